What follows belongs to an exercise in optimizing a design on an open flow for small area, a short achievable clock period and few clock cycles; a production flow would make more cautious choices.
At most, simulation tests tie the RTL to the original design; equivalence was not proved.
Order is by start time. A run may have started before the one above it ended, and the first run may already hold edits.
Not every run is shown, and edits may drop behaviour that the tests do not exercise.
For runs 2 and 4, only the layout was checked, not whether the RTL still works.

$ cat design/flow/design.v
module alu #(
    parameter INT_W  = 6,
    parameter FRAC_W = 10,
    parameter INST_W = 4,
    parameter DATA_W = INT_W + FRAC_W
)(
    input                     i_clk,
    input                     i_rst_n,
    input signed [DATA_W-1:0] i_data_a,
    input signed [DATA_W-1:0] i_data_b,
    input        [INST_W-1:0] i_inst,
    output                    o_valid,
    output                    o_busy,
    output       [DATA_W-1:0] o_data
);
integer i;
reg [3:0] cnt;
reg [1:0] state, n_state;
reg o_valid_w, o_valid_r;
wire [INST_W-1:0] i_inst_w;
reg [INST_W-1:0] i_inst_r;
wire signed [DATA_W-1:0] i_data_a_w, i_data_b_w;
reg signed [DATA_W-1:0] i_data_a_r, i_data_b_r;
reg signed [DATA_W-1:0] o_data_w;
reg signed [DATA_W-1:0] o_data_r;
reg o_busy_r;
wire signed [DATA_W:0] add, sub;
wire signed [2*DATA_W-1:0] mul;
wire signed [21:0] mul_trunc_temp;
wire signed [DATA_W-1:0] mul_rnd;
wire signed [DATA_W:0] mac;
wire [4:0] mask;
wire signed [DATA_W-1:0] gelu_stg1_rnd;
wire signed [2*DATA_W-1:0] rhs1_1;
wire signed [40:0] rhs1_2;
wire signed [41:0] rhs1;
wire signed [25:0] lhs1;
wire signed [67:0] gelu_stg1;
wire signed [28:0] gelu_stg1_trunc_temp;
assign rhs1_1 = i_data_a_r * i_data_a_r;
assign rhs1_2 = rhs1_1 * 23;
assign rhs1 = rhs1_2 + 536870912;
assign lhs1 = i_data_a_r * 817;
assign gelu_stg1 = lhs1 * rhs1;
assign gelu_stg1_trunc_temp = gelu_stg1[67:39]+gelu_stg1[38];
assign gelu_stg1_rnd = (gelu_stg1[67]) ? ((gelu_stg1_trunc_temp < 16'sh8000)?16'h8000:{gelu_stg1_trunc_temp[28], gelu_stg1_trunc_temp[14:0]}) : ((gelu_stg1_trunc_temp > 16'sh7FFF)?16'h7FFF:{gelu_stg1_trunc_temp[28], gelu_stg1_trunc_temp[14:0]});
wire signed [DATA_W:0] gelu_stg2;
wire [DATA_W-1:0] abs_gelu_stg1_rnd;
wire signed [DATA_W-1:0] gelu_stg2_rnd;
wire signed [25:0] gelu_stg2_1;
wire signed [26:0] gelu_stg2_2;
wire signed [DATA_W:0] gelu_stg2_trunc_temp;
assign abs_gelu_stg1_rnd = (gelu_stg1_rnd[DATA_W-1]) ? ~(gelu_stg1_rnd)+1 : gelu_stg1_rnd;
assign gelu_stg2_1 = gelu_stg1_rnd * 512;
assign gelu_stg2_2 = (gelu_stg2_1[25]) ? gelu_stg2_1 - 262144 : gelu_stg2_1 + 262144;
assign gelu_stg2_trunc_temp = gelu_stg2_2[26:10]+gelu_stg2_2[9];
assign gelu_stg2 = (abs_gelu_stg1_rnd < 1536) ? ((abs_gelu_stg1_rnd < 512)?{gelu_stg1_rnd[DATA_W-1], gelu_stg1_rnd}:gelu_stg2_trunc_temp) : ((gelu_stg1_rnd[DATA_W-1]) ? -1024 : 1024);
assign gelu_stg2_rnd = (gelu_stg1_rnd[DATA_W-1]) ? ((gelu_stg2_trunc_temp < 16'sh8000)?16'h8000:{gelu_stg2[DATA_W], gelu_stg2[14:0]}) : ((gelu_stg2_trunc_temp > 16'sh7FFF)?16'h7FFF:{gelu_stg2[DATA_W], gelu_stg2[14:0]});
wire signed [DATA_W-1:0] gelu_stg3_rnd;
wire signed [DATA_W:0] rhs3;
wire signed [25:0] lhs3;
wire signed [42:0] gelu_stg3;
wire signed [22:0] gelu_stg3_trunc_temp;
assign rhs3 = 1024 + gelu_stg2_rnd;
assign lhs3 = 512 * i_data_a_r;
assign gelu_stg3 = lhs3*rhs3;
assign gelu_stg3_trunc_temp = gelu_stg3[42:20]+gelu_stg3[19];
assign gelu_stg3_rnd = (gelu_stg3[42]) ? ((gelu_stg3_trunc_temp < 16'sh8000)?16'h8000:{gelu_stg3_trunc_temp[22], gelu_stg3_trunc_temp[14:0]}) : ((gelu_stg3_trunc_temp > 16'sh7FFF)?16'h7FFF:{gelu_stg3_trunc_temp[22], gelu_stg3_trunc_temp[14:0]});
wire SIGN_A, SIGN_B;
wire [4:0] EXPO_A, EXPO_B;
wire [10:0] MANT_A, MANT_B;  
wire [5:0] abs_expo_diff;
wire [18:0] extend_mant_A, extend_mant_B;
wire [18:0] sh_mant_A, sh_mant_B;
wire [19:0] mant_S_temp;
reg sign_S_r;
wire sign_S_w;
reg [5:0] expo_S_w, expo_S_r;
reg [19:0] mant_S_w, mant_S_r;
wire carry, borrow;
wire guard, round, sticky, bias;
wire SIGN_S;
wire [4:0] EXPO_S;
wire [10:0] MANT_S;
assign SIGN_A = i_data_a_r[DATA_W-1];
assign EXPO_A = i_data_a_r[14:10];
assign MANT_A = {1'b1, i_data_a_r[9:0]};
assign SIGN_B = (i_inst_r == 9) ? !i_data_b_r[DATA_W-1] : i_data_b_r[DATA_W-1];
assign EXPO_B = i_data_b_r[14:10];
assign MANT_B = {1'b1, i_data_b_r[9:0]};
assign abs_expo_diff = (EXPO_A > EXPO_B) ? EXPO_A-EXPO_B : EXPO_B-EXPO_A;
assign extend_mant_A = {MANT_A, 8'b0};
assign extend_mant_B = {MANT_B, 8'b0};
assign sh_mant_A = (EXPO_A > EXPO_B) ? extend_mant_A : extend_mant_A>>abs_expo_diff;     
assign sh_mant_B = (EXPO_A > EXPO_B) ? extend_mant_B>>abs_expo_diff : extend_mant_B;
assign mant_S_temp = (SIGN_A^SIGN_B) ? ((SIGN_A)?sh_mant_B-sh_mant_A:sh_mant_A-sh_mant_B) : sh_mant_A+sh_mant_B;
assign sign_S_w = borrow || (SIGN_A & SIGN_B);
assign carry = mant_S_r[19] & !(SIGN_A^SIGN_B);
assign borrow = mant_S_temp[19] & (SIGN_A^SIGN_B);
assign guard = mant_S_w[8];
assign round = mant_S_w[7];
assign sticky = |mant_S_w[6:0];
assign bias = (round && sticky) || (guard && round && !sticky);
assign SIGN_S = sign_S_w; 
assign EXPO_S = (MANT_S[10]) ? expo_S_w+1 : expo_S_w;
assign MANT_S = mant_S_w[17:8]+bias;
assign add = i_data_a_r + i_data_b_r;
assign sub = i_data_a_r - i_data_b_r;
assign mul = i_data_a_r * i_data_b_r;
assign mul_trunc_temp = mul[31:10]+mul[9];
assign mul_rnd = (mul[2*DATA_W-1]) ? ((mul_trunc_temp < 16'sh8000)?16'h8000:{mul_trunc_temp[21], mul_trunc_temp[14:0]}) : ((mul_trunc_temp > 16'sh7FFF)?16'h7FFF:{mul_trunc_temp[21], mul_trunc_temp[14:0]});
assign mac = o_data_r + mul_rnd;
assign mask = i_data_a_r[0]+i_data_a_r[1]+i_data_a_r[2]+i_data_a_r[3]+
            i_data_a_r[4]+i_data_a_r[5]+i_data_a_r[6]+i_data_a_r[7]+
            i_data_a_r[8]+i_data_a_r[9]+i_data_a_r[10]+i_data_a_r[11]+
            i_data_a_r[12]+i_data_a_r[13]+i_data_a_r[14]+i_data_a_r[15];
assign i_inst_w = (state == 2) ? i_inst : i_inst_r;
assign i_data_a_w = (state == 2) ? i_data_a : i_data_a_r;
assign i_data_b_w = (state == 2) ? i_data_b : i_data_b_r;
assign o_busy = o_busy_r;
assign o_data = o_data_r;
assign o_valid = o_valid_r;
always @(*) begin
    expo_S_w = 0;
    if(cnt == 0)begin  
        expo_S_w = (EXPO_A > EXPO_B) ? {1'b0, EXPO_A} : {1'b0, EXPO_B};
    end
    else begin
        expo_S_w = (carry) ? expo_S_r+1 : ((mant_S_r[18])?expo_S_r:expo_S_r-1);
    end
end
always @(*) begin
    mant_S_w = 0;
    if(cnt == 0)begin
        mant_S_w = (borrow) ? ~(mant_S_temp)+1 : mant_S_temp;
    end
    else begin
        mant_S_w = (carry) ? mant_S_r>>1 : ((mant_S_r[18])?mant_S_r:mant_S_r<<1);
    end
end
always @(*) begin
    case (state)
        0: n_state = 1;
        1: n_state = 2;
        2: n_state = 3;
        3: n_state = (o_valid_w) ? 1 : 3;
    endcase
end
always @(*) begin
    if(state == 1)begin
        o_busy_r = 0;
    end
    else begin
        o_busy_r = 1;
    end
end
always @(*) begin
    if(state == 3)
        case (i_inst_r)
            0: o_valid_w = 1;
            1: o_valid_w = 1;
            2: o_valid_w = 1;
            3: o_valid_w = 1;
            4: o_valid_w = 1;
            5: o_valid_w = (i_data_a_r[15-cnt] == 1);
            6: o_valid_w = (cnt == mask-1);
            7: o_valid_w = (cnt == i_data_b_r-1);
            8,9: o_valid_w = (cnt != 0 && mant_S_r[18]);
            default: o_valid_w = 0;
        endcase
    else begin
        o_valid_w = 0; 
    end
end
always @(*) begin
    if(state == 3)begin
        case (i_inst_r)
            0: begin
                o_data_w = (add[DATA_W]) ? ((add < 16'sh8000)?16'h8000:{add[DATA_W], add[14:0]}) : ((add > 16'sh7FFF)?16'h7FFF:{add[DATA_W], add[14:0]});
            end
            1: begin
                o_data_w = (sub[DATA_W]) ? ((sub < 16'sh8000)?16'h8000:{sub[DATA_W], sub[14:0]}) : ((sub > 16'sh7FFF)?16'h7FFF:{sub[DATA_W], sub[14:0]});
            end
            2: begin
                o_data_w = mul_rnd;
            end
            3: begin
                o_data_w = (mac[DATA_W]) ? ((mac < 16'sh8000)?16'h8000:{mac[DATA_W], mac[14:0]}) : ((mac > 16'sh7FFF)?16'h7FFF:{mac[DATA_W], mac[14:0]});
            end
            4: begin
                o_data_w = gelu_stg3_rnd;
            end
            5: begin
                o_data_w = {12'b0, cnt};
            end
            6: begin
                o_data_w[0] = (cnt == 0) ? ~i_data_b_r[15] : ~o_data_r[15];
                for(i=0; i<DATA_W-1; i=i+1)begin
                    o_data_w[i+1] = (cnt == 0) ?  i_data_b_r[i] : o_data_r[i];
                end
            end
            7: begin
                o_data_w[0] = (cnt == 0) ? (((i_data_a_r[15]^i_data_a_r[13])^i_data_a_r[12])^i_data_a_r[10]) : (((o_data_r[15]^o_data_r[13])^o_data_r[12])^o_data_r[10]);
                for(i=0; i<DATA_W-1; i=i+1)begin
                    o_data_w[i+1] = (cnt == 0) ?  i_data_a_r[i] : o_data_r[i];
                end
            end 
            8,9: begin
                o_data_w = {SIGN_S, EXPO_S, MANT_S[9:0]};
            end
            default: o_data_w = 0;
        endcase
    end
    else begin
        o_data_w = o_data_r;
    end
end
always @(posedge i_clk or negedge i_rst_n) begin
    if(!i_rst_n)begin
        cnt <= 0;
    end
    else begin
        if(state == 3)begin
            case (i_inst)
                5: cnt <= (i_data_a_r[15-cnt] == 1) ? 0 : cnt+1;
                6: cnt <= (cnt == mask-1) ? 0 : cnt+1;
                7: cnt <= (cnt == i_data_b_r-1) ? 0 : cnt+1;
                8,9: cnt <= (cnt != 0 && mant_S_r[18]) ? 0 : cnt+1;
            endcase
        end
    end
end
always @(posedge i_clk or negedge i_rst_n) begin
    if(!i_rst_n)begin
        state <= 0;
        sign_S_r <= 0;
        expo_S_r <= 0;
        mant_S_r <= 0;
        i_inst_r <= 0;
        i_data_a_r <= 0;
        i_data_b_r <= 0;
        o_valid_r <= 0;
        o_data_r <= 0;
    end
    else begin
        state <= n_state;
        sign_S_r <= sign_S_w;
        expo_S_r <= expo_S_w;
        mant_S_r <= mant_S_w;
        i_inst_r <= i_inst_w;
        i_data_a_r <= i_data_a_w;
        i_data_b_r <= i_data_b_w;
        o_valid_r <= o_valid_w;
        o_data_r <= o_data_w;
    end
end
endmodule
$ cat design/flow/run.sh
#!/bin/bash
# synth_recipe.tcl (not shown) runs the flow's synth.tcl, then flattens the netlist and writes it again
# the make line also repeats each setting of config.mk as NAME=value (left out here)
make -C /OpenROAD-flow-scripts/flow DESIGN_CONFIG=/design/flow/config.mk WORK_HOME=/design/flow/orfs CLKGATE_MAP_FILE= SYNTH_SCRIPT=/design/flow/synth_recipe.tcl finish
$ cat design/flow/config.mk
export PLATFORM = sky130hd
export DESIGN_NAME = alu
export DESIGN_NICKNAME = alu
export VERILOG_FILES = /design/flow/design.v
export SDC_FILE = /design/flow/constraint.sdc
export NUM_CORES = 4
export LEC_CHECK = 0
export CAP_MARGIN = 20
export CORE_MARGIN = 2
export CORE_UTILIZATION = 40
export SLEW_MARGIN = 20
$ cat design/flow/constraint.sdc
create_clock -name core_clock -period 32.0 [get_ports {i_clk}]
set_input_delay 6.4000 -clock core_clock [delete_from_list [all_inputs] [get_ports {i_clk}]]
set_output_delay 6.4000 -clock core_clock [all_outputs]
set_load 0.01 [all_outputs]
==> qor.txt, run 1 <==
Worst Hold Depth -> 2
CP required -> 32260 ps
Worst path depth -> 127
Gr ovfl total -> 0
Post-synthesis cell count -> 10200
Final instance area -> 93010 sq um
Final Core Density -> 43.42%
Initial DRC count -> 5721
Layout area overhead -> 8.073%
Cell variety after synth -> 114
R2R depth -> 127
Final worst slack -> 1547 ps
Post-synthesis sequential area ratio -> 2.442%
Critical Path Start Type -> register
CTS tree -> yes
Synth Flop Type -> dfrtp_1
Pins Over Slew Limit -> 0
Worst Hold Class -> register to register
GRT Util Overall -> 26.72%
TritonCTS Buffers -> 9
Final HPWL DP -> 234.4 mm
Maximum clock rate -> 32.84 MHz
CP Class -> register to register
# DRC -> 0
Period utilisation layout -> 95.16%
H-tree levels -> 3
Synthesized area -> 86060 sq um
CP Capture Type -> register
R2r endpoint -> o_data_r[5]
Crit-path leading delay family -> adder cells
Port bufs -> 55
Critical R2R Launch -> i_data_a_r[3]
Asr flop ratio synth -> 100.0%
Post-DP Area -> 91710 sq um
Cell Rows -> 170
Max stage delay cell, worst path -> fa_1
Post-synth EDFFs -> 0
Flop and latch count out of synthesis -> 84
First-pass GRT wire length -> 451.3 mm
Layout cell share with drive strength beyond 1 -> 7.110%
Outcome -> no timing/DRC/antenna violations
Top cell by count, worst path -> fa_1
Drt wl/cell -> 22.05 um
Hold path endpoint -> state[1]
Final setup viols -> 0
Hold Vio Cnt, Final -> 0
Post-synth top area cell -> fa_1
Post-route clock skew -> 15.87 ps
Count leader, synth -> inv_1
Total number of yosys warnings -> 1
Die width -> 467.8 um
Final ANT Viol Nets -> 0
Yosys top cell area share -> 43.82%
Max_slew headroom -> 21.38%
Clk pin slew, worst setup/hold paths -> 80 ps
Worst slew pin tran -> 1167 ps
Clk root buf -> clkbuf_16
Avg Inst Size Synth -> 8.442 sq um
Pre-CTS setup slack -> 163.3 ps
Top cells by count, synth -> inv_1, fa_1, nand2_1
Die H -> 467.8 um
Die area -> 218900 sq um
Starting Density -> 40.18%
Min cycle time layout -> 30450 ps
CORE AREA -> 214200 sq um
Clock insertion delay at the later pin of the skew report -> 410 ps
Drt via density -> 5.499
CP max FO -> 35
Syn_nets -> 12860
Setup TNS -> 0 ps
Max_cap viols -> 0
Max incr delay on CP -> 610 ps
Drt first pass iters -> 6
Fillcell total -> 21250
CP Data Arrival Time -> 30720 ps
WP buf/inv -> 25
Final net count -> 12870
Min-delay src -> state[1]
Vias -> 71840
RD Place Congestion -> 1.005
FF-to-FF setup slack -> 1550 ps
Vias in the first global route -> 76240
Worst-case clock buffer depth -> 2
Largest net degree at the start of global routing -> 69
CTS sink cnt -> 84
# hold bufs at CTS -> 0
I/O pin total -> 56
Initial antenna violation count -> 19
Final wirelength -> 288.0 mm
Synth area leaders -> fa_1, ha_1, inv_1
==> worst max path at each step <==
stage,start,end,slack (ps)
after floorplan,i_data_a_r[15],o_data_r[10],40
after global placement,i_data_a_r[3],o_data_r[2],470
after detailed placement,i_data_a_r[3],o_data_r[8],160
after CTS,i_data_a_r[3],o_data_r[8],5
after global routing,i_data_a_r[6],o_data_r[5],-50
final,i_data_a_r[3],o_data_r[5],1550
==> cell type report <==
class	count	area, sq um	share of cell area, %
Clock buffer	9	225.2	0.2421
Multi-Input combinational cell	7400	74890	80.52
Inverter	2261	8509	9.149
Timing Repair Buffer	450	3588	3.858
Sequential cell	84	2128	2.288
Clock inverter	7	76.32	0.08206
Tap cell	2838	3551	3.818
Antenna cell	15	37.54	0.04036
==> metal layers <==
metal,part of all wire (%),global-route usage [%],wire length (um)
met1,42,36.24,120800
met2,47,44.11,135300
met3,7.8,4.075,22360
met4,3.3,7.820,9521
met5,0.0045,0,13
==> worst reg2reg max path, delay by kind of cell, from the launching register on <==
| kind | cells | cell delay, ps |
|---|---|---|
| adders and majority gates | 30 | 13830 |
| DFF | 1 | 440 |
| xor gates and xnor gates | 3 | 630 |
| and+or+nand+nor | 35 | 7010 |
| muxes | 3 | 500 |
| buffers and inverters | 25 | 2620 |
| AOI/OAI and AO/OA | 31 | 5300 |
==> placed cells by master, fill, tap and decap left out, types with 43 or more instances in the layout <==
cell type	n
or3_1	48
and2_1	232
a21o_1	90
nand4_1	43
nor3_1	210
inv_1	2235
xnor2_1	235
and3_1	49
nor2_1	678
dfrtp_1	69
nand3_1	100
o21bai_1	72
fa_1	1881
mux2i_1	59
a211oi_1	49
xor2_1	103
buf_4	382
o21ai_0	290
o211ai_1	46
a31oi_1	67
nand2_1	1241
a21oi_1	327
nand2b_1	124
clkdlybuf4s50_1	54
ha_1	733
==> per-stage QoR <==
stage               hold WS (ps)  instances
floorplan                  494.0      10200
global placement           525.9      13010
detailed placement         549.6      13010
CTS                        570.3      13030
global route               612.3      13060
finish                     564.1      13060
==> cells by family after synthesis <==
kind of cell	after synthesis	synth area share, %
buf+inv	2711	11.86
xor+xnor	393	4.008
mux	89	1.210
fa+ha+maj	2629	54.64
simple gates	2938	15.64
flops	84	2.442
compound gates	1351	10.20
==> timing repair <==
action	4_1_cts	5_1_grt
resized for setup	0	183
setup buffers	0	23
endpoints found under the setup margin	0	16
==> sequential cells by signal, indices dropped and copies added, names as in the netlist <==
signal	cells
i_data_a_r	16
cnt	4
i_inst_r	4
o_data_r	16
state	2
i_data_b_r	16
mant_S_r	20
o_valid_r	1
expo_S_r	5
Testbench counts, summed over its fixed seeds: cycles 8,058.
Power of run 1 is not shown: default switching activity piles up to over one toggle a cycle in this logic, so the estimate is an artifact.
==> run 2: changes to the inputs <==
==> design/flow/design.v (replaced) <==
module alu #(
    parameter INT_W  = 6,
    parameter FRAC_W = 10,
    parameter INST_W = 4,
    parameter DATA_W = INT_W + FRAC_W
)(
    input                     i_clk,
    input                     i_rst_n,
    input signed [DATA_W-1:0] i_data_a,
    input signed [DATA_W-1:0] i_data_b,
    input        [INST_W-1:0] i_inst,
    output                    o_valid,
    output                    o_busy,
    output       [DATA_W-1:0] o_data
);
reg busy_r;
reg v1, v2, v3, v4;
always @(posedge i_clk or negedge i_rst_n) begin
    if (!i_rst_n) begin
        busy_r <= 1'b1;
        v1 <= 1'b0; v2 <= 1'b0; v3 <= 1'b0; v4 <= 1'b0;
    end else begin
        busy_r <= 1'b0;
        v1 <= ~busy_r;
        v2 <= v1;
        v3 <= v2;
        v4 <= v3;
    end
end
assign o_busy  = busy_r;
assign o_valid = v4;
reg [15:0] a1, b1;
reg [3:0]  op1;
always @(posedge i_clk) begin
    a1  <= i_data_a;
    b1  <= i_data_b;
    op1 <= i_inst;
end
wire [10:0] amag = a1[15] ? (~a1[10:0] + 11'd1) : a1[10:0];
wire        g_in = ($signed(a1) >= -16'sd1710) && ($signed(a1) <= 16'sd1709);
wire [21:0] asq  = amag * amag;
wire [27:0] kprod = asq[21:6] * 12'd2349 + 28'd8192;
wire [15:0] gM   = 16'd52288 + kprod[27:14];
wire        fsa  = a1[15];
wire        fsb  = b1[15] ^ op1[0];
wire        fswp = b1[14:0] > a1[14:0];
wire [14:0] fbig = fswp ? b1[14:0] : a1[14:0];
wire [14:0] fsml = fswp ? a1[14:0] : b1[14:0];
wire [4:0]  fdif = fbig[14:10] - fsml[14:10];
wire [18:0] fsh  = {1'b1, fsml[9:0], 8'b0} >> fdif;
wire [19:0] fsum = (fsa ^ fsb) ? ({1'b0, 1'b1, fbig[9:0], 8'b0} - {1'b0, fsh})
                               : ({1'b0, 1'b1, fbig[9:0], 8'b0} + {1'b0, fsh});
wire        fsgn = fswp ? fsb : fsa;
reg [15:0] a2;
reg [16:0] y2;
reg [3:0]  op2;
reg        gin2;
reg [4:0]  fe2;
reg        fs2;
always @(posedge i_clk) begin
    op2  <= op1;
    gin2 <= g_in;
    fe2  <= fbig[14:10];
    fs2  <= fsgn;
    if (op1[3]) begin
        a2 <= fsum[15:0];
        y2 <= {13'b0, fsum[19:16]};
    end else begin
        a2 <= a1;
        y2 <= (op1 == 4'd4) ? {1'b0, gM} : {b1[15], b1};
    end
end
wire signed [32:0] prod = $signed(a2) * $signed(y2);
wire signed [22:0] mtr = $signed(prod[32:10]) + $signed({22'b0, prod[9]});
wire [15:0] mrnd = (mtr > 23'sd32767) ? 16'h7fff : (mtr < -23'sd32768) ? 16'h8000 : mtr[15:0];
wire signed [16:0] s1 = $signed(prod[32:16]) + $signed({16'b0, prod[15]});
wire [16:0] s1abs = s1[16] ? -s1 : s1;
wire signed [16:0] s1h = s1 + (s1[16] ? -17'sd511 : 17'sd513);
wire signed [11:0] tt = (s1abs < 17'd512) ? s1[11:0] : s1h[12:1];
wire [10:0] gz = 11'd1024 + tt[10:0];
wire signed [16:0] sadd = $signed(a2) + $signed(y2[15:0]);
wire signed [16:0] ssub = $signed(a2) - $signed(y2[15:0]);
wire [15:0] radd = (sadd[16] != sadd[15]) ? {sadd[16], {15{~sadd[16]}}} : sadd[15:0];
wire [15:0] rsub = (ssub[16] != ssub[15]) ? {ssub[16], {15{~ssub[16]}}} : ssub[15:0];
reg [3:0] clz;
integer i;
always @(*) begin
    clz = 4'd0;
    for (i = 0; i < 16; i = i + 1)
        if (a2[i]) clz = 4'd15 - i[3:0];
end
reg [4:0] pop;
always @(*) begin
    pop = 5'd0;
    for (i = 0; i < 16; i = i + 1)
        pop = pop + {4'b0, a2[i]};
end
wire [31:0] jy  = {y2[15:0], ~y2[15:0]} << pop;
wire [15:0] rjc = jy[31:16];
function [31:0] lfsr_seq(input [15:0] x);
    integer j;
    reg [31:0] u;
    begin
        u = {x, 16'b0};
        for (j = 0; j < 16; j = j + 1)
            u[15-j] = u[31-j] ^ u[29-j] ^ u[28-j] ^ u[26-j];
        lfsr_seq = u;
    end
endfunction
wire [31:0] lu = lfsr_seq(a2);
wire [31:0] ly   = lu << y2[4:0];
wire [15:0] rlf  = ly[31:16];
wire [19:0] fm = {y2[3:0], a2};
reg [3:0] flz;
always @(*) begin
    flz = 4'd11;
    for (i = 0; i < 11; i = i + 1)
        if (fm[18-i] && flz == 4'd11) flz = i[3:0];
end
wire [18:0] fn   = fm[19] ? fm[19:1] : (fm[18:0] << flz);
wire        fbias = fn[7] & (fn[8] | (|fn[6:0]));
wire [10:0] fman = {1'b0, fn[17:8]} + {10'b0, fbias};
wire [4:0]  fexp = fe2 + {4'b0, fm[19]} - {1'b0, fm[19] ? 4'd0 : flz} + {4'b0, fman[10]};
wire [15:0] rfp  = {fs2, fexp, fman[9:0]};
reg [15:0] r3;
reg [10:0] z3;
reg        mac3, gel3;
always @(posedge i_clk) begin
    mac3 <= (op2 == 4'd3);
    gel3 <= (op2 == 4'd4) & gin2;
    z3   <= gz;
    case (op2)
        4'd0: r3 <= radd;
        4'd1: r3 <= rsub;
        4'd2, 4'd3: r3 <= mrnd;
        4'd4: r3 <= (gin2 | ~a2[15]) ? a2 : 16'd0;
        4'd5: r3 <= {12'b0, clz};
        4'd6: r3 <= rjc;
        4'd7: r3 <= rlf;
        default: r3 <= rfp;
    endcase
end
wire signed [16:0] macs = $signed(o_data_r) + $signed(r3);
wire [15:0] rmac = (macs[16] != macs[15]) ? {macs[16], {15{~macs[16]}}} : macs[15:0];
wire signed [23:0] gp = $signed(r3[11:0]) * $signed({1'b0, z3});
wire signed [12:0] gres = (gp + 24'sd1024) >>> 11;
reg [15:0] o_data_r;
always @(posedge i_clk or negedge i_rst_n) begin
    if (!i_rst_n)
        o_data_r <= 16'd0;
    else if (v3)
        o_data_r <= mac3 ? rmac : gel3 ? {{3{gres[12]}}, gres} : r3;
end
assign o_data = o_data_r;
endmodule
==> run 2 against run 1 <==
  * Still clean
  * Core utilization shrank 0.68 points
  * Setup slack improved by 17000 ps
  * Worst hold slack got worse by 210 ps
  * Global-route usage is 2.5 points lower
  * Wire length fell by 61%
  * Highest routed layer unchanged
==> qor.txt, run 2 <==
Setup fix buffers added after clock tree synthesis -> 0
Flop and latch count out of synthesis -> 130
Maximum clock rate -> 75.07 MHz
CTS sink cnt -> 130
Yosys top cell area share -> 28.48%
Cell variety after synth -> 106
Drt first pass iters -> 7
Vias in the first global route -> 31340
Post-synthesis cell count -> 4490
Final setup viols -> 0
CP endpoint -> y2[13]
R2R depth -> 47
Largest net degree at the start of global routing -> 51
Layout area overhead -> 6.263%
Max_cap viols -> 0
CP Class -> register to register
Post-synth EDFFs -> 0
Die width -> 307.2 um
Initial antenna violation count -> 4
Critical R2R Launch -> a1[0]
Synth Flop Type -> dfxtp_1
# DRC -> 0
Storage cell area -> 2713 sq um
I/O pin total -> 56
CP required -> 32400 ps
Post-synth top area cell -> fa_1
FF-to-FF setup slack -> 18680 ps
Total number of yosys warnings -> 1
Initial DRC count -> 2767
Final net count -> 5371
Synthesized area -> 36760 sq um
Pins Over Slew Limit -> 0
CP max FO -> 14
Starting Density -> 40.23%
Setup TNS -> 0 ps
Final HPWL DP -> 88.74 mm
Period utilisation layout -> 41.63%
Multi-input gate area -> 30360 sq um
Drt via density -> 5.505
Gr ovfl total -> 0
CP Data Arrival Time -> 13720 ps
Clk pin slew, worst setup/hold paths -> 70 ps
Max incr delay on CP -> 560 ps
R2r endpoint -> y2[13]
Syn_nets -> 5447
Post-synthesis sequential area ratio -> 7.369%
Commonest non-fill, non-tap cell in the layout -> inv_1
Vias -> 30910
Post-route clock skew -> 22.07 ps
Top cell by count, worst path -> inv_1
Count leader, synth -> inv_1
RSZ-0062 raised after global routing -> no
Clock insertion delay at the later pin of the skew report -> 500 ps
Final wirelength -> 111.8 mm
Most frequent cells in the layout -> inv_1, fa_1, nand2_1
Drt wl/cell -> 19.91 um
Critical Path Start Type -> register
CTS tree -> yes
First-pass GRT wire length -> 178.0 mm
Avg Inst Size Synth -> 8.187 sq um
Top cells by count, synth -> inv_1, fa_1, nand2_1
Worst-case clock buffer depth -> 2
TritonCTS Buffers -> 17
Max stage delay cell, worst path -> o311ai_0
Final ANT Viol Nets -> 0
Largest Register -> y2
CP Capture Type -> register
H-tree levels -> 4
Post-CTS sizing -> 0
Synth area leaders -> fa_1, ha_1, inv_1
Min cycle time layout -> 13320 ps
RD Place Congestion -> 0.9508
Fillcell total -> 9285
CORE AREA -> 91390 sq um
Max_slew headroom -> 28.10%
Port bufs -> 55
Asr flop ratio synth -> 16.15%
Worst slew pin tran -> 1065 ps
GRT Util Overall -> 24.24%
Outcome -> no timing/DRC/antenna violations
Die H -> 307.2 um
Clk root buf -> clkbuf_16
Die area -> 94340 sq um
Max reg flops -> 17
Layout cell share with drive strength beyond 1 -> 3.908%
Hold Vio Cnt, Final -> 0
Cell Rows -> 111
Crit. Startpoint -> a1[0]
# hold bufs at CTS -> 0
Worst Hold Class -> register to register
## run 2: changes by cell type after synthesis, sizes merged, moves of 114 or more
cell    delta
a21oi    -114
and2     -124
clkbuf   -226
fa      -1361
ha       -342
inv     -1476
nand2    -766
nor2     -329
nor3     -138
o21ai    -143
## run 2: worst min-delay path by stage
stage,startpoint,end,cells after the start
2_1_floorplan,v1,v2,0
3_3_place_gp,v1,v2,0
3_5_place_dp,v1,v2,0
4_1_cts,v1,v2,0
5_1_grt,v1,v2,0
6_report,v1,v2,0
## run 2: final cells by class
type / count / share of cell area [%]
Clock inverter: 15 / 0.6054
Antenna cell: 1 / 0.006406
Inverter: 784 / 7.534
Sequential cell: 130 / 6.944
Clock buffer: 17 / 1.089
Tap cell: 1186 / 3.799
Timing Repair Buffer: 101 / 2.293
Multi-Input combinational cell: 3380 / 77.73
## run 2: critical path: cells and delay by family (launching register included)
family	cells	cell delay (ps)
and+or+nand+nor	3	450
xor gates and xnor gates	2	650
buffers and inverters	9	920
AOI/OAI and AO/OA	19	4760
muxes	1	320
adders and majority gates	13	5600
DFF	1	510
## run 2: kinds of logic after synthesis
kind of cell	count (synthesis)	synth area share (%)
simple gates	1269	15.70
buf+inv	980	10.08
fa+ha+maj	919	41.96
compound gates	802	14.43
xor+xnor	245	5.929
mux	144	4.520
flops	130	7.369
other cells	1	0.01020
## run 2: per-layer routing
layer / up-vias / global-route usage (%) / part of all wire (%)
li1: 14550 / - / -
met1: 15020 / 32.38 / 44
met2: 1099 / 39.60 / 46
met3: 232 / 3.239 / 6.4
met4: 4 / 9.870 / 4.3
met5: - / 0 / 0.023
## run 2: through the flow
step	utilization (%)	worst slack (ps)	area, sq um	cells	hold slack, ps
detailed placement	42.01	18690	38390	5580	337.8
floorplan	-	19990	36760	4490	331.2
global route	42.74	17490	39060	5613	359.6
global placement	42.01	18840	38390	5580	338.5
finish	42.74	18680	39060	5614	355.0
CTS	42.73	18580	39050	5612	358.4
Power of run 2 is left out for the same reason.
==> run 3: changes to the inputs <==
==> design/flow/design.v (replaced) <==
module alu #(
    parameter INT_W  = 6,
    parameter FRAC_W = 10,
    parameter INST_W = 4,
    parameter DATA_W = INT_W + FRAC_W
)(
    input                     i_clk,
    input                     i_rst_n,
    input signed [DATA_W-1:0] i_data_a,
    input signed [DATA_W-1:0] i_data_b,
    input        [INST_W-1:0] i_inst,
    output                    o_valid,
    output                    o_busy,
    output       [DATA_W-1:0] o_data
);
integer i;
reg busy_r, pz;
reg v1, v2, v3, v4, v5, v6;
always @(posedge i_clk or negedge i_rst_n) begin
    if (!i_rst_n) begin
        busy_r <= 1'b1;
        v1 <= 1'b0; v2 <= 1'b0; v3 <= 1'b0; v4 <= 1'b0; v5 <= 1'b0; v6 <= 1'b0;
        pz <= 1'b1;
    end else begin
        busy_r <= 1'b0;
        v1 <= ~busy_r;
        v2 <= v1;
        v3 <= v2;
        v4 <= v3;
        v5 <= v4;
        v6 <= v5;
        if (v5) pz <= 1'b0;
    end
end
assign o_busy  = busy_r;
assign o_valid = v6;
reg [15:0] a1, b1;
reg [3:0]  op1;
always @(posedge i_clk) begin
    a1  <= i_data_a;
    b1  <= i_data_b;
    op1 <= i_inst;
end
wire signed [15:0] sa1 = a1;
wire        g_in = (sa1 >= -16'sd1710) && (sa1 <= 16'sd1709);
wire [10:0] gc  = a1[10:0] ^ {11{a1[15]}};
reg  [21:0] asq;
always @(*) begin
    asq = {10'b0, a1[15], 11'b0} & 22'd0;
    for (i = 0; i < 11; i = i + 1)
        asq = asq + ({21'b0, gc[i]} << (2*i));
    for (i = 0; i < 11; i = i + 1)
        asq = asq + (({11'b0, gc} & {22{gc[i]}} & ~((22'd1 << (i+1)) - 22'd1)) << (i + 1));
    asq = asq + (a1[15] ? {10'b0, gc, 1'b1} : 22'd0);
end
wire        fsa  = a1[15];
wire        fsb  = b1[15] ^ op1[0];
wire        fswp = b1[14:0] > a1[14:0];
wire [14:0] fbig = fswp ? b1[14:0] : a1[14:0];
wire [14:0] fsml = fswp ? a1[14:0] : b1[14:0];
wire [4:0]  fdif = fbig[14:10] - fsml[14:10];
wire [18:0] fsh  = {1'b1, fsml[9:0], 8'b0} >> fdif;
wire [19:0] fsum = (fsa ^ fsb) ? ({1'b0, 1'b1, fbig[9:0], 8'b0} - {1'b0, fsh})
                               : ({1'b0, 1'b1, fbig[9:0], 8'b0} + {1'b0, fsh});
wire        fsgn = fswp ? fsb : fsa;
reg [15:0] x2, y2;
reg [3:0]  op2;
reg        gin2;
always @(posedge i_clk) begin
    op2  <= op1;
    gin2 <= g_in;
    x2   <= op1[3] ? fsum[15:0] : a1;
    y2   <= op1[3] ? {6'b0, fsgn, fbig[14:10], fsum[19:16]}
          : (op1 == 4'd4) ? asq[21:6] : b1;
end
wire [29:0] kprod = {14'b0, y2} * 30'd2349 + 30'd8192 + (30'd52288 << 14);
wire [15:0] gM    = kprod[29:14];
wire [19:0] fm = {y2[3:0], x2};
reg [3:0] flz;
always @(*) begin
    flz = 4'd11;
    for (i = 10; i >= 0; i = i - 1)
        if (fm[18-i]) flz = i[3:0];
end
wire [18:0] fn    = fm[19] ? fm[19:1] : (fm[18:0] << flz);
wire        fbias = fn[7] & (fn[8] | (|fn[6:0]));
wire [10:0] fman  = {1'b0, fn[17:8]} + {10'b0, fbias};
wire [4:0]  fexp  = y2[8:4] + {4'b0, fm[19]} - {1'b0, fm[19] ? 4'd0 : flz} + {4'b0, fman[10]};
wire [15:0] rfp   = {y2[9], fexp, fman[9:0]};
wire signed [15:0] sx2 = x2;
wire signed [15:0] sy2 = y2;
wire signed [16:0] sadd = sx2 + sy2;
wire signed [16:0] ssub = sx2 - sy2;
wire [15:0] radd = (sadd[16] != sadd[15]) ? {sadd[16], {15{~sadd[16]}}} : sadd[15:0];
wire [15:0] rsub = (ssub[16] != ssub[15]) ? {ssub[16], {15{~ssub[16]}}} : ssub[15:0];
reg [3:0] clz;
always @(*) begin
    clz = 4'd0;
    for (i = 0; i < 16; i = i + 1)
        if (x2[i]) clz = 4'd15 - i[3:0];
end
reg [4:0] pop;
always @(*) begin
    pop = 5'd0;
    for (i = 0; i < 16; i = i + 1)
        pop = pop + {4'b0, x2[i]};
end
wire [31:0] jy  = {y2, ~y2} << pop;
function [31:0] lfsr_seq(input [15:0] x);
    integer j;
    reg [31:0] u;
    begin
        u = {x, 16'b0};
        for (j = 0; j < 16; j = j + 1)
            u[15-j] = u[31-j] ^ u[29-j] ^ u[28-j] ^ u[26-j];
        lfsr_seq = u;
    end
endfunction
wire [31:0] lu = lfsr_seq(x2);
wire [31:0] ly = lu << y2[4:0];
reg [15:0] x3;
reg [16:0] y3;
reg [3:0]  op3;
reg        gin3;
always @(posedge i_clk) begin
    op3  <= op2;
    gin3 <= gin2;
    y3   <= (op2 == 4'd4) ? {1'b0, gM} : {y2[15], y2};
    case (op2)
        4'd0: x3 <= radd;
        4'd1: x3 <= rsub;
        4'd5: x3 <= {12'b0, clz};
        4'd6: x3 <= jy[31:16];
        4'd7: x3 <= ly[31:16];
        4'd8, 4'd9: x3 <= rfp;
        default: x3 <= x2;
    endcase
end
wire signed [15:0] sx3 = x3;
wire signed [16:0] sy3 = y3;
wire signed [32:0] prod = sx3 * sy3;
reg [23:0] p4;
reg [15:0] x4;
reg [3:0]  op4;
reg        gin4;
always @(posedge i_clk) begin
    op4  <= op3;
    gin4 <= gin3;
    p4   <= prod[32:9];
    x4   <= x3;
end
wire signed [22:0] mtr  = p4[23:1] + {22'b0, p4[0]};
wire [15:0] mrnd = (mtr > 23'sd32767) ? 16'h7fff : (mtr < -23'sd32768) ? 16'h8000 : mtr[15:0];
wire signed [12:0] s1   = p4[19:7] + {12'b0, p4[6]};
wire [12:0]        s1ab = s1[12] ? -s1 : s1;
wire signed [12:0] s1h  = s1 + (s1[12] ? -13'sd511 : 13'sd513);
wire signed [11:0] tt   = (s1ab < 13'd512) ? s1[11:0] : s1h[12:1];
wire [10:0]        gz   = 11'd1024 + tt[10:0];
reg [15:0] r5;
reg [10:0] z5;
reg        mac5, gel5;
always @(posedge i_clk) begin
    mac5 <= (op4 == 4'd3);
    gel5 <= (op4 == 4'd4) & gin4;
    z5   <= gz;
    if (op4 == 4'd2 || op4 == 4'd3)
        r5 <= mrnd;
    else if (op4 == 4'd4 && !gin4 && x4[15])
        r5 <= 16'd0;
    else
        r5 <= x4;
end
reg [15:0] o_data_r;
wire [15:0]        prev = pz ? 16'd0 : o_data_r;
wire signed [15:0] sprev = prev;
wire signed [15:0] sr5 = r5;
wire signed [16:0] macs = sprev + sr5;
wire [15:0]        rmac = (macs[16] != macs[15]) ? {macs[16], {15{~macs[16]}}} : macs[15:0];
wire signed [11:0] sga = r5[11:0];
wire signed [11:0] sgz = {1'b0, z5};
wire signed [23:0] gp   = sga * sgz;
wire signed [12:0] gres = (gp + 24'sd1024) >>> 11;
always @(posedge i_clk) begin
    if (v5)
        o_data_r <= mac5 ? rmac : gel5 ? {{3{gres[12]}}, gres} : r5;
end
assign o_data = o_data_r;
endmodule
==> run 3 against run 2 <==
  * Maximum frequency increased by 65%
  * Cell count barely moved
  * Setup slack improved by 5300 ps
  * Die area grew 1.7%
  * First-iteration DRC count fell by 15%
  * Synthesized cell count is 1.6% lower
  * Critical path depth shrank 46
  * Count of clock-buffer cells in the layout rose by 15
  * Cell area is 2.7% higher
  * Still clean on timing, DRC and antenna
==> qor.txt, run 3 <==
Final ANT Viol Nets -> 0
Clock insertion delay at the later pin of the skew report -> 600 ps
Worst slew pin tran -> 1116 ps
Period utilisation layout -> 25.15%
Post-synthesis cell count -> 4420
Max incr delay on CP -> 530 ps
I/O pin total -> 56
Cell Rows -> 112
Setup fix buffers added after clock tree synthesis -> 0
Cell variety after synth -> 91
Yosys top cell area share -> 26.81%
Vias -> 30480
Final setup viols -> 0
Setup TNS -> 0 ps
Die H -> 309.8 um
Drt wl/cell -> 18.97 um
Initial DRC count -> 2360
Count leader, synth -> inv_1
Worst-case clock buffer depth -> 3
Synthesized area -> 37400 sq um
Syn_nets -> 5369
WP buf/inv -> 1
Avg Inst Size Synth -> 8.463 sq um
Synth Flop Type -> dfxtp_1
Asr flop ratio synth -> 3.828%
Post-synth EDFFs -> 16
CTS sink cnt -> 209
Antenna diodes -> 0
GRT Util Overall -> 22.60%
Max reg flops -> 24
Worst Hold Class -> register to register
Drt via density -> 5.433
Critical Path Start Type -> register
Layout area overhead -> 7.239%
Hold Vio Cnt, Final -> 0
Port bufs -> 55
Synth area leaders -> fa_1, ha_1, dfxtp_1
Outcome -> no timing/DRC/antenna violations
# hold bufs at CTS -> 0
Commonest non-fill, non-tap cell in the layout -> inv_1
Post-synth top area cell -> fa_1
Max_slew headroom -> 25.47%
CORE AREA -> 93050 sq um
Vias in the first global route -> 30740
Post-CTS sizing -> 0
Worst-path cell chain -> clkdlybuf4s50_1
Layout cell share with drive strength beyond 1 -> 4.960%
Min cycle time layout -> 8049 ps
CP Capture Type -> output pin
CTS tree -> yes
TritonCTS Buffers -> 28
RD Place Congestion -> 0.9397
Max_cap viols -> 0
Largest registers -> p4: 24 flops, y3: 17 flops
Drt first pass iters -> 6
Die width -> 309.8 um
Final HPWL DP -> 83.95 mm
Flop and latch count out of synthesis -> 209
Clk root buf -> clkbuf_16
Initial antenna violation count -> 1
Pins Over Slew Limit -> 0
RSZ-0062 raised after global routing -> no
Die area -> 95970 sq um
Fillcell total -> 9457
CP max FO -> 2
Final net count -> 5282
Total number of yosys warnings -> 1
Most frequent cells in the layout -> inv_1, fa_1, nand2_1
Largest Register -> p4
Post-route clock skew -> 31.22 ps
Final wirelength -> 106.4 mm
Post-synthesis sequential area ratio -> 11.73%
CP required -> 25600 ps
Max stage delay cell, worst path -> dfstp_2
# DRC -> 0
H-tree levels -> 1
Gr ovfl total -> 0
CP Class -> register to output pin
Largest net degree at the start of global routing -> 61
First-pass GRT wire length -> 172.1 mm
Clk pin slew, worst setup/hold paths -> 60 ps
Top cells by count, synth -> inv_1, fa_1, nand2_1
Maximum clock rate -> 124.2 MHz
CP Data Arrival Time -> 1650 ps
Starting Density -> 40.20%
Crit-path leading delay family -> flip-flops
[run 3: cell count changes in the layout (fill, tap and decap cells not counted), moves of 23 or more]
cell | previous run | this run
and2_1 | 108 | 176
dfxtp_1 | 106 | 181
fa_1 | 523 | 500
inv_1 | 768 | 690
mux2i_1 | 103 | 77
nor2_1 | 361 | 246
nor2b_1 | 26 | 51
o21ai_0 | 167 | 200
or2_2 | 11 | 53
xnor2_1 | 182 | 154
[run 3: final cells by class]
type	count	area (sq um)	area share, %
Clock buffer	32	768.2	1.915
Multi-Input combinational cell	3301	29630	73.86
Sequential cell	209	4392	10.95
Inverter	694	2605	6.494
Clock inverter	20	270.3	0.6738
Timing Repair Buffer	99	880.8	2.196
Tap cell	1254	1569	3.912
[run 3: metal layers]
metal  share of wire (%)  routed length [um]  vias to the layer above  track usage (%)
met5              0.0038                   4                        -                0
met4                 2.9                3050                        2            5.865
met3                 5.6                5969                      167            1.872
met2                  47               49920                      960            37.91
met1                  45               47460                    15060            31.41
li1                    -                   -                    14290                -
[run 3: cell families (layout without fill, tap and decap cells)]
kind of cell	Yosys count	count (layout)	share of synthesized area [%]
AND/OR/NAND/NOR	1259	1259	16.03
flip-flops	209	209	11.73
buffers and inverters	910	845	9.179
XOR/XNOR	219	219	5.128
AO/OA/AOI/OAI	795	795	13.48
other	1	1	0.01003
multiplexers	113	113	3.837
adder cells (fa/ha/maj)	914	914	40.61
[run 3: through the flow]
step	instance area, sq um	setup WS, ps	hold slack (ps)	utilization [%]	instances
after CTS	40090	23910	327.9	43.09	5609
after detailed placement	39060	24490	313.6	41.97	5557
after global placement	39060	24530	313.2	41.97	5557
after floorplan	37400	25070	309.6	-	4420
after global routing	40110	23620	331.7	43.11	5609
final	40110	23950	325.6	43.11	5609
[run 3: path summary, 6_finish.rpt]
kind	slack [ps]	startpoint	endpoint	depth (start not counted)
setup / recovery	23950	busy_r	o_busy	1
hold / removal	330	op3[3]	op4[3]	0
setup reg to reg	24240	a1[10]	y2[2]	30
hold reg to reg	330	op3[3]	op4[3]	0
max in group asynchronous	25630	i_rst_n	busy_r	1
min in group asynchronous	6070	i_rst_n	v6	1
Testbench counts for the RTL of run 3, summed over its fixed seeds: cycles 1,648.
Power of run 3 is left out for the same reason.
==> run 4: changes to the inputs <==
--- a/design/flow/design.v
+++ b/design/flow/design.v
@@ -44,15 +44,187 @@
 wire signed [15:0] sa1 = a1;
 wire        g_in = (sa1 >= -16'sd1710) && (sa1 <= 16'sd1709);
 wire [10:0] gc  = a1[10:0] ^ {11{a1[15]}};
-reg  [21:0] asq;
-always @(*) begin
-    asq = {10'b0, a1[15], 11'b0} & 22'd0;
-    for (i = 0; i < 11; i = i + 1)
-        asq = asq + ({21'b0, gc[i]} << (2*i));
-    for (i = 0; i < 11; i = i + 1)
-        asq = asq + (({11'b0, gc} & {22{gc[i]}} & ~((22'd1 << (i+1)) - 22'd1)) << (i + 1));
-    asq = asq + (a1[15] ? {10'b0, gc, 1'b1} : 22'd0);
-end
+wire [15:0] asq6;
+wire sq_w0 = gc[0] & gc[1];
+wire sq_w1 = gc[0] & gc[2];
+wire sq_w2 = gc[0] & gc[3];
+wire sq_w3 = gc[0] & gc[4];
+wire sq_w4 = gc[0] & gc[5];
+wire sq_w5 = gc[0] & gc[6];
+wire sq_w6 = gc[0] & gc[7];
+wire sq_w7 = gc[0] & gc[8];
+wire sq_w8 = gc[0] & gc[9];
+wire sq_w9 = gc[0] & gc[10];
+wire sq_w10 = a1[15] & gc[0];
+wire sq_w11 = gc[1] & gc[2];
+wire sq_w12 = gc[1] & gc[3];
+wire sq_w13 = gc[1] & gc[4];
+wire sq_w14 = gc[1] & gc[5];
+wire sq_w15 = gc[1] & gc[6];
+wire sq_w16 = gc[1] & gc[7];
+wire sq_w17 = gc[1] & gc[8];
+wire sq_w18 = gc[1] & gc[9];
+wire sq_w19 = gc[1] & gc[10];
+wire sq_w20 = a1[15] & gc[1];
+wire sq_w21 = gc[2] & gc[3];
+wire sq_w22 = gc[2] & gc[4];
+wire sq_w23 = gc[2] & gc[5];
+wire sq_w24 = gc[2] & gc[6];
+wire sq_w25 = gc[2] & gc[7];
+wire sq_w26 = gc[2] & gc[8];
+wire sq_w27 = gc[2] & gc[9];
+wire sq_w28 = gc[2] & gc[10];
+wire sq_w29 = a1[15] & gc[2];
+wire sq_w30 = gc[3] & gc[4];
+wire sq_w31 = gc[3] & gc[5];
+wire sq_w32 = gc[3] & gc[6];
+wire sq_w33 = gc[3] & gc[7];
+wire sq_w34 = gc[3] & gc[8];
+wire sq_w35 = gc[3] & gc[9];
+wire sq_w36 = gc[3] & gc[10];
+wire sq_w37 = a1[15] & gc[3];
+wire sq_w38 = gc[4] & gc[5];
+wire sq_w39 = gc[4] & gc[6];
+wire sq_w40 = gc[4] & gc[7];
+wire sq_w41 = gc[4] & gc[8];
+wire sq_w42 = gc[4] & gc[9];
+wire sq_w43 = gc[4] & gc[10];
+wire sq_w44 = a1[15] & gc[4];
+wire sq_w45 = gc[5] & gc[6];
+wire sq_w46 = gc[5] & gc[7];
+wire sq_w47 = gc[5] & gc[8];
+wire sq_w48 = gc[5] & gc[9];
+wire sq_w49 = gc[5] & gc[10];
+wire sq_w50 = a1[15] & gc[5];
+wire sq_w51 = gc[6] & gc[7];
+wire sq_w52 = gc[6] & gc[8];
+wire sq_w53 = gc[6] & gc[9];
+wire sq_w54 = gc[6] & gc[10];
+wire sq_w55 = a1[15] & gc[6];
+wire sq_w56 = gc[7] & gc[8];
+wire sq_w57 = gc[7] & gc[9];
+wire sq_w58 = gc[7] & gc[10];
+wire sq_w59 = a1[15] & gc[7];
+wire sq_w60 = gc[8] & gc[9];
+wire sq_w61 = gc[8] & gc[10];
+wire sq_w62 = a1[15] & gc[8];
+wire sq_w63 = gc[9] & gc[10];
+wire sq_w64 = a1[15] & gc[9];
+wire sq_w65 = a1[15] & gc[10];
+wire sq_s66 = sq_w8 ^ sq_w17;
+wire sq_c66 = sq_w8 & sq_w17;
+wire sq_s67 = sq_w9 ^ sq_w18;
+wire sq_c67 = sq_w9 & sq_w18;
+wire sq_s68 = sq_w19 ^ sq_w27;
+wire sq_c68 = sq_w19 & sq_w27;
+wire sq_s69 = sq_w4 ^ sq_w13;
+wire sq_c69 = sq_w4 & sq_w13;
+wire sq_s70 = sq_w5 ^ sq_w14;
+wire sq_c70 = sq_w5 & sq_w14;
+wire sq_s71 = sq_w6 ^ sq_w15 ^ sq_w23;
+wire sq_c71 = (sq_w6 & sq_w15) | (sq_w6 & sq_w23) | (sq_w15 & sq_w23);
+wire sq_s72 = sq_w30 ^ gc[4];
+wire sq_c72 = sq_w30 & gc[4];
+wire sq_s73 = sq_w7 ^ sq_w16 ^ sq_w24;
+wire sq_c73 = (sq_w7 & sq_w16) | (sq_w7 & sq_w24) | (sq_w16 & sq_w24);
+wire sq_s74 = sq_w31 ^ sq_w62;
+wire sq_c74 = sq_w31 & sq_w62;
+wire sq_s75 = sq_s66 ^ sq_w25 ^ sq_w32;
+wire sq_c75 = (sq_s66 & sq_w25) | (sq_s66 & sq_w32) | (sq_w25 & sq_w32);
+wire sq_s76 = sq_w38 ^ gc[5] ^ sq_w64;
+wire sq_c76 = (sq_w38 & gc[5]) | (sq_w38 & sq_w64) | (gc[5] & sq_w64);
+wire sq_s77 = sq_c66 ^ sq_s67 ^ sq_w26;
+wire sq_c77 = (sq_c66 & sq_s67) | (sq_c66 & sq_w26) | (sq_s67 & sq_w26);
+wire sq_s78 = sq_w33 ^ sq_w39 ^ sq_w65;
+wire sq_c78 = (sq_w33 & sq_w39) | (sq_w33 & sq_w65) | (sq_w39 & sq_w65);
+wire sq_s79 = sq_c67 ^ sq_s68 ^ sq_w34;
+wire sq_c79 = (sq_c67 & sq_s68) | (sq_c67 & sq_w34) | (sq_s68 & sq_w34);
+wire sq_s80 = sq_w40 ^ sq_w45 ^ gc[6];
+wire sq_c80 = (sq_w40 & sq_w45) | (sq_w40 & gc[6]) | (sq_w45 & gc[6]);
+wire sq_s81 = sq_c68 ^ sq_w28 ^ sq_w35;
+wire sq_c81 = (sq_c68 & sq_w28) | (sq_c68 & sq_w35) | (sq_w28 & sq_w35);
+wire sq_s82 = sq_w41 ^ sq_w46;
+wire sq_c82 = sq_w41 & sq_w46;
+wire sq_s83 = sq_w36 ^ sq_w42 ^ sq_w47;
+wire sq_c83 = (sq_w36 & sq_w42) | (sq_w36 & sq_w47) | (sq_w42 & sq_w47);
+wire sq_s84 = sq_w51 ^ gc[7];
+wire sq_c84 = sq_w51 & gc[7];
+wire sq_s85 = sq_w43 ^ sq_w48;
+wire sq_c85 = sq_w43 & sq_w48;
+wire sq_s86 = sq_w49 ^ sq_w53;
+wire sq_c86 = sq_w49 & sq_w53;
+wire sq_s87 = sq_w2 ^ sq_w11;
+wire sq_c87 = sq_w2 & sq_w11;
+wire sq_s88 = sq_w3 ^ sq_w12;
+wire sq_c88 = sq_w3 & sq_w12;
+wire sq_s89 = sq_s69 ^ sq_w21 ^ gc[3];
+wire sq_c89 = (sq_s69 & sq_w21) | (sq_s69 & gc[3]) | (sq_w21 & gc[3]);
+wire sq_s90 = sq_c69 ^ sq_s70 ^ sq_w22;
+wire sq_c90 = (sq_c69 & sq_s70) | (sq_c69 & sq_w22) | (sq_s70 & sq_w22);
+wire sq_s91 = sq_c70 ^ sq_s71 ^ sq_s72;
+wire sq_c91 = (sq_c70 & sq_s71) | (sq_c70 & sq_s72) | (sq_s71 & sq_s72);
+wire sq_s92 = sq_c71 ^ sq_c72 ^ sq_s73;
+wire sq_c92 = (sq_c71 & sq_c72) | (sq_c71 & sq_s73) | (sq_c72 & sq_s73);
+wire sq_s93 = sq_c73 ^ sq_c74 ^ sq_s75;
+wire sq_c93 = (sq_c73 & sq_c74) | (sq_c73 & sq_s75) | (sq_c74 & sq_s75);
+wire sq_s94 = sq_c75 ^ sq_c76 ^ sq_s77;
+wire sq_c94 = (sq_c75 & sq_c76) | (sq_c75 & sq_s77) | (sq_c76 & sq_s77);
+wire sq_s95 = sq_c77 ^ sq_c78 ^ sq_s79;
+wire sq_c95 = (sq_c77 & sq_c78) | (sq_c77 & sq_s79) | (sq_c78 & sq_s79);
+wire sq_s96 = sq_c79 ^ sq_c80 ^ sq_s81;
+wire sq_c96 = (sq_c79 & sq_c80) | (sq_c79 & sq_s81) | (sq_c80 & sq_s81);
+wire sq_s97 = sq_c81 ^ sq_c82 ^ sq_s83;
+wire sq_c97 = (sq_c81 & sq_c82) | (sq_c81 & sq_s83) | (sq_c82 & sq_s83);
+wire sq_s98 = sq_c83 ^ sq_c84 ^ sq_s85;
+wire sq_c98 = (sq_c83 & sq_c84) | (sq_c83 & sq_s85) | (sq_c84 & sq_s85);
+wire sq_s99 = sq_c85 ^ sq_s86 ^ sq_w56;
+wire sq_c99 = (sq_c85 & sq_s86) | (sq_c85 & sq_w56) | (sq_s86 & sq_w56);
+wire sq_s100 = sq_c86 ^ sq_w54;
+wire sq_c100 = sq_c86 & sq_w54;
+wire sq_s101 = sq_w58 ^ sq_w60;
+wire sq_c101 = sq_w58 & sq_w60;
+wire sq_s102 = sq_w0 ^ gc[1];
+wire sq_c102 = sq_w0 & gc[1];
+wire sq_s103 = sq_w1 ^ sq_w29;
+wire sq_c103 = sq_w1 & sq_w29;
+wire sq_s104 = sq_s87 ^ gc[2] ^ sq_w37;
+wire sq_c104 = (sq_s87 & gc[2]) | (sq_s87 & sq_w37) | (gc[2] & sq_w37);
+wire sq_s105 = sq_c87 ^ sq_s88 ^ sq_w44;
+wire sq_c105 = (sq_c87 & sq_s88) | (sq_c87 & sq_w44) | (sq_s88 & sq_w44);
+wire sq_s106 = sq_c88 ^ sq_s89 ^ sq_w50;
+wire sq_c106 = (sq_c88 & sq_s89) | (sq_c88 & sq_w50) | (sq_s89 & sq_w50);
+wire sq_s107 = sq_c89 ^ sq_s90 ^ sq_w55;
+wire sq_c107 = (sq_c89 & sq_s90) | (sq_c89 & sq_w55) | (sq_s90 & sq_w55);
+wire sq_s108 = sq_c90 ^ sq_s91 ^ sq_w59;
+wire sq_c108 = (sq_c90 & sq_s91) | (sq_c90 & sq_w59) | (sq_s91 & sq_w59);
+wire sq_s109 = sq_c91 ^ sq_s92 ^ sq_s74;
+wire sq_c109 = (sq_c91 & sq_s92) | (sq_c91 & sq_s74) | (sq_s92 & sq_s74);
+wire sq_s110 = sq_c92 ^ sq_s93 ^ sq_s76;
+wire sq_c110 = (sq_c92 & sq_s93) | (sq_c92 & sq_s76) | (sq_s93 & sq_s76);
+wire sq_s111 = sq_c93 ^ sq_s94 ^ sq_s78;
+wire sq_c111 = (sq_c93 & sq_s94) | (sq_c93 & sq_s78) | (sq_s94 & sq_s78);
+wire sq_s112 = sq_c94 ^ sq_s95 ^ sq_s80;
+wire sq_c112 = (sq_c94 & sq_s95) | (sq_c94 & sq_s80) | (sq_s95 & sq_s80);
+wire sq_s113 = sq_c95 ^ sq_s96 ^ sq_s82;
+wire sq_c113 = (sq_c95 & sq_s96) | (sq_c95 & sq_s82) | (sq_s96 & sq_s82);
+wire sq_s114 = sq_c96 ^ sq_s97 ^ sq_s84;
+wire sq_c114 = (sq_c96 & sq_s97) | (sq_c96 & sq_s84) | (sq_s97 & sq_s84);
+wire sq_s115 = sq_c97 ^ sq_s98 ^ sq_w52;
+wire sq_c115 = (sq_c97 & sq_s98) | (sq_c97 & sq_w52) | (sq_s98 & sq_w52);
+wire sq_s116 = sq_c98 ^ sq_s99 ^ gc[8];
+wire sq_c116 = (sq_c98 & sq_s99) | (sq_c98 & gc[8]) | (sq_s99 & gc[8]);
+wire sq_s117 = sq_c99 ^ sq_s100 ^ sq_w57;
+wire sq_c117 = (sq_c99 & sq_s100) | (sq_c99 & sq_w57) | (sq_s100 & sq_w57);
+wire sq_s118 = sq_c100 ^ sq_s101 ^ gc[9];
+wire sq_c118 = (sq_c100 & sq_s101) | (sq_c100 & gc[9]) | (sq_s101 & gc[9]);
+wire sq_s119 = sq_c101 ^ sq_w61;
+wire sq_c119 = sq_c101 & sq_w61;
+wire sq_s120 = sq_w63 ^ gc[10];
+wire sq_c120 = sq_w63 & gc[10];
+wire [21:0] sq_r0 = {sq_c120, sq_c119, sq_c118, sq_c117, sq_c116, sq_c115, sq_c114, sq_c113, sq_c112, sq_c111, sq_c110, sq_c109, sq_c108, sq_c107, sq_c106, sq_c105, sq_c104, sq_c103, sq_c102, sq_s102, sq_w10, gc[0]};
+wire [21:0] sq_r1 = {1'b0, sq_s120, sq_s119, sq_s118, sq_s117, sq_s116, sq_s115, sq_s114, sq_s113, sq_s112, sq_s111, sq_s110, sq_s109, sq_s108, sq_s107, sq_s106, sq_s105, sq_s104, sq_s103, sq_w20, 1'b0, a1[15]};
+wire [21:0] sq_sum = sq_r0 + sq_r1;
+assign asq6 = sq_sum[21:6];
 wire        fsa  = a1[15];
 wire        fsb  = b1[15] ^ op1[0];
 wire        fswp = b1[14:0] > a1[14:0];
@@ -71,10 +243,133 @@
     gin2 <= g_in;
     x2   <= op1[3] ? fsum[15:0] : a1;
     y2   <= op1[3] ? {6'b0, fsgn, fbig[14:10], fsum[19:16]}
-          : (op1 == 4'd4) ? asq[21:6] : b1;
+          : (op1 == 4'd4) ? asq6 : b1;
 end
-wire [29:0] kprod = {14'b0, y2} * 30'd2349 + 30'd8192 + (30'd52288 << 14);
-wire [15:0] gM    = kprod[29:14];
+wire [15:0] gM;
+wire km_s0 = y2[13] ^ y2[11];
+wire km_c0 = y2[13] & y2[11];
+wire km_s1 = y2[14] ^ y2[12];
+wire km_c1 = y2[14] & y2[12];
+wire km_s2 = y2[15] ^ y2[13];
+wire km_c2 = y2[15] & y2[13];
+wire km_s3 = y2[8] ^ y2[6];
+wire km_c3 = y2[8] & y2[6];
+wire km_s4 = y2[9] ^ y2[7] ^ y2[6];
+wire km_c4 = (y2[9] & y2[7]) | (y2[9] & y2[6]) | (y2[7] & y2[6]);
+wire km_s5 = y2[10] ^ y2[8] ^ y2[7];
+wire km_c5 = (y2[10] & y2[8]) | (y2[10] & y2[7]) | (y2[8] & y2[7]);
+wire km_s6 = y2[11] ^ y2[9] ^ y2[8];
+wire km_c6 = (y2[11] & y2[9]) | (y2[11] & y2[8]) | (y2[9] & y2[8]);
+wire km_s7 = y2[6] ^ y2[3];
+wire km_c7 = y2[6] & y2[3];
+wire km_s8 = y2[12] ^ y2[10] ^ y2[9];
+wire km_c8 = (y2[12] & y2[10]) | (y2[12] & y2[9]) | (y2[10] & y2[9]);
+wire km_s9 = y2[7] ^ y2[4] ^ y2[1];
+wire km_c9 = (y2[7] & y2[4]) | (y2[7] & y2[1]) | (y2[4] & y2[1]);
+wire km_s10 = km_s0 ^ y2[10] ^ y2[8];
+wire km_c10 = (km_s0 & y2[10]) | (km_s0 & y2[8]) | (y2[10] & y2[8]);
+wire km_s11 = y2[5] ^ y2[2] ^ 1'b1;
+wire km_c11 = (y2[5] & y2[2]) | (y2[5] & 1'b1) | (y2[2] & 1'b1);
+wire km_s12 = km_c0 ^ km_s1 ^ y2[11];
+wire km_c12 = (km_c0 & km_s1) | (km_c0 & y2[11]) | (km_s1 & y2[11]);
+wire km_s13 = y2[9] ^ y2[6] ^ y2[3];
+wire km_c13 = (y2[9] & y2[6]) | (y2[9] & y2[3]) | (y2[6] & y2[3]);
+wire km_s14 = km_c1 ^ km_s2 ^ y2[12];
+wire km_c14 = (km_c1 & km_s2) | (km_c1 & y2[12]) | (km_s2 & y2[12]);
+wire km_s15 = y2[10] ^ y2[7] ^ y2[4];
+wire km_c15 = (y2[10] & y2[7]) | (y2[10] & y2[4]) | (y2[7] & y2[4]);
+wire km_s16 = km_c2 ^ y2[14] ^ y2[13];
+wire km_c16 = (km_c2 & y2[14]) | (km_c2 & y2[13]) | (y2[14] & y2[13]);
+wire km_s17 = y2[11] ^ y2[8] ^ y2[5];
+wire km_c17 = (y2[11] & y2[8]) | (y2[11] & y2[5]) | (y2[8] & y2[5]);
+wire km_s18 = y2[15] ^ y2[14] ^ y2[12];
+wire km_c18 = (y2[15] & y2[14]) | (y2[15] & y2[12]) | (y2[14] & y2[12]);
+wire km_s19 = y2[9] ^ y2[6];
+wire km_c19 = y2[9] & y2[6];
+wire km_s20 = y2[15] ^ y2[13] ^ y2[10];
+wire km_c20 = (y2[15] & y2[13]) | (y2[15] & y2[10]) | (y2[13] & y2[10]);
+wire km_s21 = y2[5] ^ y2[3];
+wire km_c21 = y2[5] & y2[3];
+wire km_s22 = y2[6] ^ y2[4] ^ y2[3];
+wire km_c22 = (y2[6] & y2[4]) | (y2[6] & y2[3]) | (y2[4] & y2[3]);
+wire km_s23 = y2[7] ^ y2[5] ^ y2[4];
+wire km_c23 = (y2[7] & y2[5]) | (y2[7] & y2[4]) | (y2[5] & y2[4]);
+wire km_s24 = km_s3 ^ y2[5] ^ y2[3];
+wire km_c24 = (km_s3 & y2[5]) | (km_s3 & y2[3]) | (y2[5] & y2[3]);
+wire km_s25 = km_c3 ^ km_s4 ^ y2[4];
+wire km_c25 = (km_c3 & km_s4) | (km_c3 & y2[4]) | (km_s4 & y2[4]);
+wire km_s26 = km_c4 ^ km_s5 ^ y2[5];
+wire km_c26 = (km_c4 & km_s5) | (km_c4 & y2[5]) | (km_s5 & y2[5]);
+wire km_s27 = km_c5 ^ km_s6 ^ km_s7;
+wire km_c27 = (km_c5 & km_s6) | (km_c5 & km_s7) | (km_s6 & km_s7);
+wire km_s28 = km_c6 ^ km_c7 ^ km_s8;
+wire km_c28 = (km_c6 & km_c7) | (km_c6 & km_s8) | (km_c7 & km_s8);
+wire km_s29 = km_c8 ^ km_c9 ^ km_s10;
+wire km_c29 = (km_c8 & km_c9) | (km_c8 & km_s10) | (km_c9 & km_s10);
+wire km_s30 = km_c10 ^ km_c11 ^ km_s12;
+wire km_c30 = (km_c10 & km_c11) | (km_c10 & km_s12) | (km_c11 & km_s12);
+wire km_s31 = km_c12 ^ km_c13 ^ km_s14;
+wire km_c31 = (km_c12 & km_c13) | (km_c12 & km_s14) | (km_c13 & km_s14);
+wire km_s32 = km_c14 ^ km_c15 ^ km_s16;
+wire km_c32 = (km_c14 & km_c15) | (km_c14 & km_s16) | (km_c15 & km_s16);
+wire km_s33 = km_c16 ^ km_c17 ^ km_s18;
+wire km_c33 = (km_c16 & km_c17) | (km_c16 & km_s18) | (km_c17 & km_s18);
+wire km_s34 = km_c18 ^ km_c19 ^ km_s20;
+wire km_c34 = (km_c18 & km_c19) | (km_c18 & km_s20) | (km_c19 & km_s20);
+wire km_s35 = km_c20 ^ y2[14] ^ y2[11];
+wire km_c35 = (km_c20 & y2[14]) | (km_c20 & y2[11]) | (y2[14] & y2[11]);
+wire km_s36 = y2[15] ^ y2[12] ^ y2[9];
+wire km_c36 = (y2[15] & y2[12]) | (y2[15] & y2[9]) | (y2[12] & y2[9]);
+wire km_s37 = y2[3] ^ y2[1];
+wire km_c37 = y2[3] & y2[1];
+wire km_s38 = y2[4] ^ y2[2] ^ y2[1];
+wire km_c38 = (y2[4] & y2[2]) | (y2[4] & y2[1]) | (y2[2] & y2[1]);
+wire km_s39 = km_s21 ^ y2[2] ^ y2[0];
+wire km_c39 = (km_s21 & y2[2]) | (km_s21 & y2[0]) | (y2[2] & y2[0]);
+wire km_s40 = km_c21 ^ km_s22 ^ y2[1];
+wire km_c40 = (km_c21 & km_s22) | (km_c21 & y2[1]) | (km_s22 & y2[1]);
+wire km_s41 = km_c22 ^ km_s23 ^ y2[2];
+wire km_c41 = (km_c22 & km_s23) | (km_c22 & y2[2]) | (km_s23 & y2[2]);
+wire km_s42 = km_c23 ^ km_s24 ^ y2[0];
+wire km_c42 = (km_c23 & km_s24) | (km_c23 & y2[0]) | (km_s24 & y2[0]);
+wire km_s43 = km_c24 ^ km_s25 ^ y2[1];
+wire km_c43 = (km_c24 & km_s25) | (km_c24 & y2[1]) | (km_s25 & y2[1]);
+wire km_s44 = km_c25 ^ km_s26 ^ y2[2];
+wire km_c44 = (km_c25 & km_s26) | (km_c25 & y2[2]) | (km_s26 & y2[2]);
+wire km_s45 = km_c26 ^ km_s27 ^ y2[0];
+wire km_c45 = (km_c26 & km_s27) | (km_c26 & y2[0]) | (km_s27 & y2[0]);
+wire km_s46 = km_c27 ^ km_s28 ^ km_s9;
+wire km_c46 = (km_c27 & km_s28) | (km_c27 & km_s9) | (km_s28 & km_s9);
+wire km_s47 = km_c28 ^ km_s29 ^ km_s11;
+wire km_c47 = (km_c28 & km_s29) | (km_c28 & km_s11) | (km_s29 & km_s11);
+wire km_s48 = km_c29 ^ km_s30 ^ km_s13;
+wire km_c48 = (km_c29 & km_s30) | (km_c29 & km_s13) | (km_s30 & km_s13);
+wire km_s49 = km_c30 ^ km_s31 ^ km_s15;
+wire km_c49 = (km_c30 & km_s31) | (km_c30 & km_s15) | (km_s31 & km_s15);
+wire km_s50 = km_c31 ^ km_s32 ^ km_s17;
+wire km_c50 = (km_c31 & km_s32) | (km_c31 & km_s17) | (km_s32 & km_s17);
+wire km_s51 = km_c32 ^ km_s33 ^ km_s19;
+wire km_c51 = (km_c32 & km_s33) | (km_c32 & km_s19) | (km_s33 & km_s19);
+wire km_s52 = km_c33 ^ km_s34 ^ y2[7];
+wire km_c52 = (km_c33 & km_s34) | (km_c33 & y2[7]) | (km_s34 & y2[7]);
+wire km_s53 = km_c34 ^ km_s35 ^ y2[8];
+wire km_c53 = (km_c34 & km_s35) | (km_c34 & y2[8]) | (km_s35 & y2[8]);
+wire km_s54 = km_c35 ^ km_s36 ^ 1'b1;
+wire km_c54 = (km_c35 & km_s36) | (km_c35 & 1'b1) | (km_s36 & 1'b1);
+wire km_s55 = km_c36 ^ y2[13] ^ y2[10];
+wire km_c55 = (km_c36 & y2[13]) | (km_c36 & y2[10]) | (y2[13] & y2[10]);
+wire km_s56 = y2[14] ^ y2[11];
+wire km_c56 = y2[14] & y2[11];
+wire km_s57 = y2[15] ^ y2[12];
+wire km_c57 = y2[15] & y2[12];
+wire km_s58 = y2[13] ^ 1'b1;
+wire km_c58 = y2[13] & 1'b1;
+wire km_s59 = y2[14] ^ 1'b1;
+wire km_c59 = y2[14] & 1'b1;
+wire [29:0] km_r0 = {1'b1, 1'b1, 1'b0, km_c59, km_c58, km_c57, km_c56, km_c55, km_c54, km_c53, km_c52, km_c51, km_c50, km_c49, km_c48, km_c47, km_c46, km_c45, km_c44, km_c43, km_c42, km_c41, km_c40, km_c39, km_c38, km_c37, km_s37, y2[2], y2[1], y2[0]};
+wire [29:0] km_r1 = {1'b0, 1'b0, 1'b0, y2[15], km_s59, km_s58, km_s57, km_s56, km_s55, km_s54, km_s53, km_s52, km_s51, km_s50, km_s49, km_s48, km_s47, km_s46, km_s45, km_s44, km_s43, km_s42, km_s41, km_s40, km_s39, km_s38, y2[0], y2[0], 1'b0, 1'b0};
+wire [29:0] km_sum = km_r0 + km_r1;
+assign gM = km_sum[29:14];
 wire [19:0] fm = {y2[3:0], x2};
 reg [3:0] flz;
 always @(*) begin
@@ -136,9 +431,425 @@
         default: x3 <= x2;
     endcase
 end
-wire signed [15:0] sx3 = x3;
-wire signed [16:0] sy3 = y3;
-wire signed [32:0] prod = sx3 * sy3;
+wire [23:0] prod;
+wire m1_w0 = x3[0] ^ 1'b0;
+wire m1_w1 = (x3[1] & ~x3[0] & ~1'b0) | (~x3[1] & x3[0] & 1'b0);
+wire m1_w2 = x3[1] & ~(x3[0] & 1'b0);
+wire m1_w3 = ((m1_w0 & y3[0]) | (m1_w1 & 1'b0)) ^ m1_w2;
+wire m1_w4 = ((m1_w0 & y3[1]) | (m1_w1 & y3[0])) ^ m1_w2;
+wire m1_w5 = ((m1_w0 & y3[2]) | (m1_w1 & y3[1])) ^ m1_w2;
+wire m1_w6 = ((m1_w0 & y3[3]) | (m1_w1 & y3[2])) ^ m1_w2;
+wire m1_w7 = ((m1_w0 & y3[4]) | (m1_w1 & y3[3])) ^ m1_w2;
+wire m1_w8 = ((m1_w0 & y3[5]) | (m1_w1 & y3[4])) ^ m1_w2;
+wire m1_w9 = ((m1_w0 & y3[6]) | (m1_w1 & y3[5])) ^ m1_w2;
+wire m1_w10 = ((m1_w0 & y3[7]) | (m1_w1 & y3[6])) ^ m1_w2;
+wire m1_w11 = ((m1_w0 & y3[8]) | (m1_w1 & y3[7])) ^ m1_w2;
+wire m1_w12 = ((m1_w0 & y3[9]) | (m1_w1 & y3[8])) ^ m1_w2;
+wire m1_w13 = ((m1_w0 & y3[10]) | (m1_w1 & y3[9])) ^ m1_w2;
+wire m1_w14 = ((m1_w0 & y3[11]) | (m1_w1 & y3[10])) ^ m1_w2;
+wire m1_w15 = ((m1_w0 & y3[12]) | (m1_w1 & y3[11])) ^ m1_w2;
+wire m1_w16 = ((m1_w0 & y3[13]) | (m1_w1 & y3[12])) ^ m1_w2;
+wire m1_w17 = ((m1_w0 & y3[14]) | (m1_w1 & y3[13])) ^ m1_w2;
+wire m1_w18 = ((m1_w0 & y3[15]) | (m1_w1 & y3[14])) ^ m1_w2;
+wire m1_w19 = ((m1_w0 & y3[16]) | (m1_w1 & y3[15])) ^ m1_w2;
+wire m1_w20 = ((m1_w0 & y3[16]) | (m1_w1 & y3[16])) ^ m1_w2;
+wire m1_w21 = ~m1_w20;
+wire m1_w22 = x3[2] ^ x3[1];
+wire m1_w23 = (x3[3] & ~x3[2] & ~x3[1]) | (~x3[3] & x3[2] & x3[1]);
+wire m1_w24 = x3[3] & ~(x3[2] & x3[1]);
+wire m1_w25 = ((m1_w22 & y3[0]) | (m1_w23 & 1'b0)) ^ m1_w24;
+wire m1_w26 = ((m1_w22 & y3[1]) | (m1_w23 & y3[0])) ^ m1_w24;
+wire m1_w27 = ((m1_w22 & y3[2]) | (m1_w23 & y3[1])) ^ m1_w24;
+wire m1_w28 = ((m1_w22 & y3[3]) | (m1_w23 & y3[2])) ^ m1_w24;
+wire m1_w29 = ((m1_w22 & y3[4]) | (m1_w23 & y3[3])) ^ m1_w24;
+wire m1_w30 = ((m1_w22 & y3[5]) | (m1_w23 & y3[4])) ^ m1_w24;
+wire m1_w31 = ((m1_w22 & y3[6]) | (m1_w23 & y3[5])) ^ m1_w24;
+wire m1_w32 = ((m1_w22 & y3[7]) | (m1_w23 & y3[6])) ^ m1_w24;
+wire m1_w33 = ((m1_w22 & y3[8]) | (m1_w23 & y3[7])) ^ m1_w24;
+wire m1_w34 = ((m1_w22 & y3[9]) | (m1_w23 & y3[8])) ^ m1_w24;
+wire m1_w35 = ((m1_w22 & y3[10]) | (m1_w23 & y3[9])) ^ m1_w24;
+wire m1_w36 = ((m1_w22 & y3[11]) | (m1_w23 & y3[10])) ^ m1_w24;
+wire m1_w37 = ((m1_w22 & y3[12]) | (m1_w23 & y3[11])) ^ m1_w24;
+wire m1_w38 = ((m1_w22 & y3[13]) | (m1_w23 & y3[12])) ^ m1_w24;
+wire m1_w39 = ((m1_w22 & y3[14]) | (m1_w23 & y3[13])) ^ m1_w24;
+wire m1_w40 = ((m1_w22 & y3[15]) | (m1_w23 & y3[14])) ^ m1_w24;
+wire m1_w41 = ((m1_w22 & y3[16]) | (m1_w23 & y3[15])) ^ m1_w24;
+wire m1_w42 = ((m1_w22 & y3[16]) | (m1_w23 & y3[16])) ^ m1_w24;
+wire m1_w43 = ~m1_w42;
+wire m1_w44 = x3[4] ^ x3[3];
+wire m1_w45 = (x3[5] & ~x3[4] & ~x3[3]) | (~x3[5] & x3[4] & x3[3]);
+wire m1_w46 = x3[5] & ~(x3[4] & x3[3]);
+wire m1_w47 = ((m1_w44 & y3[0]) | (m1_w45 & 1'b0)) ^ m1_w46;
+wire m1_w48 = ((m1_w44 & y3[1]) | (m1_w45 & y3[0])) ^ m1_w46;
+wire m1_w49 = ((m1_w44 & y3[2]) | (m1_w45 & y3[1])) ^ m1_w46;
+wire m1_w50 = ((m1_w44 & y3[3]) | (m1_w45 & y3[2])) ^ m1_w46;
+wire m1_w51 = ((m1_w44 & y3[4]) | (m1_w45 & y3[3])) ^ m1_w46;
+wire m1_w52 = ((m1_w44 & y3[5]) | (m1_w45 & y3[4])) ^ m1_w46;
+wire m1_w53 = ((m1_w44 & y3[6]) | (m1_w45 & y3[5])) ^ m1_w46;
+wire m1_w54 = ((m1_w44 & y3[7]) | (m1_w45 & y3[6])) ^ m1_w46;
+wire m1_w55 = ((m1_w44 & y3[8]) | (m1_w45 & y3[7])) ^ m1_w46;
+wire m1_w56 = ((m1_w44 & y3[9]) | (m1_w45 & y3[8])) ^ m1_w46;
+wire m1_w57 = ((m1_w44 & y3[10]) | (m1_w45 & y3[9])) ^ m1_w46;
+wire m1_w58 = ((m1_w44 & y3[11]) | (m1_w45 & y3[10])) ^ m1_w46;
+wire m1_w59 = ((m1_w44 & y3[12]) | (m1_w45 & y3[11])) ^ m1_w46;
+wire m1_w60 = ((m1_w44 & y3[13]) | (m1_w45 & y3[12])) ^ m1_w46;
+wire m1_w61 = ((m1_w44 & y3[14]) | (m1_w45 & y3[13])) ^ m1_w46;
+wire m1_w62 = ((m1_w44 & y3[15]) | (m1_w45 & y3[14])) ^ m1_w46;
+wire m1_w63 = ((m1_w44 & y3[16]) | (m1_w45 & y3[15])) ^ m1_w46;
+wire m1_w64 = ((m1_w44 & y3[16]) | (m1_w45 & y3[16])) ^ m1_w46;
+wire m1_w65 = ~m1_w64;
+wire m1_w66 = x3[6] ^ x3[5];
+wire m1_w67 = (x3[7] & ~x3[6] & ~x3[5]) | (~x3[7] & x3[6] & x3[5]);
+wire m1_w68 = x3[7] & ~(x3[6] & x3[5]);
+wire m1_w69 = ((m1_w66 & y3[0]) | (m1_w67 & 1'b0)) ^ m1_w68;
+wire m1_w70 = ((m1_w66 & y3[1]) | (m1_w67 & y3[0])) ^ m1_w68;
+wire m1_w71 = ((m1_w66 & y3[2]) | (m1_w67 & y3[1])) ^ m1_w68;
+wire m1_w72 = ((m1_w66 & y3[3]) | (m1_w67 & y3[2])) ^ m1_w68;
+wire m1_w73 = ((m1_w66 & y3[4]) | (m1_w67 & y3[3])) ^ m1_w68;
+wire m1_w74 = ((m1_w66 & y3[5]) | (m1_w67 & y3[4])) ^ m1_w68;
+wire m1_w75 = ((m1_w66 & y3[6]) | (m1_w67 & y3[5])) ^ m1_w68;
+wire m1_w76 = ((m1_w66 & y3[7]) | (m1_w67 & y3[6])) ^ m1_w68;
+wire m1_w77 = ((m1_w66 & y3[8]) | (m1_w67 & y3[7])) ^ m1_w68;
+wire m1_w78 = ((m1_w66 & y3[9]) | (m1_w67 & y3[8])) ^ m1_w68;
+wire m1_w79 = ((m1_w66 & y3[10]) | (m1_w67 & y3[9])) ^ m1_w68;
+wire m1_w80 = ((m1_w66 & y3[11]) | (m1_w67 & y3[10])) ^ m1_w68;
+wire m1_w81 = ((m1_w66 & y3[12]) | (m1_w67 & y3[11])) ^ m1_w68;
+wire m1_w82 = ((m1_w66 & y3[13]) | (m1_w67 & y3[12])) ^ m1_w68;
+wire m1_w83 = ((m1_w66 & y3[14]) | (m1_w67 & y3[13])) ^ m1_w68;
+wire m1_w84 = ((m1_w66 & y3[15]) | (m1_w67 & y3[14])) ^ m1_w68;
+wire m1_w85 = ((m1_w66 & y3[16]) | (m1_w67 & y3[15])) ^ m1_w68;
+wire m1_w86 = ((m1_w66 & y3[16]) | (m1_w67 & y3[16])) ^ m1_w68;
+wire m1_w87 = ~m1_w86;
+wire m1_w88 = x3[8] ^ x3[7];
+wire m1_w89 = (x3[9] & ~x3[8] & ~x3[7]) | (~x3[9] & x3[8] & x3[7]);
+wire m1_w90 = x3[9] & ~(x3[8] & x3[7]);
+wire m1_w91 = ((m1_w88 & y3[0]) | (m1_w89 & 1'b0)) ^ m1_w90;
+wire m1_w92 = ((m1_w88 & y3[1]) | (m1_w89 & y3[0])) ^ m1_w90;
+wire m1_w93 = ((m1_w88 & y3[2]) | (m1_w89 & y3[1])) ^ m1_w90;
+wire m1_w94 = ((m1_w88 & y3[3]) | (m1_w89 & y3[2])) ^ m1_w90;
+wire m1_w95 = ((m1_w88 & y3[4]) | (m1_w89 & y3[3])) ^ m1_w90;
+wire m1_w96 = ((m1_w88 & y3[5]) | (m1_w89 & y3[4])) ^ m1_w90;
+wire m1_w97 = ((m1_w88 & y3[6]) | (m1_w89 & y3[5])) ^ m1_w90;
+wire m1_w98 = ((m1_w88 & y3[7]) | (m1_w89 & y3[6])) ^ m1_w90;
+wire m1_w99 = ((m1_w88 & y3[8]) | (m1_w89 & y3[7])) ^ m1_w90;
+wire m1_w100 = ((m1_w88 & y3[9]) | (m1_w89 & y3[8])) ^ m1_w90;
+wire m1_w101 = ((m1_w88 & y3[10]) | (m1_w89 & y3[9])) ^ m1_w90;
+wire m1_w102 = ((m1_w88 & y3[11]) | (m1_w89 & y3[10])) ^ m1_w90;
+wire m1_w103 = ((m1_w88 & y3[12]) | (m1_w89 & y3[11])) ^ m1_w90;
+wire m1_w104 = ((m1_w88 & y3[13]) | (m1_w89 & y3[12])) ^ m1_w90;
+wire m1_w105 = ((m1_w88 & y3[14]) | (m1_w89 & y3[13])) ^ m1_w90;
+wire m1_w106 = ((m1_w88 & y3[15]) | (m1_w89 & y3[14])) ^ m1_w90;
+wire m1_w107 = ((m1_w88 & y3[16]) | (m1_w89 & y3[15])) ^ m1_w90;
+wire m1_w108 = ((m1_w88 & y3[16]) | (m1_w89 & y3[16])) ^ m1_w90;
+wire m1_w109 = ~m1_w108;
+wire m1_w110 = x3[10] ^ x3[9];
+wire m1_w111 = (x3[11] & ~x3[10] & ~x3[9]) | (~x3[11] & x3[10] & x3[9]);
+wire m1_w112 = x3[11] & ~(x3[10] & x3[9]);
+wire m1_w113 = ((m1_w110 & y3[0]) | (m1_w111 & 1'b0)) ^ m1_w112;
+wire m1_w114 = ((m1_w110 & y3[1]) | (m1_w111 & y3[0])) ^ m1_w112;
+wire m1_w115 = ((m1_w110 & y3[2]) | (m1_w111 & y3[1])) ^ m1_w112;
+wire m1_w116 = ((m1_w110 & y3[3]) | (m1_w111 & y3[2])) ^ m1_w112;
+wire m1_w117 = ((m1_w110 & y3[4]) | (m1_w111 & y3[3])) ^ m1_w112;
+wire m1_w118 = ((m1_w110 & y3[5]) | (m1_w111 & y3[4])) ^ m1_w112;
+wire m1_w119 = ((m1_w110 & y3[6]) | (m1_w111 & y3[5])) ^ m1_w112;
+wire m1_w120 = ((m1_w110 & y3[7]) | (m1_w111 & y3[6])) ^ m1_w112;
+wire m1_w121 = ((m1_w110 & y3[8]) | (m1_w111 & y3[7])) ^ m1_w112;
+wire m1_w122 = ((m1_w110 & y3[9]) | (m1_w111 & y3[8])) ^ m1_w112;
+wire m1_w123 = ((m1_w110 & y3[10]) | (m1_w111 & y3[9])) ^ m1_w112;
+wire m1_w124 = ((m1_w110 & y3[11]) | (m1_w111 & y3[10])) ^ m1_w112;
+wire m1_w125 = ((m1_w110 & y3[12]) | (m1_w111 & y3[11])) ^ m1_w112;
+wire m1_w126 = ((m1_w110 & y3[13]) | (m1_w111 & y3[12])) ^ m1_w112;
+wire m1_w127 = ((m1_w110 & y3[14]) | (m1_w111 & y3[13])) ^ m1_w112;
+wire m1_w128 = ((m1_w110 & y3[15]) | (m1_w111 & y3[14])) ^ m1_w112;
+wire m1_w129 = ((m1_w110 & y3[16]) | (m1_w111 & y3[15])) ^ m1_w112;
+wire m1_w130 = ((m1_w110 & y3[16]) | (m1_w111 & y3[16])) ^ m1_w112;
+wire m1_w131 = ~m1_w130;
+wire m1_w132 = x3[12] ^ x3[11];
+wire m1_w133 = (x3[13] & ~x3[12] & ~x3[11]) | (~x3[13] & x3[12] & x3[11]);
+wire m1_w134 = x3[13] & ~(x3[12] & x3[11]);
+wire m1_w135 = ((m1_w132 & y3[0]) | (m1_w133 & 1'b0)) ^ m1_w134;
+wire m1_w136 = ((m1_w132 & y3[1]) | (m1_w133 & y3[0])) ^ m1_w134;
+wire m1_w137 = ((m1_w132 & y3[2]) | (m1_w133 & y3[1])) ^ m1_w134;
+wire m1_w138 = ((m1_w132 & y3[3]) | (m1_w133 & y3[2])) ^ m1_w134;
+wire m1_w139 = ((m1_w132 & y3[4]) | (m1_w133 & y3[3])) ^ m1_w134;
+wire m1_w140 = ((m1_w132 & y3[5]) | (m1_w133 & y3[4])) ^ m1_w134;
+wire m1_w141 = ((m1_w132 & y3[6]) | (m1_w133 & y3[5])) ^ m1_w134;
+wire m1_w142 = ((m1_w132 & y3[7]) | (m1_w133 & y3[6])) ^ m1_w134;
+wire m1_w143 = ((m1_w132 & y3[8]) | (m1_w133 & y3[7])) ^ m1_w134;
+wire m1_w144 = ((m1_w132 & y3[9]) | (m1_w133 & y3[8])) ^ m1_w134;
+wire m1_w145 = ((m1_w132 & y3[10]) | (m1_w133 & y3[9])) ^ m1_w134;
+wire m1_w146 = ((m1_w132 & y3[11]) | (m1_w133 & y3[10])) ^ m1_w134;
+wire m1_w147 = ((m1_w132 & y3[12]) | (m1_w133 & y3[11])) ^ m1_w134;
+wire m1_w148 = ((m1_w132 & y3[13]) | (m1_w133 & y3[12])) ^ m1_w134;
+wire m1_w149 = ((m1_w132 & y3[14]) | (m1_w133 & y3[13])) ^ m1_w134;
+wire m1_w150 = ((m1_w132 & y3[15]) | (m1_w133 & y3[14])) ^ m1_w134;
+wire m1_w151 = ((m1_w132 & y3[16]) | (m1_w133 & y3[15])) ^ m1_w134;
+wire m1_w152 = ((m1_w132 & y3[16]) | (m1_w133 & y3[16])) ^ m1_w134;
+wire m1_w153 = ~m1_w152;
+wire m1_w154 = x3[14] ^ x3[13];
+wire m1_w155 = (x3[15] & ~x3[14] & ~x3[13]) | (~x3[15] & x3[14] & x3[13]);
+wire m1_w156 = x3[15] & ~(x3[14] & x3[13]);
+wire m1_w157 = ((m1_w154 & y3[0]) | (m1_w155 & 1'b0)) ^ m1_w156;
+wire m1_w158 = ((m1_w154 & y3[1]) | (m1_w155 & y3[0])) ^ m1_w156;
+wire m1_w159 = ((m1_w154 & y3[2]) | (m1_w155 & y3[1])) ^ m1_w156;
+wire m1_w160 = ((m1_w154 & y3[3]) | (m1_w155 & y3[2])) ^ m1_w156;
+wire m1_w161 = ((m1_w154 & y3[4]) | (m1_w155 & y3[3])) ^ m1_w156;
+wire m1_w162 = ((m1_w154 & y3[5]) | (m1_w155 & y3[4])) ^ m1_w156;
+wire m1_w163 = ((m1_w154 & y3[6]) | (m1_w155 & y3[5])) ^ m1_w156;
+wire m1_w164 = ((m1_w154 & y3[7]) | (m1_w155 & y3[6])) ^ m1_w156;
+wire m1_w165 = ((m1_w154 & y3[8]) | (m1_w155 & y3[7])) ^ m1_w156;
+wire m1_w166 = ((m1_w154 & y3[9]) | (m1_w155 & y3[8])) ^ m1_w156;
+wire m1_w167 = ((m1_w154 & y3[10]) | (m1_w155 & y3[9])) ^ m1_w156;
+wire m1_w168 = ((m1_w154 & y3[11]) | (m1_w155 & y3[10])) ^ m1_w156;
+wire m1_w169 = ((m1_w154 & y3[12]) | (m1_w155 & y3[11])) ^ m1_w156;
+wire m1_w170 = ((m1_w154 & y3[13]) | (m1_w155 & y3[12])) ^ m1_w156;
+wire m1_w171 = ((m1_w154 & y3[14]) | (m1_w155 & y3[13])) ^ m1_w156;
+wire m1_w172 = ((m1_w154 & y3[15]) | (m1_w155 & y3[14])) ^ m1_w156;
+wire m1_w173 = ((m1_w154 & y3[16]) | (m1_w155 & y3[15])) ^ m1_w156;
+wire m1_w174 = ((m1_w154 & y3[16]) | (m1_w155 & y3[16])) ^ m1_w156;
+wire m1_w175 = ~m1_w174;
+wire m1_s176 = m1_w13 ^ m1_w33;
+wire m1_c176 = m1_w13 & m1_w33;
+wire m1_s177 = m1_w14 ^ m1_w34;
+wire m1_c177 = m1_w14 & m1_w34;
+wire m1_s178 = m1_w15 ^ m1_w35 ^ m1_w55;
+wire m1_c178 = (m1_w15 & m1_w35) | (m1_w15 & m1_w55) | (m1_w35 & m1_w55);
+wire m1_s179 = m1_w75 ^ m1_w95;
+wire m1_c179 = m1_w75 & m1_w95;
+wire m1_s180 = m1_w16 ^ m1_w36 ^ m1_w56;
+wire m1_c180 = (m1_w16 & m1_w36) | (m1_w16 & m1_w56) | (m1_w36 & m1_w56);
+wire m1_s181 = m1_w76 ^ m1_w96;
+wire m1_c181 = m1_w76 & m1_w96;
+wire m1_s182 = m1_w17 ^ m1_w37 ^ m1_w57;
+wire m1_c182 = (m1_w17 & m1_w37) | (m1_w17 & m1_w57) | (m1_w37 & m1_w57);
+wire m1_s183 = m1_w77 ^ m1_w97 ^ m1_w117;
+wire m1_c183 = (m1_w77 & m1_w97) | (m1_w77 & m1_w117) | (m1_w97 & m1_w117);
+wire m1_s184 = m1_w137 ^ m1_w157;
+wire m1_c184 = m1_w137 & m1_w157;
+wire m1_s185 = m1_w18 ^ m1_w38 ^ m1_w58;
+wire m1_c185 = (m1_w18 & m1_w38) | (m1_w18 & m1_w58) | (m1_w38 & m1_w58);
+wire m1_s186 = m1_w78 ^ m1_w98 ^ m1_w118;
+wire m1_c186 = (m1_w78 & m1_w98) | (m1_w78 & m1_w118) | (m1_w98 & m1_w118);
+wire m1_s187 = m1_w138 ^ m1_w158;
+wire m1_c187 = m1_w138 & m1_w158;
+wire m1_s188 = m1_w19 ^ m1_w39 ^ m1_w59;
+wire m1_c188 = (m1_w19 & m1_w39) | (m1_w19 & m1_w59) | (m1_w39 & m1_w59);
+wire m1_s189 = m1_w79 ^ m1_w99 ^ m1_w119;
+wire m1_c189 = (m1_w79 & m1_w99) | (m1_w79 & m1_w119) | (m1_w99 & m1_w119);
+wire m1_s190 = m1_w139 ^ m1_w159;
+wire m1_c190 = m1_w139 & m1_w159;
+wire m1_s191 = m1_w21 ^ m1_w40 ^ m1_w60;
+wire m1_c191 = (m1_w21 & m1_w40) | (m1_w21 & m1_w60) | (m1_w40 & m1_w60);
+wire m1_s192 = m1_w80 ^ m1_w100 ^ m1_w120;
+wire m1_c192 = (m1_w80 & m1_w100) | (m1_w80 & m1_w120) | (m1_w100 & m1_w120);
+wire m1_s193 = m1_w140 ^ m1_w160 ^ 1'b1;
+wire m1_c193 = (m1_w140 & m1_w160) | (m1_w140 & 1'b1) | (m1_w160 & 1'b1);
+wire m1_s194 = m1_w41 ^ m1_w61 ^ m1_w81;
+wire m1_c194 = (m1_w41 & m1_w61) | (m1_w41 & m1_w81) | (m1_w61 & m1_w81);
+wire m1_s195 = m1_w101 ^ m1_w121 ^ m1_w141;
+wire m1_c195 = (m1_w101 & m1_w121) | (m1_w101 & m1_w141) | (m1_w121 & m1_w141);
+wire m1_s196 = m1_w161 ^ 1'b1;
+wire m1_c196 = m1_w161 & 1'b1;
+wire m1_s197 = m1_w43 ^ m1_w62 ^ m1_w82;
+wire m1_c197 = (m1_w43 & m1_w62) | (m1_w43 & m1_w82) | (m1_w62 & m1_w82);
+wire m1_s198 = m1_w102 ^ m1_w122 ^ m1_w142;
+wire m1_c198 = (m1_w102 & m1_w122) | (m1_w102 & m1_w142) | (m1_w122 & m1_w142);
+wire m1_s199 = m1_w63 ^ m1_w83 ^ m1_w103;
+wire m1_c199 = (m1_w63 & m1_w83) | (m1_w63 & m1_w103) | (m1_w83 & m1_w103);
+wire m1_s200 = m1_w123 ^ m1_w143;
+wire m1_c200 = m1_w123 & m1_w143;
+wire m1_s201 = m1_w65 ^ m1_w84 ^ m1_w104;
+wire m1_c201 = (m1_w65 & m1_w84) | (m1_w65 & m1_w104) | (m1_w84 & m1_w104);
+wire m1_s202 = m1_w85 ^ m1_w105;
+wire m1_c202 = m1_w85 & m1_w105;
+wire m1_s203 = m1_w9 ^ m1_w29;
+wire m1_c203 = m1_w9 & m1_w29;
+wire m1_s204 = m1_w10 ^ m1_w30;
+wire m1_c204 = m1_w10 & m1_w30;
+wire m1_s205 = m1_w11 ^ m1_w31 ^ m1_w51;
+wire m1_c205 = (m1_w11 & m1_w31) | (m1_w11 & m1_w51) | (m1_w31 & m1_w51);
+wire m1_s206 = m1_w71 ^ m1_w91;
+wire m1_c206 = m1_w71 & m1_w91;
+wire m1_s207 = m1_w12 ^ m1_w32 ^ m1_w52;
+wire m1_c207 = (m1_w12 & m1_w32) | (m1_w12 & m1_w52) | (m1_w32 & m1_w52);
+wire m1_s208 = m1_w72 ^ m1_w92;
+wire m1_c208 = m1_w72 & m1_w92;
+wire m1_s209 = m1_s176 ^ m1_w53 ^ m1_w73;
+wire m1_c209 = (m1_s176 & m1_w53) | (m1_s176 & m1_w73) | (m1_w53 & m1_w73);
+wire m1_s210 = m1_w93 ^ m1_w113 ^ m1_w112;
+wire m1_c210 = (m1_w93 & m1_w113) | (m1_w93 & m1_w112) | (m1_w113 & m1_w112);
+wire m1_s211 = m1_c176 ^ m1_s177 ^ m1_w54;
+wire m1_c211 = (m1_c176 & m1_s177) | (m1_c176 & m1_w54) | (m1_s177 & m1_w54);
+wire m1_s212 = m1_w74 ^ m1_w94 ^ m1_w114;
+wire m1_c212 = (m1_w74 & m1_w94) | (m1_w74 & m1_w114) | (m1_w94 & m1_w114);
+wire m1_s213 = m1_c177 ^ m1_s178 ^ m1_s179;
+wire m1_c213 = (m1_c177 & m1_s178) | (m1_c177 & m1_s179) | (m1_s178 & m1_s179);
+wire m1_s214 = m1_w115 ^ m1_w135 ^ m1_w134;
+wire m1_c214 = (m1_w115 & m1_w135) | (m1_w115 & m1_w134) | (m1_w135 & m1_w134);
+wire m1_s215 = m1_c178 ^ m1_c179 ^ m1_s180;
+wire m1_c215 = (m1_c178 & m1_c179) | (m1_c178 & m1_s180) | (m1_c179 & m1_s180);
+wire m1_s216 = m1_s181 ^ m1_w116 ^ m1_w136;
+wire m1_c216 = (m1_s181 & m1_w116) | (m1_s181 & m1_w136) | (m1_w116 & m1_w136);
+wire m1_s217 = m1_c180 ^ m1_c181 ^ m1_s182;
+wire m1_c217 = (m1_c180 & m1_c181) | (m1_c180 & m1_s182) | (m1_c181 & m1_s182);
+wire m1_s218 = m1_s183 ^ m1_s184 ^ m1_w156;
+wire m1_c218 = (m1_s183 & m1_s184) | (m1_s183 & m1_w156) | (m1_s184 & m1_w156);
+wire m1_s219 = m1_c182 ^ m1_c183 ^ m1_c184;
+wire m1_c219 = (m1_c182 & m1_c183) | (m1_c182 & m1_c184) | (m1_c183 & m1_c184);
+wire m1_s220 = m1_s185 ^ m1_s186 ^ m1_s187;
+wire m1_c220 = (m1_s185 & m1_s186) | (m1_s185 & m1_s187) | (m1_s186 & m1_s187);
+wire m1_s221 = m1_c185 ^ m1_c186 ^ m1_c187;
+wire m1_c221 = (m1_c185 & m1_c186) | (m1_c185 & m1_c187) | (m1_c186 & m1_c187);
+wire m1_s222 = m1_s188 ^ m1_s189 ^ m1_s190;
+wire m1_c222 = (m1_s188 & m1_s189) | (m1_s188 & m1_s190) | (m1_s189 & m1_s190);
+wire m1_s223 = m1_c188 ^ m1_c189 ^ m1_c190;
+wire m1_c223 = (m1_c188 & m1_c189) | (m1_c188 & m1_c190) | (m1_c189 & m1_c190);
+wire m1_s224 = m1_s191 ^ m1_s192 ^ m1_s193;
+wire m1_c224 = (m1_s191 & m1_s192) | (m1_s191 & m1_s193) | (m1_s192 & m1_s193);
+wire m1_s225 = m1_c191 ^ m1_c192 ^ m1_c193;
+wire m1_c225 = (m1_c191 & m1_c192) | (m1_c191 & m1_c193) | (m1_c192 & m1_c193);
+wire m1_s226 = m1_s194 ^ m1_s195 ^ m1_s196;
+wire m1_c226 = (m1_s194 & m1_s195) | (m1_s194 & m1_s196) | (m1_s195 & m1_s196);
+wire m1_s227 = m1_c194 ^ m1_c195 ^ m1_c196;
+wire m1_c227 = (m1_c194 & m1_c195) | (m1_c194 & m1_c196) | (m1_c195 & m1_c196);
+wire m1_s228 = m1_s197 ^ m1_s198 ^ m1_w162;
+wire m1_c228 = (m1_s197 & m1_s198) | (m1_s197 & m1_w162) | (m1_s198 & m1_w162);
+wire m1_s229 = m1_c197 ^ m1_c198 ^ m1_s199;
+wire m1_c229 = (m1_c197 & m1_c198) | (m1_c197 & m1_s199) | (m1_c198 & m1_s199);
+wire m1_s230 = m1_s200 ^ m1_w163 ^ 1'b1;
+wire m1_c230 = (m1_s200 & m1_w163) | (m1_s200 & 1'b1) | (m1_w163 & 1'b1);
+wire m1_s231 = m1_c199 ^ m1_c200 ^ m1_s201;
+wire m1_c231 = (m1_c199 & m1_c200) | (m1_c199 & m1_s201) | (m1_c200 & m1_s201);
+wire m1_s232 = m1_w124 ^ m1_w144 ^ m1_w164;
+wire m1_c232 = (m1_w124 & m1_w144) | (m1_w124 & m1_w164) | (m1_w144 & m1_w164);
+wire m1_s233 = m1_c201 ^ m1_s202 ^ m1_w125;
+wire m1_c233 = (m1_c201 & m1_s202) | (m1_c201 & m1_w125) | (m1_s202 & m1_w125);
+wire m1_s234 = m1_w145 ^ m1_w165 ^ 1'b1;
+wire m1_c234 = (m1_w145 & m1_w165) | (m1_w145 & 1'b1) | (m1_w165 & 1'b1);
+wire m1_s235 = m1_c202 ^ m1_w87 ^ m1_w106;
+wire m1_c235 = (m1_c202 & m1_w87) | (m1_c202 & m1_w106) | (m1_w87 & m1_w106);
+wire m1_s236 = m1_w126 ^ m1_w146 ^ m1_w166;
+wire m1_c236 = (m1_w126 & m1_w146) | (m1_w126 & m1_w166) | (m1_w146 & m1_w166);
+wire m1_s237 = m1_w107 ^ m1_w127 ^ m1_w147;
+wire m1_c237 = (m1_w107 & m1_w127) | (m1_w107 & m1_w147) | (m1_w127 & m1_w147);
+wire m1_s238 = m1_w167 ^ 1'b1;
+wire m1_c238 = m1_w167 & 1'b1;
+wire m1_s239 = m1_w109 ^ m1_w128 ^ m1_w148;
+wire m1_c239 = (m1_w109 & m1_w128) | (m1_w109 & m1_w148) | (m1_w128 & m1_w148);
+wire m1_s240 = m1_w129 ^ m1_w149;
+wire m1_c240 = m1_w129 & m1_w149;
+wire m1_s241 = m1_w7 ^ m1_w27;
+wire m1_c241 = m1_w7 & m1_w27;
+wire m1_s242 = m1_w8 ^ m1_w28;
+wire m1_c242 = m1_w8 & m1_w28;
+wire m1_s243 = m1_s203 ^ m1_w49 ^ m1_w69;
+wire m1_c243 = (m1_s203 & m1_w49) | (m1_s203 & m1_w69) | (m1_w49 & m1_w69);
+wire m1_s244 = m1_c203 ^ m1_s204 ^ m1_w50;
+wire m1_c244 = (m1_c203 & m1_s204) | (m1_c203 & m1_w50) | (m1_s204 & m1_w50);
+wire m1_s245 = m1_c204 ^ m1_s205 ^ m1_s206;
+wire m1_c245 = (m1_c204 & m1_s205) | (m1_c204 & m1_s206) | (m1_s205 & m1_s206);
+wire m1_s246 = m1_c205 ^ m1_c206 ^ m1_s207;
+wire m1_c246 = (m1_c205 & m1_c206) | (m1_c205 & m1_s207) | (m1_c206 & m1_s207);
+wire m1_s247 = m1_c207 ^ m1_c208 ^ m1_s209;
+wire m1_c247 = (m1_c207 & m1_c208) | (m1_c207 & m1_s209) | (m1_c208 & m1_s209);
+wire m1_s248 = m1_c209 ^ m1_c210 ^ m1_s211;
+wire m1_c248 = (m1_c209 & m1_c210) | (m1_c209 & m1_s211) | (m1_c210 & m1_s211);
+wire m1_s249 = m1_c211 ^ m1_c212 ^ m1_s213;
+wire m1_c249 = (m1_c211 & m1_c212) | (m1_c211 & m1_s213) | (m1_c212 & m1_s213);
+wire m1_s250 = m1_c213 ^ m1_c214 ^ m1_s215;
+wire m1_c250 = (m1_c213 & m1_c214) | (m1_c213 & m1_s215) | (m1_c214 & m1_s215);
+wire m1_s251 = m1_c215 ^ m1_c216 ^ m1_s217;
+wire m1_c251 = (m1_c215 & m1_c216) | (m1_c215 & m1_s217) | (m1_c216 & m1_s217);
+wire m1_s252 = m1_c217 ^ m1_c218 ^ m1_s219;
+wire m1_c252 = (m1_c217 & m1_c218) | (m1_c217 & m1_s219) | (m1_c218 & m1_s219);
+wire m1_s253 = m1_c219 ^ m1_c220 ^ m1_s221;
+wire m1_c253 = (m1_c219 & m1_c220) | (m1_c219 & m1_s221) | (m1_c220 & m1_s221);
+wire m1_s254 = m1_c221 ^ m1_c222 ^ m1_s223;
+wire m1_c254 = (m1_c221 & m1_c222) | (m1_c221 & m1_s223) | (m1_c222 & m1_s223);
+wire m1_s255 = m1_c223 ^ m1_c224 ^ m1_s225;
+wire m1_c255 = (m1_c223 & m1_c224) | (m1_c223 & m1_s225) | (m1_c224 & m1_s225);
+wire m1_s256 = m1_c225 ^ m1_c226 ^ m1_s227;
+wire m1_c256 = (m1_c225 & m1_c226) | (m1_c225 & m1_s227) | (m1_c226 & m1_s227);
+wire m1_s257 = m1_c227 ^ m1_c228 ^ m1_s229;
+wire m1_c257 = (m1_c227 & m1_c228) | (m1_c227 & m1_s229) | (m1_c228 & m1_s229);
+wire m1_s258 = m1_c229 ^ m1_c230 ^ m1_s231;
+wire m1_c258 = (m1_c229 & m1_c230) | (m1_c229 & m1_s231) | (m1_c230 & m1_s231);
+wire m1_s259 = m1_c231 ^ m1_c232 ^ m1_s233;
+wire m1_c259 = (m1_c231 & m1_c232) | (m1_c231 & m1_s233) | (m1_c232 & m1_s233);
+wire m1_s260 = m1_c233 ^ m1_c234 ^ m1_s235;
+wire m1_c260 = (m1_c233 & m1_c234) | (m1_c233 & m1_s235) | (m1_c234 & m1_s235);
+wire m1_s261 = m1_c235 ^ m1_c236 ^ m1_s237;
+wire m1_c261 = (m1_c235 & m1_c236) | (m1_c235 & m1_s237) | (m1_c236 & m1_s237);
+wire m1_s262 = m1_c237 ^ m1_c238 ^ m1_s239;
+wire m1_c262 = (m1_c237 & m1_c238) | (m1_c237 & m1_s239) | (m1_c238 & m1_s239);
+wire m1_s263 = m1_c239 ^ m1_s240 ^ m1_w169;
+wire m1_c263 = (m1_c239 & m1_s240) | (m1_c239 & m1_w169) | (m1_s240 & m1_w169);
+wire m1_s264 = m1_c240 ^ m1_w131 ^ m1_w150;
+wire m1_c264 = (m1_c240 & m1_w131) | (m1_c240 & m1_w150) | (m1_w131 & m1_w150);
+wire m1_s265 = m1_w151 ^ m1_w171;
+wire m1_c265 = m1_w151 & m1_w171;
+wire m1_s266 = m1_w5 ^ m1_w25;
+wire m1_c266 = m1_w5 & m1_w25;
+wire m1_s267 = m1_w6 ^ m1_w26;
+wire m1_c267 = m1_w6 & m1_w26;
+wire m1_s268 = m1_s241 ^ m1_w47 ^ m1_w46;
+wire m1_c268 = (m1_s241 & m1_w47) | (m1_s241 & m1_w46) | (m1_w47 & m1_w46);
+wire m1_s269 = m1_c241 ^ m1_s242 ^ m1_w48;
+wire m1_c269 = (m1_c241 & m1_s242) | (m1_c241 & m1_w48) | (m1_s242 & m1_w48);
+wire m1_s270 = m1_c242 ^ m1_s243 ^ m1_w68;
+wire m1_c270 = (m1_c242 & m1_s243) | (m1_c242 & m1_w68) | (m1_s243 & m1_w68);
+wire m1_s271 = m1_c243 ^ m1_s244 ^ m1_w70;
+wire m1_c271 = (m1_c243 & m1_s244) | (m1_c243 & m1_w70) | (m1_s244 & m1_w70);
+wire m1_s272 = m1_c244 ^ m1_s245 ^ m1_w90;
+wire m1_c272 = (m1_c244 & m1_s245) | (m1_c244 & m1_w90) | (m1_s245 & m1_w90);
+wire m1_s273 = m1_c245 ^ m1_s246 ^ m1_s208;
+wire m1_c273 = (m1_c245 & m1_s246) | (m1_c245 & m1_s208) | (m1_s246 & m1_s208);
+wire m1_s274 = m1_c246 ^ m1_s247 ^ m1_s210;
+wire m1_c274 = (m1_c246 & m1_s247) | (m1_c246 & m1_s210) | (m1_s247 & m1_s210);
+wire m1_s275 = m1_c247 ^ m1_s248 ^ m1_s212;
+wire m1_c275 = (m1_c247 & m1_s248) | (m1_c247 & m1_s212) | (m1_s248 & m1_s212);
+wire m1_s276 = m1_c248 ^ m1_s249 ^ m1_s214;
+wire m1_c276 = (m1_c248 & m1_s249) | (m1_c248 & m1_s214) | (m1_s249 & m1_s214);
+wire m1_s277 = m1_c249 ^ m1_s250 ^ m1_s216;
+wire m1_c277 = (m1_c249 & m1_s250) | (m1_c249 & m1_s216) | (m1_s250 & m1_s216);
+wire m1_s278 = m1_c250 ^ m1_s251 ^ m1_s218;
+wire m1_c278 = (m1_c250 & m1_s251) | (m1_c250 & m1_s218) | (m1_s251 & m1_s218);
+wire m1_s279 = m1_c251 ^ m1_s252 ^ m1_s220;
+wire m1_c279 = (m1_c251 & m1_s252) | (m1_c251 & m1_s220) | (m1_s252 & m1_s220);
+wire m1_s280 = m1_c252 ^ m1_s253 ^ m1_s222;
+wire m1_c280 = (m1_c252 & m1_s253) | (m1_c252 & m1_s222) | (m1_s253 & m1_s222);
+wire m1_s281 = m1_c253 ^ m1_s254 ^ m1_s224;
+wire m1_c281 = (m1_c253 & m1_s254) | (m1_c253 & m1_s224) | (m1_s254 & m1_s224);
+wire m1_s282 = m1_c254 ^ m1_s255 ^ m1_s226;
+wire m1_c282 = (m1_c254 & m1_s255) | (m1_c254 & m1_s226) | (m1_s255 & m1_s226);
+wire m1_s283 = m1_c255 ^ m1_s256 ^ m1_s228;
+wire m1_c283 = (m1_c255 & m1_s256) | (m1_c255 & m1_s228) | (m1_s256 & m1_s228);
+wire m1_s284 = m1_c256 ^ m1_s257 ^ m1_s230;
+wire m1_c284 = (m1_c256 & m1_s257) | (m1_c256 & m1_s230) | (m1_s257 & m1_s230);
+wire m1_s285 = m1_c257 ^ m1_s258 ^ m1_s232;
+wire m1_c285 = (m1_c257 & m1_s258) | (m1_c257 & m1_s232) | (m1_s258 & m1_s232);
+wire m1_s286 = m1_c258 ^ m1_s259 ^ m1_s234;
+wire m1_c286 = (m1_c258 & m1_s259) | (m1_c258 & m1_s234) | (m1_s259 & m1_s234);
+wire m1_s287 = m1_c259 ^ m1_s260 ^ m1_s236;
+wire m1_c287 = (m1_c259 & m1_s260) | (m1_c259 & m1_s236) | (m1_s260 & m1_s236);
+wire m1_s288 = m1_c260 ^ m1_s261 ^ m1_s238;
+wire m1_c288 = (m1_c260 & m1_s261) | (m1_c260 & m1_s238) | (m1_s261 & m1_s238);
+wire m1_s289 = m1_c261 ^ m1_s262 ^ m1_w168;
+wire m1_c289 = (m1_c261 & m1_s262) | (m1_c261 & m1_w168) | (m1_s262 & m1_w168);
+wire m1_s290 = m1_c262 ^ m1_s263 ^ 1'b1;
+wire m1_c290 = (m1_c262 & m1_s263) | (m1_c262 & 1'b1) | (m1_s263 & 1'b1);
+wire m1_s291 = m1_c263 ^ m1_s264 ^ m1_w170;
+wire m1_c291 = (m1_c263 & m1_s264) | (m1_c263 & m1_w170) | (m1_s264 & m1_w170);
+wire m1_s292 = m1_c264 ^ m1_s265 ^ 1'b1;
+wire m1_c292 = (m1_c264 & m1_s265) | (m1_c264 & 1'b1) | (m1_s265 & 1'b1);
+wire m1_s293 = m1_c265 ^ m1_w153 ^ m1_w172;
+wire m1_c293 = (m1_c265 & m1_w153) | (m1_c265 & m1_w172) | (m1_w153 & m1_w172);
+wire m1_s294 = m1_w173 ^ 1'b1;
+wire m1_c294 = m1_w173 & 1'b1;
+wire [32:0] m1_r0 = {1'b1, m1_c294, m1_c293, m1_c292, m1_c291, m1_c290, m1_c289, m1_c288, m1_c287, m1_c286, m1_c285, m1_c284, m1_c283, m1_c282, m1_c281, m1_c280, m1_c279, m1_c278, m1_c277, m1_c276, m1_c275, m1_c274, m1_c273, m1_c272, m1_c271, m1_c270, m1_c269, m1_c268, m1_c267, m1_c266, m1_s266, m1_w4, m1_w3};
+wire [32:0] m1_r1 = {1'b0, m1_w175, m1_s294, m1_s293, m1_s292, m1_s291, m1_s290, m1_s289, m1_s288, m1_s287, m1_s286, m1_s285, m1_s284, m1_s283, m1_s282, m1_s281, m1_s280, m1_s279, m1_s278, m1_s277, m1_s276, m1_s275, m1_s274, m1_s273, m1_s272, m1_s271, m1_s270, m1_s269, m1_s268, m1_s267, m1_w24, 1'b0, m1_w2};
+wire [32:0] m1_sum = m1_r0 + m1_r1;
+assign prod = m1_sum[32:9];
 reg [23:0] p4;
 reg [15:0] x4;
 reg [3:0]  op4;
@@ -146,7 +857,7 @@
 always @(posedge i_clk) begin
     op4  <= op3;
     gin4 <= gin3;
-    p4   <= prod[32:9];
+    p4   <= prod;
     x4   <= x3;
 end
 wire signed [22:0] mtr  = p4[23:1] + {22'b0, p4[0]};
@@ -176,10 +887,233 @@
 wire signed [15:0] sr5 = r5;
 wire signed [16:0] macs = sprev + sr5;
 wire [15:0]        rmac = (macs[16] != macs[15]) ? {macs[16], {15{~macs[16]}}} : macs[15:0];
-wire signed [11:0] sga = r5[11:0];
-wire signed [11:0] sgz = {1'b0, z5};
-wire signed [23:0] gp   = sga * sgz;
-wire signed [12:0] gres = (gp + 24'sd1024) >>> 11;
+wire [12:0] gres;
+wire m2_w0 = r5[0] ^ 1'b0;
+wire m2_w1 = (r5[1] & ~r5[0] & ~1'b0) | (~r5[1] & r5[0] & 1'b0);
+wire m2_w2 = r5[1] & ~(r5[0] & 1'b0);
+wire m2_w3 = ((m2_w0 & z5[0]) | (m2_w1 & 1'b0)) ^ m2_w2;
+wire m2_w4 = ((m2_w0 & z5[1]) | (m2_w1 & z5[0])) ^ m2_w2;
+wire m2_w5 = ((m2_w0 & z5[2]) | (m2_w1 & z5[1])) ^ m2_w2;
+wire m2_w6 = ((m2_w0 & z5[3]) | (m2_w1 & z5[2])) ^ m2_w2;
+wire m2_w7 = ((m2_w0 & z5[4]) | (m2_w1 & z5[3])) ^ m2_w2;
+wire m2_w8 = ((m2_w0 & z5[5]) | (m2_w1 & z5[4])) ^ m2_w2;
+wire m2_w9 = ((m2_w0 & z5[6]) | (m2_w1 & z5[5])) ^ m2_w2;
+wire m2_w10 = ((m2_w0 & z5[7]) | (m2_w1 & z5[6])) ^ m2_w2;
+wire m2_w11 = ((m2_w0 & z5[8]) | (m2_w1 & z5[7])) ^ m2_w2;
+wire m2_w12 = ((m2_w0 & z5[9]) | (m2_w1 & z5[8])) ^ m2_w2;
+wire m2_w13 = ((m2_w0 & z5[10]) | (m2_w1 & z5[9])) ^ m2_w2;
+wire m2_w14 = ((m2_w0 & 1'b0) | (m2_w1 & z5[10])) ^ m2_w2;
+wire m2_w15 = ((m2_w0 & 1'b0) | (m2_w1 & 1'b0)) ^ m2_w2;
+wire m2_w16 = ~m2_w15;
+wire m2_w17 = r5[2] ^ r5[1];
+wire m2_w18 = (r5[3] & ~r5[2] & ~r5[1]) | (~r5[3] & r5[2] & r5[1]);
+wire m2_w19 = r5[3] & ~(r5[2] & r5[1]);
+wire m2_w20 = ((m2_w17 & z5[0]) | (m2_w18 & 1'b0)) ^ m2_w19;
+wire m2_w21 = ((m2_w17 & z5[1]) | (m2_w18 & z5[0])) ^ m2_w19;
+wire m2_w22 = ((m2_w17 & z5[2]) | (m2_w18 & z5[1])) ^ m2_w19;
+wire m2_w23 = ((m2_w17 & z5[3]) | (m2_w18 & z5[2])) ^ m2_w19;
+wire m2_w24 = ((m2_w17 & z5[4]) | (m2_w18 & z5[3])) ^ m2_w19;
+wire m2_w25 = ((m2_w17 & z5[5]) | (m2_w18 & z5[4])) ^ m2_w19;
+wire m2_w26 = ((m2_w17 & z5[6]) | (m2_w18 & z5[5])) ^ m2_w19;
+wire m2_w27 = ((m2_w17 & z5[7]) | (m2_w18 & z5[6])) ^ m2_w19;
+wire m2_w28 = ((m2_w17 & z5[8]) | (m2_w18 & z5[7])) ^ m2_w19;
+wire m2_w29 = ((m2_w17 & z5[9]) | (m2_w18 & z5[8])) ^ m2_w19;
+wire m2_w30 = ((m2_w17 & z5[10]) | (m2_w18 & z5[9])) ^ m2_w19;
+wire m2_w31 = ((m2_w17 & 1'b0) | (m2_w18 & z5[10])) ^ m2_w19;
+wire m2_w32 = ((m2_w17 & 1'b0) | (m2_w18 & 1'b0)) ^ m2_w19;
+wire m2_w33 = ~m2_w32;
+wire m2_w34 = r5[4] ^ r5[3];
+wire m2_w35 = (r5[5] & ~r5[4] & ~r5[3]) | (~r5[5] & r5[4] & r5[3]);
+wire m2_w36 = r5[5] & ~(r5[4] & r5[3]);
+wire m2_w37 = ((m2_w34 & z5[0]) | (m2_w35 & 1'b0)) ^ m2_w36;
+wire m2_w38 = ((m2_w34 & z5[1]) | (m2_w35 & z5[0])) ^ m2_w36;
+wire m2_w39 = ((m2_w34 & z5[2]) | (m2_w35 & z5[1])) ^ m2_w36;
+wire m2_w40 = ((m2_w34 & z5[3]) | (m2_w35 & z5[2])) ^ m2_w36;
+wire m2_w41 = ((m2_w34 & z5[4]) | (m2_w35 & z5[3])) ^ m2_w36;
+wire m2_w42 = ((m2_w34 & z5[5]) | (m2_w35 & z5[4])) ^ m2_w36;
+wire m2_w43 = ((m2_w34 & z5[6]) | (m2_w35 & z5[5])) ^ m2_w36;
+wire m2_w44 = ((m2_w34 & z5[7]) | (m2_w35 & z5[6])) ^ m2_w36;
+wire m2_w45 = ((m2_w34 & z5[8]) | (m2_w35 & z5[7])) ^ m2_w36;
+wire m2_w46 = ((m2_w34 & z5[9]) | (m2_w35 & z5[8])) ^ m2_w36;
+wire m2_w47 = ((m2_w34 & z5[10]) | (m2_w35 & z5[9])) ^ m2_w36;
+wire m2_w48 = ((m2_w34 & 1'b0) | (m2_w35 & z5[10])) ^ m2_w36;
+wire m2_w49 = ((m2_w34 & 1'b0) | (m2_w35 & 1'b0)) ^ m2_w36;
+wire m2_w50 = ~m2_w49;
+wire m2_w51 = r5[6] ^ r5[5];
+wire m2_w52 = (r5[7] & ~r5[6] & ~r5[5]) | (~r5[7] & r5[6] & r5[5]);
+wire m2_w53 = r5[7] & ~(r5[6] & r5[5]);
+wire m2_w54 = ((m2_w51 & z5[0]) | (m2_w52 & 1'b0)) ^ m2_w53;
+wire m2_w55 = ((m2_w51 & z5[1]) | (m2_w52 & z5[0])) ^ m2_w53;
+wire m2_w56 = ((m2_w51 & z5[2]) | (m2_w52 & z5[1])) ^ m2_w53;
+wire m2_w57 = ((m2_w51 & z5[3]) | (m2_w52 & z5[2])) ^ m2_w53;
+wire m2_w58 = ((m2_w51 & z5[4]) | (m2_w52 & z5[3])) ^ m2_w53;
+wire m2_w59 = ((m2_w51 & z5[5]) | (m2_w52 & z5[4])) ^ m2_w53;
+wire m2_w60 = ((m2_w51 & z5[6]) | (m2_w52 & z5[5])) ^ m2_w53;
+wire m2_w61 = ((m2_w51 & z5[7]) | (m2_w52 & z5[6])) ^ m2_w53;
+wire m2_w62 = ((m2_w51 & z5[8]) | (m2_w52 & z5[7])) ^ m2_w53;
+wire m2_w63 = ((m2_w51 & z5[9]) | (m2_w52 & z5[8])) ^ m2_w53;
+wire m2_w64 = ((m2_w51 & z5[10]) | (m2_w52 & z5[9])) ^ m2_w53;
+wire m2_w65 = ((m2_w51 & 1'b0) | (m2_w52 & z5[10])) ^ m2_w53;
+wire m2_w66 = ((m2_w51 & 1'b0) | (m2_w52 & 1'b0)) ^ m2_w53;
+wire m2_w67 = ~m2_w66;
+wire m2_w68 = r5[8] ^ r5[7];
+wire m2_w69 = (r5[9] & ~r5[8] & ~r5[7]) | (~r5[9] & r5[8] & r5[7]);
+wire m2_w70 = r5[9] & ~(r5[8] & r5[7]);
+wire m2_w71 = ((m2_w68 & z5[0]) | (m2_w69 & 1'b0)) ^ m2_w70;
+wire m2_w72 = ((m2_w68 & z5[1]) | (m2_w69 & z5[0])) ^ m2_w70;
+wire m2_w73 = ((m2_w68 & z5[2]) | (m2_w69 & z5[1])) ^ m2_w70;
+wire m2_w74 = ((m2_w68 & z5[3]) | (m2_w69 & z5[2])) ^ m2_w70;
+wire m2_w75 = ((m2_w68 & z5[4]) | (m2_w69 & z5[3])) ^ m2_w70;
+wire m2_w76 = ((m2_w68 & z5[5]) | (m2_w69 & z5[4])) ^ m2_w70;
+wire m2_w77 = ((m2_w68 & z5[6]) | (m2_w69 & z5[5])) ^ m2_w70;
+wire m2_w78 = ((m2_w68 & z5[7]) | (m2_w69 & z5[6])) ^ m2_w70;
+wire m2_w79 = ((m2_w68 & z5[8]) | (m2_w69 & z5[7])) ^ m2_w70;
+wire m2_w80 = ((m2_w68 & z5[9]) | (m2_w69 & z5[8])) ^ m2_w70;
+wire m2_w81 = ((m2_w68 & z5[10]) | (m2_w69 & z5[9])) ^ m2_w70;
+wire m2_w82 = ((m2_w68 & 1'b0) | (m2_w69 & z5[10])) ^ m2_w70;
+wire m2_w83 = ((m2_w68 & 1'b0) | (m2_w69 & 1'b0)) ^ m2_w70;
+wire m2_w84 = ~m2_w83;
+wire m2_w85 = r5[10] ^ r5[9];
+wire m2_w86 = (r5[11] & ~r5[10] & ~r5[9]) | (~r5[11] & r5[10] & r5[9]);
+wire m2_w87 = r5[11] & ~(r5[10] & r5[9]);
+wire m2_w88 = ((m2_w85 & z5[0]) | (m2_w86 & 1'b0)) ^ m2_w87;
+wire m2_w89 = ((m2_w85 & z5[1]) | (m2_w86 & z5[0])) ^ m2_w87;
+wire m2_w90 = ((m2_w85 & z5[2]) | (m2_w86 & z5[1])) ^ m2_w87;
+wire m2_w91 = ((m2_w85 & z5[3]) | (m2_w86 & z5[2])) ^ m2_w87;
+wire m2_w92 = ((m2_w85 & z5[4]) | (m2_w86 & z5[3])) ^ m2_w87;
+wire m2_w93 = ((m2_w85 & z5[5]) | (m2_w86 & z5[4])) ^ m2_w87;
+wire m2_w94 = ((m2_w85 & z5[6]) | (m2_w86 & z5[5])) ^ m2_w87;
+wire m2_w95 = ((m2_w85 & z5[7]) | (m2_w86 & z5[6])) ^ m2_w87;
+wire m2_w96 = ((m2_w85 & z5[8]) | (m2_w86 & z5[7])) ^ m2_w87;
+wire m2_w97 = ((m2_w85 & z5[9]) | (m2_w86 & z5[8])) ^ m2_w87;
+wire m2_w98 = ((m2_w85 & z5[10]) | (m2_w86 & z5[9])) ^ m2_w87;
+wire m2_w99 = ((m2_w85 & 1'b0) | (m2_w86 & z5[10])) ^ m2_w87;
+wire m2_w100 = ((m2_w85 & 1'b0) | (m2_w86 & 1'b0)) ^ m2_w87;
+wire m2_w101 = ~m2_w100;
+wire m2_s102 = m2_w13 ^ m2_w28 ^ m2_w43;
+wire m2_c102 = (m2_w13 & m2_w28) | (m2_w13 & m2_w43) | (m2_w28 & m2_w43);
+wire m2_s103 = m2_w14 ^ m2_w29;
+wire m2_c103 = m2_w14 & m2_w29;
+wire m2_s104 = m2_w16 ^ m2_w30 ^ m2_w45;
+wire m2_c104 = (m2_w16 & m2_w30) | (m2_w16 & m2_w45) | (m2_w30 & m2_w45);
+wire m2_s105 = m2_w31 ^ m2_w46;
+wire m2_c105 = m2_w31 & m2_w46;
+wire m2_s106 = m2_w9 ^ m2_w24;
+wire m2_c106 = m2_w9 & m2_w24;
+wire m2_s107 = m2_w10 ^ m2_w25;
+wire m2_c107 = m2_w10 & m2_w25;
+wire m2_s108 = m2_w11 ^ m2_w26 ^ m2_w41;
+wire m2_c108 = (m2_w11 & m2_w26) | (m2_w11 & m2_w41) | (m2_w26 & m2_w41);
+wire m2_s109 = m2_w56 ^ m2_w71;
+wire m2_c109 = m2_w56 & m2_w71;
+wire m2_s110 = m2_w12 ^ m2_w27 ^ m2_w42;
+wire m2_c110 = (m2_w12 & m2_w27) | (m2_w12 & m2_w42) | (m2_w27 & m2_w42);
+wire m2_s111 = m2_w57 ^ m2_w72;
+wire m2_c111 = m2_w57 & m2_w72;
+wire m2_s112 = m2_s102 ^ m2_w58 ^ m2_w73;
+wire m2_c112 = (m2_s102 & m2_w58) | (m2_s102 & m2_w73) | (m2_w58 & m2_w73);
+wire m2_s113 = m2_w88 ^ m2_w87 ^ 1'b1;
+wire m2_c113 = (m2_w88 & m2_w87) | (m2_w88 & 1'b1) | (m2_w87 & 1'b1);
+wire m2_s114 = m2_c102 ^ m2_s103 ^ m2_w44;
+wire m2_c114 = (m2_c102 & m2_s103) | (m2_c102 & m2_w44) | (m2_s103 & m2_w44);
+wire m2_s115 = m2_w59 ^ m2_w74 ^ m2_w89;
+wire m2_c115 = (m2_w59 & m2_w74) | (m2_w59 & m2_w89) | (m2_w74 & m2_w89);
+wire m2_s116 = m2_c103 ^ m2_s104 ^ m2_w60;
+wire m2_c116 = (m2_c103 & m2_s104) | (m2_c103 & m2_w60) | (m2_s104 & m2_w60);
+wire m2_s117 = m2_w75 ^ m2_w90 ^ 1'b1;
+wire m2_c117 = (m2_w75 & m2_w90) | (m2_w75 & 1'b1) | (m2_w90 & 1'b1);
+wire m2_s118 = m2_c104 ^ m2_s105 ^ m2_w61;
+wire m2_c118 = (m2_c104 & m2_s105) | (m2_c104 & m2_w61) | (m2_s105 & m2_w61);
+wire m2_s119 = m2_w76 ^ m2_w91 ^ 1'b1;
+wire m2_c119 = (m2_w76 & m2_w91) | (m2_w76 & 1'b1) | (m2_w91 & 1'b1);
+wire m2_s120 = m2_c105 ^ m2_w33 ^ m2_w47;
+wire m2_c120 = (m2_c105 & m2_w33) | (m2_c105 & m2_w47) | (m2_w33 & m2_w47);
+wire m2_s121 = m2_w62 ^ m2_w77 ^ m2_w92;
+wire m2_c121 = (m2_w62 & m2_w77) | (m2_w62 & m2_w92) | (m2_w77 & m2_w92);
+wire m2_s122 = m2_w48 ^ m2_w63 ^ m2_w78;
+wire m2_c122 = (m2_w48 & m2_w63) | (m2_w48 & m2_w78) | (m2_w63 & m2_w78);
+wire m2_s123 = m2_w93 ^ 1'b1;
+wire m2_c123 = m2_w93 & 1'b1;
+wire m2_s124 = m2_w50 ^ m2_w64 ^ m2_w79;
+wire m2_c124 = (m2_w50 & m2_w64) | (m2_w50 & m2_w79) | (m2_w64 & m2_w79);
+wire m2_s125 = m2_w65 ^ m2_w80;
+wire m2_c125 = m2_w65 & m2_w80;
+wire m2_s126 = m2_w7 ^ m2_w22;
+wire m2_c126 = m2_w7 & m2_w22;
+wire m2_s127 = m2_w8 ^ m2_w23;
+wire m2_c127 = m2_w8 & m2_w23;
+wire m2_s128 = m2_s106 ^ m2_w39 ^ m2_w54;
+wire m2_c128 = (m2_s106 & m2_w39) | (m2_s106 & m2_w54) | (m2_w39 & m2_w54);
+wire m2_s129 = m2_c106 ^ m2_s107 ^ m2_w40;
+wire m2_c129 = (m2_c106 & m2_s107) | (m2_c106 & m2_w40) | (m2_s107 & m2_w40);
+wire m2_s130 = m2_c107 ^ m2_s108 ^ m2_s109;
+wire m2_c130 = (m2_c107 & m2_s108) | (m2_c107 & m2_s109) | (m2_s108 & m2_s109);
+wire m2_s131 = m2_c108 ^ m2_c109 ^ m2_s110;
+wire m2_c131 = (m2_c108 & m2_c109) | (m2_c108 & m2_s110) | (m2_c109 & m2_s110);
+wire m2_s132 = m2_c110 ^ m2_c111 ^ m2_s112;
+wire m2_c132 = (m2_c110 & m2_c111) | (m2_c110 & m2_s112) | (m2_c111 & m2_s112);
+wire m2_s133 = m2_c112 ^ m2_c113 ^ m2_s114;
+wire m2_c133 = (m2_c112 & m2_c113) | (m2_c112 & m2_s114) | (m2_c113 & m2_s114);
+wire m2_s134 = m2_c114 ^ m2_c115 ^ m2_s116;
+wire m2_c134 = (m2_c114 & m2_c115) | (m2_c114 & m2_s116) | (m2_c115 & m2_s116);
+wire m2_s135 = m2_c116 ^ m2_c117 ^ m2_s118;
+wire m2_c135 = (m2_c116 & m2_c117) | (m2_c116 & m2_s118) | (m2_c117 & m2_s118);
+wire m2_s136 = m2_c118 ^ m2_c119 ^ m2_s120;
+wire m2_c136 = (m2_c118 & m2_c119) | (m2_c118 & m2_s120) | (m2_c119 & m2_s120);
+wire m2_s137 = m2_c120 ^ m2_c121 ^ m2_s122;
+wire m2_c137 = (m2_c120 & m2_c121) | (m2_c120 & m2_s122) | (m2_c121 & m2_s122);
+wire m2_s138 = m2_c122 ^ m2_c123 ^ m2_s124;
+wire m2_c138 = (m2_c122 & m2_c123) | (m2_c122 & m2_s124) | (m2_c123 & m2_s124);
+wire m2_s139 = m2_c124 ^ m2_s125 ^ m2_w95;
+wire m2_c139 = (m2_c124 & m2_s125) | (m2_c124 & m2_w95) | (m2_s125 & m2_w95);
+wire m2_s140 = m2_c125 ^ m2_w67 ^ m2_w81;
+wire m2_c140 = (m2_c125 & m2_w67) | (m2_c125 & m2_w81) | (m2_w67 & m2_w81);
+wire m2_s141 = m2_w82 ^ m2_w97;
+wire m2_c141 = m2_w82 & m2_w97;
+wire m2_s142 = m2_w5 ^ m2_w20;
+wire m2_c142 = m2_w5 & m2_w20;
+wire m2_s143 = m2_w6 ^ m2_w21;
+wire m2_c143 = m2_w6 & m2_w21;
+wire m2_s144 = m2_s126 ^ m2_w37 ^ m2_w36;
+wire m2_c144 = (m2_s126 & m2_w37) | (m2_s126 & m2_w36) | (m2_w37 & m2_w36);
+wire m2_s145 = m2_c126 ^ m2_s127 ^ m2_w38;
+wire m2_c145 = (m2_c126 & m2_s127) | (m2_c126 & m2_w38) | (m2_s127 & m2_w38);
+wire m2_s146 = m2_c127 ^ m2_s128 ^ m2_w53;
+wire m2_c146 = (m2_c127 & m2_s128) | (m2_c127 & m2_w53) | (m2_s128 & m2_w53);
+wire m2_s147 = m2_c128 ^ m2_s129 ^ m2_w55;
+wire m2_c147 = (m2_c128 & m2_s129) | (m2_c128 & m2_w55) | (m2_s129 & m2_w55);
+wire m2_s148 = m2_c129 ^ m2_s130 ^ m2_w70;
+wire m2_c148 = (m2_c129 & m2_s130) | (m2_c129 & m2_w70) | (m2_s130 & m2_w70);
+wire m2_s149 = m2_c130 ^ m2_s131 ^ m2_s111;
+wire m2_c149 = (m2_c130 & m2_s131) | (m2_c130 & m2_s111) | (m2_s131 & m2_s111);
+wire m2_s150 = m2_c131 ^ m2_s132 ^ m2_s113;
+wire m2_c150 = (m2_c131 & m2_s132) | (m2_c131 & m2_s113) | (m2_s132 & m2_s113);
+wire m2_s151 = m2_c132 ^ m2_s133 ^ m2_s115;
+wire m2_c151 = (m2_c132 & m2_s133) | (m2_c132 & m2_s115) | (m2_s133 & m2_s115);
+wire m2_s152 = m2_c133 ^ m2_s134 ^ m2_s117;
+wire m2_c152 = (m2_c133 & m2_s134) | (m2_c133 & m2_s117) | (m2_s134 & m2_s117);
+wire m2_s153 = m2_c134 ^ m2_s135 ^ m2_s119;
+wire m2_c153 = (m2_c134 & m2_s135) | (m2_c134 & m2_s119) | (m2_s135 & m2_s119);
+wire m2_s154 = m2_c135 ^ m2_s136 ^ m2_s121;
+wire m2_c154 = (m2_c135 & m2_s136) | (m2_c135 & m2_s121) | (m2_s136 & m2_s121);
+wire m2_s155 = m2_c136 ^ m2_s137 ^ m2_s123;
+wire m2_c155 = (m2_c136 & m2_s137) | (m2_c136 & m2_s123) | (m2_s137 & m2_s123);
+wire m2_s156 = m2_c137 ^ m2_s138 ^ m2_w94;
+wire m2_c156 = (m2_c137 & m2_s138) | (m2_c137 & m2_w94) | (m2_s138 & m2_w94);
+wire m2_s157 = m2_c138 ^ m2_s139 ^ 1'b1;
+wire m2_c157 = (m2_c138 & m2_s139) | (m2_c138 & 1'b1) | (m2_s139 & 1'b1);
+wire m2_s158 = m2_c139 ^ m2_s140 ^ m2_w96;
+wire m2_c158 = (m2_c139 & m2_s140) | (m2_c139 & m2_w96) | (m2_s140 & m2_w96);
+wire m2_s159 = m2_c140 ^ m2_s141 ^ 1'b1;
+wire m2_c159 = (m2_c140 & m2_s141) | (m2_c140 & 1'b1) | (m2_s141 & 1'b1);
+wire m2_s160 = m2_c141 ^ m2_w84 ^ m2_w98;
+wire m2_c160 = (m2_c141 & m2_w84) | (m2_c141 & m2_w98) | (m2_w84 & m2_w98);
+wire m2_s161 = m2_w99 ^ 1'b1;
+wire m2_c161 = m2_w99 & 1'b1;
+wire [23:0] m2_r0 = {1'b1, m2_c161, m2_c160, m2_c159, m2_c158, m2_c157, m2_c156, m2_c155, m2_c154, m2_c153, m2_c152, m2_c151, m2_c150, m2_c149, m2_c148, m2_c147, m2_c146, m2_c145, m2_c144, m2_c143, m2_c142, m2_s142, m2_w4, m2_w3};
+wire [23:0] m2_r1 = {1'b0, m2_w101, m2_s161, m2_s160, m2_s159, m2_s158, m2_s157, m2_s156, m2_s155, m2_s154, m2_s153, m2_s152, m2_s151, m2_s150, m2_s149, m2_s148, m2_s147, m2_s146, m2_s145, m2_s144, m2_s143, m2_w19, 1'b0, m2_w2};
+wire [23:0] m2_sum = m2_r0 + m2_r1;
+assign gres = m2_sum[23:11];
 always @(posedge i_clk) begin
     if (v5)
         o_data_r <= mac5 ? rmac : gel5 ? {{3{gres[12]}}, gres} : r5;
==> run 4 against run 3 <==
  * Clock skew down 20 ps
  * Global-route usage up 0.62 points
  * Cell count down 15%
  * Via count down 11%
  * Die area down 17%
  * First-iteration DRC count up 6.2%
  * Wire length down 13%
  * Synthesized cell count down 14%
  * Setup slack better by 39 ps
  * Flip-flop and latch count unchanged
  * Non-clock buffer count up 24
  * Worst hold slack worse by 1.9 ps
  * Critical path type unchanged
==> qor.txt, run 4 <==
Crit-path leading delay family -> flip-flops
Post-route clock skew -> 10.76 ps
Largest Register -> p4
Die area -> 79330 sq um
Synth area leaders -> fa_1, ha_1, dfxtp_1
I/O pin total -> 56
Max_slew headroom -> 24.55%
Final HPWL DP -> 70.48 mm
Max_cap viols -> 0
Final net count -> 4249
Gr busiest metal -> met2
Most frequent cells in the layout -> inv_1, ha_1, nor2_1
Post-CTS sizing -> 0
Cell variety after synth -> 90
First-pass GRT wire length -> 148.5 mm
Drt first pass iters -> 6
Outcome -> no timing/DRC/antenna violations
Worst Hold Class -> register to register
Port bufs -> 55
Met1 GRT Util -> 31.51%
Clk pin slew, worst setup/hold paths -> 60 ps
Met2 Usage GRT -> 38.86%
RD Place Congestion -> 0.9400
Synth Flop Type -> dfxtp_1
Clk root buf -> clkbuf_16
Syn_nets -> 4351
RSZ-0062 raised after global routing -> no
CP Capture Type -> output pin
Period utilisation layout -> 25.03%
Final setup viols -> 0
Vias -> 27240
Antenna diodes -> 0
Final ANT Viol Nets -> 0
Clock insertion delay at the later pin of the skew report -> 570 ps
Die H -> 281.7 um
Largest registers -> p4: 24 flops, y3: 17 flops
Yosys top cell area share -> 14.15%
Initial DRC count -> 2506
Commonest non-fill, non-tap cell in the layout -> inv_1
Die width -> 281.7 um
CP Class -> register to output pin
CP max FO -> 2
CORE AREA -> 76080 sq um
CTS sink cnt -> 209
Gr ovfl total -> 0
Post-synthesis cell count -> 3797
Post-synthesis sequential area ratio -> 14.23%
GRT Util Overall -> 23.22%
Top cells by count, synth -> inv_1, ha_1, nor2_1
Drt via density -> 5.740
Count leader, synth -> inv_1
Layout area overhead -> 7.900%
# hold bufs at CTS -> 0
Total number of yosys warnings -> 1
Flop and latch count out of synthesis -> 209
Final wirelength -> 92.77 mm
TritonCTS Buffers -> 27
Worst-path cell chain -> clkdlybuf4s50_1
Layout cell share with drive strength beyond 1 -> 5.490%
CTS tree -> yes
Setup fix buffers added after clock tree synthesis -> 0
Max stage delay cell, worst path -> dfstp_2
Avg Inst Size Synth -> 8.121 sq um
Pins Over Slew Limit -> 0
Vias in the first global route -> 26500
Starting Density -> 40.53%
Post-synth top area cell -> fa_1
Post-synth EDFFs -> 16
Synthesized area -> 30840 sq um
Largest net degree at the start of global routing -> 66
WP buf/inv -> 1
# DRC -> 0
Worst slew pin tran -> 1130 ps
Initial antenna violation count -> 2
Drt wl/cell -> 19.55 um
Worst-case clock buffer depth -> 3
H-tree levels -> 1
Maximum clock rate -> 124.8 MHz
M3 GR Usage -> 3.215%
CP required -> 25600 ps
Setup TNS -> 0 ps
Max reg flops -> 24
Worst hold slack -> 323.7 ps
CP Data Arrival Time -> 1610 ps
Hold Vio Cnt, Final -> 0
Max incr delay on CP -> 530 ps
Min cycle time layout -> 8011 ps
Critical Path Start Type -> register
Cell Rows -> 101
Asr flop ratio synth -> 3.828%
==> run 4: cell count changes after synthesis, moves of 112 or more <==
cell     delta
inv_1     -379
fa_1      -283
and2_1    -161
a22oi_1   +159
nand2_1   -204
ha_1      -112
==> run 4: cell families after synthesis <==
family          Yosys count  synth area share [%]
mux                     115                 4.362
buf+inv                 574                 7.113
xor+xnor                399                 11.33
fa+ha+maj               521                 26.41
simple gates            922                 13.91
other cells               1               0.01216
compound gates         1056                 22.64
flops                   209                 14.23
==> run 4: layer usage <==
metal  wire length, um  vias to the layer above
li1                  -                    13060
met1             41220                    13070
met2             42870                      965
met3              6283                      148
met4              2391                        0
met5                 0                        -
==> run 4: per-stage QoR <==
stage / cell area, sq um / instances / worst slack (ps) / util [%]
3_5_place_dp: 32240 / 4696 / 24160 / 42.38
4_1_cts: 33270 / 4746 / 23960 / 43.73
2_1_floorplan: 30840 / 3797 / 25070 / -
6_report: 33270 / 4746 / 23990 / 43.74
5_1_grt: 33270 / 4746 / 23390 / 43.74
3_3_place_gp: 32230 / 4696 / 24210 / 42.37
==> run 4: worst paths after layout <==
| check | start | slack (ps) | end | cells after the start |
|---|---|---|---|---|
| max in group asynchronous | i_rst_n | 25600 | busy_r | 1 |
| worst min-delay path | op3[1] | 320 | op4[1] | 0 |
| worst max-delay path | busy_r | 23990 | o_busy | 1 |
| min in group asynchronous | i_rst_n | 6100 | v5 | 1 |
| worst max register to register | a1[10] | 24060 | y2[2] | 29 |
| worst min register to register | op3[1] | 320 | op4[1] | 0 |
==> run 4: layout make-up <==
| type | instances | area (sq um) |
|---|---|---|
| fill | 7698 | 42800 |
| multi-input combinational | 3014 | 24300 |
| sequential | 209 | 4392 |
| tap | 1030 | 1289 |
| inverter | 320 | 1201 |
| timing repair buffer | 123 | 1061 |
| clock buffer | 34 | 774.5 |
| clock inverter | 16 | 254.0 |
Power of run 4 is left out for the same reason.
==> run 5: changes to the inputs <==
--- a/design/flow/design.v
+++ b/design/flow/design.v
@@ -371,28 +371,11 @@
 wire [29:0] km_sum = km_r0 + km_r1;
 assign gM = km_sum[29:14];
 wire [19:0] fm = {y2[3:0], x2};
-reg [3:0] flz;
+reg  [3:0]  flz;
 always @(*) begin
-    flz = 4'd11;
-    for (i = 10; i >= 0; i = i - 1)
-        if (fm[18-i]) flz = i[3:0];
-end
-wire [18:0] fn    = fm[19] ? fm[19:1] : (fm[18:0] << flz);
-wire        fbias = fn[7] & (fn[8] | (|fn[6:0]));
-wire [10:0] fman  = {1'b0, fn[17:8]} + {10'b0, fbias};
-wire [4:0]  fexp  = y2[8:4] + {4'b0, fm[19]} - {1'b0, fm[19] ? 4'd0 : flz} + {4'b0, fman[10]};
-wire [15:0] rfp   = {y2[9], fexp, fman[9:0]};
-wire signed [15:0] sx2 = x2;
-wire signed [15:0] sy2 = y2;
-wire signed [16:0] sadd = sx2 + sy2;
-wire signed [16:0] ssub = sx2 - sy2;
-wire [15:0] radd = (sadd[16] != sadd[15]) ? {sadd[16], {15{~sadd[16]}}} : sadd[15:0];
-wire [15:0] rsub = (ssub[16] != ssub[15]) ? {ssub[16], {15{~ssub[16]}}} : ssub[15:0];
-reg [3:0] clz;
-always @(*) begin
-    clz = 4'd0;
-    for (i = 0; i < 16; i = i + 1)
-        if (x2[i]) clz = 4'd15 - i[3:0];
+    flz = 4'd12;
+    for (i = 11; i >= 0; i = i - 1)
+        if (fm[19-i]) flz = i[3:0];
 end
 reg [4:0] pop;
 always @(*) begin
@@ -400,7 +383,27 @@
     for (i = 0; i < 16; i = i + 1)
         pop = pop + {4'b0, x2[i]};
 end
-wire [31:0] jy  = {y2, ~y2} << pop;
+reg [15:0] x3;
+reg [16:0] y3;
+reg [3:0]  op3;
+reg        gin3;
+always @(posedge i_clk) begin
+    op3  <= op2;
+    gin3 <= gin2;
+    x3   <= (op2 == 4'd6) ? {11'b0, pop} : x2;
+    y3   <= (op2 == 4'd4) ? {1'b0, gM}
+          : op2[3] ? {3'b0, flz, y2[9:0]} : {y2[15], y2};
+end
+wire               ssb  = op3[0];
+wire        [15:0] syy  = y3[15:0] ^ {16{ssb}};
+wire        [16:0] sres = {x3[15], x3} + {syy[15], syy} + {16'b0, ssb};
+wire        [15:0] rads = (sres[16] != sres[15]) ? {sres[16], {15{~sres[16]}}} : sres[15:0];
+reg [3:0] clz;
+always @(*) begin
+    clz = 4'd0;
+    for (i = 0; i < 16; i = i + 1)
+        if (x3[i]) clz = 4'd15 - i[3:0];
+end
 function [31:0] lfsr_seq(input [15:0] x);
     integer j;
     reg [31:0] u;
@@ -411,26 +414,16 @@
         lfsr_seq = u;
     end
 endfunction
-wire [31:0] lu = lfsr_seq(x2);
-wire [31:0] ly = lu << y2[4:0];
-reg [15:0] x3;
-reg [16:0] y3;
-reg [3:0]  op3;
-reg        gin3;
-always @(posedge i_clk) begin
-    op3  <= op2;
-    gin3 <= gin2;
-    y3   <= (op2 == 4'd4) ? {1'b0, gM} : {y2[15], y2};
-    case (op2)
-        4'd0: x3 <= radd;
-        4'd1: x3 <= rsub;
-        4'd5: x3 <= {12'b0, clz};
-        4'd6: x3 <= jy[31:16];
-        4'd7: x3 <= ly[31:16];
-        4'd8, 4'd9: x3 <= rfp;
-        default: x3 <= x2;
-    endcase
-end
+wire [31:0] lu = lfsr_seq(x3);
+wire        isfp = op3[3];
+wire [31:0] shv  = isfp ? {y3[3:0], x3, 12'b0} : (op3[0] ? lu : {y3[15:0], ~y3[15:0]});
+wire [4:0]  shn  = isfp ? {1'b0, y3[13:10]} : (op3[0] ? y3[4:0] : x3[4:0]);
+wire [31:0] shw  = shv << shn;
+wire [18:0] fn   = shw[31:13];
+wire        fbias = fn[7] & (fn[8] | (|fn[6:0]));
+wire [10:0] fman  = {1'b0, fn[17:8]} + {10'b0, fbias};
+wire [4:0]  fexp  = y3[8:4] + 5'd1 - {1'b0, y3[13:10]} + {4'b0, fman[10]};
+wire [15:0] rfp   = {y3[9], fexp, fman[9:0]};
 wire [23:0] prod;
 wire m1_w0 = x3[0] ^ 1'b0;
 wire m1_w1 = (x3[1] & ~x3[0] & ~1'b0) | (~x3[1] & x3[0] & 1'b0);
@@ -858,7 +851,13 @@
     op4  <= op3;
     gin4 <= gin3;
     p4   <= prod;
-    x4   <= x3;
+    case (op3)
+        4'd0, 4'd1: x4 <= rads;
+        4'd5: x4 <= {12'b0, clz};
+        4'd6, 4'd7: x4 <= shw[31:16];
+        4'd8, 4'd9: x4 <= rfp;
+        default: x4 <= x3;
+    endcase
 end
 wire signed [22:0] mtr  = p4[23:1] + {22'b0, p4[0]};
 wire [15:0] mrnd = (mtr > 23'sd32767) ? 16'h7fff : (mtr < -23'sd32768) ? 16'h8000 : mtr[15:0];
==> run 5 against run 4 <==
  * Wire length down 11%
  * First-iteration DRC count down 23%
  * Synthesized cell count down 7.4%
  * Still clean
  * Count of clock-buffer cells in the layout down 2
  * Largest cell class unchanged
==> qor.txt, run 5 <==
Outcome -> no timing/DRC/antenna violations
Vias in the first global route -> 24410
Cell variety after synth -> 112
Clk root buf -> clkbuf_16
CTS sink cnt -> 209
Pre-CTS setup slack -> 24570 ps
Final setup viols -> 0
Period utilisation layout -> 24.94%
FF-to-FF setup slack -> 24540 ps
H-tree levels -> 1
Crit. Startpoint -> busy_r
Synth Flop Type -> dfxtp_1
Initial DRC count -> 1920
Fillcell total -> 7248
Largest net degree at the start of global routing -> 71
Min cycle time layout -> 7980 ps
CP max FO -> 2
Cell Rows -> 99
RSZ-0062 raised after global routing -> no
Max_cap viols -> 0
Initial antenna violation count -> 0
CTS tree -> yes
Worst-path cell chain -> clkdlybuf4s50_1
Commonest non-fill, non-tap cell in the layout -> inv_1
Max stage delay cell, worst path -> dfstp_2
Setup TNS -> 0 ps
Layout cell share with drive strength beyond 1 -> 6.496%
Top sig layer -> met4
Final HPWL DP -> 62.73 mm
Max_slew headroom -> 24.56%
Final ANT Viol Nets -> 0
Worst-case clock buffer depth -> 3
WP buf/inv -> 1
Flop and latch count out of synthesis -> 209
Post-synthesis cell count -> 3517
I/O pin total -> 56
Largest Register -> p4
Clk pin slew, worst setup/hold paths -> 60 ps
Drt first pass iters -> 6
Count leader, synth -> inv_1
Asr flop ratio synth -> 3.828%
Drt wl/cell -> 18.89 um
# DRC -> 0
Post-route clock skew -> 23.75 ps
Clock insertion delay at the later pin of the skew report -> 560 ps
Setup fix buffers added after clock tree synthesis -> 0
Die H -> 275.3 um
Met1 wire length -> 35.71 mm
Vias -> 24620
Post-synth EDFFs -> 16
CP Class -> register to output pin
Max incr delay on CP -> 520 ps
Top cells by count, synth -> inv_1, ha_1, xnor2_1
Met3 WL post-DR -> 4.761 mm
Maximum clock rate -> 125.3 MHz
Synth area leaders -> fa_1, dfxtp_1, ha_1
TritonCTS Buffers -> 25
CP endpoint -> o_busy
Post-synthesis sequential area ratio -> 14.90%
Max reg flops -> 24
GRT Util Overall -> 21.93%
Critical R2R Launch -> a1[10]
Final wirelength -> 82.96 mm
Pins Over Slew Limit -> 0
Final worst slack -> 24020 ps
First-pass GRT wire length -> 134.0 mm
Crit-path leading delay family -> flip-flops
Avg Inst Size Synth -> 8.373 sq um
RD Place Congestion -> 0.9066
Antenna diodes -> 0
Gr ovfl total -> 0
Final net count -> 3947
Starting Density -> 40.36%
Die area -> 75810 sq um
Worst path depth -> 1
Worst slew pin tran -> 1130 ps
Layout area overhead -> 7.066%
Largest registers -> p4: 24 flops, y3: 17 flops
CORE AREA -> 72960 sq um
Drt via density -> 5.605
Total number of yosys warnings -> 1
CP required -> 25600 ps
Most frequent cells in the layout -> inv_1, ha_1, xnor2_1
Die width -> 275.3 um
Yosys top cell area share -> 14.75%
Syn_nets -> 4048
# hold bufs at CTS -> 0
R2r endpoint -> y2[2]
Post-synth top area cell -> fa_1
Post-CTS sizing -> 0
Worst Hold Class -> register to register
CP Capture Type -> output pin
R2R depth -> 27
CP Data Arrival Time -> 1580 ps
Critical Path Start Type -> register
DR WL met2 -> 40.28 mm
Hold Vio Cnt, Final -> 0
Synthesized area -> 29450 sq um
Port bufs -> 55
run 5: cell types whose count changed in the layout (fill, tap and decap cells not counted), moves of 24 or more:
cell,previous run,this run
nor2_1,294,224
a21oi_1,245,197
inv_1,311,358
nand2_1,258,214
o21ai_0,226,185
o21a_1,37,13
run 5: worst min path at each step:
stage | from | end | slack, ps | cells after the start
floorplan | gin2 | gin3 | 310 | 0
global placement | gin2 | gin3 | 310 | 0
detailed placement | gin3 | gin4 | 310 | 0
CTS | gin3 | gin4 | 330 | 0
global route | gin3 | gin4 | 350 | 0
finish | gin3 | gin4 | 330 | 0
run 5: kinds of logic after synthesis:
family | after synthesis | synth area share, %
and+or+nand+nor | 771 | 12.55
AOI/OAI and AO/OA | 922 | 20.96
other | 1 | 0.01273
xor gates and xnor gates | 409 | 12.55
DFF | 209 | 14.90
buffers and inverters | 604 | 8.000
adders and majority gates | 494 | 26.51
muxes | 107 | 4.521
run 5: layout make-up:
cell class | instances | area, sq um | area share (%)
tap | 959 | 1200 | 3.806
timing repair buffer | 113 | 985.9 | 3.127
inverter | 363 | 1363 | 4.322
clock inverter | 12 | 157.7 | 0.5000
multi-input combinational | 2704 | 22740 | 72.11
clock buffer | 32 | 691.9 | 2.195
sequential | 209 | 4395 | 13.94
run 5: layer usage:
layer  vias to the layer above  GRT usage, %
met5                         -             0
li1                      11910             -
met4                         0         6.060
met1                     11790         28.46
met2                       785         38.55
met3                       134         2.366
run 5: stage by stage:
step                hold WS, ps  std cells  utilization, %  instance area (sq um)
floorplan                 309.6       3517               -                  29450
finish                    329.2       4392           43.21                  31530
CTS                       329.5       4392           43.21                  31520
detailed placement        315.0       4348           42.04                  30670
global route              347.0       4392           43.21                  31530
global placement          313.9       4348           42.04                  30670
run 5: worst register-to-register path, stage by stage (launching register included):
cell and delay (ps):
dfxtp_1 410, inv_1 130, ha_1 750, nand4_2 230, nor4_4 540, a21o_2 530
a22oi_1 230, ha_1 740, inv_2 230, mux4_2 520, mux4_1 590, nand2_1 100
and2_1 150, ha_1 290, inv_1 110, a21oi_1 80, o21bai_1 170, a21oi_1 90
o21bai_1 190, a21oi_1 100, o21bai_1 220, a21oi_1 100, o21ai_0 140, nor2_1 60
a21oi_1 120, o31ai_1 100, xnor2_1 150, a221o_1 290
Testbench counts for the RTL of run 5, summed over its fixed seeds: cycles 1,648.
Power of run 5 is left out for the same reason.

-- separate check: timing with driven ports --
Ports are ideal in the flow. The routed layouts listed here were re-timed in OpenROAD.
Step 1 sets driving cells, clkbuf_16 on the clock port and buf_2 on the other inputs (assumed; they add their load-dependent delay and slew).
Step 2, shift: input delay + t, output delay - t, t = (earliest + latest rising clock arrival at the registers) / 2. This alone moves slack from input paths to output paths.
Slacks: no drivers / after step 1 / after step 2; pairs: no drivers / after step 1.
run | shift t [ns] | setup WS [ns] | worst register clock-pin slew, ns | worst data-port slew with drivers (ns)
run 1 | 0.450 | 1.547 / 1.547 / 1.547 | 0.08 / 0.08 | 0.18
run 2 | 0.556 | 18.678 / 18.678 / 18.678 | 0.08 / 0.08 | 0.06
run 3 | 0.641 | 23.950 / 23.895 / 24.237 | 0.07 / 0.07 | 0.04
run 4 | 0.621 | 23.989 / 23.930 / 24.062 | 0.07 / 0.07 | 0.04
run 5 | 0.595 | 24.020 / 23.970 / 24.540 | 0.07 / 0.07 | 0.04
After both steps every run listed still meets setup and hold.
